Background: an optimization exercise with open tools, aiming at small area. Do not read the settings as production practice.
In this exercise RTL edits were held to simulation tests only and were not proved equivalent to the original.
Runs are listed by start time; runs that overlapped did not see each other's results, and the first one shown may already differ from the original design.
Some runs may be left out. An edit can pass the tests and still lose a function that they never use.
Power and IR drop assume default switching activity.

File: design/flow/design.v
module unsignedsubtractor(x,y,d,bout);
	parameter size = 4;
	input [size-1:0] x;
	input [size-1:0] y;
	output [size-1:0] d;
	wire [size-1:0] boutbuf;
	output bout;
	fullsubtractor FS1(x[0],y[0],0,d[0],boutbuf[0]);
	genvar i;
	generate
	for(i = 1; i<size; i=i+1) begin: subtractors
			fullsubtractor FS(x[i],y[i],boutbuf[i-1],d[i],boutbuf[i]);
		end	
	endgenerate
	assign bout = boutbuf[size-1];
endmodule
module unsignedripplecarryadder(x,y,s,cout);
	parameter size = 4;
	input [size-1:0] x;
	input [size-1:0] y;
	output[size-1:0] s;
	wire [size-1:0] coutbuf;
	output cout;
	fulladder FA1(x[0],y[0],0,s[0],coutbuf[0]);
	genvar i; 
	generate
	for(i = 1; i<size; i=i+1) begin: adders
		fulladder FA(x[i],y[i],coutbuf[i-1],s[i],coutbuf[i]);
		end
	endgenerate 
	assign cout = coutbuf[size-1];
endmodule
module multiplyby2(x,p,c);
	input [7:0] x;
	output [7:0] p;
	output c;
	assign c = x[7];
	assign p = x << 1;
endmodule
module divideby2(x,q,r);
	input [7:0] x;
	output [7:0] q;
	output r; 
	assign r = x[0];
	assign q = x >> 1;
endmodule
module fulladder(x,y,cin,s,cout);
	input x;
	input y;
	input cin;
	output s;
	output cout;
	assign s = x^y^cin;
	assign cout = (y&cin) | (x&y) | (x&cin);
endmodule
module fullsubtractor(x,y,bin,d,bout);
	input x;
	input y;
	input bin;
	output d;
	output bout;
	assign d = x^y^bin;
	assign bout = (y&bin) | ((~x)&bin) | ((~x)&y);
endmodule
module oOR(x,y, oout);
	input [3:0] x;
	input [3:0] y;
	output [3:0] oout;
	assign oout = x|y;
endmodule 
module nNOT(z,nout);
	input [7:0]z;
	output [7:0] nout;
	assign nout = ~z;
endmodule 
module EXOR(x,y,eout);
	input [3:0] x;
	input [3:0] y;
	output [3:0] eout;
	assign eout = x^y;
endmodule 
module aAND(x,y,aout);
	input [3:0] x;
	input [3:0] y;
	output [3:0] aout;
	assign aout = x&y;
endmodule 
module max(x,y,o);
	input [3:0] x;
	input [3:0] y;
	output [3:0] o;
	wire greateroutput;
	greater G1(x,y,greateroutput);
	assign o[3] = (x[3] & greateroutput) | (y[3] & ~greateroutput);
	assign o[2] = (x[2] & greateroutput) | (y[2] & ~greateroutput);
	assign o[1] = (x[1] & greateroutput) | (y[1] & ~greateroutput);
	assign o[0] = (x[0] & greateroutput) | (y[0] & ~greateroutput);
endmodule 
module lessthan(x,y,o);
	input [3:0] x;
	input [3:0] y;
	output reg o;
	always @(x,y) begin
		o = 0;
		if(x < y) begin
			o = 1;
			end
		end
endmodule 
module greater(x,y,o);
	input [3:0] x;
	input [3:0] y;
	output reg o;
	always @(x,y) begin
		o = 0;
		if(x > y) begin
			o = 1;
			end
		end
endmodule
module equal(x,y,o);
	input [3:0] x;
	input [3:0] y;
	output reg o;
	always @(x,y) begin
		o = 0;
		if(x == y) begin
			o = 1;
			end
		end
endmodule 
module signedadder(x,y,s);
	input [3:0] x, y;
	output [7:0] s;
	wire [4:0] signextensionx, signextensiony;
	assign signextensionx [4] = x [3];
	assign signextensionx [3:0] = x;
	assign signextensiony [4] = y [3];
	assign signextensiony [3:0] = y;
	wire [4:0] coutbuf;
	fulladder FA1(signextensionx[0],signextensiony[0],0,s[0],coutbuf[0]);
	genvar i; 
	generate
	for(i = 1; i<=4; i=i+1) begin: signedadders
		fulladder FA(signextensionx[i],signextensiony[i],coutbuf[i-1],s[i],coutbuf[i]);
		end
	endgenerate 
	assign s[5] = s[4];
	assign s[6] = s[4];
	assign s[7] = s[4];
endmodule
module signedsubtractor(x,y,d);
	input [3:0] x, y;
	output reg [7:0] d;
	wire [7:0] dbuf,dplus8,diff;
	wire [3:0] negy;
	assign negy = ~y + 1;
	signedadder sa1(x,7,dbuf);
	signedadder sa2(dbuf,1,dplus8);
	signedadder sa3(x,negy,diff);
	always @(x,y) begin
		if(y == 8) begin
			d = dplus8;
		end
		else begin
			d = diff;
		end
	end
endmodule
module sevensegment(binaryin,decin,sevenseg,decout);
	input [3:0] binaryin;
	input decin; 
	output reg [6:0] sevenseg;
	output decout; 
	assign decout = decin;
	always @(binaryin) begin
		case(binaryin)
			4'b0000 : sevenseg = 7'b1000000;  
			4'b0001 : sevenseg = 7'b1111001;  
			4'b0010 : sevenseg = 7'b0100100;	 
			4'b0011 : sevenseg = 7'b0110000;	 
			4'b0100 : sevenseg = 7'b0011001;	 
			4'b0101 : sevenseg = 7'b0010010;	 
			4'b0110 : sevenseg = 7'b0000010;	 
			4'b0111 : sevenseg = 7'b1111000;	 
			4'b1000 : sevenseg = 7'b0000000;	 
			4'b1001 : sevenseg = 7'b0010000;	 
			4'b1010 : sevenseg = 7'b0001000;	 
			4'b1011 : sevenseg = 7'b0000011;	 
			4'b1100 : sevenseg = 7'b1000110;	 
			4'b1101 : sevenseg = 7'b0100001;	 
			4'b1110 : sevenseg = 7'b0000110;  
			4'b1111 : sevenseg = 7'b0001110;	 
			endcase
		end
endmodule 
module sevensegmodedisplay(mode, sevensegmode1,sevensegmode2);
	input [3:0] mode;
	output reg [6:0] sevensegmode1;
	output reg [6:0] sevensegmode2;
	always @(mode) begin
		case(mode)
			4'b0000 :  
			begin
				sevensegmode1 = 7'b0001000;	
				sevensegmode2 = 7'b0001000;
			end
			4'b0001 :  
			begin
				sevensegmode1 = 7'b0001000;	
				sevensegmode2 = 7'b0010010;
			end
			4'b0010 :  
			begin
				sevensegmode1 = 7'b0001000; 
				sevensegmode2 = 7'b0001100;
			end
			4'b0011 :  
			begin
				sevensegmode1 = 7'b0001000; 
				sevensegmode2 = 7'b0100001;
			end
			4'b0100 :  
			begin
				sevensegmode1 = 7'b1000111; 
				sevensegmode2 = 7'b0001000;
			end
			4'b0101 :  
			begin
				sevensegmode1 = 7'b1000111;	
				sevensegmode2 = 7'b1000000;
			end
			4'b0110 :  
			begin
				sevensegmode1 = 7'b1000111; 
				sevensegmode2 = 7'b0001001;
			end
			4'b0111 :  
			begin
				sevensegmode1 = 7'b1000111; 
				sevensegmode2 = 7'b0101011;
			end
			4'b1000 :  
			begin
				sevensegmode1 = 7'b1000110;	
				sevensegmode2 = 7'b0000110;
			end
			4'b1001 :  
			begin
				sevensegmode1 = 7'b1000110; 
				sevensegmode2 = 7'b0000010;
			end
			4'b1010 :  
			begin
				sevensegmode1 = 7'b1000110; 
				sevensegmode2 = 7'b1000111;
			end
			4'b1011 :  
			begin
				sevensegmode1 = 7'b1000110; 
				sevensegmode2 = 7'b0001001;
			end
			4'b1100:  
			begin
				sevensegmode1 = 7'b0101011;
				sevensegmode2 = 7'b0101111;
			end
			4'b1101:  
			begin
				sevensegmode1 = 7'b0010010;
				sevensegmode2 = 7'b0001000;
			end
			4'b1110:  
			begin
				sevensegmode1 = 7'b0010010;
				sevensegmode2 = 7'b0010010;
			end
			4'b1111:  
			begin
				sevensegmode1 = 7'b0101011;
				sevensegmode2 = 7'b0001110;
			end
			endcase
		end
endmodule
module multip(ArithAdd,Addcarry,ArithSub,Subborrow,Arithx2,x2carry,Arithd2,d2remainder,Logand,Logor,Logxor,Lognot,Compeq,Compgreat,Compless,CompMAX,nightrid,signedadd,signedsub,O,S,outputLED,multiplydecpoint,dividedecpoint);
	input [7:0] ArithAdd,ArithSub,Arithx2,Arithd2,Logand,Logor,Logxor,Lognot,Compeq,Compgreat,Compless,CompMAX,signedadd,signedsub;
	input [3:0] S;
	input [9:0] nightrid;
	input Addcarry, Subborrow, x2carry, d2remainder;
	output reg multiplydecpoint,dividedecpoint;
	output reg [7:0] O;
	output reg [9:0] outputLED;
	always@(*)
	begin
		multiplydecpoint = 1;
		dividedecpoint = 1; 
		case(S)
		4'b0000 :
		begin
			O = ArithAdd;  
			outputLED[7:0] = O;
			outputLED[8] = 0;
			outputLED[9] = Addcarry;
		end
		4'b0001 : 
		begin
			O = ArithSub;  
			outputLED[7:0] = O;
			outputLED[8] = 0;
			outputLED[9] = Subborrow;
		end
		4'b0010 : 
		begin
			O = Arithx2;  
			outputLED[7:0] = O;
			outputLED[8] = 0;
			outputLED[9] = x2carry;
			multiplydecpoint = ~x2carry;
		end
		4'b0011 : 
		begin
			O = Arithd2;  
			outputLED[7:0] = O;
			outputLED[8] = 0;
			outputLED[9] = d2remainder;
			dividedecpoint = ~d2remainder;
		end
		4'b0100 :
		begin
			O = Logand;  
			outputLED[7:0] = O;
			outputLED[9:8] = 2'b00;
		end
		4'b0101 : 
		begin 
			O = Logor;  
			outputLED[7:0] = O;
			outputLED[9:8] = 2'b00;
		end
		4'b0110 : 
		begin
			O = Logxor;  
			outputLED[7:0] = O;
			outputLED[9:8] = 2'b00;
		end
		4'b0111 : 
		begin
			O = Lognot;  
			outputLED[7:0] = O;
			outputLED[9:8] = 2'b00;
		end
		4'b1000 : 
		begin
			O = Compeq;  
			outputLED[7:0] = O;
			outputLED[9:8] = 2'b00;
		end
		4'b1001 : 
		begin
			O = Compgreat;  
			outputLED[7:0] = O;
			outputLED[9:8] = 2'b00;
		end
		4'b1010 : 
		begin
			O = Compless;  
			outputLED[7:0] = O;
			outputLED[9:8] = 2'b00;
		end
		4'b1011 :
		begin
			O = CompMAX;  
			outputLED[7:0] = O;
			outputLED[9:8] = 2'b00;
		end
		4'b1100 : 
		begin
			O = 0;
			outputLED = nightrid;  
		end
		4'b1101 :  
		begin
			O = signedadd;
			outputLED[7:0] = O;
			outputLED[9:8] = 0;
		end
		4'b1110 :  
		begin
			O = signedsub;
			outputLED[7:0] = O;
			outputLED[9:8] = 0;
		end
		4'b1111:  
		begin
			O = 0;
			outputLED = 0;
		end
		endcase
	end
endmodule
module knightrider(clkin,LEDout,mode,speed,reset);
	input clkin;
	input reset;
	input [3:0] mode;
	input [3:0] speed;
	reg [31:0] divider;
	reg shiftdirection1, shiftdirection2, shiftdirection9, shiftdirection11, shiftdirection12;
	output reg [9:0] LEDout;
	reg [13:0] LEDbuf1, LEDbuf2;
	reg [9:0] LEDbuf3, LEDbuf4, LEDbuf5, LEDbuf6, LEDbuf7, LEDbuf8, LEDbuf10, LEDbuf11, LEDbuf12;
	reg[17:0] LEDbuf9;
	localparam TICK = 100;
	always @(posedge clkin) begin
		if(reset) begin
			LEDout = 10'b0000000000;
			divider = 0;
			shiftdirection1 = 0;
			shiftdirection2 = 1;
			shiftdirection9 = 0;
			shiftdirection11 = 0;
			shiftdirection12 = 0;
			LEDbuf1 = 14'b00000000001100;
			LEDbuf2 = 14'b00110000000000;
			LEDbuf3 = 10'b0000011111;
			LEDbuf4 = 10'b0101010101;
			LEDbuf5 = 10'b0011001100;
			LEDbuf6 = 10'b0000110000;
			LEDbuf7 = 10'b0001111000;
			LEDbuf8 = 10'b1110000111;
			LEDbuf9 = 17'b00000000000110000;
			LEDbuf10 = 10'b0000000000;
			LEDbuf11 = 10'b0000000000;
			LEDbuf12 = 10'b0000000000;
		end
		else begin
		divider = divider + 1;
		if(divider >= (TICK*(speed+1))) begin
			divider = 0;
			if(LEDbuf1[13:12] == 2'b11) begin
				shiftdirection1 = 1;
			end
			if(LEDbuf1[1:0] == 2'b11) begin
				shiftdirection1 = 0;
			end
			if(LEDbuf2[13:12] == 2'b11) begin
				shiftdirection2 = 1;
			end
			if(LEDbuf2[1:0] == 2'b11) begin
				shiftdirection2 = 0;
			end
			if(LEDbuf9[17:16] == 2'b11) begin
				shiftdirection9 = 1;
			end
			if(LEDbuf9[1:0] == 2'b11) begin
				shiftdirection9 = 0;
			end
			if(LEDbuf11 == 10'b1111111111) begin
				shiftdirection11 = 1;
			end
			if(LEDbuf11 == 0) begin
				shiftdirection11 = 0;
			end
			if(LEDbuf12 == 10'b1111111111) begin
				shiftdirection12 = 1;
			end
			if(LEDbuf12 == 0) begin
				shiftdirection12 = 0;
			end
			if(shiftdirection1 == 0) begin
				LEDbuf1 = LEDbuf1 << 1;
			end
			if(shiftdirection1 == 1) begin
				LEDbuf1 = LEDbuf1 >> 1;
			end
			if(shiftdirection2 == 0) begin
				LEDbuf2 = LEDbuf2 << 1;
			end
			if(shiftdirection2 == 1) begin
				LEDbuf2 = LEDbuf2 >> 1;
			end
			LEDbuf3 = LEDbuf3 ^ 10'b1111111111;
			LEDbuf4 = LEDbuf4 ^ 10'b1111111111;
			LEDbuf5 = LEDbuf5 ^ 10'b1111111111;
			LEDbuf6 = LEDbuf6 ^ 10'b1111111111;
			LEDbuf7 = LEDbuf7 ^ 10'b1111111111;
			LEDbuf8 = LEDbuf8 ^ 10'b1001111001;
			if(shiftdirection9 == 0) begin
				LEDbuf9 = LEDbuf9 << 4;
			end
			if(shiftdirection9 == 1) begin
				LEDbuf9 = LEDbuf9 >> 4;
			end
			if(LEDbuf10 == 10'b1111111111) begin
				LEDbuf10 = ~LEDbuf10;
			end
			LEDbuf10 = LEDbuf10 << 1;
			LEDbuf10 = LEDbuf10 + 1;
			if(shiftdirection11 == 0) begin
				LEDbuf11 = LEDbuf11 << 1;
				LEDbuf11 = LEDbuf11 + 1;
			end
			if(shiftdirection11 == 1) begin
				LEDbuf11 = LEDbuf11 >> 1;
			end
			if(shiftdirection12 == 0) begin
				LEDbuf12 = LEDbuf12 << 1;
				LEDbuf12 = LEDbuf12 + 1;
			end
			if(shiftdirection12 == 1) begin
				LEDbuf12 = LEDbuf12 << 1;
			end
			if(mode == 0) begin
				LEDout = LEDbuf1 [11:2];
			end
			if(mode == 1) begin
				LEDout = ~LEDbuf1 [11:2];
			end
			if(mode == 2) begin
				LEDout = (LEDbuf1 [11:2] | LEDbuf2 [11:2]);
			end
			if(mode == 3) begin
				LEDout = ~(LEDbuf1 [11:2] | LEDbuf2 [11:2]);
			end
			if(mode == 4) begin
				LEDout = (LEDbuf1 [11:2] | LEDbuf2 [11:2]);
				if(LEDbuf1 == LEDbuf2) begin
					LEDout = 10'b1111111111;
					LEDbuf1 = 14'b00000000000011;
					LEDbuf2 = 14'b11000000000000;
				end
			end
			if(mode == 5) begin
				LEDout = ~(LEDbuf1 [11:2] | LEDbuf2 [11:2]);
				if(LEDbuf1 == LEDbuf2) begin
					LEDout = 10'b0000000000;
					LEDbuf1 = 14'b00000000000011;
					LEDbuf2 = 14'b11000000000000;
				end
			end
			if(mode == 6) begin 
				LEDout = LEDbuf3;
			end
			if(mode == 7) begin
				LEDout = LEDbuf4;
			end
			if(mode == 8) begin
				LEDout = LEDbuf5;
			end
			if(mode == 9) begin
				LEDout = LEDbuf6;
			end
			if(mode == 10) begin
				LEDout = LEDbuf7;
			end
			if(mode == 11) begin
				LEDout = LEDbuf8;
			end
			if(mode == 12) begin
				LEDout = LEDbuf9[13:4];
			end
			if(mode == 13) begin
				LEDout = LEDbuf10;
			end
			if(mode == 14) begin
				LEDout = LEDbuf11;
			end
			if(mode == 15) begin
				LEDout = LEDbuf12;
			end
		end
		end
	end
endmodule
module DE10_LITE_Golden_Top(
	input 		          		ADC_CLK_10,
	input 		          		reset,
	output		     [7:0]		HEX0,
	output		     [7:0]		HEX1,
	output		     [7:0]		HEX2,
	output		     [7:0]		HEX3,
	output		     [7:0]		HEX4,
	output		     [7:0]		HEX5,
	input 		     [1:0]		KEY,
	output		     [9:0]		LEDR,
	input 		     [9:0]		SW
);
reg [1:0] switchstate;
reg [1:0] keystate;
reg [1:0] keyprev;
wire [3:0] modecontrol;
wire[7:0] muxout;
wire [7:0] sumout,diffout,productout,quotientout,orout,andout,xorout,notout,greaterout,lessthanout,equalout,maxout,signedaddout, signedsubout;
wire [9:0] knightrider;
wire decin;
wire addercarry;
wire subtractorborrow;
wire multiplycarry;
wire divideremainder;
wire leftover;
wire multiplydecpoint;
wire dividedecpoint;
assign decin = 1'b1;
assign sumout[7:4] = 4'b0000;
assign diffout[7:4] = 4'b0000;
assign andout[7:4] = 4'b0000;
assign orout[7:4] = 4'b0000;
assign xorout[7:4] = 4'b0000;
assign equalout[7:1] = 7'b0000000;
assign greaterout[7:1] = 7'b0000000;
assign lessthanout[7:1] = 7'b0000000;
assign maxout[7:4] = 4'b0000;
always @(posedge ADC_CLK_10) begin
	keyprev <= KEY;
	if (reset) begin
		keystate <= 2'b00;
	end
	else begin
		if (KEY[0] & ~keyprev[0])
			keystate[1] <= ~keystate[1];
		if (KEY[1] & ~keyprev[1])
			keystate[0] <= ~keystate[0];
	end
end
always @(*) begin
	switchstate = SW[9:8];
	end
assign modecontrol = {keystate, switchstate};
signedadder sa1(SW[7:4],SW[3:0],signedaddout);
signedsubtractor ss1(SW[7:4],SW[3:0],signedsubout);
multiplyby2 m1(SW[7:0],productout,multiplycarry);
divideby2 d1(SW[7:0],quotientout,divideremainder);
unsignedripplecarryadder a1(SW[7:4],SW[3:0],sumout[3:0],addercarry);
unsignedsubtractor s1(SW[7:4],SW[3:0],diffout[3:0],subtractorborrow);
aAND and1(SW[7:4],SW[3:0],andout[3:0]);
oOR o1(SW[7:4],SW[3:0],orout[3:0]);
EXOR x1(SW[7:4],SW[3:0],xorout[3:0]);
nNOT n1(SW[7:0],notout);
equal e1(SW[7:4],SW[3:0],equalout[0]);
greater g1(SW[7:4],SW[3:0],greaterout[0]);
lessthan l1(SW[7:4],SW[3:0],lessthanout[0]);
max max1(SW[7:4],SW[3:0],maxout[3:0]);
knightrider kr1(ADC_CLK_10,knightrider,SW[7:4],SW[3:0],reset);
multip mux1(sumout,addercarry,diffout,subtractorborrow,productout,multiplycarry,quotientout,divideremainder,andout,orout,xorout,notout,equalout,greaterout,lessthanout,maxout,knightrider,signedaddout,signedsubout,muxout,modecontrol,LEDR[9:0],multiplydecpoint,dividedecpoint);
sevensegment seg5(SW[7:4],decin,HEX5[6:0],HEX5[7]);
sevensegment seg4(SW[3:0],decin,HEX4[6:0],HEX4[7]);
sevensegmodedisplay segmode(modecontrol,HEX3[6:0],HEX2[6:0]);
sevensegment seg0(muxout[3:0],dividedecpoint,HEX0[6:0],HEX0[7]);
sevensegment seg1(muxout[7:4],multiplydecpoint,HEX1[6:0],HEX1[7]);
assign HEX3[7] = 1'b1;
assign HEX2[7] = 1'b1;
endmodule
File: design/flow/run.sh
#!/bin/bash
# synth_recipe.tcl (not shown) runs the flow's synth.tcl, then flattens the netlist and writes it again
# the make line also repeats each setting of config.mk as NAME=value (left out here)
make -C /OpenROAD-flow-scripts/flow DESIGN_CONFIG=/design/flow/config.mk WORK_HOME=/design/flow/orfs CLKGATE_MAP_FILE= SYNTH_SCRIPT=/design/flow/synth_recipe.tcl finish
File: design/flow/config.mk
export PLATFORM = sky130hd
export DESIGN_NAME = DE10_LITE_Golden_Top
export DESIGN_NICKNAME = DE10_LITE_Golden_Top
export VERILOG_FILES = /design/flow/design.v
export SDC_FILE = /design/flow/constraint.sdc
export NUM_CORES = 4
export LEC_CHECK = 0
export CAP_MARGIN = 20
export CORE_MARGIN = 2
export CORE_UTILIZATION = 40
export SLEW_MARGIN = 20
File: design/flow/constraint.sdc
create_clock -name core_clock -period 12.0 [get_ports {ADC_CLK_10}]
set_input_delay 2.4000 -clock core_clock [delete_from_list [all_inputs] [get_ports {ADC_CLK_10}]]
set_output_delay 2.4000 -clock core_clock [all_outputs]
set_load 0.01 [all_outputs]
==> results of run 1 <==
-- worst max path at each step --
| stage | endpoint | slack (ns) | depth (start not counted) |
|---|---|---|---|
| 2_1_floorplan | HEX1[3] | 3.43 | 15 |
| 3_3_place_gp | HEX1[3] | 1.86 | 16 |
| 3_5_place_dp | HEX1[3] | 1.70 | 16 |
| 4_1_cts | HEX1[3] | 1.69 | 16 |
| 5_1_grt | HEX1[3] | 1.28 | 16 |
| 6_report | HEX1[3] | 1.62 | 16 |
-- per-stage QoR --
step	total power, W	setup WS (ns)	util [%]
floorplan	0.000921	3.43	-
global placement	0.00106	1.86	43.2
detailed placement	0.00107	1.70	43.2
CTS	0.00163	1.69	45.1
global route	0.00170	1.28	45.1
finish	0.00163	1.62	45.1
-- Yosys cell counts (23+ instances only) --
master                     number  share of area, %
sky130_fd_sc_hd__o22ai_1       29               1.4
sky130_fd_sc_hd__nand2_1      197               5.6
sky130_fd_sc_hd__xnor2_1       75               5.0
sky130_fd_sc_hd__ha_1         101               9.6
sky130_fd_sc_hd__o21ai_0       71               2.7
sky130_fd_sc_hd__a211oi_1      26               1.5
sky130_fd_sc_hd__inv_1         69               2.0
sky130_fd_sc_hd__nand2b_1      41               1.9
sky130_fd_sc_hd__mux2i_1       29               2.2
sky130_fd_sc_hd__clkbuf_1      82               2.3
sky130_fd_sc_hd__nor3_1        23              0.87
sky130_fd_sc_hd__nand3_1       72               2.7
sky130_fd_sc_hd__dfxtp_1      183                28
sky130_fd_sc_hd__nor2_1       144               4.1
sky130_fd_sc_hd__a21oi_1      127               4.8
-- area by class of cell --
type	instances	share of cell area (%)
Clock buffer	17	2.91
Clock inverter	15	1.10
Inverter	73	1.87
Multi-Input combinational cell	1326	60.3
Sequential cell	183	25.1
Tap cell	442	3.78
Timing Repair Buffer	76	5.00
-- cells in the final DEF (no fill, tap or decap), drive strengths merged, types with 9 or more instances in the layout --
| cell type | n |
|---|---|
| or3 | 12 |
| fa | 11 |
| o21ai | 72 |
| nand3 | 72 |
| a31oi | 10 |
| o22ai | 29 |
| nor3 | 23 |
| mux2 | 17 |
| or2 | 10 |
| dfxtp | 183 |
| nand2b | 41 |
| ha | 101 |
| xnor2 | 75 |
| a21oi | 127 |
| clkinv | 9 |
| nor2b | 18 |
| nor4 | 20 |
| conb | 23 |
| clkbuf | 17 |
| buf | 11 |
| mux2i | 29 |
| xor2 | 11 |
| o31ai | 13 |
| o211ai | 20 |
| inv | 75 |
| a211oi | 26 |
| nand4 | 21 |
| nand3b | 11 |
| clkdlybuf4s50 | 65 |
| nand2 | 198 |
| a221oi | 9 |
| nor2 | 144 |
| and3 | 20 |
-- worst max-delay path, delay by kind of cell --
| kind | cells | cell delay [ns] |
|---|---|---|
| AO/OA/AOI/OAI | 2 | 1.15 |
| adder cells (fa/ha/maj) | 5 | 1.64 |
| buffers and inverters | 7 | 2.12 |
| multiplexers | 2 | 0.66 |
-- flip-flops by register name (all words and copies together), names as in the netlist, 14 cells and up --
signal       flops
kr1.divider     32
kr1.LEDbuf9     18
kr1.LEDbuf2     14
kr1.LEDbuf1     14
-- cells by family after synthesis --
kind of cell,Yosys count,synth area share [%]
AO/OA/AOI/OAI,433,22.2
XOR/XNOR,86,5.72
adder cells (fa/ha/maj),112,11.3
buffers and inverters,188,5.89
flip-flops,183,27.8
multiplexers,48,4.00
other,2,0.0571
AND/OR/NAND/NOR,624,23.0
-- per-layer routing --
layer / vias to the layer above / GRT usage [%] / part of all wire, %
met1: 5874 / 30.2 / 45
li1: 6000 / - / -
met4: 0 / 7.52 / 2.5
met2: 396 / 37.0 / 46
met5: - / 0 / 0
met3: 63 / 4.11 / 6.3
-- power groups by stage --
stage | registers, W | logic [W] | clock network [W]
2_1_floorplan | 0.000664 | 0.000256 | 0
3_3_place_gp | 0.000673 | 0.000389 | 0
3_5_place_dp | 0.000674 | 0.000393 | 0
4_1_cts | 0.000660 | 0.000395 | 0.000579
5_1_grt | 0.000664 | 0.000437 | 0.000602
6_report | 0.000660 | 0.000398 | 0.000568
==> impl_metrics.prom, run 1 <==
# TYPE chip_impl_metric gauge
chip_impl_info{name="outcome",value="complete, no violations"} 1
chip_impl_metric{name="path_max_fanout",unit=""} 15
chip_impl_info{name="min_delay_worst_endpoint",value="kr1.LEDbuf10[9]"} 1
chip_impl_info{name="timing.critical_path.to_type",value="output pin"} 1
chip_impl_metric{name="dpl.cell_count",unit=""} 2100
chip_impl_metric{name="number_of_clock_buffers_inserted_by_tritoncts",unit=""} 17
chip_impl_metric{name="tightest_slew",unit="ns"} 1.06
chip_impl_metric{name="final_area",unit="sq mm"} 0.0146
chip_impl_metric{name="post_dp_cell_area",unit="sq mm"} 0.0140
chip_impl_metric{name="clock_tree.htree_level_count",unit=""} 4
chip_impl_metric{name="post_route_cells_drive_above_1_share",unit="%"} 5.15
chip_impl_metric{name="grt_remaining_overflow",unit=""} 0
chip_impl_metric{name="groute.usage.overall",unit="%"} 22.7
chip_impl_info{name="worst_path_most_repeated_cell",value="sky130_fd_sc_hd__inv_1"} 1
chip_impl_info{name="cp-start-kind",value="input pin"} 1
chip_impl_metric{name="dr_total_vias",unit=""} 12333
chip_impl_metric{name="clockBufferDepth",unit=""} 2
chip_impl_metric{name="drt_wirelength",unit="um"} 39200
chip_impl_metric{name="yosys_register_bits",unit=""} 183
chip_impl_metric{name="post_synthesis_mean_instance_area",unit="sq um"} 7.85
chip_impl_metric{name="core_area",unit="sq mm"} 0.0325
chip_impl_metric{name="final.setup_skew",unit="ns"} 0.0186
chip_impl_metric{name="worst_r2r_path_depth",unit=""} 17
chip_impl_metric{name="n_fill_cell",unit=""} 3248
chip_impl_metric{name="dr.first_iter.drc_count",unit=""} 969
chip_impl_metric{name="hold_crit_depth",unit=""} 2
chip_impl_metric{name="final_period_minus_worst_setup_slack",unit="ns"} 10.38
chip_impl_metric{name="netlist_instances",unit=""} 1676
chip_impl_metric{name="fin_worst_hold_slack",unit="ns"} 0.457
chip_impl_metric{name="globalplace.congestion",unit=""} 0.934
chip_impl_metric{name="synth.lib_cells_used.distinct",unit=""} 90
chip_impl_info{name="cts_tree",value="done"} 1
chip_impl_metric{name="worst_skew_pair.late_latency",unit="ns"} 0.45
chip_impl_metric{name="holdBufCountCts",unit=""} 0
chip_impl_metric{name="grt_pass1_wl",unit="um"} 62100
chip_impl_metric{name="dieArea",unit="sq mm"} 0.0344
chip_impl_metric{name="ir_drop",unit="mV"} 0.107
chip_impl_metric{name="sw_frac_of_total",unit="%"} 32.0
chip_impl_info{name="synth_top_flop_cell",value="sky130_fd_sc_hd__dfxtp_1"} 1
chip_impl_metric{name="post_synth_instance_area",unit="sq mm"} 0.0132
chip_impl_metric{name="initial_core_util",unit="%"} 40.6
chip_impl_metric{name="cts_repair_resize_count",unit=""} 0
chip_impl_metric{name="timing_max_transition_violations_final",unit=""} 0
chip_impl_metric{name="synth-edff-count",unit=""} 0
chip_impl_metric{name="combinationalPowerShare",unit="%"} 24.5
chip_impl_metric{name="clk_pin_slew_worst_paths",unit="ns"} 0.07
chip_impl_info{name="worstPathCellList",value="clkdlybuf4s50_1, inv_1, ha_1, inv_1, fa_1, inv_1, fa_1, inv_1, fa_1, mux2i_1, o22ai_1, a222oi_1, inv_1, ha_1, mux4_2, clkdlybuf4s50_1"} 1
chip_impl_metric{name="flow.area_growth_from_synthesis",unit="%"} 11.1
chip_impl_metric{name="synthesis.yosys.warnings",unit=""} 15
chip_impl_info{name="rsz0062_at_grt",value="no"} 1
chip_impl_metric{name="drt_pre_antenna_iters",unit=""} 5
chip_impl_metric{name="first_global_vias",unit=""} 11474
chip_impl_metric{name="std_cell_rows",unit=""} 66
chip_impl_metric{name="place.port_buffers",unit=""} 67
chip_impl_metric{name="stdcell_count",unit=""} 2132
chip_impl_metric{name="worst-endpoint-required",unit="ns"} 9.60
chip_impl_info{name="cts_root_buf",value="sky130_fd_sc_hd__clkbuf_16"} 1
chip_impl_metric{name="postSynth.asyncResetShare",unit="%"} 0
chip_impl_info{name="setup.worst_path.class",value="input pin to output pin"} 1
chip_impl_metric{name="setup_viol",unit=""} 0
chip_impl_info{name="crit-reg2reg-launch",value="kr1.LEDbuf1[12]"} 1
chip_impl_metric{name="vias_per_cell",unit=""} 5.78
chip_impl_info{name="crit_path_start",value="SW[0]"} 1
chip_impl_info{name="hold_class",value="flip-flop to flip-flop"} 1
chip_impl_metric{name="cts.repair_timing.setup_buffer_count",unit=""} 0
chip_impl_metric{name="clkSinkCount",unit=""} 183
chip_impl_info{name="critPathSlowestCell",value="sky130_fd_sc_hd__a222oi_1"} 1
chip_impl_metric{name="seq_power_share",unit="%"} 40.6
chip_impl_metric{name="chipHeight",unit="um"} 185
chip_impl_metric{name="floorplan.die.width",unit="um"} 185
chip_impl_metric{name="fmax",unit="MHz"} 96.3
chip_impl_metric{name="wl_per_cell",unit="um"} 18.4
chip_impl_metric{name="top_level_ports",unit=""} 72
chip_impl_metric{name="final_net_count",unit=""} 1803
chip_impl_metric{name="drv.max_cap_violation_count",unit=""} 0
chip_impl_metric{name="total_leakage_power",unit="nW"} 5.78
chip_impl_metric{name="worst-r2r-setup-slack",unit="ns"} 5.64
chip_impl_metric{name="netSwitchingPower",unit="W"} 0.000520
chip_impl_metric{name="cellPowerDensity",unit="mW/mm^2"} 111
chip_impl_metric{name="hpwlAfterDp",unit="um"} 27900
chip_impl_metric{name="area_taken_by_multi_input_logic_gates",unit="sq mm"} 0.00881
chip_impl_metric{name="final-seq-area",unit="sq mm"} 0.00366
chip_impl_info{name="holdCritStartpoint",value="kr1.LEDbuf10[9]"} 1
chip_impl_metric{name="grt_start_max_net_pins",unit=""} 90
chip_impl_metric{name="yosysSeqAreaShare",unit="%"} 27.8
chip_impl_metric{name="period_share",unit="%"} 86.5
chip_impl_metric{name="max_slew_margin",unit="%"} 29.6
chip_impl_metric{name="totalNegativeSetupSlack",unit="ns"} 0
chip_impl_metric{name="antenna_violations_before_repair",unit=""} 0
chip_impl_metric{name="post-route-drc-count",unit=""} 0
chip_impl_info{name="timing.rr.end",value="kr1.LEDout[9]"} 1
chip_impl_metric{name="power.share.clock",unit="%"} 34.9
chip_impl_metric{name="final_antenna_violating_net_count",unit=""} 0
chip_impl_metric{name="power_report.internal_total",unit="W"} 0.00111
chip_impl_metric{name="report.final.hold_viol_count",unit=""} 0
chip_impl_metric{name="cpPeakStageDelay",unit="ns"} 0.96
chip_impl_metric{name="crit_arrival",unit="ns"} 7.98
chip_impl_metric{name="insertedDiodeCount",unit=""} 0
==> run 2, diff against run 1 <==
==> design/flow/design.v (replaced) <==
module DE10_LITE_Golden_Top(ADC_CLK_10, reset, HEX0, HEX1, HEX2, HEX3, HEX4, HEX5, KEY, LEDR, SW);
	input ADC_CLK_10;
	input reset;
	output [7:0] HEX0;
	output [7:0] HEX1;
	output [7:0] HEX2;
	output [7:0] HEX3;
	output [7:0] HEX4;
	output [7:0] HEX5;
	input [1:0] KEY;
	output [9:0] LEDR;
	input [9:0] SW;
reg keystate_1;
wire n70;
reg keystate_0;
wire n72;
wire n73;
wire n74;
wire n75;
wire n76;
wire n77;
wire n78;
wire n79;
wire n80;
wire n81;
wire n82;
wire n83;
wire n84;
wire n85;
wire n86;
wire n87;
wire n88;
wire n89;
wire n90;
wire n91;
wire n92;
wire n93;
wire n94;
wire n95;
wire n96;
wire n97;
wire n98;
wire n99;
wire n100;
wire n101;
wire n102;
wire n103;
wire n104;
wire n105;
wire n106;
wire n107;
wire n108;
wire n109;
wire n110;
wire n111;
wire n112;
wire n113;
wire n114;
wire n115;
wire n116;
wire n117;
wire n118;
wire n119;
wire n120;
wire n121;
wire n122;
wire n123;
wire n124;
wire n125;
wire n126;
wire n127;
wire n128;
wire n129;
wire n130;
wire n131;
wire n132;
wire n133;
wire n134;
wire n135;
wire n136;
wire n137;
wire n138;
wire n139;
wire n140;
wire n141;
wire n142;
wire n143;
wire n144;
wire n145;
wire n146;
wire n147;
wire n148;
wire n149;
wire n150;
wire n151;
wire n152;
wire n153;
wire n154;
wire n155;
wire n156;
wire n157;
wire n158;
wire n159;
wire n160;
wire n161;
wire n162;
wire n163;
wire n164;
wire n165;
wire n166;
wire n167;
wire n168;
wire n169;
wire n170;
wire n171;
wire n172;
wire n173;
wire n174;
wire n175;
wire n176;
wire n177;
wire n178;
wire n179;
wire n180;
wire n181;
wire n182;
wire n183;
wire n184;
wire n185;
wire n186;
wire n187;
wire n188;
wire n189;
wire n190;
wire n191;
wire n192;
wire n193;
wire n194;
wire n195;
wire n196;
wire n197;
wire n198;
wire n199;
wire n200;
wire n201;
wire n202;
wire n203;
wire n204;
wire n205;
wire n206;
wire n207;
wire n208;
wire n209;
wire n210;
wire n211;
wire n212;
reg kr1_k_1;
reg kr1_k_2;
wire n215;
wire n216;
wire n217;
wire n218;
reg kr1_k_3;
wire n220;
reg kr1_k_4;
wire n222;
reg kr1_k_5;
wire n224;
wire n225;
wire n226;
reg kr1_k_0;
wire n228;
reg kr1_msel_3;
wire n230;
reg kr1_msel_0;
reg kr1_msel_1;
wire n233;
wire n234;
wire n235;
reg kr1_msel_2;
wire n237;
wire n238;
reg kr1_p_1;
wire n240;
wire n241;
wire n242;
wire n243;
reg kr1_p_3;
wire n245;
reg kr1_p_2;
wire n247;
wire n248;
wire n249;
wire n250;
wire n251;
wire n252;
wire n253;
wire n254;
wire n255;
wire n256;
wire n257;
wire n258;
wire n259;
wire n260;
wire n261;
wire n262;
wire n263;
wire n264;
wire n265;
wire n266;
wire n267;
wire n268;
reg kr1_p_0;
wire n270;
wire n271;
wire n272;
wire n273;
wire n274;
wire n275;
wire n276;
wire n277;
wire n278;
wire n279;
wire n280;
wire n281;
wire n282;
wire n283;
wire n284;
wire n285;
wire n286;
wire n287;
wire n288;
wire n289;
wire n290;
wire n291;
wire n292;
wire n293;
wire n294;
wire n295;
wire n296;
wire n297;
wire n298;
wire n299;
wire n300;
wire n301;
wire n302;
wire n303;
wire n304;
wire n305;
wire n306;
wire n307;
wire n308;
wire n309;
wire n310;
wire n311;
wire n312;
wire n313;
wire n314;
wire n315;
wire n316;
wire n317;
wire n318;
wire n319;
wire n320;
wire n321;
wire n322;
wire n323;
wire n324;
wire n325;
wire n326;
wire n327;
wire n328;
wire n329;
wire n330;
wire n331;
wire n332;
wire n333;
wire n334;
wire n335;
wire n336;
wire n337;
wire n338;
wire n339;
wire n340;
wire n341;
wire n342;
wire n343;
wire n344;
wire n345;
wire n346;
wire n347;
wire n348;
wire n349;
wire n350;
wire n351;
wire n352;
wire n353;
wire n354;
wire n355;
wire n356;
wire n357;
wire n358;
wire n359;
wire n360;
wire n361;
wire n362;
wire n363;
wire n364;
wire n365;
wire n366;
wire n367;
wire n368;
wire n369;
wire n370;
wire n371;
wire n372;
wire n373;
wire n374;
wire n375;
wire n376;
wire n377;
wire n378;
wire n379;
wire n380;
wire n381;
wire n382;
wire n383;
wire n384;
wire n385;
wire n386;
wire n387;
wire n388;
wire n389;
wire n390;
wire n391;
wire n392;
wire n393;
wire n394;
wire n395;
wire n396;
wire n397;
wire n398;
wire n399;
wire n400;
wire n401;
wire n402;
wire n403;
wire n404;
wire n405;
wire n406;
wire n407;
wire n408;
wire n409;
wire n410;
wire n411;
wire n412;
wire n413;
wire n414;
wire n415;
wire n416;
wire n417;
wire n418;
wire n419;
wire n420;
wire n421;
wire n422;
wire n423;
wire n424;
wire n425;
wire n426;
wire n427;
wire n428;
wire n429;
wire n430;
wire n431;
wire n432;
wire n433;
wire n434;
wire n435;
wire n436;
wire n437;
wire n438;
wire n439;
wire n440;
wire n441;
wire n442;
wire n443;
wire n444;
wire n445;
wire n446;
wire n447;
wire n448;
wire n449;
wire n450;
wire n451;
wire n452;
wire n453;
wire n454;
wire n455;
wire n456;
wire n457;
wire n458;
wire n459;
wire n460;
wire n461;
wire n462;
wire n463;
wire n464;
wire n465;
wire n466;
wire n467;
wire n468;
wire n469;
wire n470;
wire n471;
wire n472;
wire n473;
wire n474;
wire n475;
wire n476;
wire n477;
wire n478;
wire n479;
wire n480;
wire n481;
wire n482;
wire n483;
wire n484;
wire n485;
wire n486;
wire n487;
wire n488;
wire n489;
wire n490;
wire n491;
wire n492;
wire n493;
wire n494;
wire n495;
wire n496;
wire n497;
wire n498;
wire n499;
wire n500;
wire n501;
wire n502;
wire n503;
wire n504;
wire n505;
wire n506;
wire n507;
wire n508;
wire n509;
wire n510;
wire n511;
wire n512;
wire n513;
wire n514;
reg kr1_q_2;
wire n516;
reg kr1_q_3;
wire n518;
wire n519;
reg kr1_q_1;
wire n521;
reg kr1_r_1;
wire n523;
reg kr1_r_5;
wire n525;
reg kr1_r_0;
reg kr1_r_6;
wire n528;
wire n529;
reg kr1_r_2;
wire n531;
reg kr1_r_4;
wire n533;
reg kr1_r_3;
wire n535;
wire n536;
reg kr1_q_0;
wire n538;
wire n539;
wire n540;
wire n541;
wire n542;
wire n543;
wire n544;
wire n545;
wire n546;
wire n547;
wire n548;
wire n549;
wire n550;
wire n551;
wire n552;
wire n553;
wire n554;
wire n555;
wire n556;
wire n557;
wire n558;
wire n559;
wire n560;
wire n561;
wire n562;
wire n563;
wire n564;
wire n565;
wire n566;
wire n567;
wire n568;
reg kr1_dir;
wire n570;
wire n571;
wire n572;
wire n573;
wire n574;
wire n575;
wire n576;
wire n577;
wire n578;
wire n579;
wire n580;
wire n581;
wire n582;
wire n583;
wire n584;
wire n585;
wire n586;
wire n587;
wire n588;
wire n589;
wire n590;
wire n591;
wire n592;
wire n593;
wire n594;
wire n595;
wire n596;
wire n597;
wire n598;
wire n599;
wire n600;
wire n601;
wire n602;
wire n603;
wire n604;
wire n605;
wire n606;
wire n607;
wire n608;
wire n609;
wire n610;
wire n611;
wire n612;
wire n613;
reg keyprev_1;
wire n615;
wire n616;
wire n617;
wire n618;
wire n619;
wire n620;
wire n621;
reg keyprev_0;
wire n623;
wire n624;
wire n625;
wire n626;
wire n627;
wire n628;
wire n629;
wire n630;
wire n631;
assign n70 = (~keystate_1);
assign n72 = (~keystate_0);
assign n73 = (~n70&~n72);
assign n74 = (~n73);
assign n75 = (~SW[8]);
assign n76 = (~SW[9]&~n75);
assign n77 = (~SW[9]);
assign n78 = (~SW[8]&~n77);
assign n79 = (~n76&~n78);
assign HEX3[4] = (~n74&~n79);
assign n80 = (~keystate_1&~keystate_0);
assign HEX3[2] = (~n80&~n73);
assign n81 = (~n72&~n79);
assign HEX3[3] = (~HEX3[2]&~n81);
assign HEX3[1] = (~n80);
assign HEX3[0] = (~n72&~HEX3[4]);
assign n82 = (~n73) | (~n75);
assign n83 = (~keystate_0&~n75) | (~n82);
assign n84 = (~SW[8]&~SW[9]);
assign n85 = (~HEX3[1]&~n73) | (~SW[9]&~n73);
assign HEX2[3] = (~n78&~n85) | (~keystate_1&~SW[8]);
assign HEX2[6] = (~n83&~n84&~HEX2[3]);
assign n86 = (~n75&~n77);
assign n87 = (~n86);
assign n88 = (~keystate_1&~n87);
assign n89 = (~n88);
assign n90 = (~SW[9]&~n82);
assign n91 = (~n90);
assign HEX2[5] = (~n89) | (~n91);
assign n92 = (~n76);
assign n93 = (~n72&~n92) | (~keystate_1&~SW[8]);
assign n94 = (~n77&~n81) | (~n80&~n81);
assign HEX2[4] = (~n93&~n94);
assign n95 = (~keystate_1&~n72);
assign n96 = (~n94);
assign HEX2[2] = (~n72&~n95&~n96) | (~SW[8]&~n95&~n96);
assign HEX2[1] = (~n72&~n93) | (~n86&~n93);
assign n97 = (~SW[9]&~n90) | (~HEX3[2]&~n90);
assign HEX2[0] = (~n97) | (~n89);
assign n98 = (~SW[6]);
assign n99 = (~n78);
assign n100 = (~HEX3[1]&~n99);
assign n101 = (~n100);
assign n102 = (~n95);
assign n103 = (~n102&~n87);
assign n104 = (~n103);
assign n105 = (~SW[7]&~n104) | (~n98&~n101);
assign n106 = (~n103) | (~n98);
assign n107 = (~HEX3[1]&~n87);
assign n108 = (~n107) | (~SW[7]);
assign n109 = (~n100) | (~SW[5]);
assign n110 = (~n106) | (~n108) | (~n109);
assign n111 = (~n107) | (~SW[6]);
assign n112 = (~SW[5]);
assign n113 = (~n103) | (~n112);
assign n114 = (~n100) | (~SW[4]);
assign n115 = (~n111) | (~n113) | (~n114);
assign n116 = (~n115);
assign n117 = (~n105&~n110&~n116);
assign n118 = (~n110);
assign n119 = (~n115&~n118);
assign n120 = (~n105);
assign n121 = (~n107) | (~SW[5]);
assign n122 = (~SW[4]);
assign n123 = (~n103) | (~n122);
assign n124 = (~n100) | (~SW[3]);
assign n125 = (~n121) | (~n123) | (~n124);
assign n126 = (~n120) | (~n125);
assign n127 = (~n119) | (~n105) | (~n125);
assign n128 = (~n119&~n126) | (~n127);
assign HEX1[5] = (n117) | (n128);
assign n129 = (~n125&~n118);
assign n130 = (~n129);
assign n131 = (~n115&~n110);
assign n132 = (~n131) | (~n125);
assign n133 = (~n130) | (~n132);
assign n134 = (~n115&~n105);
assign n135 = (~n133) | (~n134);
assign HEX1[4] = (~n135) | (~n126) | (~n132);
assign n136 = (~n125);
assign n137 = (~n136&~n110) | (~n105&~n110);
assign n138 = (~SW[6]&~SW[2]);
assign n139 = (~SW[2]);
assign n140 = (~n98&~n139);
assign n141 = (~SW[1]);
assign n142 = (~n112&~n141);
assign n143 = (~n142);
assign n144 = (~SW[0]);
assign n145 = (~n122&~n144);
assign n146 = (~n145);
assign n147 = (~SW[5]&~SW[1]);
assign n148 = (~n143&~n147) | (~n146&~n147);
assign n149 = (~n140&~n148);
assign n150 = (~n138&~n149);
assign n151 = (~SW[7]);
assign n152 = (~SW[3]);
assign n153 = (~n151&~n152);
assign n154 = (~n153);
assign n155 = (~n150) | (~n154);
assign n156 = (~SW[7]&~SW[3]);
assign n157 = (~n156);
assign n158 = (~n156&~n153);
assign n159 = (~n158);
assign n160 = (~SW[5]&~n141) | (~SW[4]&~n144);
assign n161 = (~n112&~SW[1]) | (~n160);
assign n162 = (~SW[6]&~n139) | (~n161);
assign n163 = (~n98&~SW[2]) | (~n162);
assign n164 = (~n147&~n142);
assign n165 = (~n138&~n140);
assign n166 = (~n164&~n165);
assign n167 = (~SW[4]&~n144);
assign n168 = (~SW[0]&~n122);
assign n169 = (~n167&~n168);
assign n170 = (~n166) | (~n169);
assign n171 = (~SW[2]&~SW[1]);
assign n172 = (~n170) | (~n144) | (~n171);
assign n173 = (~SW[7]&~n152);
assign n174 = (~n159&~n172) | (~n159&~n173) | (~n163&~n172) | (~n163&~n173);
assign n175 = (~n76&~n174) | (~n76&~n78) | (~n155&~n174) | (~n157&~n174) | (~n155&~n78) | (~n157&~n78);
assign n176 = (~n74&~n175);
assign n177 = (~n176);
assign HEX1[3] = (~n116&~n129&~n137) | (~n135) | (~n177);
assign n178 = (~n105&~n117) | (~n110&~n117);
assign HEX1[2] = (~n128&~n178) | (~n177);
assign n179 = (~n130&~n134) | (~n177);
assign n180 = (~n179);
assign HEX1[1] = (~n136&~HEX1[5]&~n131) | (~n180);
assign n181 = (~n110&~n116);
assign n182 = (~n181&~n119);
assign HEX1[0] = (~n120&~n136&~n182) | (~n135);
assign n183 = (~SW[4]&~SW[6]);
assign n184 = (~n122&~n98);
assign n185 = (~n183&~n184);
assign n186 = (~SW[7]&~SW[5]);
assign n187 = (~SW[5]&~n151);
assign n188 = (~n184) | (~n187);
assign n189 = (~n188);
assign n190 = (~n185&~n189) | (~n186&~n189);
assign n191 = (~n151) | (~SW[5]);
assign n192 = (~SW[4]&~n98);
assign HEX5[5] = (~n190&~n192) | (~n191&~n192);
assign n193 = (~n192);
assign n194 = (~SW[7]) | (~SW[4]) | (~SW[5]);
assign n195 = (~n193&~n186) | (~n194&~n186);
assign HEX5[4] = (~n183&~n189&~n195);
assign n196 = (~n187&~HEX5[5]) | (~SW[6]) | (~n188);
assign n197 = (n151&n196) | (n112&n196);
assign n198 = (~n185) | (~n186);
assign HEX5[3] = (~n185&~n197) | (~n198);
assign n199 = (~SW[4]&~n191) | (~n195);
assign n200 = (~n183) | (~n151) | (~SW[5]);
assign HEX5[2] = (~n98&~n199) | (~n200);
assign HEX5[1] = (n184&n186) | (n195);
assign HEX5[0] = (~SW[6]&~n194) | (~n190);
assign n201 = (~keystate_0&~n70&~n87);
assign n202 = (~SW[9]&~n102&~n154);
assign n203 = (~n201&~n202) | (~n157&~n202);
assign n204 = (~n159&~n94) | (~SW[3]&~n104) | (~n203);
assign n205 = (~SW[9]&~SW[3]) | (~SW[7]);
assign n206 = (~SW[0]&~n87);
assign n207 = (~n75&~n206) | (~n205&~n206);
assign n208 = (~n204&~n207) | (~n150&~n207);
assign n209 = (~n163);
assign n210 = (~n209&~n173) | (~n159&~n173);
assign n211 = (~n210);
assign n212 = (~n92&~n211) | (~n80);
assign n215 = (~kr1_k_1&~kr1_k_2);
assign n216 = (~kr1_k_1);
assign n217 = (~kr1_k_2);
assign n218 = (~n216&~n217);
assign n220 = (~kr1_k_3);
assign n222 = (~kr1_k_4);
assign n224 = (~kr1_k_5);
assign n225 = (~n220&~n224) | (~n222&~n224);
assign n226 = (~n215) | (~n222);
assign n228 = (~n225&~kr1_k_0) | (~n226&~kr1_k_0);
assign n230 = (~kr1_msel_3);
assign n233 = (~kr1_msel_0&~kr1_msel_1);
assign n234 = (~n233);
assign n235 = (~n230&~n234);
assign n237 = (~n228) | (~kr1_msel_2) | (~n235);
assign n238 = (~n215&~n218&~n237);
assign n240 = (~kr1_p_1);
assign n241 = (~kr1_msel_3&~kr1_msel_2);
assign n242 = (~kr1_msel_0);
assign n243 = (~n241) | (~n242);
assign n245 = (~kr1_p_3);
assign n247 = (~kr1_p_2&~n245);
assign n248 = (~n247);
assign n249 = (~n243&~n248);
assign n250 = (~n249);
assign n251 = (~kr1_msel_1&~n242);
assign n252 = (~n251) | (~n241);
assign n253 = (~n252);
assign n254 = (~kr1_k_0);
assign n255 = (~kr1_msel_1);
assign n256 = (~kr1_msel_2);
assign n257 = (~kr1_msel_3&~n255&~n256);
assign n258 = (~n257);
assign n259 = (~n254&~n258);
assign n260 = (~n253&~n259) | (~n245&~n259);
assign n261 = (~n240&~n250) | (~n260);
assign n262 = (~kr1_msel_0&~kr1_k_0);
assign n263 = (~kr1_msel_2&~n230);
assign n264 = (~n263);
assign n265 = (~n255&~n262&~n264) | (~n254&~n262&~n264);
assign n266 = (~kr1_p_2);
assign n267 = (~kr1_msel_3&~n256&~n234);
assign n268 = (~n267);
assign n270 = (~kr1_p_0&~kr1_p_1);
assign n271 = (~n245&~n266);
assign n272 = (~n271);
assign n273 = (~n270&~n272);
assign n274 = (~n273) | (~n240);
assign n275 = (~n241) | (~kr1_msel_0);
assign n276 = (~n274) | (~n230) | (~n251);
assign n277 = (~n268&~n274) | (~n275) | (~n276);
assign n278 = (~n277);
assign n279 = (~n242&~n267) | (~n234&~n267) | (~n241&~n267);
assign n280 = (~kr1_p_2&~n279);
assign n281 = (~n278) | (~n240);
assign n282 = (~n240&~n280) | (~n281);
assign n283 = (~kr1_p_0&~n282) | (~n266&~n278);
assign n284 = (~n265&~n283);
assign n285 = (~n242&~n254);
assign n286 = (~n262&~n285);
assign n287 = (~n255&~n264&~n286);
assign n288 = (kr1_p_3&~n282) | (~kr1_p_3&n282);
assign n289 = (~n280&~n277) | (~kr1_p_0);
assign n290 = (~n289);
assign n291 = (~n288) | (~n290);
assign n292 = (~n284&~n287) | (~n291);
assign n293 = (~kr1_k_2&~n222);
assign n294 = (~kr1_k_3&~kr1_k_5);
assign n295 = (~kr1_k_3&~kr1_k_4&~n224);
assign n296 = (~n293&~n295) | (~n294&~n295);
assign n297 = (~kr1_k_5&~n220);
assign n298 = (~n297);
assign n299 = (~n296) | (~n298);
assign n300 = (~n230&~n255&~n256);
assign n301 = (~n300);
assign n302 = (~kr1_k_4&~n217);
assign n303 = (~n302) | (~n294);
assign n304 = (~n302&~n298) | (~n303);
assign n305 = (~n304);
assign n306 = (~n301&~n305);
assign n307 = (~kr1_k_1&~kr1_k_0);
assign n308 = (~n216&~n254);
assign n309 = (~n308);
assign n310 = (~kr1_k_3&~n307) | (~n309);
assign n311 = (~n293);
assign n312 = (~n302);
assign n313 = (~n310) | (~n224) | (~n311) | (~n312);
assign n314 = (~n251);
assign n315 = (~n230&~n256&~n225&~n314);
assign n316 = (~n313) | (~n315);
assign n317 = (~n316);
assign n318 = (~n306&~n317);
assign n319 = (~n217&~n311) | (~n217&~n297) | (~n295&~n311) | (~n295&~n297);
assign n320 = (~n304&~n319);
assign n321 = (~n320);
assign n322 = (~n318) | (~n321);
assign n323 = (~n293&~n302) | (~n216);
assign n324 = (~n323&~n305);
assign n325 = (~n320&~n324) | (~n301&~n324);
assign n326 = (~n322) | (~n325);
assign n327 = (~n304&~n313) | (n304&n313);
assign n328 = (~n311&~n220&~n302) | (~kr1_k_1&~n220&~n302);
assign n329 = (~n326);
assign n330 = (~n242&~n301);
assign n331 = (~n329&~n330) | (~n327&~n330);
assign n332 = (~n328&~n331);
assign n333 = (~n332) | (~n299);
assign n334 = (~n299&~n326&~n327) | (~n333);
assign n335 = (~n238&~n261&~n292&~n334);
assign LEDR[9] = (~n91&~n335) | (~n208&~n212);
assign n336 = (~n107);
assign n337 = (~SW[9]&~n146);
assign n338 = (~n206&~n337) | (~n95);
assign n339 = (~n169&~n94) | (~n141&~n336) | (~n338);
assign n340 = (~n158&~n170);
assign n341 = (~n92&~n340) | (~n122&~n87);
assign n342 = (~n84&~n341) | (~n84&~n210) | (~n340&~n341) | (~n340&~n210);
assign n343 = (~n77&~n206&~n210) | (~n342);
assign n344 = (~n343) | (~keystate_1) | (~n72);
assign n345 = (~n344);
assign n346 = (~n339&~n345);
assign n347 = (~n140) | (~n95) | (~n77);
assign n348 = (~n152&~n336) | (~n141&~n101) | (~n347);
assign n349 = (~n141) | (~SW[5]);
assign n350 = (~n95&~n83);
assign n351 = (n83&n349&n160) | (n350&n148);
assign n352 = (~n165&~n351) | (~n96);
assign n353 = (~n165&~n352) | (~n351&~n352);
assign n354 = (~n139&~n348&~n353) | (~n103&~n348&~n353);
assign n355 = (~n210) | (~n98);
assign n356 = (~SW[2]&~n210) | (~n201) | (~n355);
assign n357 = (~n354) | (~n356);
assign n358 = (~n357);
assign n359 = (~n358&~n346);
assign n360 = (~n346);
assign n361 = (~n357&~n360);
assign n362 = (~n359&~n361);
assign n363 = (~n96&~HEX2[4]) | (~n96&~n167) | (~n145&~HEX2[4]) | (~n350&~HEX2[4]) | (~n145&~n167) | (~n350&~n167);
assign n364 = (~SW[9]&~n102&~n143);
assign n365 = (~n139&~n336) | (~n144&~n101);
assign n366 = (~n141&~n364&~n365) | (~n103&~n364&~n365);
assign n367 = (~n363) | (~n96) | (~n164);
assign n368 = (~n210) | (~n112);
assign n369 = (~SW[1]&~n210) | (~n201) | (~n368);
assign n370 = (~n164&~n363) | (~n366) | (~n367) | (~n369);
assign n371 = (~n150&~HEX2[4]) | (~n150&~n209) | (~n96&~HEX2[4]) | (~n350&~HEX2[4]) | (~n96&~n209) | (~n350&~n209);
assign n372 = (n204&~n371) | (~n204&n371);
assign n373 = (~n139&~n101) | (~n122&~n336) | (~n372);
assign n374 = (~n370&~n373);
assign n375 = (~n373);
assign n376 = (~n370&~n375);
assign n377 = (~n376) | (~n359);
assign n378 = (~n377);
assign n379 = (~n362&~n378) | (~n374&~n378);
assign n380 = (~n375) | (~n370);
assign HEX0[5] = (~n346&~n379) | (~n346&~n380) | (~n357&~n379) | (~n357&~n380);
assign n381 = (~n373&~n346) | (~n370&~n346);
assign n382 = (~n374&~n381);
assign HEX0[4] = (~n361&~n382&~n378);
assign n383 = (~n377) | (~n357);
assign n384 = (~n376&~HEX0[5]);
assign n385 = (~n383&~n384);
assign n386 = (~n373&~n385) | (~n370&~n385);
assign n387 = (~n362) | (~n374);
assign HEX0[3] = (~n362&~n386) | (~n387);
assign n388 = (~n361);
assign HEX0[2] = (~n380&~n388) | (~n375&~n383);
assign n389 = (~n388) | (~n382);
assign n390 = (~n359) | (~n374);
assign HEX0[1] = (~n389) | (~n390);
assign HEX0[0] = (~n357&~n389) | (~n379);
assign n391 = (~kr1_k_1&~n296) | (~n319);
assign n392 = (~n391) | (~n330);
assign n393 = (~kr1_p_0);
assign n394 = (~n393&~n266);
assign n395 = (~kr1_p_3&~n266);
assign n396 = (~n247&~n395) | (~n270&~n394);
assign n397 = (~n396&~n279);
assign n398 = (~n277&~n397) | (~n396&~n397);
assign n399 = (~kr1_k_0&~n392) | (~n398);
assign n400 = (~kr1_p_1&~n266);
assign n401 = (~n264&~n286);
assign n402 = (~n262&~n285&~n258);
assign n403 = (~n253&~n401&~n402) | (~n400&~n401&~n402);
assign n404 = (~n320&~n326) | (~n308&~n326);
assign n405 = (~n404) | (~kr1_k_0);
assign n406 = (~n243&~n396&~n400) | (~n403) | (~n405);
assign n407 = (~n319);
assign n408 = (~n327) | (~n407);
assign n409 = (~n242&~n327) | (~n408);
assign n410 = (~n313);
assign n411 = (~kr1_k_1&~n321);
assign n412 = (~n410&~n411) | (~n308&~n307);
assign n413 = (~n412&~n301) | (~n305&~n301);
assign n414 = (~n329&~n391) | (~n329&~n413) | (~n323&~n391) | (~n409&~n391) | (~n323&~n413) | (~n409&~n413);
assign n415 = (~n414) | (~n177);
assign n416 = (~n177) | (~n91);
assign n417 = (~n399&~n406&~n415) | (~n416);
assign LEDR[6] = (~n417) | (~n118);
assign n418 = (~n253&~n259) | (~n240&~n259);
assign n419 = (~n395);
assign n420 = (~n243&~n419);
assign n421 = (~n420) | (~kr1_p_1);
assign n422 = (~n418) | (~n421);
assign n423 = (~n242&~n301&~n319);
assign n424 = (~n270&~n419);
assign n425 = (~n424&~n277);
assign n426 = (~n279&~n425) | (~n424&~n425);
assign n427 = (~n426&~n176);
assign n428 = (~kr1_msel_1&~n264);
assign n429 = (~n428) | (~n286);
assign n430 = (~kr1_k_1&~n254&~n225);
assign n431 = (~n235&~n287) | (~n430&~n287);
assign n432 = (~n427) | (~n429) | (~n431);
assign n433 = (~n422&~n423&~n404&~n432) | (~n416);
assign LEDR[5] = (~n433) | (~n116);
assign n434 = (~n393&~n240);
assign n435 = (~n270&~n434);
assign n436 = (~kr1_k_1&~kr1_k_0) | (~n306);
assign n437 = (~kr1_k_0&~n258);
assign n438 = (~n435&~n437) | (~n420&~n437);
assign n439 = (~n326&~n411) | (~n254&~n411);
assign n440 = (~n439) | (~n317);
assign n441 = (~n252&~n435) | (~n436) | (~n438) | (~n440);
assign n442 = (~n329) | (~n409);
assign n443 = (~n309&~n442);
assign n444 = (~n301&~n319&~n443);
assign n445 = (~n432&~n441&~n444) | (~n416);
assign LEDR[4] = (~n445) | (~n136);
assign n446 = (~n391) | (~n242) | (~n300);
assign n447 = (~n446);
assign n448 = (~kr1_k_1&~n254) | (~n447);
assign n449 = (~n420&~n401) | (~n240&~n401);
assign n450 = (~n252&~n400) | (~n448) | (~n449) | (~n398);
assign n451 = (~n258&~n286) | (~n318);
assign n452 = (~n300&~n451) | (~n411&~n451);
assign n453 = (~n315&~n452) | (~n411&~n452);
assign n454 = (~n450&~n453) | (~n90);
assign LEDR[3] = (~n375) | (~n454);
assign n455 = (~kr1_p_3&~n394);
assign n456 = (~n400&~n434) | (~n455);
assign n457 = (~n315);
assign n458 = (~n320&~n410) | (~n307&~n410);
assign n459 = (~n319&~n458) | (~n308&~n458);
assign n460 = (~n457&~n459) | (~n243&~n456);
assign n461 = (~n242&~n264) | (~kr1_msel_1&~n264) | (~n254&~n264);
assign n462 = (~n456);
assign n463 = (~n240&~n462) | (~n247&~n462);
assign n464 = (~n279&~n463);
assign n465 = (~n429&~n277&~n464) | (~n429&~n463&~n464) | (~n461&~n277&~n464) | (~n461&~n463&~n464);
assign n466 = (~n456&~n437) | (~n253&~n437);
assign n467 = (~n465) | (~n446) | (~n466);
assign n468 = (~n413&~n460&~n467);
assign LEDR[2] = (~n91&~n468) | (~n358);
assign n469 = (n289&n284) | (n288&n284);
assign n470 = (~kr1_p_3&~kr1_p_2);
assign n471 = (~n470);
assign n472 = (~n225);
assign n473 = (~n472) | (~kr1_k_1) | (~kr1_msel_2) | (~n234);
assign n474 = (~n311&~n262) | (~kr1_msel_3&~n262) | (~n294&~n262);
assign n475 = (~n240&~n243&~n471) | (~n473&~n474);
assign n476 = (~n245&~n238) | (~n253&~n238);
assign n477 = (~n476);
assign n478 = (~n237&~n477) | (~n252&~n477);
assign n479 = (~n451&~n447&~n475&~n478);
assign n480 = (~n469&~n91) | (~n479&~n91);
assign LEDR[1] = (n370) | (n480);
assign n481 = (~n242&~n327) | (~n299&~n327);
assign n482 = (~n301&~n481);
assign n483 = (~n435);
assign n484 = (~n437&~n315);
assign n485 = (~n243&~n471&~n483) | (~n484);
assign n486 = (~n478&~n482&~n485&~n292);
assign LEDR[0] = (~n91&~n486) | (~n346);
assign n487 = (~SW[2]&~n141);
assign n488 = (~n487) | (~n152);
assign n489 = (~SW[1]&~n139);
assign n490 = (~n152&~n489) | (~SW[0]);
assign n491 = (~n489);
assign n492 = (~SW[3]&~n491);
assign HEX4[5] = (~n488&~n492) | (~n490&~n492);
assign n493 = (~n152&~n171);
assign HEX4[4] = (~n491&~n493) | (~n144&~n493);
assign n494 = (~SW[3]&~SW[0]);
assign n495 = (~SW[0]&~n139);
assign n496 = (~SW[2]&~n144);
assign n497 = (~n495&~n496) | (~n152) | (~n141);
assign HEX4[3] = (~n141&~n494&~n495&~n496) | (~n497);
assign n498 = (~SW[3]) | (~SW[2]);
assign n499 = (~SW[2]&~n144) | (~SW[1]&~n144);
assign HEX4[2] = (~n488&~n499) | (~n498&~n499);
assign n500 = (~SW[3]&~n492) | (~SW[1]&~n492);
assign n501 = (~SW[3]&~SW[1]) | (~n495);
assign HEX4[1] = (~n144&~n500) | (~n501);
assign n502 = (~n493) | (~n499);
assign HEX4[0] = (~n497) | (~n502);
assign n503 = (~n489) | (~SW[3]) | (~n144);
assign HEX4[6] = (~SW[3]&~n489&~n487&~n495) | (~n503);
assign n504 = (~n374) | (~n358);
assign HEX0[6] = (~n383&~n384) | (~n504);
assign n505 = (~n186);
assign HEX5[6] = (~SW[6]&~n505) | (~n196);
assign n506 = (~n180) | (~n120);
assign n507 = (~n179&~n182) | (~n105&~n182);
assign HEX1[6] = (~n506&~n507) | (~n182&~n507);
assign HEX3[5] = (~n76&~n78&~n74);
assign n508 = (~n305&~n405);
assign n509 = (~n508&~n334) | (~n407&~n309);
assign n510 = (~n249&~n402) | (~n435&~n402);
assign n511 = (~n469) | (~n476) | (~n510);
assign n512 = (~n443&~n511);
assign LEDR[8] = (~n509&~n91) | (~n512&~n91);
assign HEX0[7] = (~n107) | (~SW[0]);
assign HEX1[7] = (~n100) | (~SW[7]);
assign n513 = (~kr1_p_1&~n250) | (~n260) | (~n392) | (~n465);
assign n514 = (~n513&~n415) | (~n416);
assign LEDR[7] = (~n514) | (~n120);
assign n516 = (~kr1_q_2);
assign n518 = (~n152) | (~kr1_q_3);
assign n519 = (~n516&~SW[2]) | (~n518);
assign n521 = (~kr1_q_1);
assign n523 = (~kr1_r_1);
assign n525 = (~kr1_r_5);
assign n528 = (~n525) | (~kr1_r_0) | (~kr1_r_6);
assign n529 = (~n523&~n528);
assign n531 = (~kr1_r_2);
assign n533 = (~kr1_r_4);
assign n535 = (~n529) | (~n531) | (~kr1_r_3) | (~n533);
assign n536 = (~n535);
assign n538 = (~kr1_q_0&~n536);
assign n539 = (~n536) | (~kr1_q_0);
assign n540 = (n521&SW[0]&n539) | (SW[1]&SW[0]&n539) | (n521&n538&n539) | (SW[1]&n538&n539);
assign n541 = (~n521&~n516&~n540) | (~n521&~SW[2]&~n540) | (~SW[1]&~n516&~n540) | (~SW[1]&~SW[2]&~n540);
assign n542 = (~n519&~n541) | (~kr1_q_3&~n152);
assign n543 = (~n542);
assign n544 = (~reset&~n543);
assign n545 = (~n544);
assign n546 = (~reset&~n542);
assign n547 = (~n546) | (~n228);
assign n548 = (~n254&~n545) | (~n547);
assign n549 = (~n544) | (~n535);
assign n550 = (~n533&~n549);
assign n551 = (~kr1_r_3);
assign n552 = (~n551&~n549);
assign n553 = (~n531&~n549);
assign n554 = (~n523&~n549);
assign n555 = (~kr1_r_0);
assign n556 = (~n555&~n549);
assign n557 = (~n525&~kr1_r_6) | (~n544);
assign n558 = (~n525&~n557) | (~kr1_r_6&~n557);
assign n559 = (~n521&~n539);
assign n560 = (~kr1_q_2&~n559) | (~n544);
assign n561 = (~kr1_q_2&~n560) | (~n559&~n560);
assign n562 = (~n539);
assign n563 = (~kr1_q_1&~n562) | (~n544);
assign n564 = (~n559&~n563);
assign n565 = (~n538&~n562&~n545);
assign n566 = (~n98&~n544) | (~n98&~n256) | (~n546&~n544) | (~n546&~n256);
assign n567 = (~n112&~n544) | (~n112&~n255) | (~n546&~n544) | (~n546&~n255);
assign n568 = (~n122&~n544) | (~n122&~n242) | (~n546&~n544) | (~n546&~n242);
assign n570 = (~kr1_dir);
assign n571 = (~kr1_p_0&~n570);
assign n572 = (~kr1_dir&~n393);
assign n573 = (~n571&~n572) | (~n483);
assign n574 = (~n573) | (~n395);
assign n575 = (~n270) | (~n470);
assign n576 = (~kr1_p_2&~n573);
assign n577 = (~n543) | (~n575) | (~n576);
assign n578 = (~n266&~n543) | (~n574) | (~n577);
assign n579 = (~n578);
assign n580 = (~reset&~n579);
assign n581 = (~n572&~n271);
assign n582 = (~n570&~kr1_p_0) | (~n581);
assign n583 = (~n543&~kr1_p_1) | (~n582&~kr1_p_1);
assign n584 = (~n582) | (~kr1_p_1);
assign n585 = (~kr1_p_1&~n570) | (~SW[6]) | (~n186);
assign n586 = (~n585) | (~n245);
assign n587 = (~n586) | (~n394);
assign n588 = (~n584) | (~n575) | (~n587);
assign n589 = (~n543) | (~n588);
assign n590 = (~n589);
assign n591 = (~reset);
assign n592 = (~n583&~n590) | (~n591);
assign n593 = (~n240&~n581) | (~n393&~n588) | (~n546);
assign n594 = (~n393&~n545) | (~n593);
assign n595 = (~n217&~n309&~n542);
assign n596 = (~n595);
assign n597 = (~n220&~n596) | (~kr1_k_4);
assign n598 = (~n595) | (~kr1_k_3) | (~n222);
assign n599 = (~n543) | (~kr1_k_5);
assign n600 = (~n599) | (~n591);
assign n601 = (~n597&~n600) | (~n598&~n600);
assign n602 = (~n559&~kr1_q_3) | (~kr1_q_2&~kr1_q_3);
assign n603 = (~n602&~n545);
assign n604 = (~n525&~n549);
assign n605 = (~n596) | (~kr1_k_5);
assign n606 = (~n595&~reset) | (~n459&~reset);
assign n607 = (~n225&~n605) | (~n225&~n606) | (~n546&~n605) | (~n546&~n606);
assign n608 = (~reset&~n273);
assign n609 = (~n575&~n544) | (~n608&~n544);
assign n610 = (~n578&~n455&~n609) | (~n272&~n455&~n609) | (~n589&~n455&~n609);
assign n611 = (~n543&~kr1_dir) | (~n271&~kr1_dir);
assign n612 = (~n611&~n609);
assign n613 = (~KEY[1]);
assign n615 = (~keyprev_1&~n613);
assign n616 = (~n615&~reset) | (~keystate_0&~reset);
assign n617 = (keystate_0&n616) | (n615&n616);
assign n618 = (~n599) | (~kr1_k_3);
assign n619 = (~n595&~reset) | (~n294&~reset);
assign n620 = (~n595&~n618) | (~n619);
assign n621 = (~KEY[0]);
assign n623 = (~keyprev_0&~n621);
assign n624 = (~n623&~reset) | (~keystate_1&~reset);
assign n625 = (keystate_1&n624) | (n623&n624);
assign n626 = (~n591&~n544) | (~n309&~n544) | (~n472&~n544);
assign n627 = (~n626) | (~n217) | (~n472) | (~n546);
assign n628 = (~n217&~n626) | (~n627);
assign n629 = (~n151&~n544) | (~n151&~n230) | (~n546&~n544) | (~n546&~n230);
assign n630 = (~kr1_k_1&~n546);
assign n631 = (~n307&~n630&~n626);
always @(posedge ADC_CLK_10) keyprev_0 <= KEY[0];
always @(posedge ADC_CLK_10) keyprev_1 <= KEY[1];
always @(posedge ADC_CLK_10) kr1_msel_0 <= n568;
always @(posedge ADC_CLK_10) kr1_msel_1 <= n567;
always @(posedge ADC_CLK_10) kr1_msel_2 <= n566;
always @(posedge ADC_CLK_10) kr1_msel_3 <= n629;
always @(posedge ADC_CLK_10) kr1_q_0 <= n565;
always @(posedge ADC_CLK_10) kr1_q_1 <= n564;
always @(posedge ADC_CLK_10) kr1_q_2 <= n561;
always @(posedge ADC_CLK_10) kr1_q_3 <= n603;
always @(posedge ADC_CLK_10) kr1_r_0 <= n558;
always @(posedge ADC_CLK_10) kr1_r_1 <= n556;
always @(posedge ADC_CLK_10) kr1_r_2 <= n554;
always @(posedge ADC_CLK_10) kr1_r_3 <= n553;
always @(posedge ADC_CLK_10) kr1_r_4 <= n552;
always @(posedge ADC_CLK_10) kr1_r_5 <= n550;
always @(posedge ADC_CLK_10) kr1_r_6 <= n604;
always @(posedge ADC_CLK_10) kr1_k_0 <= n548;
always @(posedge ADC_CLK_10) kr1_k_1 <= n631;
always @(posedge ADC_CLK_10) kr1_k_2 <= n628;
always @(posedge ADC_CLK_10) kr1_k_3 <= n620;
always @(posedge ADC_CLK_10) kr1_k_4 <= n601;
always @(posedge ADC_CLK_10) kr1_k_5 <= n607;
always @(posedge ADC_CLK_10) kr1_p_0 <= n594;
always @(posedge ADC_CLK_10) kr1_p_1 <= n592;
always @(posedge ADC_CLK_10) kr1_p_2 <= n580;
always @(posedge ADC_CLK_10) kr1_p_3 <= n610;
always @(posedge ADC_CLK_10) kr1_dir <= n612;
always @(posedge ADC_CLK_10) keystate_0 <= n617;
always @(posedge ADC_CLK_10) keystate_1 <= n625;
assign HEX2[7] = 1'b1;
assign HEX3[6] = HEX3[2];
assign HEX3[7] = 1'b1;
assign HEX4[7] = 1'b1;
assign HEX5[7] = 1'b1;
endmodule
--- a/design/flow/config.mk
+++ b/design/flow/config.mk
@@ -5,6 +5,7 @@
 export SDC_FILE = /design/flow/constraint.sdc
 export NUM_CORES = 4
 export LEC_CHECK = 0
+export ABC_AREA = 1
 export CAP_MARGIN = 20
 export CORE_MARGIN = 2
 export CORE_UTILIZATION = 40
==> impl_metrics.prom, run 2 <==
# TYPE chip_impl_metric gauge
chip_impl_metric{name="worst-endpoint-required",unit="ns"} 9.60
chip_impl_metric{name="final_net_count",unit=""} 837
chip_impl_metric{name="max_slew_margin",unit="%"} 59.9
chip_impl_info{name="rsz0062_at_grt",value="no"} 1
chip_impl_metric{name="total_leakage_power",unit="nW"} 2.48
chip_impl_metric{name="drt_wirelength",unit="um"} 13800
chip_impl_metric{name="synth.lib_cells_used.distinct",unit=""} 49
chip_impl_info{name="timing.critical_path.to_type",value="output pin"} 1
chip_impl_metric{name="insertedDiodeCount",unit=""} 0
chip_impl_metric{name="top_level_ports",unit=""} 72
chip_impl_metric{name="grt_remaining_overflow",unit=""} 0
chip_impl_metric{name="vias_per_cell",unit=""} 5.28
chip_impl_metric{name="holdBufCountCts",unit=""} 0
chip_impl_metric{name="grt_pass1_wl",unit="um"} 22600
chip_impl_metric{name="utilization_after_layout",unit="%"} 49.7
chip_impl_metric{name="cts.repair_timing.setup_buffer_count",unit=""} 0
chip_impl_metric{name="yosysSeqAreaShare",unit="%"} 14.2
chip_impl_metric{name="clk_pin_slew_worst_paths",unit="ns"} 0.07
chip_impl_metric{name="initial_core_util",unit="%"} 41.1
chip_impl_info{name="yosys-top-cells-count",value="159 x sky130_fd_sc_hd__nand2_1, 111 x sky130_fd_sc_hd__inv_1, 70 x sky130_fd_sc_hd__nor2_1"} 1
chip_impl_metric{name="ir_drop",unit="mV"} 0.0600
chip_impl_info{name="final_cell_mix",value="159 x sky130_fd_sc_hd__nand2_1, 111 x sky130_fd_sc_hd__inv_1, 70 x sky130_fd_sc_hd__nor2_1"} 1
chip_impl_info{name="synth_top_flop_cell",value="sky130_fd_sc_hd__dfxtp_1"} 1
chip_impl_metric{name="final_period_minus_worst_setup_slack",unit="ns"} 8.53
chip_impl_metric{name="setup_viol",unit=""} 0
chip_impl_metric{name="final_area",unit="sq mm"} 0.00511
chip_impl_metric{name="first_global_vias",unit=""} 4633
chip_impl_metric{name="antenna_violations_before_repair",unit=""} 0
chip_impl_metric{name="groute.usage.overall",unit="%"} 24.7
chip_impl_metric{name="post_dp_cell_area",unit="sq mm"} 0.00501
chip_impl_metric{name="final-seq-area",unit="sq um"} 601
chip_impl_info{name="most_common_cell_after_layout_fill_and_taps_aside",value="sky130_fd_sc_hd__nand2_1"} 1
chip_impl_metric{name="globalplace.congestion",unit=""} 0.951
chip_impl_metric{name="totalNegativeSetupSlack",unit="ns"} 0
chip_impl_metric{name="post-route-drc-count",unit=""} 0
chip_impl_metric{name="clockBufferDepth",unit=""} 2
chip_impl_metric{name="fmax",unit="MHz"} 117
chip_impl_metric{name="core_area",unit="sq mm"} 0.0103
chip_impl_metric{name="final.setup_skew",unit="ns"} 0.0119
chip_impl_metric{name="path_max_fanout",unit=""} 11
chip_impl_metric{name="dieArea",unit="sq mm"} 0.0114
chip_impl_metric{name="final_antenna_violating_net_count",unit=""} 0
chip_impl_info{name="synth_area_leaders",value="sky130_fd_sc_hd__ha_1 15%, sky130_fd_sc_hd__dfxtp_1 14%, sky130_fd_sc_hd__nand2_1 14%"} 1
chip_impl_metric{name="crit_arrival",unit="ns"} 6.13
chip_impl_metric{name="period_share",unit="%"} 71.1
chip_impl_info{name="cp-start-kind",value="input pin"} 1
chip_impl_info{name="outcome",value="complete, no violations"} 1
chip_impl_metric{name="n_fill_cell",unit=""} 1062
chip_impl_metric{name="cellPowerDensity",unit="mW/mm^2"} 72.8
chip_impl_metric{name="flow.area_growth_from_synthesis",unit="%"} 20.9
chip_impl_info{name="cts_root_buf",value="sky130_fd_sc_hd__clkbuf_8"} 1
chip_impl_metric{name="hpwlAfterDp",unit="um"} 11300
chip_impl_metric{name="postSynth.asyncResetShare",unit="%"} 0
chip_impl_metric{name="fin_worst_hold_slack",unit="ns"} 0.422
chip_impl_metric{name="total_power",unit="W"} 0.000372
chip_impl_metric{name="std_cell_rows",unit=""} 37
chip_impl_metric{name="netlist_instances",unit=""} 705
chip_impl_metric{name="place.port_buffers",unit=""} 67
chip_impl_metric{name="post_synthesis_mean_instance_area",unit="sq um"} 5.99
chip_impl_info{name="yosysMostFrequentCell",value="sky130_fd_sc_hd__nand2_1"} 1
chip_impl_metric{name="clock_tree.htree_level_count",unit=""} 2
chip_impl_info{name="netlist.top_cell.by_area",value="sky130_fd_sc_hd__ha_1"} 1
chip_impl_metric{name="tightest_slew",unit="ns"} 0.601
chip_impl_info{name="cts_tree",value="done"} 1
chip_impl_metric{name="drv.max_cap_violation_count",unit=""} 0
chip_impl_metric{name="drt_pre_antenna_iters",unit=""} 5
chip_impl_metric{name="number_of_clock_buffers_inserted_by_tritoncts",unit=""} 5
chip_impl_metric{name="post_synth_instance_area",unit="sq mm"} 0.00422
chip_impl_info{name="hold_class",value="flip-flop to flip-flop"} 1
chip_impl_metric{name="cts_repair_resize_count",unit=""} 0
chip_impl_metric{name="chipHeight",unit="um"} 107
chip_impl_info{name="setup.worst_path.class",value="input pin to output pin"} 1
chip_impl_metric{name="clkSinkCount",unit=""} 30
chip_impl_metric{name="report.final.hold_viol_count",unit=""} 0
chip_impl_metric{name="post_route_cells_drive_above_1_share",unit="%"} 8.02
chip_impl_metric{name="timing_max_transition_violations_final",unit=""} 0
chip_impl_metric{name="wl_per_cell",unit="um"} 15.2
chip_impl_metric{name="synthesis.yosys.warnings",unit=""} 1
chip_impl_metric{name="area_taken_by_multi_input_logic_gates",unit="sq mm"} 0.00309
chip_impl_metric{name="grt_start_max_net_pins",unit=""} 15
chip_impl_metric{name="dr_total_vias",unit=""} 4795
chip_impl_metric{name="dr.first_iter.drc_count",unit=""} 253
chip_impl_metric{name="yosys_register_bits",unit=""} 30
chip_impl_metric{name="worst_skew_pair.late_latency",unit="ns"} 0.30
chip_impl_metric{name="synth-edff-count",unit=""} 0
chip_impl_metric{name="synth.top_cell.area_share",unit="%"} 15.1
chip_impl_metric{name="floorplan.die.width",unit="um"} 107
-- run 2: cell types whose count changed after synthesis, sizes merged, moves of 50 or more --
cell,delta
nor2,-69
ha,-50
dfxtp,-153
a21oi,-89
inv,+58
xnor2,-75
clkbuf,-81
-- run 2: logic make-up (layout without fill, tap and decap cells) --
family / count (synthesis) / count (layout) / share of synthesized area (%)
buffers and inverters: 138 / 203 / 12.9
AOI/OAI and AO/OA: 152 / 152 / 21.6
xor gates and xnor gates: 2 / 2 / 0.415
adders and majority gates: 51 / 51 / 15.1
other: 1 / 4 / 0.0888
and+or+nand+nor: 330 / 330 / 35.5
muxes: 1 / 1 / 0.267
DFF: 30 / 30 / 14.2
-- run 2: path summary, 6_finish.rpt --
path                               from      end  slack (ns)  cells past startpoint
worst max-delay path              SW[6]  HEX0[3]        3.47                     21
worst min-delay path            kr1_r_1  kr1_r_2        0.42                      2
worst max register to register  kr1_r_5  kr1_k_1        9.49                     12
worst min register to register  kr1_r_1  kr1_r_2        0.42                      2
-- run 2: layout make-up --
cell class	count	area share [%]
multi-input combinational	540	60.5
timing repair buffer	67	13.1
sequential	30	11.8
inverter	128	9.41
tap	136	3.33
clock buffer	6	1.62
clock inverter	2	0.245
-- run 2: routing by layer --
layer	global-route usage [%]	wire length, um	part of all wire [%]	vias up
li1	-	-	-	2448
met5	0	0	0	-
met1	31.5	6160	45	2166
met4	9.93	430	3.1	0
met3	3.71	752	5.4	31
met2	41.8	6490	47	150
-- run 2: through the flow --
| step | setup WS [ns] | instances |
|---|---|---|
| detailed placement | 3.47 | 901 |
| finish | 3.47 | 909 |
| CTS | 3.47 | 909 |
| global route | 3.21 | 909 |
| global placement | 3.59 | 901 |
| floorplan | 5.21 | 708 |
-- run 2: critical path, cell delays in order --
cell	delay, ns
sky130_fd_sc_hd__clkdlybuf4s50_1	0.74
sky130_fd_sc_hd__inv_1	0.25
sky130_fd_sc_hd__ha_1	0.36
sky130_fd_sc_hd__nor3b_1	0.37
sky130_fd_sc_hd__nand2_1	0.09
sky130_fd_sc_hd__nand2_1	0.07
sky130_fd_sc_hd__nand2_1	0.04
sky130_fd_sc_hd__a32oi_1	0.15
sky130_fd_sc_hd__nand2_1	0.10
sky130_fd_sc_hd__nand2_1	0.08
sky130_fd_sc_hd__nand2_1	0.09
sky130_fd_sc_hd__ha_1	0.35
sky130_fd_sc_hd__nand3_2	0.12
sky130_fd_sc_hd__nand3_2	0.09
sky130_fd_sc_hd__nand2_2	0.05
sky130_fd_sc_hd__nand2_2	0.06
sky130_fd_sc_hd__nand2_2	0.05
sky130_fd_sc_hd__nand2_1	0.05
sky130_fd_sc_hd__nand2_1	0.04
sky130_fd_sc_hd__nand2_1	0.05
sky130_fd_sc_hd__clkdlybuf4s50_1	0.53
-- run 2: where the power goes --
group / switching [W] / internal, W / leakage, nW / total (W)
combinational: 0.0000972 / 0.0000790 / 2.19 / 0.000176
sequential: 0.00000286 / 0.000101 / 0.244 / 0.000104
clock: 0.0000451 / 0.0000461 / 0.0472 / 0.0000912
==> run 3, diff against run 2 <==
==> design/flow/design.v (replaced) <==
module knightrider(clkin,LEDout,mode,speed,reset);
	input clkin;
	input reset;
	input [3:0] mode;
	input [3:0] speed;
	output reg [9:0] LEDout;
	localparam [3:0] P_COL = 4'd13;
	localparam [6:0] R99 = 7'd75;
	localparam [511:0] KN_T = 512'h10027262524232221201f1e1d1c1b1a191817161514131211100f0e0d0c0b0a090807060504030201;
	localparam [255:0] PB_T = 256'h20217171518131611140f120d100b0e090c070a0508030601040202;
	localparam [4095:0] KD_T = 4096'hc0000000000000001ff0060000000000cff00f000000000c07f01f80000000c003f03fc00000000001f07fe0000000c000f0fff00000000c0071fff800000000c033fffc000000000017fffe00000000ffffffff0000000c1ff7fdff000000c00ff3fcff0000000007f1fc7f000000c003f0fc3f0000000c01f07c1f00000000c0f03c0f0000000000701c0700000000c0300c030000000c00100401000000c03ff00000000000001ff00600000000c00ff00f000000000c07f01f8000000000c3f03fc00000000001f07fe000000000c0f0fff00000000c0071fff8000000c00033fffc000000000017fffe000000c03fffffff0000000c1ff7fdff00000000cff3fcff0000000007f1fc7f00000000c3f0fc3f0000000c01f07c1f000000c000f03c0f0000000000701c07000000c000300c030000000c0010040100000000fff00000;
	localparam [511:0] BD_T = 512'h80201000c030300060186000300cc000180780000c03000006078000030cc0000198600000f030000060100000000;
	reg [3:0] q;
	reg [6:0] r;
	reg [5:0] k;
	reg [3:0] p;
	reg dir;
	reg [3:0] msel;
	wire [6:0] rn = {r[5:0], ~(r[6] ^ r[5])};
	wire rend = (r == R99);
	wire [3:0] qe = ~(q ^ speed);
	wire [3:0] qg = q & ~speed;
	wire gt = qg[3] | (qe[3] & (qg[2] | (qe[2] & (qg[1] | (qe[1] & qg[0])))));
	wire eqs = &qe;
	wire step = gt | (rend & eqs);
	wire [3:0] qn = {q[3] ^ (q[2] & q[1] & q[0]), q[2] ^ (q[1] & q[0]), q[1] ^ q[0], ~q[0]};
	wire [5:0] kn = KN_T[{k, 3'b000} +: 6];
	wire [3:0] pnx;
	wire dnx;
	assign {pnx, dnx} = PB_T[{p, dir, 3'b000} +: 5];
	wire col = (mode[3:1] == 3'b010) & (pnx == 4'd6);
	always @(posedge clkin) begin
		if (reset) begin
			q <= 4'd0;
			r <= 7'd0;
			k <= 6'd40;
			p <= 4'd2;
			dir <= 1'b0;
			msel <= 4'd15;
		end else if (step) begin
			q <= 4'd0;
			r <= 7'd0;
			k <= kn;
			p <= col ? P_COL : pnx;
			dir <= dnx;
			msel <= mode;
		end else if (rend) begin
			q <= qn;
			r <= 7'd0;
		end else begin
			r <= rn;
		end
	end
	wire [39:0] kd = KD_T[{k, 6'b000000} +: 40];
	wire [9:0] b1, b12;
	assign {b1, b12} = BD_T[{p, 5'b00000} +: 20];
	wire iscol = (p == P_COL);
	wire ph = k[0];
	always @(*) begin
		case (msel)
			4'd0: LEDout = b1;
			4'd1: LEDout = ~b1;
			4'd2: LEDout = b12;
			4'd3: LEDout = ~b12;
			4'd4: LEDout = iscol ? 10'b1111111111 : b12;
			4'd5: LEDout = iscol ? 10'b0000000000 : ~b12;
			4'd6: LEDout = 10'b0000011111 ^ {10{ph}};
			4'd7: LEDout = 10'b0101010101 ^ {10{ph}};
			4'd8: LEDout = 10'b0011001100 ^ {10{ph}};
			4'd9: LEDout = 10'b0000110000 ^ {10{ph}};
			4'd10: LEDout = 10'b0001111000 ^ {10{ph}};
			4'd11: LEDout = 10'b1110000111 ^ (10'b1001111001 & {10{ph}});
			4'd12: LEDout = kd[39:30];
			4'd13: LEDout = kd[29:20];
			4'd14: LEDout = kd[19:10];
			default: LEDout = kd[9:0];
		endcase
	end
endmodule
module DE10_LITE_Golden_Top(
	input 		          		ADC_CLK_10,
	input 		          		reset,
	output		     [7:0]		HEX0,
	output		     [7:0]		HEX1,
	output		     [7:0]		HEX2,
	output		     [7:0]		HEX3,
	output		     [7:0]		HEX4,
	output		     [7:0]		HEX5,
	input 		     [1:0]		KEY,
	output		     [9:0]		LEDR,
	input 		     [9:0]		SW
);
reg [1:0] keystate;
reg [1:0] keyprev;
always @(posedge ADC_CLK_10) begin
	keyprev <= KEY;
	if (reset) begin
		keystate <= 2'b00;
	end
	else begin
		if (KEY[0] & ~keyprev[0])
			keystate[1] <= ~keystate[1];
		if (KEY[1] & ~keyprev[1])
			keystate[0] <= ~keystate[0];
	end
end
wire [3:0] m = {keystate, SW[9:8]};
wire [3:0] A = SW[7:4];
wire [3:0] B = SW[3:0];
wire [9:0] kr;
knightrider kr1(ADC_CLK_10, kr, A, B, reset);
wire [3:0] c, bw;
wire [4:0] sum, dif;
assign sum[0] = A[0] ^ B[0];
assign c[0] = A[0] & B[0];
assign sum[1] = A[1] ^ B[1] ^ c[0];
assign c[1] = (A[1] & B[1]) | ((A[1] ^ B[1]) & c[0]);
assign sum[2] = A[2] ^ B[2] ^ c[1];
assign c[2] = (A[2] & B[2]) | ((A[2] ^ B[2]) & c[1]);
assign sum[3] = A[3] ^ B[3] ^ c[2];
assign c[3] = (A[3] & B[3]) | ((A[3] ^ B[3]) & c[2]);
assign sum[4] = c[3];
assign dif[0] = A[0] ^ B[0];
assign bw[0] = ~A[0] & B[0];
assign dif[1] = A[1] ^ B[1] ^ bw[0];
assign bw[1] = (~A[1] & B[1]) | (~(A[1] ^ B[1]) & bw[0]);
assign dif[2] = A[2] ^ B[2] ^ bw[1];
assign bw[2] = (~A[2] & B[2]) | (~(A[2] ^ B[2]) & bw[1]);
assign dif[3] = A[3] ^ B[3] ^ bw[2];
assign bw[3] = (~A[3] & B[3]) | (~(A[3] ^ B[3]) & bw[2]);
assign dif[4] = bw[3];
wire eq = ~|(A ^ B);
wire lt = bw[3];
wire gt = ~lt & ~eq;
wire sadd4 = A[3] ^ B[3] ^ c[3];
wire b8 = B[3] & ~|B[2:0];
wire ssub4 = b8 ? (~A[3] & |A[2:0]) : (A[3] ^ ~B[3] ^ ~bw[3]);
reg [7:0] O;
reg [9:0] L;
always @(*) begin
	L[9:8] = 2'b00;
	case (m)
		4'd0: begin O = {4'b0, sum[3:0]}; L[9] = sum[4]; end
		4'd1: begin O = {4'b0, dif[3:0]}; L[9] = lt; end
		4'd2: begin O = {SW[6:0], 1'b0}; L[9] = SW[7]; end
		4'd3: begin O = {1'b0, SW[7:1]}; L[9] = SW[0]; end
		4'd4: O = {4'b0, A & B};
		4'd5: O = {4'b0, A | B};
		4'd6: O = {4'b0, A ^ B};
		4'd7: O = ~SW[7:0];
		4'd8: O = {7'b0, eq};
		4'd9: O = {7'b0, gt};
		4'd10: O = {7'b0, lt};
		4'd11: O = {4'b0, gt ? A : B};
		4'd12: begin O = 8'd0; L[9:8] = kr[9:8]; end
		4'd13: O = {{4{sadd4}}, sum[3:0]};
		4'd14: O = {{4{ssub4}}, dif[3:0]};
		default: O = 8'd0;
	endcase
	L[7:0] = (m == 4'd12) ? kr[7:0] : O;
end
assign LEDR = L;
function [6:0] seg;
	input [3:0] v;
	case (v)
		4'h0: seg = 7'b1000000;
		4'h1: seg = 7'b1111001;
		4'h2: seg = 7'b0100100;
		4'h3: seg = 7'b0110000;
		4'h4: seg = 7'b0011001;
		4'h5: seg = 7'b0010010;
		4'h6: seg = 7'b0000010;
		4'h7: seg = 7'b1111000;
		4'h8: seg = 7'b0000000;
		4'h9: seg = 7'b0010000;
		4'hA: seg = 7'b0001000;
		4'hB: seg = 7'b0000011;
		4'hC: seg = 7'b1000110;
		4'hD: seg = 7'b0100001;
		4'hE: seg = 7'b0000110;
		default: seg = 7'b0001110;
	endcase
endfunction
reg [13:0] mn;
always @(*) begin
	case (m)
		4'd0:  mn = {7'b0001000, 7'b0001000};
		4'd1:  mn = {7'b0001000, 7'b0010010};
		4'd2:  mn = {7'b0001000, 7'b0001100};
		4'd3:  mn = {7'b0001000, 7'b0100001};
		4'd4:  mn = {7'b1000111, 7'b0001000};
		4'd5:  mn = {7'b1000111, 7'b1000000};
		4'd6:  mn = {7'b1000111, 7'b0001001};
		4'd7:  mn = {7'b1000111, 7'b0101011};
		4'd8:  mn = {7'b1000110, 7'b0000110};
		4'd9:  mn = {7'b1000110, 7'b0000010};
		4'd10: mn = {7'b1000110, 7'b1000111};
		4'd11: mn = {7'b1000110, 7'b0001001};
		4'd12: mn = {7'b0101011, 7'b0101111};
		4'd13: mn = {7'b0010010, 7'b0001000};
		4'd14: mn = {7'b0010010, 7'b0010010};
		default: mn = {7'b0101011, 7'b0001110};
	endcase
end
assign HEX5 = {1'b1, seg(A)};
assign HEX4 = {1'b1, seg(B)};
assign HEX3 = {1'b1, mn[13:7]};
assign HEX2 = {1'b1, mn[6:0]};
assign HEX1 = {~(m == 4'd2 & SW[7]), seg(O[7:4])};
assign HEX0 = {~(m == 4'd3 & SW[0]), seg(O[3:0])};
endmodule
==> design/flow/flow/run.sh (new file) <==
#!/bin/bash
# Own layout flow: the standard synthesis, then the combinational logic
# between the same registers is mapped again with a stronger ABC area script,
# then the standard layout from that netlist.
set -euo pipefail
HERE=$(cd "$(dirname "${BASH_SOURCE[0]}")" && pwd)
WORK=$(pwd)
R=$WORK/orfs/results/$FLOW_PLATFORM/DE10_LITE_Golden_Top/base
LIB=$FLOW_HOME/platforms/$FLOW_PLATFORM/lib/sky130_fd_sc_hd__tt_025C_1v80.lib
YOSYS=$(command -v yosys || echo "$FLOW_HOME/../tools/install/yosys/bin/yosys")

# 1. standard synthesis
bash standard.sh synth > "$WORK/log_1_synth.log" 2>&1

# 2. remap the logic around the registers
cp "$R/1_2_yosys.v" "$WORK/std_1_2_yosys.v"
"$YOSYS" -p "read_liberty -lib $LIB; read_verilog $WORK/std_1_2_yosys.v; hierarchy -top $FLOW_TOP; write_json $WORK/std.json" > "$WORK/log_2_tojson.log" 2>&1
python3 "$HERE/unmap.py" "$LIB" "$WORK/std.json" "$FLOW_TOP" "$WORK/unmapped.v" > "$WORK/log_3_unmap.log" 2>&1
# the platform's DONT_USE_CELLS
DU="-dont_use sky130_fd_sc_hd__probe_p_8 -dont_use sky130_fd_sc_hd__probec_p_8"
for c in $(grep -o 'cell ("sky130_fd_sc_hd__lpflow_[a-z0-9_]*")' "$LIB" | sed 's/cell ("\(.*\)")/\1/'); do DU="$DU -dont_use $c"; done
cat > "$WORK/reopt.ys" <<EOS
read_liberty -lib $LIB
read_verilog $WORK/unmapped.v
hierarchy -top $FLOW_TOP
proc
opt_clean
techmap
opt -fast
abc -liberty $LIB -script $HERE/strong.abc $DU
opt_clean -purge
splitnets
opt_clean -purge
hilomap -hicell sky130_fd_sc_hd__conb_1 HI -locell sky130_fd_sc_hd__conb_1 LO
insbuf -buf sky130_fd_sc_hd__buf_1 A X
opt_clean -purge
check -assert -mapped
stat -liberty $LIB
write_verilog -noattr -nohex -nodec $WORK/reopt_1_2_yosys.v
EOS
"$YOSYS" -s "$WORK/reopt.ys" > "$WORK/log_4_reopt.log" 2>&1
cp "$WORK/reopt_1_2_yosys.v" "$R/1_2_yosys.v"
touch "$R/1_2_yosys.v"

# 3. standard layout from the new netlist
bash standard.sh finish > "$WORK/log_5_layout.log" 2>&1
==> design/flow/flow/strong.abc (new file) <==
strash
&get -n
&deepsyn -T 40
&put
dch -f
map -a
mfs2
strash
dch -f
map -a
topo
==> design/flow/flow/unmap.py (new file) <==
#!/usr/bin/env python3
"""Rewrite a mapped Yosys JSON netlist as Verilog in which every
combinational cell becomes an assign of its liberty function and every
sequential cell stays an instance with its name, so that ABC can map the
logic again around the same registers.
usage: unmap.py LIB netlist.json TOP out.v"""
import json, re, sys

lib, js, top, out = sys.argv[1:5]

funcs = {}
seq = set()
cur = None
pin = None
for line in open(lib):
    m = re.match(r'\s*cell\s*\(\s*"?(\w+)"?\s*\)', line)
    if m:
        cur = m.group(1)
        funcs[cur] = {}
        pin = None
        continue
    if cur and re.match(r'\s*(ff|latch|statetable)\s*\(', line):
        seq.add(cur)
    m = re.match(r'\s*pin\s*\(\s*"?(\w+)"?\s*\)', line)
    if m:
        pin = m.group(1)
        continue
    m = re.match(r'\s*function\s*:\s*"(.*)"\s*;', line)
    if m and cur and pin:
        funcs[cur][pin] = m.group(1)

mod = json.load(open(js))['modules'][top]


def ident(n):
    if re.fullmatch(r'[A-Za-z_][A-Za-z0-9_]*', n):
        return n
    return '\\' + n + ' '


names = {}
for name, nn in mod['netnames'].items():
    bits = nn['bits']
    for i, b in enumerate(bits):
        if isinstance(b, str) or b in names:
            continue
        if len(bits) == 1:
            names[b] = ident(name)
        else:
            names[b] = ident(name) + '[%d]' % (i + nn.get('offset', 0))
# prefer port names: inputs, then the first output port bit on a net


def pref(pname, p, i):
    return ident(pname) + ('[%d]' % i if len(p['bits']) > 1 else '')


portnamed = set()
for d in ('input', 'output'):
    for pname, p in mod['ports'].items():
        if p['direction'] != d:
            continue
        for i, b in enumerate(p['bits']):
            if isinstance(b, int) and b not in portnamed:
                names[b] = pref(pname, p, i)
                portnamed.add(b)


def sig(b):
    if b == '0':
        return "1'b0"
    if b == '1':
        return "1'b1"
    if isinstance(b, str):
        return "1'b0"
    return names[b]


decl = {}
for name, nn in mod['netnames'].items():
    if name in mod['ports']:
        continue
    w = len(nn['bits'])
    off = nn.get('offset', 0)
    decl[name] = (w, off)

L = ["module %s(%s);" % (top, ', '.join(mod['ports']))]
for pname, p in mod['ports'].items():
    w = len(p['bits'])
    L.append("  %s %s%s;" % (p['direction'], '[%d:0] ' % (w - 1) if w > 1 else '', pname))
for name, (w, off) in decl.items():
    L.append("  wire %s%s;" % ('[%d:%d] ' % (w - 1 + off, off) if w > 1 else '', ident(name)))
for cname, c in mod['cells'].items():
    t = c['type']
    conn = c['connections']
    if t in seq or t not in funcs or not funcs[t]:
        pins = ', '.join('.%s(%s)' % (pn, sig(bs[0])) for pn, bs in conn.items())
        L.append("  %s %s(%s);" % (t, ident(cname), pins))
        continue
    for opin, fn in funcs[t].items():
        if opin not in conn:
            continue
        expr = re.sub(r'[A-Za-z_][A-Za-z0-9_]*', lambda m: sig(conn[m.group(0)][0]), fn)
        L.append("  assign %s = %s;" % (sig(conn[opin][0]), expr.replace('!', '~')))
for pname, p in mod['ports'].items():
    if p['direction'] != 'output':
        continue
    for i, b in enumerate(p['bits']):
        if sig(b) != pref(pname, p, i):
            L.append("  assign %s = %s;" % (pref(pname, p, i), sig(b)))
L.append("endmodule")
open(out, 'w').write('\n'.join(L) + '\n')
==> design/flow/standard.sh (new file) <==
#!/bin/bash
# synth_recipe.tcl (not shown) runs the flow's synth.tcl, then flattens the netlist and writes it again
# the make line also repeats each setting of config.mk as NAME=value (left out here)
make -C /OpenROAD-flow-scripts/flow DESIGN_CONFIG=/design/flow/config.mk WORK_HOME=/design/flow/orfs CLKGATE_MAP_FILE= SYNTH_SCRIPT=/design/flow/synth_recipe.tcl "${@:-finish}"
--- a/design/flow/config.mk
+++ b/design/flow/config.mk
@@ -5,7 +5,6 @@
 export SDC_FILE = /design/flow/constraint.sdc
 export NUM_CORES = 4
 export LEC_CHECK = 0
-export ABC_AREA = 1
 export CAP_MARGIN = 20
 export CORE_MARGIN = 2
 export CORE_UTILIZATION = 40
removed: design/flow/run.sh
==> impl_metrics.prom, run 3 <==
# TYPE chip_impl_metric gauge
chip_impl_info{name="outcome",value="complete, no violations"} 1
chip_impl_metric{name="cts.repair_timing.setup_buffer_count",unit=""} 0
chip_impl_info{name="dr.max_layer_used",value="met4"} 1
chip_impl_metric{name="path_depth",unit=""} 24
chip_impl_metric{name="holdBufCountCts",unit=""} 0
chip_impl_info{name="timing.critical_path.to_type",value="output pin"} 1
chip_impl_info{name="setup.worst_path.class",value="input pin to output pin"} 1
chip_impl_metric{name="ir_drop",unit="mV"} 0.0523
chip_impl_metric{name="total_power",unit="W"} 0.000377
chip_impl_metric{name="fin_worst_hold_slack",unit="ns"} 0.421
chip_impl_metric{name="post_synthesis_mean_instance_area",unit="sq um"} 5.38
chip_impl_info{name="final_cell_mix",value="150 x sky130_fd_sc_hd__nor2_1, 124 x sky130_fd_sc_hd__clkinv_1, 85 x sky130_fd_sc_hd__nand2_1"} 1
chip_impl_metric{name="n_fill_cell",unit=""} 855
chip_impl_metric{name="pre_cts_slack",unit="ns"} 3.09
chip_impl_metric{name="number_of_clock_buffers_inserted_by_tritoncts",unit=""} 5
chip_impl_metric{name="antenna_violations_before_repair",unit=""} 0
chip_impl_metric{name="post-route-drc-count",unit=""} 0
chip_impl_metric{name="grt_remaining_overflow",unit=""} 0
chip_impl_metric{name="netlist_instances",unit=""} 644
chip_impl_info{name="worst_path_most_repeated_cell",value="sky130_fd_sc_hd__clkinv_1"} 1
chip_impl_metric{name="fmax",unit="MHz"} 111
chip_impl_metric{name="tightest_slew",unit="ns"} 1.02
chip_impl_metric{name="drt_pre_antenna_iters",unit=""} 6
chip_impl_metric{name="grt_pass1_wl",unit="um"} 21300
chip_impl_metric{name="globalplace.congestion",unit=""} 0.985
chip_impl_info{name="worstPathCellList",value="clkdlybuf4s50_1, clkinv_1, nor2_1, nor2_1, clkinv_1, nor2_1, clkinv_1, nor2_1, nor3_1, clkinv_1, nand2_1, clkinv_1, a22oi_1, a21oi_1, o21ai_0, nand3_1, a21oi_1, nand2_1, nor2_1, clkinv_1, nor2_1, clkinv_1, a211oi_1, clkdlybuf4s50_1"} 1
chip_impl_metric{name="drv.max_cap_violation_count",unit=""} 0
chip_impl_metric{name="insertedDiodeCount",unit=""} 0
chip_impl_metric{name="core_area",unit="sq mm"} 0.00830
chip_impl_info{name="critPathSlowestCell",value="sky130_fd_sc_hd__clkdlybuf4s50_1"} 1
chip_impl_metric{name="wl_per_cell",unit="um"} 16.3
chip_impl_metric{name="total_leakage_power",unit="nW"} 1.57
chip_impl_metric{name="floorplan.die.width",unit="um"} 97.0
chip_impl_metric{name="cp.buffers_inverters",unit=""} 9
chip_impl_metric{name="std_cell_rows",unit=""} 33
chip_impl_metric{name="drt_wirelength",unit="um"} 13300
chip_impl_metric{name="cellPowerDensity",unit="mW/mm^2"} 86.0
chip_impl_metric{name="drt-met1-wl",unit="um"} 6080
chip_impl_metric{name="cts_repair_resize_count",unit=""} 0
chip_impl_metric{name="clkSinkCount",unit=""} 30
chip_impl_metric{name="initial_core_util",unit="%"} 41.7
chip_impl_metric{name="chipHeight",unit="um"} 97.0
chip_impl_info{name="timing.critical_path.max_delay_family",value="buffers and inverters"} 1
chip_impl_metric{name="final.setup_skew",unit="ns"} 0.0195
chip_impl_metric{name="top_level_ports",unit=""} 72
chip_impl_info{name="rsz0062_at_grt",value="no"} 1
chip_impl_metric{name="worst_r2r_path_depth",unit=""} 14
chip_impl_metric{name="largest_reg_flops",unit=""} 7
chip_impl_metric{name="met3_wirelength",unit="um"} 1280
chip_impl_metric{name="setup_slack",unit="ns"} 2.96
chip_impl_info{name="cp-start-kind",value="input pin"} 1
chip_impl_metric{name="clockBufferDepth",unit=""} 2
chip_impl_metric{name="dr_total_vias",unit=""} 4803
chip_impl_info{name="hold_class",value="flip-flop to flip-flop"} 1
chip_impl_metric{name="met2RoutedLength",unit="um"} 5710
chip_impl_metric{name="vias_per_cell",unit=""} 5.86
chip_impl_metric{name="worst_skew_pair.late_latency",unit="ns"} 0.29
chip_impl_metric{name="path_max_fanout",unit=""} 7
chip_impl_metric{name="setup_viol",unit=""} 0
chip_impl_metric{name="totalNegativeSetupSlack",unit="ns"} 0
chip_impl_metric{name="max_slew_margin",unit="%"} 30.1
chip_impl_metric{name="worst-endpoint-required",unit="ns"} 9.60
chip_impl_info{name="cts_tree",value="done"} 1
chip_impl_metric{name="hpwlAfterDp",unit="um"} 10700
chip_impl_metric{name="area_taken_by_multi_input_logic_gates",unit="sq mm"} 0.00238
chip_impl_info{name="cts_root_buf",value="sky130_fd_sc_hd__clkbuf_8"} 1
chip_impl_metric{name="synthesis.yosys.warnings",unit=""} 2
chip_impl_metric{name="first_global_vias",unit=""} 4314
chip_impl_metric{name="crit_arrival",unit="ns"} 6.64
chip_impl_metric{name="groute.usage.overall",unit="%"} 27.2
chip_impl_metric{name="final_period_minus_worst_setup_slack",unit="ns"} 9.04
chip_impl_metric{name="hold_crit_depth",unit=""} 2
chip_impl_metric{name="clk_pin_slew_worst_paths",unit="ns"} 0.08
chip_impl_metric{name="clock_tree.htree_level_count",unit=""} 2
chip_impl_metric{name="dieArea",unit="sq mm"} 0.00942
chip_impl_metric{name="dr.first_iter.drc_count",unit=""} 337
chip_impl_metric{name="timing_max_transition_violations_final",unit=""} 0
chip_impl_metric{name="final-seq-area",unit="sq um"} 601
chip_impl_metric{name="report.final.hold_viol_count",unit=""} 0
chip_impl_metric{name="period_share",unit="%"} 75.3
chip_impl_metric{name="grt_start_max_net_pins",unit=""} 11
chip_impl_metric{name="cpPeakStageDelay",unit="ns"} 0.58
chip_impl_info{name="most_common_cell_after_layout_fill_and_taps_aside",value="sky130_fd_sc_hd__nor2_1"} 1
chip_impl_metric{name="flow.area_growth_from_synthesis",unit="%"} 26.7
chip_impl_metric{name="final_antenna_violating_net_count",unit=""} 0
chip_impl_metric{name="post_synth_instance_area",unit="sq mm"} 0.00346
chip_impl_metric{name="final_net_count",unit=""} 727
chip_impl_metric{name="post_route_cells_drive_above_1_share",unit="%"} 1.82
chip_impl_metric{name="place.port_buffers",unit=""} 67
==> run 3: final timing paths <==
path | slack [ns] | from | end
max | 2.96 | SW[9] | HEX0[2]
min | 0.42 | kr1.r[4] | kr1.r[5]
max reg2reg | 8.68 | kr1.r[5] | kr1.p[0]
min reg2reg | 0.42 | kr1.r[4] | kr1.r[5]
==> run 3: area by class of cell <==
| type | count | share of cell area [%] |
|---|---|---|
| repair buffers | 67 | 15.3 |
| clock inverters | 2 | 1.37 |
| inverters | 124 | 10.6 |
| flip-flops and latches | 30 | 13.7 |
| multi-input cells | 485 | 54.2 |
| well taps | 105 | 2.99 |
| clock buffers | 6 | 1.88 |
==> run 3: where the power goes <==
part	switching, W	internal, W
sequential	0.00000121	0.000101
combinational	0.0000777	0.0000643
clock	0.0000443	0.0000887
==> run 3: stage by stage <==
step	utilization, %	instances	instance area, sq um
floorplan	-	644	3460
global placement	51.2	811	4250
detailed placement	51.2	811	4250
CTS	52.9	819	4390
global route	52.9	819	4390
finish	52.9	819	4390
==> run 3: worst min-delay path, cell delays in order, from the launching register on <==
cell,delay (ns)
sky130_fd_sc_hd__dfxtp_1,0.30
sky130_fd_sc_hd__clkinv_1,0.05
sky130_fd_sc_hd__nor2_1,0.04
==> run 3: metal layers <==
metal  up-vias  track usage (%)
met1      2164             38.5
li1       2341                -
met5         -                0
met4         0             6.83
met2       275             42.3
met3        23             5.27
==> run 4, diff against run 3 <==
--- a/design/flow/flow/run.sh
+++ b/design/flow/flow/run.sh
@@ -43,4 +43,5 @@
 touch "$R/1_2_yosys.v"
 
 # 3. standard layout from the new netlist
-bash standard.sh finish > "$WORK/log_5_layout.log" 2>&1
+# every port gets a buffer, as in the standard flow, of the smallest kind
+bash standard.sh BUFFER_PORTS_ARGS="-buffer_cell sky130_fd_sc_hd__buf_1" finish > "$WORK/log_5_layout.log" 2>&1
==> impl_metrics.prom, run 4 <==
# TYPE chip_impl_metric gauge
chip_impl_metric{name="number_of_clock_buffers_inserted_by_tritoncts",unit=""} 5
chip_impl_metric{name="dieArea",unit="sq mm"} 0.00940
chip_impl_info{name="setup.worst_path.class",value="input pin to output pin"} 1
chip_impl_metric{name="dpl.cell_count",unit=""} 807
chip_impl_info{name="critPathSlowestCell",value="sky130_fd_sc_hd__clkinv_1"} 1
chip_impl_metric{name="totalNegativeSetupSlack",unit="ns"} 0
chip_impl_metric{name="wl_per_cell",unit="um"} 16.2
chip_impl_info{name="rsz0062_at_grt",value="no"} 1
chip_impl_metric{name="area_taken_by_multi_input_logic_gates",unit="sq mm"} 0.00242
chip_impl_metric{name="cellPowerDensity",unit="mW/mm^2"} 78.8
chip_impl_metric{name="globalplace.congestion",unit=""} 1.07
chip_impl_metric{name="final_antenna_violating_net_count",unit=""} 0
chip_impl_metric{name="worst-endpoint-required",unit="ns"} 9.60
chip_impl_metric{name="first_global_vias",unit=""} 4271
chip_impl_info{name="dr.max_layer_used",value="met4"} 1
chip_impl_metric{name="vias_per_cell",unit=""} 5.86
chip_impl_info{name="cp-start-kind",value="input pin"} 1
chip_impl_metric{name="power.share.clock",unit="%"} 26.3
chip_impl_metric{name="final_net_count",unit=""} 723
chip_impl_metric{name="dr.first_iter.drc_count",unit=""} 378
chip_impl_metric{name="post_synthesis_mean_instance_area",unit="sq um"} 5.40
chip_impl_info{name="timing.critical_path.to_type",value="output pin"} 1
chip_impl_metric{name="stdcell_count",unit=""} 814
chip_impl_metric{name="grt_pass1_wl",unit="um"} 21600
chip_impl_metric{name="final.setup_skew",unit="ns"} 0.00606
chip_impl_metric{name="utilization_after_layout",unit="%"} 47.0
chip_impl_metric{name="insertedDiodeCount",unit=""} 0
chip_impl_metric{name="initial_core_util",unit="%"} 41.7
chip_impl_metric{name="netSwitchingPower",unit="W"} 0.000131
chip_impl_metric{name="period_share",unit="%"} 70.3
chip_impl_metric{name="post_route_cells_drive_above_1_share",unit="%"} 1.55
chip_impl_info{name="hold_class",value="flip-flop to flip-flop"} 1
chip_impl_info{name="cts_tree",value="done"} 1
chip_impl_metric{name="core_area",unit="sq mm"} 0.00830
chip_impl_metric{name="std_cell_rows",unit=""} 33
chip_impl_metric{name="met2RoutedLength",unit="um"} 5660
chip_impl_metric{name="clk_pin_slew_worst_paths",unit="ns"} 0.07
chip_impl_metric{name="holdBufCountCts",unit=""} 0
chip_impl_metric{name="n_fill_cell",unit=""} 939
chip_impl_info{name="most_common_cell_after_layout_fill_and_taps_aside",value="sky130_fd_sc_hd__nor2_1"} 1
chip_impl_metric{name="cpPeakStageDelay",unit="ns"} 0.42
chip_impl_metric{name="largest_reg_flops",unit=""} 7
chip_impl_metric{name="synthesis.yosys.warnings",unit=""} 2
chip_impl_metric{name="grt_start_max_net_pins",unit=""} 15
chip_impl_info{name="worst_path_most_repeated_cell",value="sky130_fd_sc_hd__nor2_1"} 1
chip_impl_metric{name="sw_frac_of_total",unit="%"} 42.6
chip_impl_metric{name="drt_pre_antenna_iters",unit=""} 5
chip_impl_info{name="worstPathCellList",value="buf_1, clkinv_1, nor2_1, nor2_1, a21oi_1, clkinv_1, nor2_1, a21oi_1, nand2_1, o21ai_0, a2111o_1, nor2_1, clkinv_1, nor2_1, nand2_1, nand2_1, nand2_1, nand4_1, o21ai_0, buf_1"} 1
chip_impl_metric{name="grt_remaining_overflow",unit=""} 0
chip_impl_metric{name="worst_skew_pair.late_latency",unit="ns"} 0.29
chip_impl_metric{name="top_level_ports",unit=""} 72
chip_impl_metric{name="total_power",unit="W"} 0.000307
chip_impl_metric{name="flow.area_growth_from_synthesis",unit="%"} 12.8
chip_impl_metric{name="met3_wirelength",unit="um"} 1130
chip_impl_metric{name="cts.repair_timing.setup_buffer_count",unit=""} 0
chip_impl_metric{name="total_leakage_power",unit="nW"} 1.34
chip_impl_metric{name="clockBufferDepth",unit=""} 2
chip_impl_metric{name="path_max_fanout",unit=""} 11
chip_impl_metric{name="hpwlAfterDp",unit="um"} 10600
chip_impl_metric{name="cts_repair_resize_count",unit=""} 0
chip_impl_metric{name="timing_max_transition_violations_final",unit=""} 0
chip_impl_metric{name="drv.max_cap_violation_count",unit=""} 0
chip_impl_metric{name="drt-met1-wl",unit="um"} 6110
chip_impl_metric{name="dr_total_vias",unit=""} 4772
chip_impl_metric{name="final-seq-area",unit="sq um"} 601
chip_impl_metric{name="fmax",unit="MHz"} 119
chip_impl_metric{name="final_period_minus_worst_setup_slack",unit="ns"} 8.44
chip_impl_metric{name="ir_drop",unit="mV"} 0.0571
chip_impl_metric{name="place.port_buffers",unit=""} 67
chip_impl_metric{name="post-route-drc-count",unit=""} 0
chip_impl_info{name="cts_root_buf",value="sky130_fd_sc_hd__clkbuf_8"} 1
chip_impl_metric{name="floorplan.die.width",unit="um"} 97.0
chip_impl_metric{name="report.final.hold_viol_count",unit=""} 0
chip_impl_metric{name="combinationalPowerShare",unit="%"} 40.0
chip_impl_info{name="outcome",value="complete, no violations"} 1
chip_impl_info{name="final_cell_mix",value="153 x sky130_fd_sc_hd__nor2_1, 112 x sky130_fd_sc_hd__clkinv_1, 75 x sky130_fd_sc_hd__nand2_1"} 1
chip_impl_metric{name="seq_power_share",unit="%"} 33.7
chip_impl_metric{name="max_slew_margin",unit="%"} 29.1
chip_impl_metric{name="chipHeight",unit="um"} 97.0
chip_impl_metric{name="post_synth_instance_area",unit="sq mm"} 0.00346
chip_impl_metric{name="clkSinkCount",unit=""} 30
chip_impl_metric{name="netlist_instances",unit=""} 640
chip_impl_metric{name="antenna_violations_before_repair",unit=""} 0
chip_impl_metric{name="crit_arrival",unit="ns"} 6.04
chip_impl_metric{name="groute.usage.overall",unit="%"} 27.6
chip_impl_metric{name="setup_viol",unit=""} 0
chip_impl_metric{name="tightest_slew",unit="ns"} 1.04
chip_impl_metric{name="clock_tree.htree_level_count",unit=""} 2
chip_impl_metric{name="power_report.internal_total",unit="W"} 0.000176
chip_impl_metric{name="drt_wirelength",unit="um"} 13200
-- run 4: worst paths after layout --
kind / start / end / slack [ns] / depth (start not counted)
max: SW[5] / HEX0[1] / 3.56 / 20
max reg2reg: kr1.r[5] / kr1.p[3] / 8.99 / 14
min: kr1.r[2] / kr1.r[3] / 0.42 / 2
min reg2reg: kr1.r[2] / kr1.r[3] / 0.42 / 2
-- run 4: worst max-delay path: cells and delay by family --
| family | cells | cell delay (ns) |
|---|---|---|
| buffers and inverters | 5 | 1.23 |
| AO/OA/AOI/OAI | 5 | 0.83 |
| AND/OR/NAND/NOR | 10 | 1.55 |
-- run 4: area by class of cell --
class / count / share of cell area [%]
Clock buffer: 5 / 1.76
Clock inverter: 2 / 0.257
Timing Repair Buffer: 67 / 6.45
Sequential cell: 30 / 15.4
Multi-Input combinational cell: 493 / 62.0
Inverter: 112 / 10.8
Tap cell: 105 / 3.37
-- run 4: metrics by stage --
stage / area [sq um] / worst slack, ns / hold slack [ns]
after global placement: 3820 / 3.74 / 0.412
after CTS: 3900 / 3.62 / 0.428
final: 3900 / 3.56 / 0.422
after detailed placement: 3820 / 3.62 / 0.417
after floorplan: 3460 / 4.89 / 0.403
after global routing: 3900 / 3.11 / 0.445
-- run 4: layer usage --
layer	up-vias	track usage, %
met5	-	0
met4	0	7.37
met3	21	4.26
met2	236	41.9
met1	2158	40.4
li1	2357	-
-- run 4: power by group through the flow --
stage | sequential, W | combinational, W | clock [W]
floorplan | 0.000105 | 0.0000797 | 0
global placement | 0.000106 | 0.000120 | 0
detailed placement | 0.000106 | 0.000121 | 0
CTS | 0.000103 | 0.000122 | 0.0000818
global route | 0.000104 | 0.000138 | 0.0000869
finish | 0.000103 | 0.000123 | 0.0000807
==> run 5, diff against run 4 <==
--- a/design/flow/config.mk
+++ b/design/flow/config.mk
@@ -7,5 +7,6 @@
 export LEC_CHECK = 0
 export CAP_MARGIN = 20
 export CORE_MARGIN = 2
-export CORE_UTILIZATION = 40
+export CORE_UTILIZATION = 60
+export CTS_BUF_LIST = sky130_fd_sc_hd__clkbuf_4
 export SLEW_MARGIN = 20
==> impl_metrics.prom, run 5 <==
# TYPE chip_impl_metric gauge
chip_impl_info{name="outcome",value="complete, no violations"} 1
chip_impl_metric{name="path_max_fanout",unit=""} 7
chip_impl_metric{name="timing_max_transition_violations_final",unit=""} 0
chip_impl_metric{name="clk_pin_slew_worst_paths",unit="ns"} 0.09
chip_impl_info{name="timing.critical_path.max_delay_family",value="compound AO/OA/AOI/OAI gates"} 1
chip_impl_metric{name="cts.repair_timing.setup_buffer_count",unit=""} 0
chip_impl_info{name="timing.critical_path.to_type",value="output pin"} 1
chip_impl_metric{name="n_fill_cell",unit=""} 532
chip_impl_metric{name="post_route_cells_drive_above_1_share",unit="%"} 1.54
chip_impl_info{name="setup.worst_path.class",value="input pin to output pin"} 1
chip_impl_metric{name="total_leakage_power",unit="nW"} 1.36
chip_impl_metric{name="tightest_slew",unit="ns"} 0.942
chip_impl_metric{name="grt_remaining_overflow",unit=""} 0
chip_impl_metric{name="max_slew_margin",unit="%"} 36.7
chip_impl_metric{name="dieArea",unit="sq mm"} 0.00639
chip_impl_info{name="cts_root_buf",value="sky130_fd_sc_hd__clkbuf_4"} 1
chip_impl_metric{name="hpwlAfterDp",unit="um"} 9950
chip_impl_metric{name="post_dp_cell_area",unit="sq mm"} 0.00378
chip_impl_metric{name="dr_total_vias",unit=""} 5015
chip_impl_metric{name="groute.usage.overall",unit="%"} 39.7
chip_impl_metric{name="worst_r2r_path_depth",unit=""} 15
chip_impl_info{name="crit-reg2reg-launch",value="kr1.r[5]"} 1
chip_impl_metric{name="chipHeight",unit="um"} 79.9
chip_impl_metric{name="holdBufCountCts",unit=""} 0
chip_impl_metric{name="top_level_ports",unit=""} 72
chip_impl_metric{name="clock_tree.htree_level_count",unit=""} 2
chip_impl_metric{name="cts_repair_resize_count",unit=""} 0
chip_impl_metric{name="ir_drop",unit="mV"} 0.147
chip_impl_metric{name="area_taken_by_multi_input_logic_gates",unit="sq mm"} 0.00239
chip_impl_info{name="critPathSlowestCell",value="sky130_fd_sc_hd__a2111oi_0"} 1
chip_impl_metric{name="drt_pre_antenna_iters",unit=""} 5
chip_impl_metric{name="worst_skew_pair.late_latency",unit="ns"} 0.34
chip_impl_info{name="worstPathCellList",value="buf_1, clkinv_1, nor2_1, a221oi_1, clkinv_1, nand2_1, o21ai_0, a21oi_1, a2111oi_0, nand2_1, nor2_1, nand2_1, a31oi_1, o22ai_1, o21ai_0, nand2_1, buf_1"} 1
chip_impl_metric{name="final_antenna_violating_net_count",unit=""} 0
chip_impl_metric{name="clockBufferDepth",unit=""} 2
chip_impl_metric{name="largest_reg_flops",unit=""} 7
chip_impl_metric{name="hold_crit_depth",unit=""} 2
chip_impl_metric{name="globalplace.congestion",unit=""} 1.04
chip_impl_metric{name="post_synth_instance_area",unit="sq mm"} 0.00346
chip_impl_metric{name="synthesis.yosys.warnings",unit=""} 2
chip_impl_info{name="rsz0062_at_grt",value="no"} 1
chip_impl_metric{name="drt_wirelength",unit="um"} 12800
chip_impl_metric{name="final_period_minus_worst_setup_slack",unit="ns"} 8.28
chip_impl_metric{name="antenna_violations_before_repair",unit=""} 0
chip_impl_metric{name="number_of_clock_buffers_inserted_by_tritoncts",unit=""} 5
chip_impl_metric{name="fmax",unit="MHz"} 121
chip_impl_info{name="timing.rr.end",value="kr1.k[3]"} 1
chip_impl_metric{name="totalNegativeSetupSlack",unit="ns"} 0
chip_impl_info{name="cts_tree",value="done"} 1
chip_impl_metric{name="cellPowerDensity",unit="mW/mm^2"} 83.3
chip_impl_metric{name="std_cell_rows",unit=""} 27
chip_impl_metric{name="grt_start_max_net_pins",unit=""} 13
chip_impl_metric{name="clkSinkCount",unit=""} 30
chip_impl_metric{name="final-seq-area",unit="sq um"} 601
chip_impl_metric{name="wl_per_cell",unit="um"} 16.4
chip_impl_info{name="final_cell_mix",value="158 x sky130_fd_sc_hd__nor2_1, 120 x sky130_fd_sc_hd__clkinv_1, 74 x sky130_fd_sc_hd__nand2_1"} 1
chip_impl_metric{name="core_area",unit="sq mm"} 0.00554
chip_impl_metric{name="floorplan.die.width",unit="um"} 79.9
chip_impl_metric{name="place.port_buffers",unit=""} 67
chip_impl_metric{name="report.final.hold_viol_count",unit=""} 0
chip_impl_metric{name="initial_core_util",unit="%"} 62.4
chip_impl_metric{name="worst-r2r-setup-slack",unit="ns"} 8.81
chip_impl_metric{name="first_global_vias",unit=""} 4386
chip_impl_metric{name="setup_viol",unit=""} 0
chip_impl_metric{name="insertedDiodeCount",unit=""} 0
chip_impl_metric{name="dr.first_iter.drc_count",unit=""} 700
chip_impl_info{name="holdCritStartpoint",value="kr1.r[3]"} 1
chip_impl_metric{name="drv.max_cap_violation_count",unit=""} 0
chip_impl_metric{name="final_area",unit="sq mm"} 0.00388
chip_impl_info{name="min_delay_worst_endpoint",value="kr1.r[4]"} 1
chip_impl_info{name="worst_path_most_repeated_cell",value="sky130_fd_sc_hd__nand2_1"} 1
chip_impl_info{name="most_common_cell_after_layout_fill_and_taps_aside",value="sky130_fd_sc_hd__nor2_1"} 1
chip_impl_metric{name="final.setup_skew",unit="ns"} 0.0140
chip_impl_metric{name="flow.area_growth_from_synthesis",unit="%"} 12.3
chip_impl_metric{name="crit_arrival",unit="ns"} 5.88
chip_impl_metric{name="period_share",unit="%"} 69.0
chip_impl_metric{name="post_synthesis_mean_instance_area",unit="sq um"} 5.39
chip_impl_metric{name="vias_per_cell",unit=""} 6.40
chip_impl_metric{name="post-route-drc-count",unit=""} 0
chip_impl_metric{name="worst-endpoint-required",unit="ns"} 9.60
chip_impl_metric{name="final_net_count",unit=""} 725
chip_impl_metric{name="cpPeakStageDelay",unit="ns"} 0.44
chip_impl_metric{name="cp.buffers_inverters",unit=""} 4
chip_impl_info{name="hold_class",value="flip-flop to flip-flop"} 1
chip_impl_metric{name="netlist_instances",unit=""} 642
chip_impl_metric{name="grt_pass1_wl",unit="um"} 20500
chip_impl_info{name="cp-start-kind",value="input pin"} 1
## run 5: cell type report
cell class / count / area share (%)
clock buffer: 5 / 0.966
clock inverter: 3 / 1.64
inverter: 119 / 11.5
multi-input combinational: 488 / 61.6
sequential: 30 / 15.5
tap: 72 / 2.32
timing repair buffer: 67 / 6.47
## run 5: metal layers
| layer | GRT usage (%) | wire length [um] |
|---|---|---|
| met5 | 0 | 0 |
| met4 | 12.2 | 455 |
| met3 | 7.69 | 1540 |
| met2 | 63.1 | 5520 |
| met1 | 54.0 | 5310 |
## run 5: worst max-delay path by stage
| stage | from | to | slack (ns) | depth (start not counted) |
|---|---|---|---|---|
| floorplan | SW[9] | HEX0[3] | 4.71 | 20 |
| global placement | SW[9] | HEX0[3] | 3.87 | 17 |
| detailed placement | SW[9] | HEX0[3] | 3.92 | 22 |
| CTS | SW[9] | HEX0[3] | 3.91 | 17 |
| global route | SW[9] | HEX0[3] | 3.32 | 17 |
| finish | SW[9] | HEX0[3] | 3.72 | 17 |
## run 5: metrics by stage
stage | worst slack, ns | cells | util (%) | hold slack [ns] | power [W]
floorplan | 4.71 | 642 | - | 0.403 | 0.000182
global placement | 3.87 | 776 | 68.3 | 0.412 | 0.000216
detailed placement | 3.92 | 776 | 68.3 | 0.415 | 0.000219
CTS | 3.91 | 784 | 70.1 | 0.430 | 0.000319
global route | 3.32 | 784 | 70.1 | 0.451 | 0.000339
finish | 3.72 | 784 | 70.1 | 0.428 | 0.000324
## run 5: tightest hold or removal path, cell delays in order, from the launching register on
cell and delay, ns:
sky130_fd_sc_hd__dfxtp_1 0.32, sky130_fd_sc_hd__clkinv_1 0.04, sky130_fd_sc_hd__nor2_1 0.03
## run 5: where the power goes
| part | switching (W) | total [W] | internal, W | leakage, nW |
|---|---|---|---|---|
| Sequential | 0.00000232 | 0.000104 | 0.000102 | 0.244 |
| Combinational | 0.0000836 | 0.000117 | 0.0000338 | 1.06 |
| Clock | 0.0000379 | 0.000102 | 0.0000642 | 0.0528 |
==> run 6, diff against run 5 <==
==> design/flow/flow/run.sh (replaced) <==
#!/bin/bash
# Own layout flow: the standard synthesis; then the combinational logic
# between the same registers is mapped again with a stronger ABC area script
# (a few seeds, the smallest netlist kept); then the standard layout from
# that netlist, with the smallest buffer on every port and a clock tree
# without dummy loads.
set -euo pipefail
HERE=$(cd "$(dirname "${BASH_SOURCE[0]}")" && pwd)
WORK=$(pwd)
R=$WORK/orfs/results/$FLOW_PLATFORM/DE10_LITE_Golden_Top/base
LIB=$FLOW_HOME/platforms/$FLOW_PLATFORM/lib/sky130_fd_sc_hd__tt_025C_1v80.lib
YOSYS=$(command -v yosys || echo "$FLOW_HOME/../tools/install/yosys/bin/yosys")
SEEDS=${SEEDS:-"1 2 3 4"}

# 1. standard synthesis
bash standard.sh synth > "$WORK/log_1_synth.log" 2>&1

# 2. remap the logic around the registers
cp "$R/1_2_yosys.v" "$WORK/std_1_2_yosys.v"
"$YOSYS" -p "read_liberty -lib $LIB; read_verilog $WORK/std_1_2_yosys.v; hierarchy -top $FLOW_TOP; write_json $WORK/std.json" > "$WORK/log_2_tojson.log" 2>&1
python3 "$HERE/unmap.py" "$LIB" "$WORK/std.json" "$FLOW_TOP" "$WORK/unmapped.v" > "$WORK/log_3_unmap.log" 2>&1
# the platform's DONT_USE_CELLS
DU="-dont_use sky130_fd_sc_hd__probe_p_8 -dont_use sky130_fd_sc_hd__probec_p_8"
for c in $(grep -o 'cell ("sky130_fd_sc_hd__lpflow_[a-z0-9_]*")' "$LIB" | sed 's/cell ("\(.*\)")/\1/'); do DU="$DU -dont_use $c"; done
for s in $SEEDS; do
  sed "s/&deepsyn /\&deepsyn -S $s /" "$HERE/strong.abc" > "$WORK/strong_$s.abc"
  cat > "$WORK/reopt_$s.ys" <<EOS
read_liberty -lib $LIB
read_verilog $WORK/unmapped.v
hierarchy -top $FLOW_TOP
proc
opt_clean
techmap
opt -fast
abc -liberty $LIB -script $WORK/strong_$s.abc $DU
opt_clean -purge
splitnets
opt_clean -purge
hilomap -hicell sky130_fd_sc_hd__conb_1 HI -locell sky130_fd_sc_hd__conb_1 LO
insbuf -buf sky130_fd_sc_hd__buf_1 A X
opt_clean -purge
check -assert -mapped
tee -o $WORK/reopt_$s.stat stat -liberty $LIB
write_verilog -noattr -nohex -nodec $WORK/reopt_$s.v
EOS
  "$YOSYS" -s "$WORK/reopt_$s.ys" > "$WORK/log_4_reopt_$s.log" 2>&1 &
done
wait
best=""
for s in $SEEDS; do
  a=$(grep "Chip area" "$WORK/reopt_$s.stat" | awk '{print $NF}')
  echo "seed $s: $a" >> "$WORK/log_4_reopt_pick.log"
  if [[ -z "$best" ]] || awk "BEGIN{exit !($a < $besta)}"; then best=$s; besta=$a; fi
done
echo "kept seed $best" >> "$WORK/log_4_reopt_pick.log"
cp "$WORK/reopt_$best.v" "$R/1_2_yosys.v"
touch "$R/1_2_yosys.v"

# 3. standard layout from the new netlist
bash standard.sh \
  BUFFER_PORTS_ARGS="-buffer_cell sky130_fd_sc_hd__buf_1" \
  CTS_ARGS="-sink_clustering_enable -repair_clock_nets -dont_use_dummy_load -buf_list sky130_fd_sc_hd__clkbuf_4" \
  finish > "$WORK/log_5_layout.log" 2>&1
==> design/flow/flow/strong.abc (replaced) <==
strash
&get -n
&deepsyn -T 60
&put
dch -f
map -a
mfs2
strash
dch -f
map -a
topo
--- a/design/flow/config.mk
+++ b/design/flow/config.mk
@@ -7,6 +7,5 @@
 export LEC_CHECK = 0
 export CAP_MARGIN = 20
 export CORE_MARGIN = 2
-export CORE_UTILIZATION = 60
-export CTS_BUF_LIST = sky130_fd_sc_hd__clkbuf_4
+export CORE_UTILIZATION = 40
 export SLEW_MARGIN = 20
==> impl_metrics.prom, run 6 <==
# TYPE chip_impl_metric gauge
chip_impl_metric{name="groute.usage.overall",unit="%"} 28.7
chip_impl_metric{name="clk_pin_slew_worst_paths",unit="ns"} 0.08
chip_impl_metric{name="clockBufferDepth",unit=""} 2
chip_impl_metric{name="hpwlAfterDp",unit="um"} 10700
chip_impl_info{name="worstPathCellList",value="buf_1, clkinv_1, nor2_1, nor2_1, nand2_1, clkinv_1, nor2_1, o21ai_0, nand2_1, o22ai_1, or2_2, a31oi_1, nor2_1, clkinv_1, nand2_1, o21ai_0, o21ai_0, o22ai_1, buf_1"} 1
chip_impl_metric{name="crit_arrival",unit="ns"} 5.80
chip_impl_metric{name="flow.area_growth_from_synthesis",unit="%"} 11.9
chip_impl_metric{name="final_period_minus_worst_setup_slack",unit="ns"} 8.20
chip_impl_metric{name="grt_start_max_net_pins",unit=""} 14
chip_impl_metric{name="sw_frac_of_total",unit="%"} 42.6
chip_impl_metric{name="post_synthesis_mean_instance_area",unit="sq um"} 5.42
chip_impl_metric{name="timing_max_transition_violations_final",unit=""} 0
chip_impl_metric{name="worst_skew_pair.late_latency",unit="ns"} 0.33
chip_impl_metric{name="stdcell_count",unit=""} 796
chip_impl_metric{name="post-route-drc-count",unit=""} 0
chip_impl_metric{name="netlist_instances",unit=""} 624
chip_impl_metric{name="power_report.internal_total",unit="W"} 0.000153
chip_impl_info{name="cp-start-kind",value="input pin"} 1
chip_impl_metric{name="post_route_cells_drive_above_1_share",unit="%"} 1.01
chip_impl_metric{name="initial_core_util",unit="%"} 41.1
chip_impl_info{name="rsz0062_at_grt",value="no"} 1
chip_impl_metric{name="fin_worst_hold_slack",unit="ns"} 0.427
chip_impl_metric{name="post_dp_cell_area",unit="sq mm"} 0.00374
chip_impl_metric{name="netSwitchingPower",unit="W"} 0.000114
chip_impl_metric{name="dpl.cell_count",unit=""} 791
chip_impl_metric{name="cts.repair_timing.setup_buffer_count",unit=""} 0
chip_impl_metric{name="final_area",unit="sq mm"} 0.00378
chip_impl_metric{name="globalplace.congestion",unit=""} 1.05
chip_impl_info{name="outcome",value="complete, no violations"} 1
chip_impl_metric{name="dieArea",unit="sq mm"} 0.00920
chip_impl_metric{name="final_antenna_violating_net_count",unit=""} 0
chip_impl_metric{name="totalNegativeSetupSlack",unit="ns"} 0
chip_impl_metric{name="grt_remaining_overflow",unit=""} 0
chip_impl_metric{name="clkSinkCount",unit=""} 30
chip_impl_metric{name="grt_pass1_wl",unit="um"} 20700
chip_impl_metric{name="drt_wirelength",unit="um"} 13300
chip_impl_metric{name="clock_tree.htree_level_count",unit=""} 2
chip_impl_metric{name="drt_pre_antenna_iters",unit=""} 5
chip_impl_metric{name="worst-endpoint-required",unit="ns"} 9.60
chip_impl_info{name="worst_path_most_repeated_cell",value="sky130_fd_sc_hd__nor2_1"} 1
chip_impl_metric{name="total_leakage_power",unit="nW"} 1.30
chip_impl_metric{name="floorplan.die.width",unit="um"} 95.9
chip_impl_metric{name="first_global_vias",unit=""} 4237
chip_impl_metric{name="cts_repair_resize_count",unit=""} 0
chip_impl_metric{name="report.final.hold_viol_count",unit=""} 0
chip_impl_metric{name="antenna_violations_before_repair",unit=""} 0
chip_impl_metric{name="max_slew_margin",unit="%"} 50.9
chip_impl_info{name="timing.critical_path.to_type",value="output pin"} 1
chip_impl_metric{name="cellPowerDensity",unit="mW/mm^2"} 70.6
chip_impl_metric{name="drv.max_cap_violation_count",unit=""} 0
chip_impl_info{name="critPathSlowestCell",value="sky130_fd_sc_hd__a31oi_1"} 1
chip_impl_metric{name="largest_reg_flops",unit=""} 7
chip_impl_metric{name="final_net_count",unit=""} 707
chip_impl_metric{name="setup_viol",unit=""} 0
chip_impl_metric{name="combinationalPowerShare",unit="%"} 42.3
chip_impl_metric{name="chipHeight",unit="um"} 95.9
chip_impl_metric{name="insertedDiodeCount",unit=""} 0
chip_impl_metric{name="place.port_buffers",unit=""} 67
chip_impl_metric{name="dr.first_iter.drc_count",unit=""} 321
chip_impl_metric{name="total_power",unit="W"} 0.000267
chip_impl_metric{name="period_share",unit="%"} 68.3
chip_impl_metric{name="seq_power_share",unit="%"} 38.4
chip_impl_info{name="hold_class",value="flip-flop to flip-flop"} 1
chip_impl_metric{name="power.share.clock",unit="%"} 19.3
chip_impl_metric{name="dr_total_vias",unit=""} 4668
chip_impl_metric{name="cpPeakStageDelay",unit="ns"} 0.39
chip_impl_metric{name="final.setup_skew",unit="ns"} 0.00356
chip_impl_metric{name="core_area",unit="sq mm"} 0.00822
chip_impl_metric{name="vias_per_cell",unit=""} 5.86
chip_impl_info{name="cts_root_buf",value="sky130_fd_sc_hd__clkbuf_4"} 1
chip_impl_metric{name="ir_drop",unit="mV"} 0.0655
chip_impl_metric{name="post_synth_instance_area",unit="sq mm"} 0.00338
chip_impl_metric{name="holdBufCountCts",unit=""} 0
chip_impl_metric{name="tightest_slew",unit="ns"} 0.736
chip_impl_metric{name="top_level_ports",unit=""} 72
chip_impl_metric{name="synthesis.yosys.warnings",unit=""} 2
chip_impl_metric{name="number_of_clock_buffers_inserted_by_tritoncts",unit=""} 5
chip_impl_metric{name="path_max_fanout",unit=""} 9
chip_impl_metric{name="std_cell_rows",unit=""} 33
chip_impl_metric{name="fmax",unit="MHz"} 122
chip_impl_info{name="setup.worst_path.class",value="input pin to output pin"} 1
chip_impl_info{name="cts_tree",value="done"} 1
chip_impl_info{name="final_cell_mix",value="156 x sky130_fd_sc_hd__nor2_1, 115 x sky130_fd_sc_hd__clkinv_1, 76 x sky130_fd_sc_hd__nand2_1"} 1
chip_impl_info{name="most_common_cell_after_layout_fill_and_taps_aside",value="sky130_fd_sc_hd__nor2_1"} 1
chip_impl_metric{name="wl_per_cell",unit="um"} 16.6
[run 6: changes by cell type in the layout (fill, tap and decap cells not counted), moves of 4 or more]
cell / before / now
sky130_fd_sc_hd__clkinv_1: 120 / 115
sky130_fd_sc_hd__a21oi_1: 56 / 43
sky130_fd_sc_hd__a211oi_1: 5 / 1
sky130_fd_sc_hd__o31ai_1: 5 / 1
sky130_fd_sc_hd__a31oi_1: 6 / 12
sky130_fd_sc_hd__a311oi_1: 1 / 5
[run 6: worst paths after layout]
kind | cells past startpoint | startpoint | slack, ns | endpoint
max reg2reg | 13 | kr1.r[5] | 8.86 | kr1.k[4]
max | 19 | SW[8] | 3.80 | HEX0[1]
min | 2 | kr1.r[4] | 0.43 | kr1.r[5]
min reg2reg | 2 | kr1.r[4] | 0.43 | kr1.r[5]
[run 6: through the flow]
stage	utilization, %	worst slack (ns)
finish	46.0	3.80
global route	46.0	3.34
CTS	46.0	3.90
detailed placement	45.6	3.91
global placement	45.6	3.83
floorplan	-	4.55
[run 6: critical path: cells and delay by family]
kind	cells	cell delay, ns
compound gates	6	1.10
simple gates	8	1.35
buf+inv	5	0.95
[run 6: area by class of cell]
type,count,area [sq um]
clock buffer,5,37.5
fill,937,4430
inverter,115,432
multi-input combinational,474,2330
sequential,30,601
tap,105,131
timing repair buffer,67,251
[run 6: routing by layer]
metal  share of wire, %  global-route usage, %  vias up  routed length (um)
met4                2.8                   8.93        0                 376
met1                 42                   35.9     2111                5620
met2                 48                   50.4      239                6310
met3                7.2                   4.39       37                 949
met5                  0                      0        -                   0
li1                   -                      -     2281                   -
[run 6: power by group through the flow]
stage          registers [W]  logic (W)  clock network, W
6_report            0.000103   0.000113         0.0000515
5_1_grt             0.000103   0.000127         0.0000583
4_1_cts             0.000103   0.000111         0.0000529
3_5_place_dp        0.000105   0.000110                 0
3_3_place_gp        0.000105   0.000111                 0
2_1_floorplan       0.000104  0.0000721                 0
==> run 7, diff against run 6 <==
--- a/design/flow/flow/run.sh
+++ b/design/flow/flow/run.sh
@@ -59,5 +59,5 @@
 # 3. standard layout from the new netlist
 bash standard.sh \
   BUFFER_PORTS_ARGS="-buffer_cell sky130_fd_sc_hd__buf_1" \
-  CTS_ARGS="-sink_clustering_enable -repair_clock_nets -dont_use_dummy_load -buf_list sky130_fd_sc_hd__clkbuf_4" \
+  CTS_ARGS="-sink_clustering_enable -sink_clustering_size 30 -sink_clustering_max_diameter 1000 -repair_clock_nets -dont_use_dummy_load -buf_list {sky130_fd_sc_hd__clkbuf_4 sky130_fd_sc_hd__clkbuf_8}" \
   finish > "$WORK/log_5_layout.log" 2>&1
==> design/flow/flow/strong.abc (replaced) <==
strash
&get -n
&deepsyn -T 150
&put
dch -f
map -a
mfs2
strash
dch -f
map -a
topo
==> impl_metrics.prom, run 7 <==
# TYPE chip_impl_metric gauge
chip_impl_info{name="outcome",value="complete, no violations"} 1
chip_impl_info{name="hold_class",value="flip-flop to flip-flop"} 1
chip_impl_metric{name="chipHeight",unit="um"} 95.2
chip_impl_metric{name="clkSinkCount",unit=""} 30
chip_impl_metric{name="grt_pass1_wl",unit="um"} 19200
chip_impl_metric{name="insertedDiodeCount",unit=""} 0
chip_impl_metric{name="groute.usage.overall",unit="%"} 26.8
chip_impl_metric{name="largest_reg_flops",unit=""} 7
chip_impl_metric{name="core_area",unit="sq mm"} 0.00813
chip_impl_metric{name="post_synth_instance_area",unit="sq mm"} 0.00333
chip_impl_metric{name="setup_slack",unit="ns"} 4.00
chip_impl_metric{name="std_cell_rows",unit=""} 33
chip_impl_metric{name="post_route_cells_drive_above_1_share",unit="%"} 1.91
chip_impl_metric{name="worst-endpoint-required",unit="ns"} 9.60
chip_impl_metric{name="globalplace.congestion",unit=""} 1.02
chip_impl_info{name="most_common_cell_after_layout_fill_and_taps_aside",value="sky130_fd_sc_hd__nor2_1"} 1
chip_impl_metric{name="top_level_ports",unit=""} 72
chip_impl_info{name="rsz0062_at_grt",value="no"} 1
chip_impl_metric{name="final.setup_skew",unit="ns"} 0.0166
chip_impl_metric{name="clock_tree.htree_level_count",unit=""} 2
chip_impl_metric{name="grt_remaining_overflow",unit=""} 0
chip_impl_metric{name="final_period_minus_worst_setup_slack",unit="ns"} 8.00
chip_impl_metric{name="wl_per_cell",unit="um"} 15.5
chip_impl_metric{name="report.final.hold_viol_count",unit=""} 0
chip_impl_metric{name="seq_power_share",unit="%"} 34.2
chip_impl_metric{name="worst-r2r-setup-slack",unit="ns"} 9.02
chip_impl_info{name="cp-start-kind",value="input pin"} 1
chip_impl_metric{name="sw_frac_of_total",unit="%"} 41.4
chip_impl_metric{name="timing_max_transition_violations_final",unit=""} 0
chip_impl_info{name="worstPathCellList",value="buf_1, clkinv_1, nor2_1, clkinv_1, nor2_1, clkinv_1, nor2_1, clkinv_1, o22ai_1, nor2_1, a21oi_1, a21oi_1, or2_2, o31ai_1, buf_1"} 1
chip_impl_metric{name="grt_start_max_net_pins",unit=""} 14
chip_impl_metric{name="max_slew_margin",unit="%"} 49.5
chip_impl_info{name="timing.critical_path.max_delay_family",value="buffers and inverters"} 1
chip_impl_metric{name="synthesis.yosys.warnings",unit=""} 2
chip_impl_metric{name="path_max_fanout",unit=""} 10
chip_impl_metric{name="netSwitchingPower",unit="W"} 0.000125
chip_impl_metric{name="cts_repair_resize_count",unit=""} 0
chip_impl_metric{name="number_of_clock_buffers_inserted_by_tritoncts",unit=""} 5
chip_impl_metric{name="ir_drop",unit="mV"} 0.0564
chip_impl_metric{name="cpPeakStageDelay",unit="ns"} 0.43
chip_impl_metric{name="final_antenna_violating_net_count",unit=""} 0
chip_impl_metric{name="tightest_slew",unit="ns"} 0.749
chip_impl_info{name="timing.critical_path.to_type",value="output pin"} 1
chip_impl_metric{name="combinationalPowerShare",unit="%"} 42.2
chip_impl_metric{name="total_leakage_power",unit="nW"} 1.36
chip_impl_metric{name="dr_total_vias",unit=""} 4513
chip_impl_metric{name="crit_arrival",unit="ns"} 5.60
chip_impl_metric{name="post_synthesis_mean_instance_area",unit="sq um"} 5.43
chip_impl_metric{name="setup_viol",unit=""} 0
chip_impl_metric{name="place.port_buffers",unit=""} 67
chip_impl_metric{name="cts.repair_timing.setup_buffer_count",unit=""} 0
chip_impl_info{name="cts_root_buf",value="sky130_fd_sc_hd__clkbuf_8"} 1
chip_impl_metric{name="totalNegativeSetupSlack",unit="ns"} 0
chip_impl_metric{name="drt_wirelength",unit="um"} 12100
chip_impl_metric{name="vias_per_cell",unit=""} 5.75
chip_impl_metric{name="pre_cts_slack",unit="ns"} 4.11
chip_impl_metric{name="antenna_violations_before_repair",unit=""} 0
chip_impl_info{name="setup.worst_path.class",value="input pin to output pin"} 1
chip_impl_info{name="cts_tree",value="done"} 1
chip_impl_metric{name="period_share",unit="%"} 66.7
chip_impl_metric{name="netlist_instances",unit=""} 612
chip_impl_metric{name="flow.area_growth_from_synthesis",unit="%"} 13.2
chip_impl_metric{name="cp.buffers_inverters",unit=""} 6
chip_impl_info{name="critPathSlowestCell",value="sky130_fd_sc_hd__o22ai_1"} 1
chip_impl_metric{name="area_taken_by_multi_input_logic_gates",unit="sq mm"} 0.00228
chip_impl_info{name="final_cell_mix",value="131 x sky130_fd_sc_hd__nor2_1, 114 x sky130_fd_sc_hd__clkinv_1, 85 x sky130_fd_sc_hd__nand2_1"} 1
chip_impl_metric{name="worst_skew_pair.late_latency",unit="ns"} 0.28
chip_impl_metric{name="clockBufferDepth",unit=""} 2
chip_impl_metric{name="power_report.internal_total",unit="W"} 0.000177
chip_impl_metric{name="drt_pre_antenna_iters",unit=""} 5
chip_impl_metric{name="post-route-drc-count",unit=""} 0
chip_impl_metric{name="initial_core_util",unit="%"} 40.9
chip_impl_metric{name="dr.first_iter.drc_count",unit=""} 359
chip_impl_metric{name="drv.max_cap_violation_count",unit=""} 0
chip_impl_metric{name="final_net_count",unit=""} 696
chip_impl_metric{name="final-seq-area",unit="sq um"} 601
chip_impl_metric{name="cellPowerDensity",unit="mW/mm^2"} 80.3
chip_impl_metric{name="n_fill_cell",unit=""} 909
chip_impl_metric{name="fmax",unit="MHz"} 125
chip_impl_metric{name="clk_pin_slew_worst_paths",unit="ns"} 0.06
chip_impl_metric{name="dieArea",unit="sq mm"} 0.00906
chip_impl_metric{name="power.share.clock",unit="%"} 23.6
chip_impl_metric{name="holdBufCountCts",unit=""} 0
chip_impl_metric{name="hpwlAfterDp",unit="um"} 9760
chip_impl_metric{name="first_global_vias",unit=""} 3988
chip_impl_metric{name="floorplan.die.width",unit="um"} 95.2
## run 7: cell type report
| type | count | area share [%] |
|---|---|---|
| multi-input combinational | 463 | 60.5 |
| tap | 105 | 3.49 |
| sequential | 30 | 15.9 |
| timing repair buffer | 68 | 6.88 |
| inverter | 114 | 11.4 |
| clock buffer | 5 | 1.83 |
## run 7: power groups by stage
| stage | clock (W) | combinational, W | sequential, W |
|---|---|---|---|
| after floorplan | 0 | 0.0000846 | 0.000105 |
| after global placement | 0 | 0.000126 | 0.000106 |
| after detailed placement | 0 | 0.000126 | 0.000106 |
| after CTS | 0.0000734 | 0.000126 | 0.000103 |
| after global routing | 0.0000763 | 0.000143 | 0.000104 |
| final | 0.0000714 | 0.000128 | 0.000103 |
## run 7: worst min-delay path, stage by stage (launching register included)
cell and delay, ns:
sky130_fd_sc_hd__dfxtp_1 0.31, sky130_fd_sc_hd__clkinv_1 0.04, sky130_fd_sc_hd__nor2_1 0.03
## run 7: metal layers
metal | GRT usage [%] | part of all wire, % | vias up
li1 | - | - | 2216
met1 | 35.5 | 43 | 2043
met2 | 44.0 | 47 | 223
met3 | 3.79 | 7.3 | 31
met4 | 10.3 | 2.9 | 0
met5 | 0 | 0 | -
## run 7: worst paths after layout
kind                    to  cells past startpoint  startpoint
hold reg to reg   kr1.r[5]                      2    kr1.r[4]
setup reg to reg  kr1.p[3]                     16    kr1.r[6]
setup / recovery   HEX1[2]                     15       SW[9]
hold / removal    kr1.r[5]                      2    kr1.r[4]
## run 7: per-stage QoR
| step | utilization (%) | hold slack [ns] | cells | area [sq um] | total power, W |
|---|---|---|---|---|---|
| floorplan | - | 0.403 | 612 | 3330 | 0.000190 |
| global placement | 45.5 | 0.410 | 780 | 3700 | 0.000232 |
| detailed placement | 45.5 | 0.414 | 780 | 3700 | 0.000231 |
| CTS | 46.3 | 0.422 | 785 | 3770 | 0.000303 |
| global route | 46.3 | 0.440 | 785 | 3770 | 0.000323 |
| finish | 46.3 | 0.420 | 785 | 3770 | 0.000302 |
==> run 8, diff against run 7 <==
--- a/design/flow/design.v
+++ b/design/flow/design.v
@@ -5,57 +5,56 @@
 	input [3:0] speed;
 	output reg [9:0] LEDout;
 	localparam [3:0] P_COL = 4'd13;
-	localparam [6:0] R99 = 7'd75;
-	localparam [511:0] KN_T = 512'h10027262524232221201f1e1d1c1b1a191817161514131211100f0e0d0c0b0a090807060504030201;
-	localparam [255:0] PB_T = 256'h20217171518131611140f120d100b0e090c070a0508030601040202;
-	localparam [4095:0] KD_T = 4096'hc0000000000000001ff0060000000000cff00f000000000c07f01f80000000c003f03fc00000000001f07fe0000000c000f0fff00000000c0071fff800000000c033fffc000000000017fffe00000000ffffffff0000000c1ff7fdff000000c00ff3fcff0000000007f1fc7f000000c003f0fc3f0000000c01f07c1f00000000c0f03c0f0000000000701c0700000000c0300c030000000c00100401000000c03ff00000000000001ff00600000000c00ff00f000000000c07f01f8000000000c3f03fc00000000001f07fe000000000c0f0fff00000000c0071fff8000000c00033fffc000000000017fffe000000c03fffffff0000000c1ff7fdff00000000cff3fcff0000000007f1fc7f00000000c3f0fc3f0000000c01f07c1f000000c000f03c0f0000000000701c07000000c000300c030000000c0010040100000000fff00000;
-	localparam [511:0] BD_T = 512'h80201000c030300060186000300cc000180780000c03000006078000030cc0000198600000f030000060100000000;
+	reg [6:0] r;
+	wire [6:0] rn = {r[5:0], r[6] ^ r[5]};
+	wire rend = r[6] & ~r[5] & r[4] & r[2] & r[0];
 	reg [3:0] q;
-	reg [6:0] r;
-	reg [5:0] k;
-	reg [3:0] p;
-	reg dir;
-	reg [3:0] msel;
-	wire [6:0] rn = {r[5:0], ~(r[6] ^ r[5])};
-	wire rend = (r == R99);
 	wire [3:0] qe = ~(q ^ speed);
 	wire [3:0] qg = q & ~speed;
 	wire gt = qg[3] | (qe[3] & (qg[2] | (qe[2] & (qg[1] | (qe[1] & qg[0])))));
-	wire eqs = &qe;
-	wire step = gt | (rend & eqs);
-	wire [3:0] qn = {q[3] ^ (q[2] & q[1] & q[0]), q[2] ^ (q[1] & q[0]), q[1] ^ q[0], ~q[0]};
-	wire [5:0] kn = KN_T[{k, 3'b000} +: 6];
+	wire step = gt | (rend & (&qe));
+	wire [3:0] qn = q + 4'd1;
+	reg [2:0] x;
+	reg [2:0] y;
+	wire [2:0] yn = y[2] ? 3'd0 : y + 3'd1;
+	wire ph = x[0];
+	localparam [127:0] B9_T = 128'h3003003000000030000300003;
+	localparam [1023:0] KD_T = 1024'h1ff0060000701c0707f1fc7f0017fffe01f07fe000000000000000000000000000f0fff00ff00f0000300c0303f0fc3f3fffffff0000000000000000000000001ff7fdff0071fff807f01f800010040101f07c1f00000000000000000000000000f03c0f0ff3fcff0033fffc03f03fc03ff00000;
+	localparam [255:0] PB_T = 256'h20217171518131611140f120d100b0e090c070a0508030601040202;
+	reg [3:0] p;
+	reg dir;
 	wire [3:0] pnx;
 	wire dnx;
-	assign {pnx, dnx} = PB_T[{p, dir, 3'b000} +: 5];
+	assign {pnx, dnx} = PB_T[{{p, dir}, 3'b000} +: 5];
 	wire col = (mode[3:1] == 3'b010) & (pnx == 4'd6);
+	localparam [511:0] BD_T = 512'h80201000c030300060186000300cc000180780000c03000006078000030cc0000198600000f030000060100000000;
+	reg [3:0] msel;
 	always @(posedge clkin) begin
 		if (reset) begin
 			q <= 4'd0;
-			r <= 7'd0;
-			k <= 6'd40;
-			p <= 4'd2;
-			dir <= 1'b0;
+			r <= 7'd1;
+			x <= 3'd0; y <= 3'd0;
+			p <= 4'd2; dir <= 1'b0;
 			msel <= 4'd15;
 		end else if (step) begin
 			q <= 4'd0;
-			r <= 7'd0;
-			k <= kn;
-			p <= col ? P_COL : pnx;
-			dir <= dnx;
+			r <= 7'd1;
+			x <= x + 3'd1; y <= yn;
+			p <= col ? P_COL : pnx; dir <= dnx;
 			msel <= mode;
 		end else if (rend) begin
 			q <= qn;
-			r <= 7'd0;
+			r <= 7'd1;
 		end else begin
 			r <= rn;
 		end
 	end
-	wire [39:0] kd = KD_T[{k, 6'b000000} +: 40];
+	wire [9:0] p12 = B9_T[{x, 4'b0000} +: 10];
+	wire [9:0] p13, p14, p15;
+	assign {p13, p14, p15} = KD_T[{{x[1:0], y}, 5'b00000} +: 30];
 	wire [9:0] b1, b12;
 	assign {b1, b12} = BD_T[{p, 5'b00000} +: 20];
 	wire iscol = (p == P_COL);
-	wire ph = k[0];
 	always @(*) begin
 		case (msel)
 			4'd0: LEDout = b1;
@@ -70,10 +69,10 @@
 			4'd9: LEDout = 10'b0000110000 ^ {10{ph}};
 			4'd10: LEDout = 10'b0001111000 ^ {10{ph}};
 			4'd11: LEDout = 10'b1110000111 ^ (10'b1001111001 & {10{ph}});
-			4'd12: LEDout = kd[39:30];
-			4'd13: LEDout = kd[29:20];
-			4'd14: LEDout = kd[19:10];
-			default: LEDout = kd[9:0];
+			4'd12: LEDout = p12;
+			4'd13: LEDout = p13;
+			4'd14: LEDout = p14;
+			default: LEDout = p15;
 		endcase
 	end
 endmodule
@@ -109,32 +108,18 @@
 wire [3:0] B = SW[3:0];
 wire [9:0] kr;
 knightrider kr1(ADC_CLK_10, kr, A, B, reset);
-wire [3:0] c, bw;
-wire [4:0] sum, dif;
-assign sum[0] = A[0] ^ B[0];
-assign c[0] = A[0] & B[0];
-assign sum[1] = A[1] ^ B[1] ^ c[0];
-assign c[1] = (A[1] & B[1]) | ((A[1] ^ B[1]) & c[0]);
-assign sum[2] = A[2] ^ B[2] ^ c[1];
-assign c[2] = (A[2] & B[2]) | ((A[2] ^ B[2]) & c[1]);
-assign sum[3] = A[3] ^ B[3] ^ c[2];
-assign c[3] = (A[3] & B[3]) | ((A[3] ^ B[3]) & c[2]);
-assign sum[4] = c[3];
-assign dif[0] = A[0] ^ B[0];
-assign bw[0] = ~A[0] & B[0];
-assign dif[1] = A[1] ^ B[1] ^ bw[0];
-assign bw[1] = (~A[1] & B[1]) | (~(A[1] ^ B[1]) & bw[0]);
-assign dif[2] = A[2] ^ B[2] ^ bw[1];
-assign bw[2] = (~A[2] & B[2]) | (~(A[2] ^ B[2]) & bw[1]);
-assign dif[3] = A[3] ^ B[3] ^ bw[2];
-assign bw[3] = (~A[3] & B[3]) | (~(A[3] ^ B[3]) & bw[2]);
-assign dif[4] = bw[3];
-wire eq = ~|(A ^ B);
-wire lt = bw[3];
-wire gt = ~lt & ~eq;
-wire sadd4 = A[3] ^ B[3] ^ c[3];
+wire sub = ~((m == 4'd0) | (m == 4'd13));
+wire [3:0] Bx = B ^ {4{sub}};
+wire [4:0] as = {1'b0, A} + {1'b0, Bx} + {4'b0, sub};
+wire [4:0] sum = as;
+wire [4:0] dif = {~as[4], as[3:0]};
+wire eq = (A == B);
+wire lt = ~as[4];
+wire gt = as[4] & ~eq;
+wire s4 = A[3] ^ Bx[3] ^ as[4];
+wire sadd4 = s4;
 wire b8 = B[3] & ~|B[2:0];
-wire ssub4 = b8 ? (~A[3] & |A[2:0]) : (A[3] ^ ~B[3] ^ ~bw[3]);
+wire ssub4 = b8 ? (~A[3] & |A[2:0]) : s4;
 reg [7:0] O;
 reg [9:0] L;
 always @(*) begin
--- a/design/flow/flow/run.sh
+++ b/design/flow/flow/run.sh
@@ -59,5 +59,5 @@
 # 3. standard layout from the new netlist
 bash standard.sh \
   BUFFER_PORTS_ARGS="-buffer_cell sky130_fd_sc_hd__buf_1" \
-  CTS_ARGS="-sink_clustering_enable -sink_clustering_size 30 -sink_clustering_max_diameter 1000 -repair_clock_nets -dont_use_dummy_load -buf_list {sky130_fd_sc_hd__clkbuf_4 sky130_fd_sc_hd__clkbuf_8}" \
+  CTS_ARGS="-sink_clustering_enable -repair_clock_nets -dont_use_dummy_load -buf_list sky130_fd_sc_hd__clkbuf_4" \
   finish > "$WORK/log_5_layout.log" 2>&1
==> impl_metrics.prom, run 8 <==
# TYPE chip_impl_metric gauge
chip_impl_metric{name="crit_arrival",unit="ns"} 6.86
chip_impl_metric{name="dieArea",unit="sq mm"} 0.00892
chip_impl_info{name="holdCritStartpoint",value="kr1.r[3]"} 1
chip_impl_metric{name="holdBufCountCts",unit=""} 0
chip_impl_metric{name="n_fill_cell",unit=""} 853
chip_impl_metric{name="cts_repair_resize_count",unit=""} 0
chip_impl_metric{name="drt_wirelength",unit="um"} 11600
chip_impl_metric{name="largest_reg_flops",unit=""} 7
chip_impl_metric{name="number_of_clock_buffers_inserted_by_tritoncts",unit=""} 5
chip_impl_metric{name="clk_pin_slew_worst_paths",unit="ns"} 0.08
chip_impl_metric{name="synthesis.yosys.warnings",unit=""} 2
chip_impl_metric{name="drv.max_cap_violation_count",unit=""} 0
chip_impl_metric{name="vias_per_cell",unit=""} 5.77
chip_impl_metric{name="top_level_ports",unit=""} 72
chip_impl_metric{name="groute.usage.overall",unit="%"} 26.5
chip_impl_metric{name="final-seq-area",unit="sq um"} 601
chip_impl_metric{name="utilization_after_layout",unit="%"} 47.0
chip_impl_info{name="cp-start-kind",value="input pin"} 1
chip_impl_info{name="timing.rr.end",value="kr1.r[3]"} 1
chip_impl_metric{name="max_slew_margin",unit="%"} 45.5
chip_impl_info{name="cts_root_buf",value="sky130_fd_sc_hd__clkbuf_4"} 1
chip_impl_metric{name="ir_drop",unit="mV"} 0.0594
chip_impl_metric{name="final.setup_skew",unit="ns"} 0.0258
chip_impl_metric{name="insertedDiodeCount",unit=""} 0
chip_impl_metric{name="post-route-drc-count",unit=""} 0
chip_impl_metric{name="floorplan.die.width",unit="um"} 94.4
chip_impl_metric{name="antenna_violations_before_repair",unit=""} 0
chip_impl_info{name="rsz0062_at_grt",value="no"} 1
chip_impl_info{name="final_cell_mix",value="134 x sky130_fd_sc_hd__nor2_1, 102 x sky130_fd_sc_hd__clkinv_1, 93 x sky130_fd_sc_hd__nand2_1"} 1
chip_impl_metric{name="tightest_slew",unit="ns"} 0.811
chip_impl_metric{name="flow.area_growth_from_synthesis",unit="%"} 12.2
chip_impl_metric{name="clockBufferDepth",unit=""} 2
chip_impl_metric{name="post_synth_instance_area",unit="sq mm"} 0.00327
chip_impl_metric{name="cts.repair_timing.setup_buffer_count",unit=""} 0
chip_impl_metric{name="clock_tree.htree_level_count",unit=""} 2
chip_impl_metric{name="fmax",unit="MHz"} 108
chip_impl_info{name="outcome",value="complete, no violations"} 1
chip_impl_info{name="setup.worst_path.class",value="input pin to output pin"} 1
chip_impl_metric{name="final_antenna_violating_net_count",unit=""} 0
chip_impl_metric{name="timing_max_transition_violations_final",unit=""} 0
chip_impl_metric{name="post_route_cells_drive_above_1_share",unit="%"} 1.05
chip_impl_metric{name="first_global_vias",unit=""} 3817
chip_impl_metric{name="std_cell_rows",unit=""} 32
chip_impl_metric{name="total_leakage_power",unit="nW"} 1.33
chip_impl_metric{name="worst-r2r-setup-slack",unit="ns"} 8.62
chip_impl_metric{name="report.final.hold_viol_count",unit=""} 0
chip_impl_metric{name="chipHeight",unit="um"} 94.4
chip_impl_metric{name="initial_core_util",unit="%"} 41.9
chip_impl_info{name="most_common_cell_after_layout_fill_and_taps_aside",value="sky130_fd_sc_hd__nor2_1"} 1
chip_impl_metric{name="drt_pre_antenna_iters",unit=""} 6
chip_impl_metric{name="worst_r2r_path_depth",unit=""} 13
chip_impl_info{name="min_delay_worst_endpoint",value="kr1.r[4]"} 1
chip_impl_metric{name="setup_viol",unit=""} 0
chip_impl_metric{name="area_taken_by_multi_input_logic_gates",unit="sq mm"} 0.00227
chip_impl_metric{name="period_share",unit="%"} 77.1
chip_impl_metric{name="worst_skew_pair.late_latency",unit="ns"} 0.33
chip_impl_metric{name="grt_start_max_net_pins",unit=""} 14
chip_impl_metric{name="final_period_minus_worst_setup_slack",unit="ns"} 9.26
chip_impl_info{name="timing.critical_path.to_type",value="output pin"} 1
chip_impl_metric{name="final_net_count",unit=""} 681
chip_impl_metric{name="grt_pass1_wl",unit="um"} 19000
chip_impl_metric{name="core_area",unit="sq mm"} 0.00781
chip_impl_metric{name="cellPowerDensity",unit="mW/mm^2"} 75.1
chip_impl_metric{name="post_synthesis_mean_instance_area",unit="sq um"} 5.47
chip_impl_metric{name="place.port_buffers",unit=""} 67
chip_impl_info{name="crit-reg2reg-launch",value="kr1.r[5]"} 1
chip_impl_metric{name="globalplace.congestion",unit=""} 1.05
chip_impl_metric{name="netlist_instances",unit=""} 598
chip_impl_metric{name="dr.first_iter.drc_count",unit=""} 398
chip_impl_info{name="hold_class",value="flip-flop to flip-flop"} 1
chip_impl_metric{name="grt_remaining_overflow",unit=""} 0
chip_impl_metric{name="clkSinkCount",unit=""} 30
chip_impl_metric{name="dr_total_vias",unit=""} 4425
chip_impl_metric{name="path_max_fanout",unit=""} 9
chip_impl_metric{name="hpwlAfterDp",unit="um"} 9340
chip_impl_metric{name="totalNegativeSetupSlack",unit="ns"} 0
chip_impl_metric{name="wl_per_cell",unit="um"} 15.2
chip_impl_metric{name="worst-endpoint-required",unit="ns"} 9.60
chip_impl_info{name="cts_tree",value="done"} 1
chip_impl_metric{name="hold_crit_depth",unit=""} 2
run 8: final cells by class:
type / count / share of cell area, %
clock buffers: 5 / 1.02
inverters: 102 / 10.4
multi-input cells: 461 / 61.8
flip-flops and latches: 30 / 16.4
well taps: 102 / 3.48
repair buffers: 67 / 6.86
run 8: metrics by stage:
step / setup slack, ns / instances / power [W] / cell area (sq um) / hold WS, ns
finish: 2.74 / 767 / 0.000275 / 3670 / 0.412
global route: 2.27 / 767 / 0.000298 / 3670 / 0.433
CTS: 2.85 / 767 / 0.000277 / 3670 / 0.411
global placement: 3.09 / 762 / 0.000225 / 3630 / 0.392
detailed placement: 2.88 / 762 / 0.000226 / 3630 / 0.397
floorplan: 3.72 / 598 / 0.000185 / 3270 / 0.388
run 8: power by group:
| group | internal, W | leakage, nW | total [W] | switching [W] |
|---|---|---|---|---|
| Clock | 0.0000195 | 0.0230 | 0.0000502 | 0.0000307 |
| Sequential | 0.000101 | 0.244 | 0.000102 | 0.00000125 |
| Combinational | 0.0000368 | 1.06 | 0.000123 | 0.0000861 |
run 8: how the worst max path moves through the flow:
stage,startpoint,endpoint
floorplan,SW[8],HEX0[4]
global placement,SW[8],HEX0[4]
detailed placement,SW[8],HEX0[4]
CTS,SW[8],HEX0[4]
global route,SW[8],HEX0[4]
finish,SW[8],HEX0[4]
run 8: per-layer routing:
layer / part of all wire (%) / global-route usage [%]
met2: 44 / 42.9
met5: 0 / 0
met1: 44 / 35.9
met4: 4.1 / 11.8
met3: 8.6 / 2.47
run 8: worst max-delay path, stage by stage:
cell                       delay (ns)
sky130_fd_sc_hd__buf_1           0.28
sky130_fd_sc_hd__nor2_1          0.13
sky130_fd_sc_hd__a21oi_1         0.45
sky130_fd_sc_hd__nor2_1          0.08
sky130_fd_sc_hd__nor4_1          0.41
sky130_fd_sc_hd__clkinv_1        0.13
sky130_fd_sc_hd__o21ai_0         0.30
sky130_fd_sc_hd__clkinv_1        0.12
sky130_fd_sc_hd__maj3_1          0.40
sky130_fd_sc_hd__o21ai_0         0.53
sky130_fd_sc_hd__clkinv_1        0.23
sky130_fd_sc_hd__o311ai_0        0.14
sky130_fd_sc_hd__o211ai_1        0.13
sky130_fd_sc_hd__nand2_1         0.15
sky130_fd_sc_hd__clkinv_1        0.16
sky130_fd_sc_hd__o32ai_1         0.41
sky130_fd_sc_hd__a21oi_1         0.09
sky130_fd_sc_hd__o21bai_1        0.17
sky130_fd_sc_hd__buf_1           0.16
==> run 9, diff against run 8 <==
--- a/design/flow/flow/run.sh
+++ b/design/flow/flow/run.sh
@@ -11,6 +11,8 @@
 LIB=$FLOW_HOME/platforms/$FLOW_PLATFORM/lib/sky130_fd_sc_hd__tt_025C_1v80.lib
 YOSYS=$(command -v yosys || echo "$FLOW_HOME/../tools/install/yosys/bin/yosys")
 SEEDS=${SEEDS:-"1 2 3 4"}
+# seeds 1 and 2 map with amap, 3 and 4 with map -a
+script_for() { case $1 in 1|2) echo "$HERE/strong.abc" ;; *) echo "$HERE/strong_map.abc" ;; esac; }
 
 # 1. standard synthesis
 bash standard.sh synth > "$WORK/log_1_synth.log" 2>&1
@@ -23,7 +25,7 @@
 DU="-dont_use sky130_fd_sc_hd__probe_p_8 -dont_use sky130_fd_sc_hd__probec_p_8"
 for c in $(grep -o 'cell ("sky130_fd_sc_hd__lpflow_[a-z0-9_]*")' "$LIB" | sed 's/cell ("\(.*\)")/\1/'); do DU="$DU -dont_use $c"; done
 for s in $SEEDS; do
-  sed "s/&deepsyn /\&deepsyn -S $s /" "$HERE/strong.abc" > "$WORK/strong_$s.abc"
+  sed "s/&deepsyn /\&deepsyn -S $s /" "$(script_for $s)" > "$WORK/strong_$s.abc"
   cat > "$WORK/reopt_$s.ys" <<EOS
 read_liberty -lib $LIB
 read_verilog $WORK/unmapped.v
==> design/flow/flow/strong.abc (replaced) <==
strash
&get -n
&deepsyn -T 150
&put
amap
topo
==> design/flow/flow/strong_map.abc (new file) <==
strash
&get -n
&deepsyn -T 150
&put
dch -f
map -a
mfs2
strash
dch -f
map -a
topo
==> impl_metrics.prom, run 9 <==
# TYPE chip_impl_metric gauge
chip_impl_metric{name="clk_pin_slew_worst_paths",unit="ns"} 0.07
chip_impl_info{name="timing.critical_path.to_type",value="output pin"} 1
chip_impl_metric{name="fin_worst_hold_slack",unit="ns"} 0.408
chip_impl_metric{name="floorplan.die.width",unit="um"} 93.8
chip_impl_metric{name="antenna_violations_before_repair",unit=""} 0
chip_impl_metric{name="final_period_minus_worst_setup_slack",unit="ns"} 8.81
chip_impl_metric{name="ir_drop",unit="mV"} 0.0612
chip_impl_metric{name="final.setup_skew",unit="ns"} 0.0273
chip_impl_metric{name="initial_core_util",unit="%"} 41.6
chip_impl_metric{name="post-route-drc-count",unit=""} 0
chip_impl_metric{name="post_synthesis_mean_instance_area",unit="sq um"} 5.58
chip_impl_metric{name="groute.usage.overall",unit="%"} 26.2
chip_impl_metric{name="cts.repair_timing.setup_buffer_count",unit=""} 0
chip_impl_metric{name="clkSinkCount",unit=""} 30
chip_impl_info{name="hold_class",value="flip-flop to flip-flop"} 1
chip_impl_metric{name="total_leakage_power",unit="nW"} 1.25
chip_impl_metric{name="drv.max_cap_violation_count",unit=""} 0
chip_impl_metric{name="cts_repair_resize_count",unit=""} 0
chip_impl_metric{name="grt_pass1_wl",unit="um"} 18500
chip_impl_metric{name="drt_pre_antenna_iters",unit=""} 6
chip_impl_metric{name="clockBufferDepth",unit=""} 2
chip_impl_metric{name="place.port_buffers",unit=""} 67
chip_impl_metric{name="timing_max_transition_violations_final",unit=""} 0
chip_impl_metric{name="chipHeight",unit="um"} 93.8
chip_impl_metric{name="hpwlAfterDp",unit="um"} 9230
chip_impl_metric{name="synthesis.yosys.warnings",unit=""} 2
chip_impl_metric{name="post_synth_instance_area",unit="sq mm"} 0.00323
chip_impl_metric{name="first_global_vias",unit=""} 3802
chip_impl_metric{name="netlist_instances",unit=""} 579
chip_impl_info{name="cts_root_buf",value="sky130_fd_sc_hd__clkbuf_4"} 1
chip_impl_info{name="cts_tree",value="done"} 1
chip_impl_metric{name="netSwitchingPower",unit="W"} 0.000116
chip_impl_metric{name="wl_per_cell",unit="um"} 15.3
chip_impl_metric{name="power_report.internal_total",unit="W"} 0.000155
chip_impl_metric{name="number_of_clock_buffers_inserted_by_tritoncts",unit=""} 5
chip_impl_metric{name="fmax",unit="MHz"} 114
chip_impl_info{name="final_cell_mix",value="120 x sky130_fd_sc_hd__nor2_1, 96 x sky130_fd_sc_hd__clkinv_1, 86 x sky130_fd_sc_hd__nand2_1"} 1
chip_impl_metric{name="dr.first_iter.drc_count",unit=""} 462
chip_impl_metric{name="path_max_fanout",unit=""} 8
chip_impl_metric{name="utilization_after_layout",unit="%"} 46.7
chip_impl_metric{name="largest_reg_flops",unit=""} 7
chip_impl_metric{name="grt_start_max_net_pins",unit=""} 19
chip_impl_metric{name="dr_total_vias",unit=""} 4298
chip_impl_metric{name="insertedDiodeCount",unit=""} 0
chip_impl_metric{name="drt_wirelength",unit="um"} 11400
chip_impl_metric{name="worst_skew_pair.late_latency",unit="ns"} 0.34
chip_impl_metric{name="holdBufCountCts",unit=""} 0
chip_impl_metric{name="sw_frac_of_total",unit="%"} 42.9
chip_impl_metric{name="tightest_slew",unit="ns"} 1.06
chip_impl_metric{name="setup_viol",unit=""} 0
chip_impl_metric{name="post_route_cells_drive_above_1_share",unit="%"} 1.08
chip_impl_metric{name="seq_power_share",unit="%"} 37.8
chip_impl_metric{name="crit_arrival",unit="ns"} 6.41
chip_impl_metric{name="flow.area_growth_from_synthesis",unit="%"} 12.3
chip_impl_info{name="outcome",value="complete, no violations"} 1
chip_impl_metric{name="worst-endpoint-required",unit="ns"} 9.60
chip_impl_metric{name="cellPowerDensity",unit="mW/mm^2"} 74.8
chip_impl_metric{name="power.share.clock",unit="%"} 19.7
chip_impl_metric{name="final_antenna_violating_net_count",unit=""} 0
chip_impl_metric{name="vias_per_cell",unit=""} 5.75
chip_impl_info{name="rsz0062_at_grt",value="no"} 1
chip_impl_metric{name="final_net_count",unit=""} 662
chip_impl_metric{name="dieArea",unit="sq mm"} 0.00881
chip_impl_metric{name="clock_tree.htree_level_count",unit=""} 2
chip_impl_info{name="setup.worst_path.class",value="input pin to output pin"} 1
chip_impl_metric{name="top_level_ports",unit=""} 72
chip_impl_metric{name="globalplace.congestion",unit=""} 0.954
chip_impl_metric{name="core_area",unit="sq mm"} 0.00777
chip_impl_metric{name="max_slew_margin",unit="%"} 28.5
chip_impl_metric{name="totalNegativeSetupSlack",unit="ns"} 0
chip_impl_metric{name="grt_remaining_overflow",unit=""} 0
chip_impl_metric{name="report.final.hold_viol_count",unit=""} 0
chip_impl_metric{name="period_share",unit="%"} 73.4
chip_impl_info{name="most_common_cell_after_layout_fill_and_taps_aside",value="sky130_fd_sc_hd__nor2_1"} 1
chip_impl_metric{name="std_cell_rows",unit=""} 32
chip_impl_metric{name="combinationalPowerShare",unit="%"} 42.5
chip_impl_info{name="cp-start-kind",value="input pin"} 1
## run 9: metrics by stage
step                      instance area (sq um)  setup WS, ns  cells  total power (W)
after floorplan                            3230          4.11    579         0.000179
after global placement                     3590          3.52    743         0.000217
after detailed placement                   3590          3.34    743         0.000218
after CTS                                  3630          3.33    748         0.000271
after global routing                       3630          2.74    748         0.000291
final                                      3630          3.19    748         0.000271
## run 9: area by class of cell
type / count / area (sq um)
clock buffer: 5 / 37.5
fill: 896 / 4140
inverter: 96 / 360
multi-input combinational: 448 / 2250
sequential: 30 / 601
tap: 102 / 128
timing repair buffer: 67 / 251
## run 9: final timing paths
path	start	end	slack, ns	depth (start not counted)
worst max-delay path	SW[8]	HEX0[1]	3.19	16
worst min-delay path	kr1.r[3]	kr1.r[4]	0.41	2
worst max register to register	kr1.r[6]	kr1.p[1]	8.57	17
worst min register to register	kr1.r[3]	kr1.r[4]	0.41	2
## run 9: power groups by stage
| stage | sequential (W) | combinational (W) | clock, W |
|---|---|---|---|
| global placement | 0.000105 | 0.000113 | 0 |
| finish | 0.000102 | 0.000115 | 0.0000533 |
| detailed placement | 0.000105 | 0.000114 | 0 |
| CTS | 0.000102 | 0.000114 | 0.0000549 |
| global route | 0.000103 | 0.000129 | 0.0000593 |
| floorplan | 0.000104 | 0.0000749 | 0 |
## run 9: worst max-delay path: stages
cell and delay, ns:
sky130_fd_sc_hd__buf_1 0.26, sky130_fd_sc_hd__nor2_1 0.11, sky130_fd_sc_hd__a21oi_1 0.51, sky130_fd_sc_hd__o211ai_1 0.21, sky130_fd_sc_hd__maj3_1 0.39, sky130_fd_sc_hd__maj3_1 0.42, sky130_fd_sc_hd__o21ai_0 0.70, sky130_fd_sc_hd__o211ai_1 0.15
sky130_fd_sc_hd__nand2_1 0.19, sky130_fd_sc_hd__clkinv_1 0.15, sky130_fd_sc_hd__nor2_1 0.18, sky130_fd_sc_hd__nand2_1 0.11, sky130_fd_sc_hd__nand2_1 0.09, sky130_fd_sc_hd__o21ai_0 0.11, sky130_fd_sc_hd__o21ai_0 0.25, sky130_fd_sc_hd__buf_1 0.18
## run 9: metal layers
layer	track usage (%)	share of wire (%)	wire length, um
met5	0	0	0
met4	5.80	1.8	206
met2	41.4	44	5040
met1	37.1	46	5230
met3	4.49	8.3	949
==> run 10, diff against run 9 <==
--- a/design/flow/design.v
+++ b/design/flow/design.v
@@ -27,7 +27,7 @@
 	wire dnx;
 	assign {pnx, dnx} = PB_T[{{p, dir}, 3'b000} +: 5];
 	wire col = (mode[3:1] == 3'b010) & (pnx == 4'd6);
-	localparam [511:0] BD_T = 512'h80201000c030300060186000300cc000180780000c03000006078000030cc0000198600000f030000060100000000;
+	localparam [511:0] BD_T = 512'h3ff0000000000080201000c030300060186000300cc000180780000c03000006078000030cc0000198600000f030000060100000000;
 	reg [3:0] msel;
 	always @(posedge clkin) begin
 		if (reset) begin
@@ -54,15 +54,14 @@
 	assign {p13, p14, p15} = KD_T[{{x[1:0], y}, 5'b00000} +: 30];
 	wire [9:0] b1, b12;
 	assign {b1, b12} = BD_T[{p, 5'b00000} +: 20];
-	wire iscol = (p == P_COL);
 	always @(*) begin
 		case (msel)
 			4'd0: LEDout = b1;
 			4'd1: LEDout = ~b1;
 			4'd2: LEDout = b12;
 			4'd3: LEDout = ~b12;
-			4'd4: LEDout = iscol ? 10'b1111111111 : b12;
-			4'd5: LEDout = iscol ? 10'b0000000000 : ~b12;
+			4'd4: LEDout = b12;
+			4'd5: LEDout = ~b12;
 			4'd6: LEDout = 10'b0000011111 ^ {10{ph}};
 			4'd7: LEDout = 10'b0101010101 ^ {10{ph}};
 			4'd8: LEDout = 10'b0011001100 ^ {10{ph}};
==> impl_metrics.prom, run 10 <==
# TYPE chip_impl_metric gauge
chip_impl_info{name="outcome",value="complete, no violations"} 1
chip_impl_info{name="final_cell_mix",value="130 x sky130_fd_sc_hd__nor2_1, 82 x sky130_fd_sc_hd__clkinv_1, 67 x sky130_fd_sc_hd__buf_1"} 1
chip_impl_metric{name="final_area",unit="sq mm"} 0.00362
chip_impl_metric{name="grt_pass1_wl",unit="um"} 18600
chip_impl_metric{name="worst_skew_pair.late_latency",unit="ns"} 0.33
chip_impl_metric{name="final_net_count",unit=""} 634
chip_impl_info{name="cts_tree",value="done"} 1
chip_impl_metric{name="synthesis.yosys.warnings",unit=""} 2
chip_impl_metric{name="initial_core_util",unit="%"} 41.4
chip_impl_info{name="min_delay_worst_endpoint",value="kr1.r[3]"} 1
chip_impl_metric{name="netSwitchingPower",unit="W"} 0.000116
chip_impl_metric{name="drt_pre_antenna_iters",unit=""} 6
chip_impl_info{name="timing.critical_path.to_type",value="output pin"} 1
chip_impl_metric{name="tightest_slew",unit="ns"} 0.786
chip_impl_metric{name="netlist_instances",unit=""} 551
chip_impl_metric{name="cts_repair_resize_count",unit=""} 0
chip_impl_metric{name="report.final.hold_viol_count",unit=""} 0
chip_impl_metric{name="final_period_minus_worst_setup_slack",unit="ns"} 10.00
chip_impl_metric{name="chipHeight",unit="um"} 93.7
chip_impl_metric{name="worst_r2r_path_depth",unit=""} 15
chip_impl_metric{name="combinationalPowerShare",unit="%"} 43.6
chip_impl_metric{name="dieArea",unit="sq mm"} 0.00878
chip_impl_metric{name="power.share.clock",unit="%"} 18.6
chip_impl_info{name="cp-start-kind",value="input pin"} 1
chip_impl_metric{name="hold_crit_depth",unit=""} 2
chip_impl_metric{name="post_dp_cell_area",unit="sq mm"} 0.00358
chip_impl_info{name="crit-reg2reg-launch",value="kr1.r[4]"} 1
chip_impl_metric{name="dr_total_vias",unit=""} 4392
chip_impl_metric{name="power_report.internal_total",unit="W"} 0.000157
chip_impl_metric{name="crit_arrival",unit="ns"} 7.60
chip_impl_metric{name="drv.max_cap_violation_count",unit=""} 0
chip_impl_metric{name="vias_per_cell",unit=""} 6.10
chip_impl_metric{name="grt_start_max_net_pins",unit=""} 15
chip_impl_metric{name="dpl.cell_count",unit=""} 715
chip_impl_metric{name="holdBufCountCts",unit=""} 0
chip_impl_metric{name="worst-endpoint-required",unit="ns"} 9.60
chip_impl_metric{name="post_route_cells_drive_above_1_share",unit="%"} 0.809
chip_impl_metric{name="dr.first_iter.drc_count",unit=""} 368
chip_impl_metric{name="wl_per_cell",unit="um"} 16.1
chip_impl_metric{name="setup_viol",unit=""} 0
chip_impl_metric{name="post-route-drc-count",unit=""} 0
chip_impl_metric{name="antenna_violations_before_repair",unit=""} 0
chip_impl_metric{name="clock_tree.htree_level_count",unit=""} 2
chip_impl_metric{name="groute.usage.overall",unit="%"} 26.0
chip_impl_info{name="rsz0062_at_grt",value="no"} 1
chip_impl_metric{name="worst-r2r-setup-slack",unit="ns"} 8.80
chip_impl_metric{name="first_global_vias",unit=""} 3977
chip_impl_metric{name="grt_remaining_overflow",unit=""} 0
chip_impl_metric{name="globalplace.congestion",unit=""} 0.990
chip_impl_info{name="crit_path_start",value="SW[8]"} 1
chip_impl_metric{name="top_level_ports",unit=""} 72
chip_impl_info{name="cts_root_buf",value="sky130_fd_sc_hd__clkbuf_4"} 1
chip_impl_metric{name="number_of_clock_buffers_inserted_by_tritoncts",unit=""} 5
chip_impl_info{name="holdCritStartpoint",value="kr1.r[2]"} 1
chip_impl_metric{name="std_cell_rows",unit=""} 32
chip_impl_metric{name="max_slew_margin",unit="%"} 47.6
chip_impl_metric{name="flow.area_growth_from_synthesis",unit="%"} 12.4
chip_impl_metric{name="insertedDiodeCount",unit=""} 0
chip_impl_metric{name="cellPowerDensity",unit="mW/mm^2"} 75.3
chip_impl_metric{name="core_area",unit="sq mm"} 0.00777
chip_impl_metric{name="utilization_after_layout",unit="%"} 46.6
chip_impl_info{name="hold_class",value="flip-flop to flip-flop"} 1
chip_impl_metric{name="drt_wirelength",unit="um"} 11600
chip_impl_metric{name="sw_frac_of_total",unit="%"} 42.5
chip_impl_metric{name="total_leakage_power",unit="nW"} 1.19
chip_impl_metric{name="hpwlAfterDp",unit="um"} 9090
chip_impl_metric{name="fmax",unit="MHz"} 100
chip_impl_metric{name="period_share",unit="%"} 83.4
chip_impl_metric{name="totalNegativeSetupSlack",unit="ns"} 0
chip_impl_metric{name="clkSinkCount",unit=""} 30
chip_impl_info{name="most_common_cell_after_layout_fill_and_taps_aside",value="sky130_fd_sc_hd__nor2_1"} 1
chip_impl_metric{name="cts.repair_timing.setup_buffer_count",unit=""} 0
chip_impl_metric{name="post_synthesis_mean_instance_area",unit="sq um"} 5.84
chip_impl_metric{name="path_max_fanout",unit=""} 9
chip_impl_metric{name="clockBufferDepth",unit=""} 2
chip_impl_metric{name="place.port_buffers",unit=""} 67
chip_impl_metric{name="clk_pin_slew_worst_paths",unit="ns"} 0.11
chip_impl_info{name="setup.worst_path.class",value="input pin to output pin"} 1
chip_impl_metric{name="n_fill_cell",unit=""} 860
chip_impl_metric{name="timing_max_transition_violations_final",unit=""} 0
chip_impl_metric{name="floorplan.die.width",unit="um"} 93.7
chip_impl_metric{name="seq_power_share",unit="%"} 37.8
chip_impl_metric{name="largest_reg_flops",unit=""} 7
chip_impl_metric{name="final.setup_skew",unit="ns"} 0.0332
chip_impl_metric{name="post_synth_instance_area",unit="sq mm"} 0.00322
chip_impl_metric{name="ir_drop",unit="mV"} 0.0316
chip_impl_metric{name="stdcell_count",unit=""} 720
chip_impl_metric{name="final_antenna_violating_net_count",unit=""} 0
## run 10: how the worst max path moves through the flow
stage	endpoint
after CTS	HEX0[6]
after global placement	HEX0[6]
after floorplan	HEX0[6]
after detailed placement	HEX0[6]
after global routing	HEX0[6]
final	HEX0[6]
## run 10: worst max-delay path, cell delays in order
cell and delay, ns:
sky130_fd_sc_hd__buf_1 0.27, sky130_fd_sc_hd__clkinv_1 0.31, sky130_fd_sc_hd__nor2_1 0.38, sky130_fd_sc_hd__clkinv_1 0.16, sky130_fd_sc_hd__nor2_1 0.14, sky130_fd_sc_hd__nor2_1 0.12, sky130_fd_sc_hd__o22ai_1 0.21, sky130_fd_sc_hd__nor2_1 0.08
sky130_fd_sc_hd__o21ai_0 0.30, sky130_fd_sc_hd__o32ai_1 0.13, sky130_fd_sc_hd__a31oi_1 0.22, sky130_fd_sc_hd__clkinv_1 0.13, sky130_fd_sc_hd__o21ai_0 0.08, sky130_fd_sc_hd__a21boi_0 0.28, sky130_fd_sc_hd__a21oi_1 0.15, sky130_fd_sc_hd__o21ai_0 0.52
sky130_fd_sc_hd__a221oi_1 0.19, sky130_fd_sc_hd__nor3_1 0.49, sky130_fd_sc_hd__clkinv_1 0.31, sky130_fd_sc_hd__nand2_1 0.17, sky130_fd_sc_hd__o21a_1 0.18, sky130_fd_sc_hd__nand2_1 0.08, sky130_fd_sc_hd__o32ai_1 0.11, sky130_fd_sc_hd__buf_1 0.19
## run 10: area by class of cell
cell class / count / area [sq um] / area share (%)
clock buffers: 5 / 37.5 / 1.04
multi-input cells: 434 / 2290 / 63.4
flip-flops and latches: 30 / 601 / 16.6
well taps: 102 / 128 / 3.53
inverters: 82 / 308 / 8.51
repair buffers: 67 / 251 / 6.96
## run 10: power by group through the flow
stage	Sequential [W]	Combinational (W)	Clock (W)
after global routing	0.000103	0.000131	0.0000576
after global placement	0.000105	0.000116	0
after CTS	0.000103	0.000117	0.0000518
after detailed placement	0.000105	0.000116	0
final	0.000103	0.000119	0.0000506
after floorplan	0.000104	0.0000778	0
## run 10: per-layer routing
metal | wire, um | vias up | global-route usage, %
met5 | 0 | - | 0
met4 | 336 | 0 | 10.3
met3 | 939 | 42 | 3.85
met2 | 5230 | 228 | 41.8
met1 | 5050 | 1989 | 35.0
li1 | - | 2133 | -
## run 10: stage by stage
stage	hold WS, ns	worst slack [ns]	total power [W]
detailed placement	0.413	2.30	0.000221
finish	0.410	2.00	0.000272
global placement	0.422	2.64	0.000221
CTS	0.420	2.26	0.000271
floorplan	0.403	3.61	0.000182
global route	0.421	1.48	0.000292
==> run 11, diff against run 10 <==
--- a/design/flow/flow/run.sh
+++ b/design/flow/flow/run.sh
@@ -10,9 +10,9 @@
 R=$WORK/orfs/results/$FLOW_PLATFORM/DE10_LITE_Golden_Top/base
 LIB=$FLOW_HOME/platforms/$FLOW_PLATFORM/lib/sky130_fd_sc_hd__tt_025C_1v80.lib
 YOSYS=$(command -v yosys || echo "$FLOW_HOME/../tools/install/yosys/bin/yosys")
-SEEDS=${SEEDS:-"1 2 3 4"}
-# seeds 1 and 2 map with amap, 3 and 4 with map -a
-script_for() { case $1 in 1|2) echo "$HERE/strong.abc" ;; *) echo "$HERE/strong_map.abc" ;; esac; }
+SEEDS=${SEEDS:-"1 2 3 4 5 6 7 8"}
+# seeds 4 and 8 map with map -a, the others with amap
+script_for() { case $1 in 4|8) echo "$HERE/strong_map.abc" ;; *) echo "$HERE/strong.abc" ;; esac; }
 
 # 1. standard synthesis
 bash standard.sh synth > "$WORK/log_1_synth.log" 2>&1
@@ -46,10 +46,13 @@
 write_verilog -noattr -nohex -nodec $WORK/reopt_$s.v
 EOS
   "$YOSYS" -s "$WORK/reopt_$s.ys" > "$WORK/log_4_reopt_$s.log" 2>&1 &
+  # at most NUM_CORES at a time
+  while (( $(jobs -rp | wc -l) >= ${NUM_CORES:-4} )); do sleep 1; done
 done
 wait
 best=""
 for s in $SEEDS; do
+  [[ -s "$WORK/reopt_$s.v" && -f "$WORK/reopt_$s.stat" ]] || { echo "seed $s: failed" >> "$WORK/log_4_reopt_pick.log"; continue; }
   a=$(grep "Chip area" "$WORK/reopt_$s.stat" | awk '{print $NF}')
   echo "seed $s: $a" >> "$WORK/log_4_reopt_pick.log"
   if [[ -z "$best" ]] || awk "BEGIN{exit !($a < $besta)}"; then best=$s; besta=$a; fi
==> impl_metrics.prom, run 11 <==
# TYPE chip_impl_metric gauge
chip_impl_metric{name="post_synthesis_mean_instance_area",unit="sq um"} 5.87
chip_impl_metric{name="final_period_minus_worst_setup_slack",unit="ns"} 10.28
chip_impl_metric{name="drv.max_cap_violation_count",unit=""} 0
chip_impl_metric{name="utilization_after_layout",unit="%"} 46.5
chip_impl_metric{name="flow.area_growth_from_synthesis",unit="%"} 12.4
chip_impl_info{name="most_common_cell_after_layout_fill_and_taps_aside",value="sky130_fd_sc_hd__nor2_1"} 1
chip_impl_metric{name="final_antenna_violating_net_count",unit=""} 0
chip_impl_info{name="timing.rr.end",value="kr1.p[3]"} 1
chip_impl_metric{name="worst-r2r-setup-slack",unit="ns"} 8.56
chip_impl_metric{name="cts.repair_timing.setup_buffer_count",unit=""} 0
chip_impl_metric{name="path_max_fanout",unit=""} 11
chip_impl_metric{name="drt_wirelength",unit="um"} 11400
chip_impl_info{name="cts_tree",value="done"} 1
chip_impl_info{name="worst_path_most_repeated_cell",value="sky130_fd_sc_hd__nor2_1"} 1
chip_impl_metric{name="number_of_clock_buffers_inserted_by_tritoncts",unit=""} 5
chip_impl_metric{name="timing_max_transition_violations_final",unit=""} 0
chip_impl_metric{name="clkSinkCount",unit=""} 30
chip_impl_info{name="crit_path_start",value="SW[8]"} 1
chip_impl_info{name="outcome",value="complete, no violations"} 1
chip_impl_info{name="cts_root_buf",value="sky130_fd_sc_hd__clkbuf_4"} 1
chip_impl_metric{name="cpPeakStageDelay",unit="ns"} 0.79
chip_impl_metric{name="report.final.hold_viol_count",unit=""} 0
chip_impl_metric{name="synthesis.yosys.warnings",unit=""} 2
chip_impl_metric{name="worst_skew_pair.late_latency",unit="ns"} 0.33
chip_impl_metric{name="hold_crit_depth",unit=""} 2
chip_impl_metric{name="top_level_ports",unit=""} 72
chip_impl_metric{name="post_route_cells_drive_above_1_share",unit="%"} 0.817
chip_impl_metric{name="first_global_vias",unit=""} 3880
chip_impl_metric{name="tightest_slew",unit="ns"} 1.01
chip_impl_metric{name="fin_worst_hold_slack",unit="ns"} 0.424
chip_impl_metric{name="clockBufferDepth",unit=""} 2
chip_impl_metric{name="netlist_instances",unit=""} 545
chip_impl_info{name="hold_class",value="flip-flop to flip-flop"} 1
chip_impl_metric{name="setup_viol",unit=""} 0
chip_impl_metric{name="post-route-drc-count",unit=""} 0
chip_impl_metric{name="place.port_buffers",unit=""} 67
chip_impl_metric{name="hpwlAfterDp",unit="um"} 9010
chip_impl_metric{name="grt_start_max_net_pins",unit=""} 20
chip_impl_metric{name="period_share",unit="%"} 85.7
chip_impl_metric{name="worst_r2r_path_depth",unit=""} 15
chip_impl_metric{name="drt_pre_antenna_iters",unit=""} 7
chip_impl_metric{name="dieArea",unit="sq mm"} 0.00872
chip_impl_metric{name="std_cell_rows",unit=""} 32
chip_impl_metric{name="antenna_violations_before_repair",unit=""} 0
chip_impl_metric{name="crit_arrival",unit="ns"} 7.88
chip_impl_metric{name="clock_tree.htree_level_count",unit=""} 2
chip_impl_metric{name="cts_repair_resize_count",unit=""} 0
chip_impl_info{name="crit-reg2reg-launch",value="kr1.r[5]"} 1
chip_impl_metric{name="initial_core_util",unit="%"} 41.4
chip_impl_metric{name="total_leakage_power",unit="nW"} 1.18
chip_impl_metric{name="vias_per_cell",unit=""} 6.03
chip_impl_metric{name="fmax",unit="MHz"} 97.3
chip_impl_info{name="final_cell_mix",value="132 x sky130_fd_sc_hd__nor2_1, 86 x sky130_fd_sc_hd__clkinv_1, 67 x sky130_fd_sc_hd__buf_1"} 1
chip_impl_metric{name="wl_per_cell",unit="um"} 15.9
chip_impl_metric{name="clk_pin_slew_worst_paths",unit="ns"} 0.07
chip_impl_info{name="critPathSlowestCell",value="sky130_fd_sc_hd__nor4_1"} 1
chip_impl_info{name="cp-endpoint",value="HEX0[1]"} 1
chip_impl_metric{name="groute.usage.overall",unit="%"} 25.9
chip_impl_metric{name="floorplan.die.width",unit="um"} 93.4
chip_impl_metric{name="globalplace.congestion",unit=""} 1.02
chip_impl_metric{name="cellPowerDensity",unit="mW/mm^2"} 83.3
chip_impl_metric{name="worst-endpoint-required",unit="ns"} 9.60
chip_impl_metric{name="post_dp_cell_area",unit="sq mm"} 0.00356
chip_impl_metric{name="dr_total_vias",unit=""} 4308
chip_impl_info{name="cp-start-kind",value="input pin"} 1
chip_impl_info{name="rsz0062_at_grt",value="no"} 1
chip_impl_metric{name="grt_pass1_wl",unit="um"} 18400
chip_impl_info{name="setup.worst_path.class",value="input pin to output pin"} 1
chip_impl_metric{name="final_net_count",unit=""} 628
chip_impl_metric{name="max_slew_margin",unit="%"} 32.3
chip_impl_metric{name="largest_reg_flops",unit=""} 7
chip_impl_metric{name="ir_drop",unit="mV"} 0.0539
chip_impl_metric{name="final.setup_skew",unit="ns"} 0.0296
chip_impl_metric{name="dr.first_iter.drc_count",unit=""} 428
chip_impl_metric{name="grt_remaining_overflow",unit=""} 0
chip_impl_metric{name="core_area",unit="sq mm"} 0.00773
chip_impl_metric{name="insertedDiodeCount",unit=""} 0
chip_impl_metric{name="final_area",unit="sq mm"} 0.00359
chip_impl_info{name="timing.critical_path.to_type",value="output pin"} 1
chip_impl_metric{name="chipHeight",unit="um"} 93.4
chip_impl_metric{name="totalNegativeSetupSlack",unit="ns"} 0
chip_impl_info{name="worstPathCellList",value="buf_1, clkinv_1, nor2_1, nor2_1, clkinv_1, a32oi_1, nand2_1, a31oi_1, clkinv_1, o21ai_0, o21ai_0, o32ai_1, a221oi_1, nor4_1, clkinv_1, nor2_1, nor2_1, nand2_1, o21a_1, nor2_1, a21o_1, o32ai_1, buf_1"} 1
chip_impl_metric{name="holdBufCountCts",unit=""} 0
chip_impl_metric{name="post_synth_instance_area",unit="sq mm"} 0.00320
-- run 11: how the worst min path moves through the flow --
stage | start | to | slack (ns)
floorplan | kr1.r[4] | kr1.r[5] | 0.40
global placement | kr1.r[0] | kr1.r[1] | 0.41
detailed placement | kr1.r[0] | kr1.r[1] | 0.42
CTS | kr1.r[0] | kr1.r[1] | 0.43
global route | kr1.r[0] | kr1.r[1] | 0.46
finish | kr1.r[0] | kr1.r[1] | 0.42
-- run 11: critical path: cells and delay by family --
family | cells | cell delay (ns)
buf+inv | 6 | 1.20
simple gates | 8 | 1.92
compound gates | 9 | 2.35
-- run 11: area by class of cell --
type,instances,area [sq um]
clock buffer,5,37.5
tap,102,128
multi-input combinational,424,2250
inverter,86,323
timing repair buffer,67,251
sequential,30,601
fill,824,4130
-- run 11: through the flow --
step | setup WS, ns | std cells | power, W
after detailed placement | 1.94 | 709 | 0.000247
after global routing | 1.14 | 714 | 0.000320
after CTS | 1.91 | 714 | 0.000298
final | 1.72 | 714 | 0.000299
after floorplan | 3.18 | 545 | 0.000202
after global placement | 2.33 | 709 | 0.000248
-- run 11: power by group --
part	internal [W]	switching, W	leakage (nW)	total (W)
logic	0.0000444	0.0000976	0.909	0.000142
clock network	0.0000195	0.0000309	0.0230	0.0000504
registers	0.000102	0.00000498	0.244	0.000107
-- run 11: per-layer routing --
| layer | GRT usage, % | share of wire [%] | wire, um | up-vias |
|---|---|---|---|---|
| met5 | 0 | 0 | 0 | - |
| met4 | 7.35 | 2.6 | 298 | 0 |
| met3 | 4.27 | 9.8 | 1120 | 33 |
| met2 | 41.5 | 44 | 5000 | 250 |
| met1 | 35.6 | 44 | 4970 | 1921 |
| li1 | - | - | - | 2104 |
==> run 12, diff against run 11 <==
--- a/design/flow/design.v
+++ b/design/flow/design.v
@@ -107,18 +107,32 @@
 wire [3:0] B = SW[3:0];
 wire [9:0] kr;
 knightrider kr1(ADC_CLK_10, kr, A, B, reset);
-wire sub = ~((m == 4'd0) | (m == 4'd13));
-wire [3:0] Bx = B ^ {4{sub}};
-wire [4:0] as = {1'b0, A} + {1'b0, Bx} + {4'b0, sub};
-wire [4:0] sum = as;
-wire [4:0] dif = {~as[4], as[3:0]};
-wire eq = (A == B);
-wire lt = ~as[4];
-wire gt = as[4] & ~eq;
-wire s4 = A[3] ^ Bx[3] ^ as[4];
-wire sadd4 = s4;
+wire [3:0] c, bw;
+wire [4:0] sum, dif;
+assign sum[0] = A[0] ^ B[0];
+assign c[0] = A[0] & B[0];
+assign sum[1] = A[1] ^ B[1] ^ c[0];
+assign c[1] = (A[1] & B[1]) | ((A[1] ^ B[1]) & c[0]);
+assign sum[2] = A[2] ^ B[2] ^ c[1];
+assign c[2] = (A[2] & B[2]) | ((A[2] ^ B[2]) & c[1]);
+assign sum[3] = A[3] ^ B[3] ^ c[2];
+assign c[3] = (A[3] & B[3]) | ((A[3] ^ B[3]) & c[2]);
+assign sum[4] = c[3];
+assign dif[0] = A[0] ^ B[0];
+assign bw[0] = ~A[0] & B[0];
+assign dif[1] = A[1] ^ B[1] ^ bw[0];
+assign bw[1] = (~A[1] & B[1]) | (~(A[1] ^ B[1]) & bw[0]);
+assign dif[2] = A[2] ^ B[2] ^ bw[1];
+assign bw[2] = (~A[2] & B[2]) | (~(A[2] ^ B[2]) & bw[1]);
+assign dif[3] = A[3] ^ B[3] ^ bw[2];
+assign bw[3] = (~A[3] & B[3]) | (~(A[3] ^ B[3]) & bw[2]);
+assign dif[4] = bw[3];
+wire eq = ~|(A ^ B);
+wire lt = bw[3];
+wire gt = ~lt & ~eq;
+wire sadd4 = A[3] ^ B[3] ^ c[3];
 wire b8 = B[3] & ~|B[2:0];
-wire ssub4 = b8 ? (~A[3] & |A[2:0]) : s4;
+wire ssub4 = b8 ? (~A[3] & |A[2:0]) : (A[3] ^ ~B[3] ^ ~bw[3]);
 reg [7:0] O;
 reg [9:0] L;
 always @(*) begin
==> impl_metrics.prom, run 12 <==
# TYPE chip_impl_metric gauge
chip_impl_info{name="outcome",value="complete, no violations"} 1
chip_impl_info{name="critPathSlowestCell",value="sky130_fd_sc_hd__a21oi_1"} 1
chip_impl_metric{name="flow.area_growth_from_synthesis",unit="%"} 12.5
chip_impl_metric{name="top_level_ports",unit=""} 72
chip_impl_metric{name="drv.max_cap_violation_count",unit=""} 0
chip_impl_metric{name="clk_pin_slew_worst_paths",unit="ns"} 0.08
chip_impl_metric{name="clockBufferDepth",unit=""} 2
chip_impl_metric{name="drt_wirelength",unit="um"} 11500
chip_impl_metric{name="final-seq-area",unit="sq um"} 601
chip_impl_metric{name="netlist_instances",unit=""} 536
chip_impl_info{name="timing.critical_path.max_delay_family",value="compound AO/OA/AOI/OAI gates"} 1
chip_impl_metric{name="worst-r2r-setup-slack",unit="ns"} 8.96
chip_impl_metric{name="number_of_clock_buffers_inserted_by_tritoncts",unit=""} 5
chip_impl_info{name="most_common_cell_after_layout_fill_and_taps_aside",value="sky130_fd_sc_hd__nor2_1"} 1
chip_impl_metric{name="worst-endpoint-required",unit="ns"} 9.60
chip_impl_metric{name="totalNegativeSetupSlack",unit="ns"} 0
chip_impl_metric{name="std_cell_rows",unit=""} 32
chip_impl_metric{name="cts_repair_resize_count",unit=""} 0
chip_impl_info{name="timing.critical_path.to_type",value="output pin"} 1
chip_impl_metric{name="dr.first_iter.drc_count",unit=""} 497
chip_impl_metric{name="total_power",unit="W"} 0.000263
chip_impl_metric{name="post_dp_cell_area",unit="sq mm"} 0.00353
chip_impl_metric{name="clock_tree.htree_level_count",unit=""} 2
chip_impl_info{name="worstPathCellList",value="buf_1, clkinv_1, a21oi_1, clkinv_1, o21ai_0, o21ai_0, nand2_1, clkinv_1, a32o_1, o21a_1, nor2_1, nor2_1, a21oi_1, clkinv_1, o21ai_0, o21ai_0, a21oi_1, clkinv_1, o211ai_1, o2111a_1, a221o_1, buf_1"} 1
chip_impl_metric{name="pre_cts_slack",unit="ns"} 3.06
chip_impl_metric{name="clkSinkCount",unit=""} 30
chip_impl_metric{name="largest_reg_flops",unit=""} 7
chip_impl_metric{name="crit_arrival",unit="ns"} 6.74
chip_impl_metric{name="worst_r2r_path_depth",unit=""} 14
chip_impl_metric{name="setup_slack",unit="ns"} 2.86
chip_impl_metric{name="final_period_minus_worst_setup_slack",unit="ns"} 9.14
chip_impl_metric{name="period_share",unit="%"} 76.2
chip_impl_metric{name="met3_usage",unit="%"} 4.67
chip_impl_info{name="min_delay_worst_endpoint",value="kr1.r[1]"} 1
chip_impl_metric{name="area_taken_by_multi_input_logic_gates",unit="sq mm"} 0.00222
chip_impl_metric{name="vias_per_cell",unit=""} 6.17
chip_impl_metric{name="floorplan.die.width",unit="um"} 93.1
chip_impl_info{name="crit-reg2reg-launch",value="kr1.r[5]"} 1
chip_impl_metric{name="cellPowerDensity",unit="mW/mm^2"} 73.7
chip_impl_metric{name="cp.buffers_inverters",unit=""} 7
chip_impl_metric{name="gr-usage-met1",unit="%"} 33.7
chip_impl_metric{name="synthesis.yosys.warnings",unit=""} 2
chip_impl_metric{name="groute.usage.overall",unit="%"} 26.0
chip_impl_metric{name="dr_total_vias",unit=""} 4349
chip_impl_metric{name="cpPeakStageDelay",unit="ns"} 0.49
chip_impl_metric{name="report.final.hold_viol_count",unit=""} 0
chip_impl_metric{name="drt_pre_antenna_iters",unit=""} 8
chip_impl_metric{name="dieArea",unit="sq mm"} 0.00866
chip_impl_metric{name="path_max_fanout",unit=""} 9
chip_impl_metric{name="total_leakage_power",unit="nW"} 1.16
chip_impl_info{name="final_cell_mix",value="116 x sky130_fd_sc_hd__nor2_1, 90 x sky130_fd_sc_hd__clkinv_1, 67 x sky130_fd_sc_hd__buf_1"} 1
chip_impl_metric{name="tightest_slew",unit="ns"} 0.909
chip_impl_info{name="cts_root_buf",value="sky130_fd_sc_hd__clkbuf_4"} 1
chip_impl_metric{name="post_route_cells_drive_above_1_share",unit="%"} 0.829
chip_impl_metric{name="gr-usage-met2",unit="%"} 42.0
chip_impl_metric{name="post_synth_instance_area",unit="sq mm"} 0.00317
chip_impl_metric{name="worst_skew_pair.late_latency",unit="ns"} 0.33
chip_impl_metric{name="final.setup_skew",unit="ns"} 0.0257
chip_impl_metric{name="core_area",unit="sq mm"} 0.00773
chip_impl_metric{name="final_antenna_violating_net_count",unit=""} 0
chip_impl_metric{name="antenna_violations_before_repair",unit=""} 0
chip_impl_metric{name="hpwlAfterDp",unit="um"} 9190
chip_impl_metric{name="fmax",unit="MHz"} 109
chip_impl_metric{name="n_fill_cell",unit=""} 829
chip_impl_info{name="setup.worst_path.class",value="input pin to output pin"} 1
chip_impl_metric{name="grt_pass1_wl",unit="um"} 18200
chip_impl_metric{name="final_net_count",unit=""} 619
chip_impl_info{name="timing.rr.end",value="kr1.p[2]"} 1
chip_impl_info{name="worst_path_most_repeated_cell",value="sky130_fd_sc_hd__clkinv_1"} 1
chip_impl_metric{name="insertedDiodeCount",unit=""} 0
chip_impl_metric{name="setup_viol",unit=""} 0
chip_impl_metric{name="fin_worst_hold_slack",unit="ns"} 0.426
chip_impl_metric{name="ir_drop",unit="mV"} 0.0731
chip_impl_info{name="crit_path_start",value="SW[9]"} 1
chip_impl_metric{name="initial_core_util",unit="%"} 41.1
chip_impl_info{name="cp-start-kind",value="input pin"} 1
chip_impl_info{name="hold_class",value="flip-flop to flip-flop"} 1
chip_impl_info{name="busiest_layer",value="met2"} 1
chip_impl_metric{name="post_synthesis_mean_instance_area",unit="sq um"} 5.92
chip_impl_info{name="rsz0062_at_grt",value="no"} 1
chip_impl_metric{name="chipHeight",unit="um"} 93.1
chip_impl_metric{name="grt_remaining_overflow",unit=""} 0
chip_impl_metric{name="globalplace.congestion",unit=""} 0.992
chip_impl_metric{name="wl_per_cell",unit="um"} 16.4
chip_impl_info{name="holdCritStartpoint",value="kr1.r[0]"} 1
chip_impl_metric{name="hold_crit_depth",unit=""} 2
chip_impl_metric{name="place.port_buffers",unit=""} 67
chip_impl_metric{name="final_area",unit="sq mm"} 0.00357
chip_impl_info{name="cts_tree",value="done"} 1
chip_impl_metric{name="cts.repair_timing.setup_buffer_count",unit=""} 0
chip_impl_metric{name="timing_max_transition_violations_final",unit=""} 0
chip_impl_metric{name="grt_start_max_net_pins",unit=""} 14
chip_impl_metric{name="holdBufCountCts",unit=""} 0
chip_impl_metric{name="first_global_vias",unit=""} 3848
chip_impl_metric{name="max_slew_margin",unit="%"} 37.8
chip_impl_metric{name="post-route-drc-count",unit=""} 0
-- run 12: worst min-delay path, cell delays in order, from the launching register on --
cell and delay (ns):
sky130_fd_sc_hd__dfxtp_1 0.31, sky130_fd_sc_hd__clkinv_1 0.05, sky130_fd_sc_hd__nor2_1 0.03
-- run 12: final cells by class --
cell class,instances,area share (%)
timing repair buffer,67,7.04
inverter,90,9.46
sequential,30,16.8
tap,102,3.57
clock buffer,5,1.05
multi-input combinational,411,62.1
-- run 12: where the power goes --
group          leakage, nW  switching (W)  internal, W
registers            0.244     0.00000123     0.000101
logic                0.897      0.0000769    0.0000343
clock network       0.0230      0.0000304    0.0000195
total                 1.16       0.000108     0.000155
-- run 12: metrics by stage --
step / cells / utilization, %
after floorplan: 536 / -
after detailed placement: 700 / 45.7
after CTS: 705 / 46.2
after global routing: 705 / 46.2
final: 705 / 46.2
after global placement: 700 / 45.7
-- run 12: metal layers --
| layer | vias to the layer above | wire length (um) |
|---|---|---|
| met4 | 0 | 385 |
| met2 | 274 | 5200 |
| li1 | 2101 | - |
| met3 | 44 | 1050 |
| met1 | 1930 | 4910 |
| met5 | - | 0 |
-- run 12: worst max-delay path by stage --
| stage | end | slack (ns) | cells past startpoint |
|---|---|---|---|
| 2_1_floorplan | HEX0[5] | 3.77 | 20 |
| 3_3_place_gp | HEX0[3] | 3.30 | 22 |
| 3_5_place_dp | HEX0[3] | 3.06 | 22 |
| 4_1_cts | HEX0[3] | 3.05 | 22 |
| 5_1_grt | HEX0[3] | 2.44 | 22 |
| 6_report | HEX0[3] | 2.86 | 22 |
==> run 13, diff against run 12 <==
==> design/flow/flow/strong.abc (replaced) <==
strash
&get -n
&deepsyn -T 300
&put
amap
topo
==> design/flow/flow/strong_map.abc (replaced) <==
strash
&get -n
&deepsyn -T 300
&put
dch -f
map -a
mfs2
strash
dch -f
map -a
topo
==> impl_metrics.prom, run 13 <==
# TYPE chip_impl_metric gauge
chip_impl_info{name="cts_root_buf",value="sky130_fd_sc_hd__clkbuf_4"} 1
chip_impl_info{name="min_delay_worst_endpoint",value="kr1.r[5]"} 1
chip_impl_metric{name="hpwlAfterDp",unit="um"} 9190
chip_impl_info{name="outcome",value="complete, no violations"} 1
chip_impl_metric{name="globalplace.congestion",unit=""} 0.981
chip_impl_metric{name="post_dp_cell_area",unit="sq mm"} 0.00350
chip_impl_metric{name="holdBufCountCts",unit=""} 0
chip_impl_metric{name="clock_tree.htree_level_count",unit=""} 2
chip_impl_metric{name="drv.max_cap_violation_count",unit=""} 0
chip_impl_metric{name="ir_drop",unit="mV"} 0.0775
chip_impl_metric{name="cellPowerDensity",unit="mW/mm^2"} 79.8
chip_impl_metric{name="worst_skew_pair.late_latency",unit="ns"} 0.33
chip_impl_metric{name="insertedDiodeCount",unit=""} 0
chip_impl_metric{name="largest_reg_flops",unit=""} 7
chip_impl_metric{name="vias_per_cell",unit=""} 6.04
chip_impl_metric{name="final_net_count",unit=""} 619
chip_impl_metric{name="clockBufferDepth",unit=""} 2
chip_impl_metric{name="worst-r2r-setup-slack",unit="ns"} 9.16
chip_impl_metric{name="core_area",unit="sq mm"} 0.00765
chip_impl_metric{name="synthesis.yosys.warnings",unit=""} 2
chip_impl_metric{name="dr_total_vias",unit=""} 4258
chip_impl_metric{name="timing_max_transition_violations_final",unit=""} 0
chip_impl_info{name="timing.rr.end",value="kr1.q[2]"} 1
chip_impl_metric{name="dieArea",unit="sq mm"} 0.00857
chip_impl_info{name="cp-start-kind",value="input pin"} 1
chip_impl_metric{name="chipHeight",unit="um"} 92.6
chip_impl_metric{name="groute.usage.overall",unit="%"} 26.6
chip_impl_metric{name="max_slew_margin",unit="%"} 45.1
chip_impl_metric{name="cts.repair_timing.setup_buffer_count",unit=""} 0
chip_impl_info{name="hold_class",value="flip-flop to flip-flop"} 1
chip_impl_info{name="cts_tree",value="done"} 1
chip_impl_metric{name="fmax",unit="MHz"} 116
chip_impl_metric{name="dr.first_iter.drc_count",unit=""} 745
chip_impl_metric{name="total_leakage_power",unit="nW"} 1.17
chip_impl_metric{name="grt_start_max_net_pins",unit=""} 16
chip_impl_metric{name="drt_pre_antenna_iters",unit=""} 6
chip_impl_metric{name="final_antenna_violating_net_count",unit=""} 0
chip_impl_metric{name="grt_pass1_wl",unit="um"} 18500
chip_impl_metric{name="clk_pin_slew_worst_paths",unit="ns"} 0.09
chip_impl_metric{name="antenna_violations_before_repair",unit=""} 0
chip_impl_info{name="holdCritStartpoint",value="kr1.r[4]"} 1
chip_impl_metric{name="report.final.hold_viol_count",unit=""} 0
chip_impl_metric{name="tightest_slew",unit="ns"} 0.824
chip_impl_info{name="setup.worst_path.class",value="input pin to output pin"} 1
chip_impl_metric{name="n_fill_cell",unit=""} 847
chip_impl_metric{name="setup_viol",unit=""} 0
chip_impl_metric{name="place.port_buffers",unit=""} 67
chip_impl_info{name="most_common_cell_after_layout_fill_and_taps_aside",value="sky130_fd_sc_hd__nor2_1"} 1
chip_impl_metric{name="cts_repair_resize_count",unit=""} 0
chip_impl_metric{name="floorplan.die.width",unit="um"} 92.6
chip_impl_metric{name="totalNegativeSetupSlack",unit="ns"} 0
chip_impl_metric{name="hold_crit_depth",unit=""} 2
chip_impl_metric{name="grt_remaining_overflow",unit=""} 0
chip_impl_info{name="rsz0062_at_grt",value="no"} 1
chip_impl_metric{name="drt_wirelength",unit="um"} 11600
chip_impl_metric{name="final_period_minus_worst_setup_slack",unit="ns"} 8.64
chip_impl_metric{name="netlist_instances",unit=""} 535
chip_impl_metric{name="cpPeakStageDelay",unit="ns"} 0.60
chip_impl_metric{name="number_of_clock_buffers_inserted_by_tritoncts",unit=""} 5
chip_impl_metric{name="top_level_ports",unit=""} 72
chip_impl_info{name="critPathSlowestCell",value="sky130_fd_sc_hd__a222oi_1"} 1
chip_impl_metric{name="crit_arrival",unit="ns"} 6.24
chip_impl_metric{name="first_global_vias",unit=""} 3785
chip_impl_info{name="timing.critical_path.to_type",value="output pin"} 1
chip_impl_metric{name="final.setup_skew",unit="ns"} 0.0170
chip_impl_metric{name="wl_per_cell",unit="um"} 16.5
chip_impl_info{name="crit-reg2reg-launch",value="kr1.r[5]"} 1
chip_impl_metric{name="post-route-drc-count",unit=""} 0
chip_impl_metric{name="initial_core_util",unit="%"} 41.0
chip_impl_info{name="timing.critical_path.max_delay_family",value="compound AO/OA/AOI/OAI gates"} 1
chip_impl_metric{name="worst_r2r_path_depth",unit=""} 15
chip_impl_metric{name="std_cell_rows",unit=""} 32
chip_impl_metric{name="path_max_fanout",unit=""} 9
chip_impl_metric{name="period_share",unit="%"} 72.0
chip_impl_metric{name="flow.area_growth_from_synthesis",unit="%"} 12.9
chip_impl_metric{name="post_synth_instance_area",unit="sq mm"} 0.00314
chip_impl_metric{name="worst-endpoint-required",unit="ns"} 9.60
chip_impl_metric{name="clkSinkCount",unit=""} 30
chip_impl_info{name="final_cell_mix",value="116 x sky130_fd_sc_hd__nor2_1, 92 x sky130_fd_sc_hd__clkinv_1, 67 x sky130_fd_sc_hd__buf_1"} 1
chip_impl_metric{name="cp.buffers_inverters",unit=""} 5
chip_impl_metric{name="final_area",unit="sq mm"} 0.00354
chip_impl_metric{name="post_synthesis_mean_instance_area",unit="sq um"} 5.86
chip_impl_metric{name="post_route_cells_drive_above_1_share",unit="%"} 0.995
chip_impl_info{name="worstPathCellList",value="buf_1, clkinv_1, a222oi_1, clkinv_1, nor3_1, a22oi_1, o21ai_0, nand2_1, o21ai_0, clkinv_1, nor2_1, nor2_1, nor2_1, nand2_1, o211ai_1, buf_1"} 1
-- run 13: how the worst max path moves through the flow --
stage | endpoint | slack, ns | depth (start not counted) | start
after CTS | HEX0[3] | 3.48 | 16 | SW[8]
after detailed placement | HEX0[1] | 3.48 | 21 | SW[8]
after global routing | HEX0[1] | 2.83 | 21 | SW[8]
final | HEX0[3] | 3.36 | 16 | SW[8]
after global placement | HEX0[3] | 3.55 | 16 | SW[8]
after floorplan | HEX0[1] | 4.41 | 14 | SW[8]
-- run 13: metal layers --
| metal | up-vias | GRT usage [%] | wire, um |
|---|---|---|---|
| li1 | 2072 | - | - |
| met2 | 245 | 39.1 | 4960 |
| met3 | 30 | 5.29 | 1090 |
| met4 | 0 | 9.70 | 257 |
| met5 | - | 0 | 0 |
| met1 | 1911 | 38.1 | 5340 |
-- run 13: tightest hold or removal path, delay by kind of cell (launching register included) --
kind                   cells  cell delay [ns]
DFF                        1             0.31
and+or+nand+nor            1             0.04
buffers and inverters      1             0.05
-- run 13: power breakdown --
group	total [W]	internal, W	leakage (nW)	switching, W
Sequential	0.000106	0.000102	0.244	0.00000378
Clock	0.0000489	0.0000195	0.0230	0.0000294
Combinational	0.000128	0.0000384	0.905	0.0000898
-- run 13: layout make-up --
cell class	instances	area, sq um	area share [%]
clock buffers	5	37.5	1.06
inverters	92	345	9.75
multi-input cells	408	2170	61.3
flip-flops and latches	30	601	17.0
well taps	102	128	3.60
repair buffers	68	259	7.31
-- run 13: through the flow --
step | setup WS, ns | hold slack (ns) | cells | total power (W) | utilization (%)
global route | 2.83 | 0.447 | 705 | 0.000302 | 46.3
detailed placement | 3.48 | 0.425 | 700 | 0.000233 | 45.8
CTS | 3.48 | 0.434 | 705 | 0.000282 | 46.3
finish | 3.36 | 0.427 | 705 | 0.000283 | 46.3
floorplan | 4.41 | 0.403 | 535 | 0.000191 | -
global placement | 3.55 | 0.410 | 700 | 0.000234 | 45.8
==> run 14, diff against run 13 <==
--- a/design/flow/flow/run.sh
+++ b/design/flow/flow/run.sh
@@ -10,9 +10,9 @@
 R=$WORK/orfs/results/$FLOW_PLATFORM/DE10_LITE_Golden_Top/base
 LIB=$FLOW_HOME/platforms/$FLOW_PLATFORM/lib/sky130_fd_sc_hd__tt_025C_1v80.lib
 YOSYS=$(command -v yosys || echo "$FLOW_HOME/../tools/install/yosys/bin/yosys")
-SEEDS=${SEEDS:-"1 2 3 4 5 6 7 8"}
-# seeds 4 and 8 map with map -a, the others with amap
-script_for() { case $1 in 4|8) echo "$HERE/strong_map.abc" ;; *) echo "$HERE/strong.abc" ;; esac; }
+SEEDS=${SEEDS:-"1 2 3 4 5 6 7 8 9 10 11 12"}
+# seeds 4, 8 and 12 map with map -a, the others with amap
+script_for() { case $1 in 4|8|12) echo "$HERE/strong_map.abc" ;; *) echo "$HERE/strong.abc" ;; esac; }
 
 # 1. standard synthesis
 bash standard.sh synth > "$WORK/log_1_synth.log" 2>&1
==> impl_metrics.prom, run 14 <==
# TYPE chip_impl_metric gauge
chip_impl_metric{name="worst-endpoint-required",unit="ns"} 9.60
chip_impl_metric{name="drt_wirelength",unit="um"} 11600
chip_impl_metric{name="final_period_minus_worst_setup_slack",unit="ns"} 8.64
chip_impl_info{name="most_common_cell_after_layout_fill_and_taps_aside",value="sky130_fd_sc_hd__nor2_1"} 1
chip_impl_metric{name="totalNegativeSetupSlack",unit="ns"} 0
chip_impl_metric{name="post-route-drc-count",unit=""} 0
chip_impl_metric{name="report.final.hold_viol_count",unit=""} 0
chip_impl_metric{name="post_synth_instance_area",unit="sq mm"} 0.00314
chip_impl_metric{name="utilization_after_layout",unit="%"} 46.3
chip_impl_metric{name="path_max_fanout",unit=""} 9
chip_impl_metric{name="post_dp_cell_area",unit="sq mm"} 0.00350
chip_impl_metric{name="insertedDiodeCount",unit=""} 0
chip_impl_metric{name="final_area",unit="sq mm"} 0.00354
chip_impl_metric{name="dpl.cell_count",unit=""} 700
chip_impl_metric{name="wl_per_cell",unit="um"} 16.5
chip_impl_metric{name="fmax",unit="MHz"} 116
chip_impl_metric{name="chipHeight",unit="um"} 92.6
chip_impl_info{name="rsz0062_at_grt",value="no"} 1
chip_impl_metric{name="synthesis.yosys.warnings",unit=""} 2
chip_impl_metric{name="hpwlAfterDp",unit="um"} 9190
chip_impl_metric{name="drt_pre_antenna_iters",unit=""} 6
chip_impl_metric{name="number_of_clock_buffers_inserted_by_tritoncts",unit=""} 5
chip_impl_metric{name="clk_pin_slew_worst_paths",unit="ns"} 0.09
chip_impl_metric{name="dr_total_vias",unit=""} 4258
chip_impl_info{name="hold_class",value="flip-flop to flip-flop"} 1
chip_impl_metric{name="netlist_instances",unit=""} 535
chip_impl_info{name="cts_root_buf",value="sky130_fd_sc_hd__clkbuf_4"} 1
chip_impl_metric{name="grt_remaining_overflow",unit=""} 0
chip_impl_metric{name="final_net_count",unit=""} 619
chip_impl_metric{name="holdBufCountCts",unit=""} 0
chip_impl_metric{name="dieArea",unit="sq mm"} 0.00857
chip_impl_info{name="worstPathCellList",value="buf_1, clkinv_1, a222oi_1, clkinv_1, nor3_1, a22oi_1, o21ai_0, nand2_1, o21ai_0, clkinv_1, nor2_1, nor2_1, nor2_1, nand2_1, o211ai_1, buf_1"} 1
chip_impl_metric{name="stdcell_count",unit=""} 705
chip_impl_metric{name="total_leakage_power",unit="nW"} 1.17
chip_impl_metric{name="clockBufferDepth",unit=""} 2
chip_impl_info{name="crit_path_start",value="SW[8]"} 1
chip_impl_info{name="cts_tree",value="done"} 1
chip_impl_metric{name="largest_reg_flops",unit=""} 7
chip_impl_metric{name="std_cell_rows",unit=""} 32
chip_impl_info{name="crit-reg2reg-launch",value="kr1.r[5]"} 1
chip_impl_metric{name="vias_per_cell",unit=""} 6.04
chip_impl_info{name="timing.critical_path.to_type",value="output pin"} 1
chip_impl_metric{name="core_area",unit="sq mm"} 0.00765
chip_impl_metric{name="clkSinkCount",unit=""} 30
chip_impl_metric{name="worst-r2r-setup-slack",unit="ns"} 9.16
chip_impl_metric{name="cts.repair_timing.setup_buffer_count",unit=""} 0
chip_impl_metric{name="cpPeakStageDelay",unit="ns"} 0.60
chip_impl_info{name="timing.critical_path.max_delay_family",value="compound AO/OA/AOI/OAI gates"} 1
chip_impl_metric{name="clock_tree.htree_level_count",unit=""} 2
chip_impl_metric{name="post_synthesis_mean_instance_area",unit="sq um"} 5.86
chip_impl_metric{name="grt_pass1_wl",unit="um"} 18500
chip_impl_metric{name="cts_repair_resize_count",unit=""} 0
chip_impl_info{name="final_cell_mix",value="116 x sky130_fd_sc_hd__nor2_1, 92 x sky130_fd_sc_hd__clkinv_1, 67 x sky130_fd_sc_hd__buf_1"} 1
chip_impl_metric{name="drv.max_cap_violation_count",unit=""} 0
chip_impl_metric{name="ir_drop",unit="mV"} 0.0775
chip_impl_metric{name="groute.usage.overall",unit="%"} 26.6
chip_impl_metric{name="grt_start_max_net_pins",unit=""} 16
chip_impl_info{name="holdCritStartpoint",value="kr1.r[4]"} 1
chip_impl_metric{name="timing_max_transition_violations_final",unit=""} 0
chip_impl_metric{name="cp.buffers_inverters",unit=""} 5
chip_impl_info{name="critPathSlowestCell",value="sky130_fd_sc_hd__a222oi_1"} 1
chip_impl_metric{name="globalplace.congestion",unit=""} 0.981
chip_impl_info{name="setup.worst_path.class",value="input pin to output pin"} 1
chip_impl_metric{name="antenna_violations_before_repair",unit=""} 0
chip_impl_metric{name="setup_viol",unit=""} 0
chip_impl_metric{name="first_global_vias",unit=""} 3785
chip_impl_metric{name="dr.first_iter.drc_count",unit=""} 745
chip_impl_metric{name="initial_core_util",unit="%"} 41.0
chip_impl_info{name="cp-start-kind",value="input pin"} 1
chip_impl_metric{name="max_slew_margin",unit="%"} 45.1
chip_impl_metric{name="place.port_buffers",unit=""} 67
chip_impl_metric{name="flow.area_growth_from_synthesis",unit="%"} 12.9
chip_impl_info{name="outcome",value="complete, no violations"} 1
chip_impl_metric{name="cellPowerDensity",unit="mW/mm^2"} 79.8
chip_impl_metric{name="top_level_ports",unit=""} 72
chip_impl_metric{name="post_route_cells_drive_above_1_share",unit="%"} 0.995
chip_impl_metric{name="final_antenna_violating_net_count",unit=""} 0
chip_impl_metric{name="floorplan.die.width",unit="um"} 92.6
chip_impl_metric{name="worst_skew_pair.late_latency",unit="ns"} 0.33
chip_impl_metric{name="crit_arrival",unit="ns"} 6.24
chip_impl_metric{name="tightest_slew",unit="ns"} 0.824
chip_impl_metric{name="period_share",unit="%"} 72.0
chip_impl_metric{name="final.setup_skew",unit="ns"} 0.0170
==> run 14: where the power goes <==
part / internal (W) / switching [W] / leakage, nW
clock network: 0.0000195 / 0.0000294 / 0.0230
logic: 0.0000384 / 0.0000898 / 0.905
registers: 0.000102 / 0.00000378 / 0.244
total: 0.000160 / 0.000123 / 1.17
==> run 14: final cells by class <==
type / instances / area (sq um)
Timing Repair Buffer: 68 / 259
Tap cell: 102 / 128
Multi-Input combinational cell: 408 / 2170
Fill cell: 847 / 4110
Sequential cell: 30 / 601
Inverter: 92 / 345
Clock buffer: 5 / 37.5
==> run 14: metrics by stage <==
step	setup WS (ns)	hold slack, ns	power, W
2_1_floorplan	4.41	0.403	0.000191
4_1_cts	3.48	0.434	0.000282
6_report	3.36	0.427	0.000283
3_3_place_gp	3.55	0.410	0.000234
3_5_place_dp	3.48	0.425	0.000233
5_1_grt	2.83	0.447	0.000302
==> run 14: worst register-to-register path, stage by stage, from the launching register on <==
cell,delay (ns)
sky130_fd_sc_hd__dfxtp_1,0.32
sky130_fd_sc_hd__clkinv_1,0.08
sky130_fd_sc_hd__nand2_1,0.08
sky130_fd_sc_hd__nor4_1,0.07
sky130_fd_sc_hd__nor2_1,0.12
sky130_fd_sc_hd__o221ai_1,0.11
sky130_fd_sc_hd__o21ai_0,0.10
sky130_fd_sc_hd__o21ai_0,0.10
sky130_fd_sc_hd__o21ai_0,0.09
sky130_fd_sc_hd__o21ai_0,0.09
sky130_fd_sc_hd__o21ai_0,0.11
sky130_fd_sc_hd__buf_4,0.19
sky130_fd_sc_hd__clkinv_1,0.08
sky130_fd_sc_hd__nor2_1,0.49
sky130_fd_sc_hd__clkinv_1,0.44
sky130_fd_sc_hd__a211oi_1,0.26
==> run 14: routing by layer <==
layer	GRT usage [%]	up-vias	wire length, um	share of wire [%]
met1	38.1	1911	5340	46
met2	39.1	245	4960	43
met5	0	-	0	0
met4	9.70	0	257	2.2
li1	-	2072	-	-
met3	5.29	30	1090	9.3
==> run 14: final timing paths <==
path	to	depth (start not counted)
worst max-delay path	HEX0[3]	16
worst min-delay path	kr1.r[5]	2
worst max register to register	kr1.q[2]	15
worst min register to register	kr1.r[5]	2

-- static timing again, ports no longer ideal --
In the flow no input, the clock included, has a driving cell. The finished layouts below were timed again as built, in two steps.
Step 1 sets driving cells, clkbuf_16 on the clock port and buf_2 on the other inputs (assumed; they add their load-dependent delay and slew).
Step 2 times the ports against the registers' clock, not the clock port: input delays grow and output delays shrink by t, the midpoint of the rising clock arrivals with the driver on.
a / b / c = no drivers / after step 1 / after step 2; a / b = the first two.
| run | t (ns) | setup WS [ns] | clock arrival spread, ns | pins driven straight from the clock port |
|---|---|---|---|---|
| run 1 | 0.499 | 1.619 / 1.594 / 1.594 | 0.019 / 0.018 | 1 |
| run 2 | 0.331 | 3.471 / 3.450 / 3.450 | 0.013 / 0.012 | 1 |
| run 3 | 0.318 | 2.962 / 2.931 / 2.931 | 0.019 / 0.019 | 1 |
| run 4 | 0.320 | 3.562 / 3.535 / 3.535 | 0.006 / 0.006 | 1 |
| run 5 | 0.356 | 3.722 / 3.699 / 3.699 | 0.014 / 0.014 | 1 |
| run 6 | 0.347 | 3.804 / 3.783 / 3.783 | 0.004 / 0.003 | 1 |
| run 7 | 0.296 | 4.001 / 3.978 / 3.978 | 0.017 / 0.017 | 1 |
| run 8 | 0.342 | 2.743 / 2.712 / 2.712 | 0.026 / 0.026 | 1 |
| run 9 | 0.348 | 3.194 / 3.170 / 3.170 | 0.027 / 0.027 | 1 |
| run 10 | 0.338 | 1.997 / 1.971 / 1.971 | 0.033 / 0.033 | 1 |
| run 11 | 0.335 | 1.721 / 1.697 / 1.697 | 0.030 / 0.030 | 1 |
| run 12 | 0.344 | 2.858 / 2.837 / 2.837 | 0.025 / 0.026 | 1 |
| run 13 | 0.340 | 3.364 / 3.338 / 3.338 | 0.017 / 0.017 | 1 |
| run 14 | 0.340 | 3.364 / 3.338 / 3.338 | 0.017 / 0.017 | 1 |
After both steps setup and hold are still met in every run listed.
